This is an optimization exercise on Yosys and OpenROAD, whose aim is small area, not a production implementation. Where RTL was checked, it was by simulation tests only, not by an equivalence proof against the original. Order is by start time. A run may have started before the one above it ended, and the first run may already hold edits. Some runs may be left out. An edit can pass the tests and still lose a function that they never use. No functional check of the RTL was part of runs 6 and 10.

## flow/design.v

```verilog
module WallaceTreeMul (A,B,C);
 input [13:0] A, B;
 output reg [27:0] C;
 reg [26:0] C_reg;
always @(*) begin
    C_reg = $signed(A) * $signed(B);
    C = {C_reg[26], C_reg};
end
endmodule
module Kogge_Stone_Rounder #(parameter DATA_WIDTH = 28, OUTPUT_WIDTH = 14) (
    input wire [DATA_WIDTH-1:0] IN,
    output reg [OUTPUT_WIDTH-1:0] OUT
);
wire [OUTPUT_WIDTH-1:0] out_round;
Kogge_Stone_ADDER_14 Stage_Round (IN[23:10], 14'b0, 1'b1, out_round);
always @(*) begin
    if(IN[9] == 1'b1) begin
        OUT = out_round;
    end
    else begin
        OUT = IN[23:10];
    end
end
endmodule
module Kogge_Stone_3IN #(parameter DATA_WIDTH = 14, OUTPUT_WIDTH = 14) (
    input wire [DATA_WIDTH-1:0] IN1,
    input wire [DATA_WIDTH-1:0] IN2,
    input wire [DATA_WIDTH-1:0] IN3,
    output wire [OUTPUT_WIDTH-1:0] RES
);
wire [DATA_WIDTH-1:0] out_1_12;
Kogge_Stone_ADDER_14 Stage1  (IN1, IN2, 1'b0, out_1_12);
Kogge_Stone_ADDER_14 Stage2  (out_1_12, IN3, 1'b0, RES);
endmodule
module Kogge_Stone_5IN #(parameter DATA_WIDTH = 28, OUTPUT_WIDTH = 14) (
    input wire [DATA_WIDTH-1:0] IN1,
    input wire [DATA_WIDTH-1:0] IN2,
    input wire [DATA_WIDTH-1:0] IN3,
    input wire [DATA_WIDTH-1:0] IN4,
    input wire [DATA_WIDTH-1:0] IN5,
    output reg [OUTPUT_WIDTH-1:0] RES
);
wire [DATA_WIDTH-1:0] out_1_12;
wire [DATA_WIDTH-1:0] out_1_34;
wire [DATA_WIDTH-1:0] out_2;
wire [DATA_WIDTH-1:0] out_3;
wire [OUTPUT_WIDTH-1:0] out_3_round;
Kogge_Stone_ADDER_28 Stage1_14_12(IN1, IN2, 1'b0, out_1_12);
Kogge_Stone_ADDER_28 Stage1_14_34(IN3, IN4, 1'b0, out_1_34);
Kogge_Stone_ADDER_28 Stage2      (out_1_12, out_1_34, 1'b0, out_2);
Kogge_Stone_ADDER_28 Stage3      (out_2, IN5, 1'b0, out_3);
Kogge_Stone_ADDER_14 Stage_Round (out_3[23:10], 14'b0, 1'b1, out_3_round);
always @(*) begin
    if(out_3[9] == 1'b1) begin
        RES = out_3_round;
    end
    else begin
        RES = out_3[23:10];
    end
end
endmodule
module Kogge_Stone_ADDER_14 #(parameter DATA_WIDTH = 14, OUTPUT_WIDTH = 14) (
    input wire [DATA_WIDTH-1:0] A,
    input wire [DATA_WIDTH-1:0] B,
    input wire                  Cin,
    output reg [OUTPUT_WIDTH-1:0] S
);
always @(*) begin
    S = A + B + {{(DATA_WIDTH-1){1'b0}}, Cin};
end
endmodule
module Kogge_Stone_ADDER_28 #(parameter DATA_WIDTH = 28, OUTPUT_WIDTH = 28) (
    input wire [DATA_WIDTH-1:0] A,
    input wire [DATA_WIDTH-1:0] B,
    input wire                  Cin,
    output reg [OUTPUT_WIDTH-1:0] S
);
always @(*) begin
    S = A + B + {{(DATA_WIDTH-1){1'b0}}, Cin};
end
endmodule
module Sig_ROM #(parameter DATA_WIDTH = 14, OUTPUT_WIDTH = 28) (
    input wire clk, rst,
    input wire [DATA_WIDTH-1:0] IN_SAM,
    output reg [OUTPUT_WIDTH-1:0] OUTPUT
);
wire [5:0] rom_addr = IN_SAM[12:7];
reg [OUTPUT_WIDTH-1:0] C12_MEM_rd;
always @(*) begin
    case (rom_addr)
        6'd0: C12_MEM_rd = 28'b00000100000000_00001000000000;
        6'd1: C12_MEM_rd = 28'b00000011111110_00001000000000;
        6'd2: C12_MEM_rd = 28'b00000011111010_00001000000001;
        6'd3: C12_MEM_rd = 28'b00000011110100_00001000000011;
        6'd4: C12_MEM_rd = 28'b00000011101101_00001000000111;
        6'd5: C12_MEM_rd = 28'b00000011100100_00001000001101;
        6'd6: C12_MEM_rd = 28'b00000011011010_00001000010100;
        6'd7: C12_MEM_rd = 28'b00000011001111_00001000011110;
        6'd8: C12_MEM_rd = 28'b00000011000011_00001000101001;
        6'd9: C12_MEM_rd = 28'b00000010110111_00001000110111;
        6'd10: C12_MEM_rd = 28'b00000010101011_00001001000110;
        6'd11: C12_MEM_rd = 28'b00000010011111_00001001010111;
        6'd12: C12_MEM_rd = 28'b00000010010011_00001001101001;
        6'd13: C12_MEM_rd = 28'b00000010000111_00001001111100;
        6'd14: C12_MEM_rd = 28'b00000001111100_00001010010000;
        6'd15: C12_MEM_rd = 28'b00000001110001_00001010100100;
        6'd16: C12_MEM_rd = 28'b00000001100111_00001010111001;
        6'd17: C12_MEM_rd = 28'b00000001011101_00001011001101;
        6'd18: C12_MEM_rd = 28'b00000001010100_00001011100001;
        6'd19: C12_MEM_rd = 28'b00000001001100_00001011110101;
        6'd20: C12_MEM_rd = 28'b00000001000100_00001100001000;
        6'd21: C12_MEM_rd = 28'b00000000111101_00001100011010;
        6'd22: C12_MEM_rd = 28'b00000000110111_00001100101100;
        6'd23: C12_MEM_rd = 28'b00000000110001_00001100111101;
        6'd24: C12_MEM_rd = 28'b00000000101100_00001101001100;
        6'd25: C12_MEM_rd = 28'b00000000100111_00001101011011;
        6'd26: C12_MEM_rd = 28'b00000000100011_00001101101001;
        6'd27: C12_MEM_rd = 28'b00000000011111_00001101110110;
        6'd28: C12_MEM_rd = 28'b00000000011011_00001110000010;
        6'd29: C12_MEM_rd = 28'b00000000011000_00001110001101;
        6'd30: C12_MEM_rd = 28'b00000000010110_00001110010111;
        6'd31: C12_MEM_rd = 28'b00000000010011_00001110100001;
        6'd32: C12_MEM_rd = 28'b00000000010001_00001110101001;
        6'd33: C12_MEM_rd = 28'b00000000001111_00001110110001;
        6'd34: C12_MEM_rd = 28'b00000000001101_00001110111001;
        6'd35: C12_MEM_rd = 28'b00000000001100_00001110111111;
        6'd36: C12_MEM_rd = 28'b00000000001010_00001111000110;
        6'd37: C12_MEM_rd = 28'b00000000001001_00001111001011;
        6'd38: C12_MEM_rd = 28'b00000000001000_00001111010000;
        6'd39: C12_MEM_rd = 28'b00000000000111_00001111010101;
        6'd40: C12_MEM_rd = 28'b00000000000110_00001111011001;
        6'd41: C12_MEM_rd = 28'b00000000000110_00001111011101;
        6'd42: C12_MEM_rd = 28'b00000000000101_00001111100000;
        6'd43: C12_MEM_rd = 28'b00000000000100_00001111100100;
        6'd44: C12_MEM_rd = 28'b00000000000100_00001111100110;
        6'd45: C12_MEM_rd = 28'b00000000000011_00001111101001;
        6'd46: C12_MEM_rd = 28'b00000000000011_00001111101011;
        6'd47: C12_MEM_rd = 28'b00000000000011_00001111101101;
        6'd48: C12_MEM_rd = 28'b00000000000010_00001111101111;
        6'd49: C12_MEM_rd = 28'b00000000000010_00001111110001;
        6'd50: C12_MEM_rd = 28'b00000000000010_00001111110010;
        6'd51: C12_MEM_rd = 28'b00000000000010_00001111110100;
        6'd52: C12_MEM_rd = 28'b00000000000001_00001111110101;
        6'd53: C12_MEM_rd = 28'b00000000000001_00001111110110;
        6'd54: C12_MEM_rd = 28'b00000000000001_00001111110111;
        6'd55: C12_MEM_rd = 28'b00000000000001_00001111111000;
        6'd56: C12_MEM_rd = 28'b00000000000001_00001111111001;
        6'd57: C12_MEM_rd = 28'b00000000000001_00001111111010;
        6'd58: C12_MEM_rd = 28'b00000000000001_00001111111010;
        6'd59: C12_MEM_rd = 28'b00000000000001_00001111111011;
        6'd60: C12_MEM_rd = 28'b00000000000001_00001111111011;
        6'd61: C12_MEM_rd = 28'b00000000000000_00001111111100;
        6'd62: C12_MEM_rd = 28'b00000000000000_00001111111100;
        6'd63: C12_MEM_rd = 28'b00000000000000_00001111111100;
        default: C12_MEM_rd = 28'b0;
    endcase
end
always @(*) begin
    OUTPUT = C12_MEM_rd;
end
endmodule
module Sig_ADDER #(parameter DATA_WIDTH_1 = 28, DATA_WIDTH_2 = 14, OUTPUT_WIDTH = 14) (
    input wire clk, rst,
    input wire [DATA_WIDTH_2-1:0] A,
    input wire [DATA_WIDTH_1-1:0] B,
    input wire SIGN,
    output reg [OUTPUT_WIDTH-1:0] OUTPUT
);
wire [27:0] OUTPUT_POS_reg1;
wire [27:0] OUTPUT_NEG_reg1;
wire [13:0] out_round;
Kogge_Stone_ADDER_28 ADDER({ {4{A[13]}}, A, {10{1'b0}}}, B, 1'b0, OUTPUT_POS_reg1);
Kogge_Stone_ADDER_28 ADDER_NEG(28'b0_0000001_00000000000000000000, ~OUTPUT_POS_reg1, 1'b1, OUTPUT_NEG_reg1);
reg [27:0] mux_out;
always @(*) begin
    if(SIGN == 1'b0) begin
        mux_out = OUTPUT_POS_reg1;
    end
    else begin
        mux_out = OUTPUT_NEG_reg1;
    end
end
Kogge_Stone_ADDER_14 Stage_Round_POS (mux_out[23:10], 14'b0, mux_out[9], out_round);
always @(*) begin
    OUTPUT = out_round;
end
endmodule
module Sig_SIGNMOD #(parameter DATA_WIDTH = 14, OUTPUT_WIDTH = 14) (
    input wire [DATA_WIDTH-1:0] IN_SAM,
    output reg [OUTPUT_WIDTH-1:0] OUTPUT
);
wire [DATA_WIDTH-1:0] OUTPUT_reg;
Kogge_Stone_ADDER_14 ADD (14'd0, ~IN_SAM, 1'b1, OUTPUT_reg);
always @(*) begin
    if(IN_SAM[13] == 1'b0) begin
        OUTPUT = IN_SAM;
    end
    else begin
        OUTPUT = OUTPUT_reg;
    end
end
endmodule
module Sig_TOP (
    input wire clk, rst,
    input wire [13:0] IN_SAM,
    output wire [13:0] FINAL_OUTPUT
);
wire [27:0] PROD;
wire [27:0] OUTPUT;
wire [13:0] IN_SAM_reg;
Sig_SIGNMOD SMOD(IN_SAM, IN_SAM_reg);
Sig_ROM ROM(clk, rst, IN_SAM_reg, OUTPUT);
WallaceTreeMul MUL(IN_SAM_reg, OUTPUT[27:14], PROD);
Sig_ADDER ADD(clk, rst, OUTPUT[13:0], PROD, IN_SAM[13],FINAL_OUTPUT);
endmodule
module Kernel_Out_MULT #(parameter DATA_WIDTH = 14, OUTPUT_WIDTH = 14) (
    input wire clk, rst,
    input wire [DATA_WIDTH-1:0] h_1,
    input wire [DATA_WIDTH-1:0] h_2,
    input wire [DATA_WIDTH-1:0] h_3,
    input wire [DATA_WIDTH-1:0] h_4,
    input wire [DATA_WIDTH-1:0] h_5,
    output reg [OUTPUT_WIDTH-1:0] Output_1,
    output reg [OUTPUT_WIDTH-1:0] Output_2,
    output reg [OUTPUT_WIDTH-1:0] Output_3,
    output reg [OUTPUT_WIDTH-1:0] Output_4
);
reg [DATA_WIDTH-1:0] kernel_out_1_1;
reg [DATA_WIDTH-1:0] kernel_out_1_2;
reg [DATA_WIDTH-1:0] kernel_out_1_3;
reg [DATA_WIDTH-1:0] kernel_out_1_4;
reg [DATA_WIDTH-1:0] kernel_out_2_1;
reg [DATA_WIDTH-1:0] kernel_out_2_2;
reg [DATA_WIDTH-1:0] kernel_out_2_3;
reg [DATA_WIDTH-1:0] kernel_out_2_4;
reg [DATA_WIDTH-1:0] kernel_out_3_1;
reg [DATA_WIDTH-1:0] kernel_out_3_2;
reg [DATA_WIDTH-1:0] kernel_out_3_3;
reg [DATA_WIDTH-1:0] kernel_out_3_4;
reg [DATA_WIDTH-1:0] kernel_out_4_1;
reg [DATA_WIDTH-1:0] kernel_out_4_2;
reg [DATA_WIDTH-1:0] kernel_out_4_3;
reg [DATA_WIDTH-1:0] kernel_out_4_4;
reg [DATA_WIDTH-1:0] kernel_out_5_1;
reg [DATA_WIDTH-1:0] kernel_out_5_2;
reg [DATA_WIDTH-1:0] kernel_out_5_3;
reg [DATA_WIDTH-1:0] kernel_out_5_4;
always @(posedge clk or negedge rst) begin
    if(!rst) begin
        kernel_out_1_1 <= 14'b11110101101110;
        kernel_out_1_2 <= 14'b00010001111111;
        kernel_out_1_3 <= 14'b11011111000111;
        kernel_out_1_4 <= 14'b00001111101110;
        kernel_out_2_1 <= 14'b00101100100110;
        kernel_out_2_2 <= 14'b11101111100011;
        kernel_out_2_3 <= 14'b11100001001110;
        kernel_out_2_4 <= 14'b11110101000101;
        kernel_out_3_1 <= 14'b00000100101001;
        kernel_out_3_2 <= 14'b11011111110001;
        kernel_out_3_3 <= 14'b00001001011011;
        kernel_out_3_4 <= 14'b11110110101100;
        kernel_out_4_1 <= 14'b11111100011001;
        kernel_out_4_2 <= 14'b11101111101100;
        kernel_out_4_3 <= 14'b00000001111111;
        kernel_out_4_4 <= 14'b00101111101001;
        kernel_out_5_1 <= 14'b00001111010001;
        kernel_out_5_2 <= 14'b00000111110001;
        kernel_out_5_3 <= 14'b00000011000110;
        kernel_out_5_4 <= 14'b11011100110110;
    end
    else begin
        kernel_out_1_1 <= 14'b11110101101110;
        kernel_out_1_2 <= 14'b00010001111111;
        kernel_out_1_3 <= 14'b11011111000111;
        kernel_out_1_4 <= 14'b00001111101110;
        kernel_out_2_1 <= 14'b00101100100110;
        kernel_out_2_2 <= 14'b11101111100011;
        kernel_out_2_3 <= 14'b11100001001110;
        kernel_out_2_4 <= 14'b11110101000101;
        kernel_out_3_1 <= 14'b00000100101001;
        kernel_out_3_2 <= 14'b11011111110001;
        kernel_out_3_3 <= 14'b00001001011011;
        kernel_out_3_4 <= 14'b11110110101100;
        kernel_out_4_1 <= 14'b11111100011001;
        kernel_out_4_2 <= 14'b11101111101100;
        kernel_out_4_3 <= 14'b00000001111111;
        kernel_out_4_4 <= 14'b00101111101001;
        kernel_out_5_1 <= 14'b00001111010001;
        kernel_out_5_2 <= 14'b00000111110001;
        kernel_out_5_3 <= 14'b00000011000110;
        kernel_out_5_4 <= 14'b11011100110110;
    end
end
localparam OUTPUT_WIDTH_NEW = 28;
wire [OUTPUT_WIDTH_NEW-1:0] h2ko_1_c1_r1;
wire [OUTPUT_WIDTH_NEW-1:0] h2ko_2_c1_r2;
wire [OUTPUT_WIDTH_NEW-1:0] h2ko_3_c1_r3;
wire [OUTPUT_WIDTH_NEW-1:0] h2ko_4_c1_r4;
wire [OUTPUT_WIDTH_NEW-1:0] h2ko_5_c1_r5;
wire [OUTPUT_WIDTH_NEW-1:0] h2ko_1_c2_r1;
wire [OUTPUT_WIDTH_NEW-1:0] h2ko_2_c2_r2;
wire [OUTPUT_WIDTH_NEW-1:0] h2ko_3_c2_r3;
wire [OUTPUT_WIDTH_NEW-1:0] h2ko_4_c2_r4;
wire [OUTPUT_WIDTH_NEW-1:0] h2ko_5_c2_r5;
wire [OUTPUT_WIDTH_NEW-1:0] h2ko_1_c3_r1;
wire [OUTPUT_WIDTH_NEW-1:0] h2ko_2_c3_r2;
wire [OUTPUT_WIDTH_NEW-1:0] h2ko_3_c3_r3;
wire [OUTPUT_WIDTH_NEW-1:0] h2ko_4_c3_r4;
wire [OUTPUT_WIDTH_NEW-1:0] h2ko_5_c3_r5;
wire [OUTPUT_WIDTH_NEW-1:0] h2ko_1_c4_r1;
wire [OUTPUT_WIDTH_NEW-1:0] h2ko_2_c4_r2;
wire [OUTPUT_WIDTH_NEW-1:0] h2ko_3_c4_r3;
wire [OUTPUT_WIDTH_NEW-1:0] h2ko_4_c4_r4;
wire [OUTPUT_WIDTH_NEW-1:0] h2ko_5_c4_r5;
WallaceTreeMul MULT11( kernel_out_1_1, h_1, h2ko_1_c1_r1);
WallaceTreeMul MULT12( kernel_out_2_1, h_2, h2ko_2_c1_r2);
WallaceTreeMul MULT13( kernel_out_3_1, h_3, h2ko_3_c1_r3);
WallaceTreeMul MULT14( kernel_out_4_1, h_4, h2ko_4_c1_r4);
WallaceTreeMul MULT15( kernel_out_5_1, h_5, h2ko_5_c1_r5);
WallaceTreeMul MULT21( kernel_out_1_2, h_1, h2ko_1_c2_r1);
WallaceTreeMul MULT22( kernel_out_2_2, h_2, h2ko_2_c2_r2);
WallaceTreeMul MULT23( kernel_out_3_2, h_3, h2ko_3_c2_r3);
WallaceTreeMul MULT24( kernel_out_4_2, h_4, h2ko_4_c2_r4);
WallaceTreeMul MULT25( kernel_out_5_2, h_5, h2ko_5_c2_r5);
WallaceTreeMul MULT31( kernel_out_1_3, h_1, h2ko_1_c3_r1);
WallaceTreeMul MULT32( kernel_out_2_3, h_2, h2ko_2_c3_r2);
WallaceTreeMul MULT33( kernel_out_3_3, h_3, h2ko_3_c3_r3);
WallaceTreeMul MULT34( kernel_out_4_3, h_4, h2ko_4_c3_r4);
WallaceTreeMul MULT35( kernel_out_5_3, h_5, h2ko_5_c3_r5);
WallaceTreeMul MULT41( kernel_out_1_4, h_1, h2ko_1_c4_r1);
WallaceTreeMul MULT42( kernel_out_2_4, h_2, h2ko_2_c4_r2);
WallaceTreeMul MULT43( kernel_out_3_4, h_3, h2ko_3_c4_r3);
WallaceTreeMul MULT44( kernel_out_4_4, h_4, h2ko_4_c4_r4);
WallaceTreeMul MULT45( kernel_out_5_4, h_5, h2ko_5_c4_r5);
wire [OUTPUT_WIDTH-1:0] Output_1_reg;
wire [OUTPUT_WIDTH-1:0] Output_2_reg;
wire [OUTPUT_WIDTH-1:0] Output_3_reg;
wire [OUTPUT_WIDTH-1:0] Output_4_reg;
Kogge_Stone_5IN ADD_1(h2ko_1_c1_r1, h2ko_2_c1_r2, h2ko_3_c1_r3, h2ko_4_c1_r4, h2ko_5_c1_r5, Output_1_reg);
Kogge_Stone_5IN ADD_2(h2ko_1_c2_r1, h2ko_2_c2_r2, h2ko_3_c2_r3, h2ko_4_c2_r4, h2ko_5_c2_r5, Output_2_reg);
Kogge_Stone_5IN ADD_3(h2ko_1_c3_r1, h2ko_2_c3_r2, h2ko_3_c3_r3, h2ko_4_c3_r4, h2ko_5_c3_r5, Output_3_reg);
Kogge_Stone_5IN ADD_4(h2ko_1_c4_r1, h2ko_2_c4_r2, h2ko_3_c4_r3, h2ko_4_c4_r4, h2ko_5_c4_r5, Output_4_reg);
always @(posedge clk or negedge rst) begin
    if(!rst) begin
        Output_1 <= 14'b0_000_0000000000;
        Output_2 <= 14'b0_000_0000000000;
        Output_3 <= 14'b0_000_0000000000;
        Output_4 <= 14'b0_000_0000000000;
    end
    else begin
        Output_1 <= Output_1_reg;
        Output_2 <= Output_2_reg;
        Output_3 <= Output_3_reg;
        Output_4 <= Output_4_reg;        
    end
end
endmodule
module BIAS_Out_ADD #(parameter DATA_WIDTH = 14, OUTPUT_WIDTH = 14) (
    input wire clk, rst,
    input wire [DATA_WIDTH-1:0] X1,
    input wire [DATA_WIDTH-1:0] X2,
    input wire [DATA_WIDTH-1:0] X3,
    input wire [DATA_WIDTH-1:0] X4,
    output reg [DATA_WIDTH-1:0] O1,
    output reg [DATA_WIDTH-1:0] O2,
    output reg [DATA_WIDTH-1:0] O3,
    output reg [DATA_WIDTH-1:0] O4
);
reg [DATA_WIDTH-1:0] bias_1;
reg [DATA_WIDTH-1:0] bias_2;
reg [DATA_WIDTH-1:0] bias_3;
reg [DATA_WIDTH-1:0] bias_4;
always @(posedge clk or negedge rst) begin
    if(!rst) begin
        bias_1 <= 14'b00000001010101;
        bias_2 <= 14'b11110101001001;
        bias_3 <= 14'b11111101011000;
        bias_4 <= 14'b00001011100100;
    end
    else begin
        bias_1 <= 14'b00000001010101;
        bias_2 <= 14'b11110101001001;
        bias_3 <= 14'b11111101011000;
        bias_4 <= 14'b00001011100100;
    end
end
wire [DATA_WIDTH-1:0] O1_wire;
wire [DATA_WIDTH-1:0] O2_wire;
wire [DATA_WIDTH-1:0] O3_wire;
wire [DATA_WIDTH-1:0] O4_wire;
Kogge_Stone_ADDER_14 ADDER1(bias_1, X1, 1'b0, O1_wire);
Kogge_Stone_ADDER_14 ADDER2(bias_2, X2, 1'b0, O2_wire);
Kogge_Stone_ADDER_14 ADDER3(bias_3, X3, 1'b0, O3_wire);
Kogge_Stone_ADDER_14 ADDER4(bias_4, X4, 1'b0, O4_wire);
always @(posedge clk or negedge rst) begin
    if(!rst) begin
        O1 <= 14'b0_000_0000000000;
        O2 <= 14'b0_000_0000000000;
        O3 <= 14'b0_000_0000000000;
        O4 <= 14'b0_000_0000000000;
    end
    else begin
        O1 <= O1_wire;
        O2 <= O2_wire;
        O3 <= O3_wire;
        O4 <= O4_wire;        
    end
end
endmodule
module OUTPUT_LAYER_TOP #(parameter DATA_WIDTH = 14, OUTPUT_WIDTH = 14) (
    input wire clk, rst,
    input wire valid,
    input wire [DATA_WIDTH-1:0] h_1,
    input wire [DATA_WIDTH-1:0] h_2,
    input wire [DATA_WIDTH-1:0] h_3,
    input wire [DATA_WIDTH-1:0] h_4,
    input wire [DATA_WIDTH-1:0] h_5,
    output wire [OUTPUT_WIDTH-1:0] Output_1,
    output wire [OUTPUT_WIDTH-1:0] Output_2,
    output wire [OUTPUT_WIDTH-1:0] Output_3,
    output wire [OUTPUT_WIDTH-1:0] Output_4
);
reg [DATA_WIDTH-1:0] h_1_reg;
reg [DATA_WIDTH-1:0] h_2_reg;
reg [DATA_WIDTH-1:0] h_3_reg;
reg [DATA_WIDTH-1:0] h_4_reg;
reg [DATA_WIDTH-1:0] h_5_reg;
always @(posedge clk or negedge rst) begin
    if(!rst) begin
        h_1_reg <= 14'b0_000_0000000000;
        h_2_reg <= 14'b0_000_0000000000;
        h_3_reg <= 14'b0_000_0000000000;
        h_4_reg <= 14'b0_000_0000000000;
        h_5_reg <= 14'b0_000_0000000000;        
    end
    else begin
        if(valid == 1'b1) begin
            h_1_reg <= h_1;
            h_2_reg <= h_2;
            h_3_reg <= h_3;
            h_4_reg <= h_4;
            h_5_reg <= h_5;
        end
    end
end
wire [DATA_WIDTH-1:0] internal_1;
wire [DATA_WIDTH-1:0] internal_2;
wire [DATA_WIDTH-1:0] internal_3;
wire [DATA_WIDTH-1:0] internal_4;
wire [DATA_WIDTH-1:0] Output_1_sig;
wire [DATA_WIDTH-1:0] Output_2_sig;
wire [DATA_WIDTH-1:0] Output_3_sig;
wire [DATA_WIDTH-1:0] Output_4_sig;
Kernel_Out_MULT KOM(clk, rst, h_1_reg,
                              h_2_reg,
                              h_3_reg,
                              h_4_reg,
                              h_5_reg,
                              internal_1,
                              internal_2,
                              internal_3,
                              internal_4
);
BIAS_Out_ADD BOA(clk, rst, internal_1,
                           internal_2,
                           internal_3,
                           internal_4,
                           Output_1_sig,
                           Output_2_sig,
                           Output_3_sig,
                           Output_4_sig
);
Sig_TOP SIG1(clk, rst, Output_1_sig, Output_1);
Sig_TOP SIG2(clk, rst, Output_2_sig, Output_2);
Sig_TOP SIG3(clk, rst, Output_3_sig, Output_3);
Sig_TOP SIG4(clk, rst, Output_4_sig, Output_4);
endmodule
module COMP #(parameter DATA_WIDTH = 14, OUTPUT_WIDTH = 2)  (
    input wire clk, rst,
    input wire [DATA_WIDTH-1:0] INX1,
    input wire [DATA_WIDTH-1:0] INX2,
    input wire [DATA_WIDTH-1:0] INX3,
    input wire [DATA_WIDTH-1:0] INX4,
    output reg [OUTPUT_WIDTH-1:0] OUTX
);
wire COM12;
wire COM13;
wire COM14;
wire COM21;
wire COM23;
wire COM24;
wire COM32;
wire COM31;
wire COM34;
wire COM42;
wire COM43;
wire COM41;
AgreaterB SUB1_2(INX1, INX2, COM12);
AgreaterB SUB1_3(INX1, INX3, COM13);
AgreaterB SUB1_4(INX1, INX4, COM14);
AgreaterB SUB2_1(INX2, INX2, COM21);
AgreaterB SUB2_3(INX2, INX3, COM23);
AgreaterB SUB2_4(INX2, INX4, COM24);
AgreaterB SUB3_2(INX3, INX2, COM32);
AgreaterB SUB3_1(INX3, INX3, COM31);
AgreaterB SUB3_4(INX3, INX4, COM34);
AgreaterB SUB4_2(INX4, INX2, COM42);
AgreaterB SUB4_3(INX4, INX3, COM43);
AgreaterB SUB4_1(INX4, INX4, COM41);
reg [3:0] MUXSEL;
always @(*) begin
    MUXSEL[0] = COM12 & COM13 & COM14;
    MUXSEL[1] = COM21 & COM23 & COM24;
    MUXSEL[2] = COM32 & COM31 & COM34;
    MUXSEL[3] = COM42 & COM43 & COM41;
end
reg [OUTPUT_WIDTH-1:0] OUTX_reg;
always @(*) begin
    case (MUXSEL)
        4'b0001: begin
            OUTX_reg = 2'b00;
        end 
        4'b0010: begin
            OUTX_reg = 2'b01;
        end 
        4'b0100: begin
            OUTX_reg = 2'b10;
        end 
        4'b1000: begin
            OUTX_reg = 2'b11;
        end 
        default: begin
            OUTX_reg = 2'b00;
        end
    endcase
end
always @(posedge clk or negedge rst) begin
    if(!rst) begin
        OUTX <= 2'b00;
    end
    else begin
        OUTX <= OUTX_reg;
    end
end
endmodule
module AgreaterB #(parameter DATA_WIDTH = 14) (
    input wire [DATA_WIDTH-1:0] A,
    input wire [DATA_WIDTH-1:0] B,
    output reg                  OUTX
);
wire [DATA_WIDTH-1:0] RES;
Kogge_Stone_ADDER_14 SUBER(A, ~B, 1'b1, RES);
always @(*) begin
    if(RES[13] == 1'b0) begin
        OUTX = 1'b1;
    end
    else begin
        OUTX = 1'b0;
    end
end
endmodule
module LSTM_HEAD (
    input  wire        clk,
    input  wire        rst,
    input  wire        valid,
    input  wire [13:0] h_1,
    input  wire [13:0] h_2,
    input  wire [13:0] h_3,
    input  wire [13:0] h_4,
    input  wire [13:0] h_5,
    output wire [1:0]  OUTX,
    output wire [13:0] SCORE_1,
    output wire [13:0] SCORE_2,
    output wire [13:0] SCORE_3,
    output wire [13:0] SCORE_4
);
OUTPUT_LAYER_TOP DENSE(clk, rst, valid,
                                 h_1,
                                 h_2,
                                 h_3,
                                 h_4,
                                 h_5,
                                 SCORE_1,
                                 SCORE_2,
                                 SCORE_3,
                                 SCORE_4
);
COMP CMP(clk, rst, SCORE_1,
                   SCORE_2,
                   SCORE_3,
                   SCORE_4,
                   OUTX
);
endmodule
```

## flow/run.sh

```bash
#!/bin/bash
# synth_recipe.tcl (not shown) runs the flow's synth.tcl, then flattens the netlist and writes it again
# the make line also repeats each setting of config.mk as NAME=value (left out here)
make -C /OpenROAD-flow-scripts/flow DESIGN_CONFIG=/design/flow/config.mk WORK_HOME=/design/flow/orfs CLKGATE_MAP_FILE= SYNTH_SCRIPT=/design/flow/synth_recipe.tcl finish
```

## flow/config.mk

```make
export PLATFORM = sky130hd
export DESIGN_NAME = LSTM_HEAD
export DESIGN_NICKNAME = LSTM_HEAD
export VERILOG_FILES = /design/flow/design.v
export SDC_FILE = /design/flow/constraint.sdc
export NUM_CORES = 4
export LEC_CHECK = 0
export CAP_MARGIN = 20
export CORE_MARGIN = 2
export CORE_UTILIZATION = 40
export SLEW_MARGIN = 20
```

## flow/constraint.sdc

```tcl
create_clock -name core_clock -period 20.0 [get_ports {clk}]
set_input_delay 4.0000 -clock core_clock [delete_from_list [all_inputs] [get_ports {clk}]]
set_output_delay 4.0000 -clock core_clock [all_outputs]
set_load 0.01 [all_outputs]
```

==> results.py, run 1 <==
metrics = {
    "sta": {
        "relSlewSlack_pct": 17.45,
        "rsz0062_at_grt": "no",
        "timing_hold_violations_final": 0,
        "finalSetupViolCount": 0,
        "period_minus_slack_ns": 17.80,
        "fin_tns_setup_ns": 0,
        "finalMaxSlewViolations": 0,
        "fmax_mhz": 56.18,
        "worst_pin_slew_ns": 1.207,
        "fin_crit_sh_pct": 89.01,
        "finClkSkew_ns": 0.03887,
    },
    "clock_network": {
        "cts.sinks": 184,
        "cts_tree": "done",
        "root_buffer": "clkbuf_16",
        "clk-insertion-delay-late_ns": 0.58,
        "clk_path_buf_depth": 2,
        "post_cts_buffers": 0,
        "cts_buffers": 17,
        "htree_levels": 4,
        "ctsHoldBuffers": 0,
        "path_clk_slew_ns": 0.11,
        "cts-resized-gates": 0,
    },
    "floorplan": {
        "num_io_pins": 131,
        "die_h_um": 504.4,
        "core_um2": 248900,
        "initial_core_util_pct": 40.24,
        "dieArea_um2": 254400,
        "die_w_um": 504.4,
        "core.rowCount": 183,
    },
    "flow_run": {
        "maxCapViolCount": 0,
    },
    "hold_path": {
        "whs_path_depth": 0,
        "hold_start": "DENSE.KOM.Output_4[0]",
        "hp-class": "reg2reg",
        "min_to": "DENSE.BOA.O4[0]",
    },
    "routing": {
        "vias": 73120,
        "first_pass_iters": 6,
        "drcViolationCount": 0,
        "via_per_inst": 5.154,
        "wire_per_inst_um": 23.03,
        "ant_nets": 0,
        "drt-initial-drc-count": 5493,
        "wl_um": 326700,
    },
    "setup_path": {
        "cp-end-kind": "output port",
        "crit_top_cell": "fa_1",
        "r2r-end": "CMP.OUTX[0]",
        "rr_worst_depth": 47,
        "crit_path_start_kind": "flop",
        "regToRegStartpoint": "DENSE.BOA.O4[4]",
        "critPathArrivalTime_ns": 13.80,
        "slowest_delay_ns": 0.91,
        "crit_type": "reg2out",
        "crit_fanout": 19,
        "required_ns": 16.00,
        "rrSetupSlack_ns": 4.70,
        "cpMaxStageDelayCell": "a2111oi_0",
    },
    "logic_synthesis": {
        "yosysTopAreaCell": "fa_1",
        "synth-main-ff-cell": "dfrtp_1",
        "yosys_warnings": 12,
        "synth_cells": 10710,
        "synth-edff-count": 0,
        "syn-cell-area_um2": 100100,
        "synthArstFlopShare_pct": 100.0,
        "synth.distinct_cells": 94,
        "ys_seq_area_share_pct": 4.598,
        "yosys_register_bits": 184,
        "avgSynthCellArea_um2": 9.353,
        "yosys-top-cells-count": "inv_1 (2925), fa_1 (2004), ha_1 (1689), nor2_1 (674), xnor2_1 (460)",
        "synth_most_common_cell": "inv_1",
        "synth_area_leaders": "fa_1 (40%), ha_1 (21%), inv_1 (11%)",
        "yosysTopAreaCellShare_pct": 40.06,
    },
    "cells_and_area": {
        "fin_nets": 14610,
        "fillers": 24470,
        "synthToLayoutAreaGrowth_pct": 6.676,
        "seqCellArea_um2": 4611,
        "drive_gt1_share_pct": 2.810,
        "multi_input_area_um2": 84060,
    },
    "status": {
        "status": "timing/DRC/antenna clean",
    },
    "grt": {
        "grt_usage_pct": 26.05,
        "grt_pass1_vias": 78040,
        "grt_max_degree": 74,
        "grt_pass1_wl_um": 496200,
        "antenna_found_initial": 7,
        "grt_remaining_overflow": 0,
    },
    "place": {
        "io_buffers": 130,
        "gp_congestion": 0.9902,
        "dpl.hpwl_um": 283100,
    },
}
[cells by family after synthesis]
kind of cell | synth area share [%]
buffers and inverters | 11.72
muxes | 0.4135
adders and majority gates | 61.18
other | 0.007499
AOI/OAI and AO/OA | 8.061
xor gates and xnor gates | 5.981
and+or+nand+nor | 8.035
DFF | 4.598
[metal layers]
metal	track usage, %	part of all wire [%]
met1	34.51	42
met2	41.01	45
met3	3.697	5.9
met4	14.47	6.9
met5	0	0
[layout make-up]
cell class / count / area share, %
antenna: 2 / 0.004685
timing repair buffer: 269 / 2.197
clock inverter: 15 / 0.1897
inverter: 2934 / 10.31
tap: 3330 / 3.900
clock buffer: 17 / 0.3982
multi-input combinational: 7436 / 78.69
sequential: 184 / 4.316
[through the flow]
| step | hold WS, ns | instance area (um^2) | worst slack [ns] | std cells | utilization [%] |
|---|---|---|---|---|---|
| detailed placement | 0.3347 | 106200 | 2.796 | 14150 | 42.67 |
| CTS | 0.3529 | 106800 | 2.104 | 14190 | 42.92 |
| global placement | 0.3388 | 106200 | 3.132 | 14150 | 42.66 |
| global route | 0.3715 | 106800 | 1.205 | 14190 | 42.92 |
| floorplan | 0.3312 | 100300 | 5.163 | 10750 | - |
| finish | 0.3507 | 106800 | 2.199 | 14190 | 42.92 |
[worst max path at each step]
stage	slack, ns	from	end
floorplan	5.16	DENSE.BOA.O1[0]	SCORE_1[13]
global placement	3.13	DENSE.BOA.O1[0]	SCORE_1[13]
detailed placement	2.80	DENSE.BOA.O1[0]	SCORE_1[12]
CTS	2.10	DENSE.BOA.O1[0]	SCORE_1[12]
global route	1.21	DENSE.BOA.O1[0]	SCORE_1[12]
finish	2.20	DENSE.BOA.O1[0]	SCORE_1[12]
[worst max-delay path: cells and delay by family, from the launching register on]
| kind | cells | cell delay [ns] |
|---|---|---|
| AND/OR/NAND/NOR | 6 | 1.95 |
| XOR/XNOR | 3 | 1.56 |
| AO/OA/AOI/OAI | 11 | 3.41 |
| flip-flops | 1 | 0.64 |
| buffers and inverters | 6 | 1.79 |
| adder cells (fa/ha/maj) | 9 | 3.88 |
[cells in the final DEF (no fill, tap or decap), types with 29 or more instances in the layout]
cell,instances
a211oi_1,37
xnor2_1,449
nor3_1,111
inv_1,2925
nand2_1,397
nor2b_1,55
or2_2,60
a31oi_1,44
nor2_1,674
and3_1,42
o21bai_1,35
dfrtp_1,179
nand2b_1,84
o211ai_1,52
and2_1,33
buf_4,140
mux2i_1,29
a21oi_1,309
ha_1,1689
conb_1,40
a21o_1,113
o21ai_0,354
a21boi_0,42
xor2_1,209
or3_1,46
clkdlybuf4s50_1,128
o21a_1,37
fa_1,2004
nand3_1,114
Power of run 1 is left out: the tool's default activity adds up to more than one toggle a clock period on the data nets, which glitch-free logic cannot reach.
## Run 2: large edit since run 1, in outline
flow/design.v: 594 -> 4302 lines; modules unchanged: 0
  DENSE: new, 3639 lines, shown in part
  FA: new, 4 lines
  HA: new, 4 lines
  SIGMOID: new, 550 lines, not shown
  GE13: new, 13 lines
  ARGMAX: new, 27 lines
  LSTM_HEAD: edited, 33 -> 65 lines
  removed: WallaceTreeMul, Kogge_Stone_Rounder, Kogge_Stone_3IN, Kogge_Stone_5IN, Kogge_Stone_ADDER_14, Kogge_Stone_ADDER_28, Sig_ROM, Sig_ADDER, Sig_SIGNMOD, Sig_TOP, Kernel_Out_MULT, BIAS_Out_ADD, OUTPUT_LAYER_TOP, COMP, AgreaterB
==> module DENSE as of run 2, first 167 of 3639 lines <==
module DENSE (
    input  wire [13:0] h_1, h_2, h_3, h_4, h_5,
    output wire [13:0] p_1, p_2, p_3, p_4
);
wire n0;
wire n1;
wire n2;
wire n3;
wire n4;
wire n5;
wire n6;
wire n7;
wire n8;
wire n9;
wire n10;
wire n11;
wire n12;
wire n13;
wire n14;
wire n15;
wire n16;
wire n17;
wire n18;
wire n19;
wire n20;
wire n21;
wire n22;
wire n23;
wire n24;
wire n25;
wire n26;
wire n27;
wire n28;
wire n29;
wire n30;
wire n31;
wire n32;
wire n33;
wire n34;
wire n35;
wire n36;
wire n37;
wire n38;
wire n39;
wire n40;
wire n41;
wire n42;
wire n43;
wire n44;
wire n45;
wire n46;
wire n47;
wire n48;
wire n49;
wire n50;
wire n51;
wire n52;
wire n53;
wire n54;
wire n55;
wire n56;
wire n57;
wire n58;
wire n59;
wire n60;
wire n61;
wire n62;
wire n63;
wire n64;
wire n65;
wire n66;
wire n67;
wire n68;
wire n69;
wire n70;
wire n71;
wire n72;
wire n73;
wire n74;
wire n75;
wire n76;
wire n77;
wire n78;
wire n79;
wire n80;
wire n81;
wire n82;
wire n83;
wire n84;
wire n85;
wire n86;
wire n87;
wire n88;
wire n89;
wire n90;
wire n91;
wire n92;
wire n93;
wire n94;
wire n95;
wire n96;
wire n97;
wire n98;
wire n99;
wire n100;
wire n101;
wire n102;
wire n103;
wire n104;
wire n105;
wire n106;
wire n107;
wire n108;
wire n109;
wire n110;
wire n111;
wire n112;
wire n113;
wire n114;
wire n115;
wire n116;
wire n117;
wire n118;
wire n119;
wire n120;
wire n121;
wire n122;
wire n123;
wire n124;
wire n125;
wire n126;
wire n127;
wire n128;
wire n129;
wire n130;
wire n131;
wire n132;
wire n133;
wire n134;
wire n135;
wire n136;
wire n137;
wire n138;
wire n139;
wire n140;
wire n141;
wire n142;
wire n143;
wire n144;
wire n145;
wire n146;
wire n147;
wire n148;
wire n149;
wire n150;
wire n151;
wire n152;
wire n153;
wire n154;
wire n155;
wire n156;
wire n157;
wire n158;
wire n159;
wire n160;
wire n161;
wire n162;
==> module FA as of run 2 <==
module FA (input wire a, b, c, output wire s, co);
assign s = a ^ b ^ c;
assign co = (a & b) | (a & c) | (b & c);
endmodule
==> module HA as of run 2 <==
module HA (input wire a, b, output wire s, co);
assign s = a ^ b;
assign co = a & b;
endmodule
==> module GE13 as of run 2 <==
module GE13 (
    input  wire [12:0] x,
    input  wire [12:0] y,
    output wire        ge
);
wire [13:0] c;
assign c[0] = 1'b1;
genvar i;
generate for (i = 0; i < 13; i = i + 1) begin : rc
    assign c[i+1] = (x[i] & ~y[i]) | (x[i] & c[i]) | (~y[i] & c[i]);
end endgenerate
assign ge = c[13];
endmodule
==> module ARGMAX as of run 2 <==
module ARGMAX (
    input  wire [11:0] s1, s2, s3, s4,
    output wire [1:0]  sel
);
wire [12:0] k1 = {~(s1[11] & s1[10]), s1};
wire [12:0] k2 = {~(s2[11] & s2[10]), s2};
wire [12:0] k3 = {~(s3[11] & s3[10]), s3};
wire [12:0] k4 = {~(s4[11] & s4[10]), s4};
wire g12, g13, g14, g23, g32, g24, g42, g34, g43;
GE13 c12 (k1, k2, g12);
GE13 c13 (k1, k3, g13);
GE13 c14 (k1, k4, g14);
GE13 c23 (k2, k3, g23);
GE13 c32 (k3, k2, g32);
GE13 c24 (k2, k4, g24);
GE13 c42 (k4, k2, g42);
GE13 c34 (k3, k4, g34);
GE13 c43 (k4, k3, g43);
wire m0 = g12 & g13 & g14;
wire m1 = g23 & g24;
wire m2 = g32 & g34;
wire m3 = g42 & g43;
assign sel = (m0 & ~m1 & ~m2 & ~m3) ? 2'd0 :
             (~m0 & m1 & ~m2 & ~m3) ? 2'd1 :
             (~m0 & ~m1 & m2 & ~m3) ? 2'd2 :
             (~m0 & ~m1 & ~m2 & m3) ? 2'd3 : 2'd0;
endmodule
==> module LSTM_HEAD as of run 2 <==
module LSTM_HEAD (
    input  wire        clk,
    input  wire        rst,
    input  wire        valid,
    input  wire [13:0] h_1,
    input  wire [13:0] h_2,
    input  wire [13:0] h_3,
    input  wire [13:0] h_4,
    input  wire [13:0] h_5,
    output reg  [1:0]  OUTX,
    output wire [13:0] SCORE_1,
    output wire [13:0] SCORE_2,
    output wire [13:0] SCORE_3,
    output wire [13:0] SCORE_4
);
localparam [13:0] M1 = 14'd3392;    
localparam [13:0] RY1 = 14'd3349;   
localparam [11:0] RZ1 = 12'd533;   
localparam [13:0] M2 = 14'd13671;    
localparam [13:0] RY2 = 14'd2094;   
localparam [11:0] RZ2 = 12'd344;   
localparam [13:0] M3 = 14'd9956;    
localparam [13:0] RY3 = 14'd6588;   
localparam [11:0] RZ3 = 12'd470;   
localparam [13:0] M4 = 14'd14847;    
localparam [13:0] RY4 = 14'd15131;   
localparam [11:0] RZ4 = 12'd690;   
wire [13:0] p_1, p_2, p_3, p_4;
DENSE dense (.h_1(h_1), .h_2(h_2), .h_3(h_3), .h_4(h_4), .h_5(h_5),
             .p_1(p_1), .p_2(p_2), .p_3(p_3), .p_4(p_4));
reg [13:0] y_1, y_2, y_3, y_4;
always @(posedge clk or negedge rst) begin
    if (!rst) begin
        y_1 <= RY1; y_2 <= RY2; y_3 <= RY3; y_4 <= RY4;
    end else if (valid) begin
        y_1 <= p_1; y_2 <= p_2; y_3 <= p_3; y_4 <= p_4;
    end
end
wire [11:0] s_1, s_2, s_3, s_4;
SIGMOID #(.M(M1)) sg1 (.y(y_1), .s(s_1));
SIGMOID #(.M(M2)) sg2 (.y(y_2), .s(s_2));
SIGMOID #(.M(M3)) sg3 (.y(y_3), .s(s_3));
SIGMOID #(.M(M4)) sg4 (.y(y_4), .s(s_4));
reg [11:0] z1_1, z1_2, z1_3, z1_4;
reg [11:0] z2_1, z2_2, z2_3, z2_4;
always @(posedge clk or negedge rst) begin
    if (!rst) begin
        z1_1 <= RZ1; z1_2 <= RZ2; z1_3 <= RZ3; z1_4 <= RZ4;
        z2_1 <= 12'd512; z2_2 <= 12'd512; z2_3 <= 12'd512; z2_4 <= 12'd512;
    end else begin
        z1_1 <= s_1; z1_2 <= s_2; z1_3 <= s_3; z1_4 <= s_4;
        z2_1 <= z1_1; z2_2 <= z1_2; z2_3 <= z1_3; z2_4 <= z1_4;
    end
end
assign SCORE_1 = {{2{z2_1[11] & z2_1[10]}}, z2_1};
assign SCORE_2 = {{2{z2_2[11] & z2_2[10]}}, z2_2};
assign SCORE_3 = {{2{z2_3[11] & z2_3[10]}}, z2_3};
assign SCORE_4 = {{2{z2_4[11] & z2_4[10]}}, z2_4};
wire [1:0] sel;
ARGMAX am (.s1(z2_1), .s2(z2_2), .s3(z2_3), .s4(z2_4), .sel(sel));
always @(posedge clk or negedge rst) begin
    if (!rst) OUTX <= 2'd0;
    else      OUTX <= sel;
end
endmodule
--- a/flow/config.mk
+++ b/flow/config.mk
@@ -11 +11,3 @@
 export SLEW_MARGIN = 20
+export SYNTH_HIERARCHICAL = 1
+export SYNTH_MINIMUM_KEEP_SIZE = 0
==> results.py, run 2 <==
metrics = {
    "setup_path": {
        "rrSetupSlack_ns": 9.66,
        "cp-end-kind": "flop",
        "regToRegStartpoint": "y_1[8]",
        "required_ns": 20.37,
        "crit_fanout": 11,
        "crit_type": "in2reg",
        "cpMaxStageDelayCell": "clkdlybuf4s50_1",
        "crit_path_start_kind": "input port",
        "critPathArrivalTime_ns": 18.35,
        "crit_top_cell": "fa_1",
        "slowest_delay_ns": 0.88,
        "rr_worst_depth": 31,
        "r2r-end": "z1_1[11]",
    },
    "routing": {
        "wl_um": 165700,
        "vias": 36290,
        "first_pass_iters": 8,
        "ant_nets": 0,
        "via_per_inst": 6.174,
        "wire_per_inst_um": 28.20,
        "drcViolationCount": 0,
        "drt-initial-drc-count": 5005,
    },
    "grt": {
        "grt_max_degree": 95,
        "grt_usage_pct": 27.89,
        "use_met2_pct": 42.46,
        "busiest_layer": "met2",
        "grt_pass1_wl_um": 251900,
        "antenna_found_initial": 2,
        "grt_remaining_overflow": 0,
        "grt_pass1_vias": 38390,
        "met3_usage_pct": 7.144,
        "grt_use_met1_pct": 38.35,
    },
    "sta": {
        "fin_tns_setup_ns": 0,
        "fmax_mhz": 55.59,
        "rsz0062_at_grt": "no",
        "period_minus_slack_ns": 17.99,
        "finalMaxSlewViolations": 0,
        "fin_crit_sh_pct": 89.94,
        "relSlewSlack_pct": 25.33,
        "worst_pin_slew_ns": 1.118,
        "finalSetupViolCount": 0,
        "timing_hold_violations_final": 0,
        "finClkSkew_ns": 0.01753,
    },
    "logic_synthesis": {
        "avgSynthCellArea_um2": 10.65,
        "yosys_register_bits": 154,
        "synth_xor_area_share_pct": 0.9624,
        "ys_seq_area_share_pct": 8.278,
        "yosys_warnings": 11,
        "synth_cells": 4442,
        "synth_fa_ha_area_share_pct": 55.61,
        "synth-edff-count": 0,
        "synth_top_family_by_area": "adder cells",
        "synth_mux_area_share_pct": 3.059,
        "synthArstFlopShare_pct": 100.0,
        "yosysTopAreaCell": "fa_1",
        "synth_most_common_cell": "fa_1",
        "synthSimpleGateAreaFrac_pct": 10.99,
        "synth_area_leaders": "fa_1 (51%), dfrtp_1 (5.4%), ha_1 (2.9%)",
        "yosysTopAreaCellShare_pct": 51.40,
        "synth_compound_area_share_pct": 14.23,
        "synth-main-ff-cell": "dfrtp_1",
        "syn-cell-area_um2": 47330,
        "yosys-top-cells-count": "fa_1 (1215), nor2_1 (317), inv_1 (305), a21oi_1 (262), nand2_1 (231)",
        "synth.distinct_cells": 102,
    },
    "clock_network": {
        "clk_path_buf_depth": 2,
        "cts_tree": "done",
        "clk-insertion-delay-late_ns": 0.49,
        "path_clk_slew_ns": 0.08,
        "ctsHoldBuffers": 0,
        "cts_buffers": 17,
        "cts-resized-gates": 0,
        "post_cts_buffers": 0,
        "htree_levels": 4,
        "cts.sinks": 154,
        "root_buffer": "clkbuf_16",
    },
    "cells_and_area": {
        "synthToLayoutAreaGrowth_pct": 5.444,
        "antenna_cells": 0,
        "fillers": 11280,
        "fin_nets": 5728,
        "multi_input_area_um2": 40160,
        "drive_gt1_share_pct": 8.591,
        "layout_common_cells": "fa_1 (1215), nor2_1 (317), inv_1 (305)",
        "layout_commonest_cell": "fa_1",
        "seqCellArea_um2": 3931,
    },
    "hold_path": {
        "whs_path_depth": 0,
        "hold_start": "z1_4[2]",
        "hp-class": "reg2reg",
        "min_to": "z2_4[2]",
    },
    "floorplan": {
        "initial_core_util_pct": 40.19,
        "core.rowCount": 126,
        "dieArea_um2": 121100,
        "core_um2": 117800,
        "num_io_pins": 131,
        "die_w_um": 348.0,
        "die_h_um": 348.0,
    },
    "status": {
        "status": "timing/DRC/antenna clean",
    },
    "place": {
        "gp_congestion": 0.9971,
        "dpl.hpwl_um": 122400,
        "io_buffers": 130,
    },
    "flow_run": {
        "maxCapViolCount": 0,
    },
}
==> run 2: cell count changes after synthesis, sizes merged, moves of 203 or more <==
cell / delta
xnor2: -419
ha: -1578
inv: -2615
nor2: -358
buf: +229
xor2: -203
fa: -789
==> run 2: final cells by class <==
| type | instances | area share [%] |
|---|---|---|
| Tap cell | 1536 | 3.851 |
| Multi-Input combinational cell | 3599 | 80.47 |
| Clock buffer | 17 | 0.8525 |
| Inverter | 316 | 2.377 |
| Timing Repair Buffer | 241 | 4.185 |
| Sequential cell | 154 | 7.878 |
| Clock inverter | 15 | 0.3861 |
==> run 2: cell families (layout without fill, tap and decap cells) <==
family | Yosys count | count (layout)
simple gates | 1060 | 1060
buf+inv | 689 | 589
flops | 154 | 154
xor+xnor | 52 | 52
fa+ha+maj | 1383 | 1383
mux | 97 | 97
compound gates | 1007 | 1007
==> run 2: how the worst max path moves through the flow <==
stage	start	end	slack, ns
final	h_3[1]	y_1[13]	2.01
after global routing	h_3[1]	y_1[13]	1.47
after CTS	h_3[1]	y_1[13]	2.07
after detailed placement	h_3[1]	y_1[13]	1.54
after global placement	h_3[1]	y_1[13]	1.62
after floorplan	h_3[2]	y_1[13]	2.88
==> run 2: layer usage <==
metal | vias to the layer above | part of all wire [%]
li1 | 14750 | -
met1 | 18650 | 40
met2 | 2442 | 45
met3 | 450 | 11
met4 | 4 | 4.6
met5 | - | 0.016
==> run 2: per-module statistics from Yosys, one instance, submodules excluded, a selection <==
module | area, um^2 | cells | flip-flops and latches | copies in the design
LSTM_HEAD | 4815 | 224 | 154 | 1
DENSE | 1720 | 315 | 0 | 1
GE13 | 202.7 | 31 | 0 | 9
ARGMAX | 66.31 | 12 | 0 | 1
FA | 20.02 | 1 | 0 | 1215
HA | 12.51 | 1 | 0 | 55
==> run 2: worst max-delay path: cells and delay by family <==
family                   cells  cell delay [ns]
buffers and inverters       14             1.96
AND/OR/NAND/NOR              2             0.67
AO/OA/AOI/OAI                2             0.27
XOR/XNOR                     4             0.57
adder cells (fa/ha/maj)     29            10.60
multiplexers                 1             0.26
==> run 2: per-stage QoR <==
step                instance area [um^2]  cells  util, %  hold WS [ns]  worst slack, ns
floorplan                          47330   4442        -        0.3312            2.883
global placement                   49280   5846    41.85        0.3322            1.619
detailed placement                 49280   5846    41.85        0.3347            1.537
CTS                                49900   5878    42.37        0.3351            2.070
global route                       49900   5878    42.37        0.3559            1.474
finish                             49900   5878    42.37        0.3325            2.012
Power of run 2 is left out for the same reason.
==> run 3: too many edits to list; what changed since run 2 <==
flow/design.v: 4302 -> 3766 lines; modules unchanged: 4
  DENSE: edited, 3639 -> 3171 lines, shown in part
  SIGMOID: edited, 550 -> 482 lines, not shown
  LSTM_HEAD: edited, 65 -> 65 lines
==> module DENSE as of run 3, first 167 of 3171 lines <==
module DENSE (
    input  wire [13:0] h_1, h_2, h_3, h_4, h_5,
    output wire [13:0] p_1, p_2, p_3, p_4
);
wire n0;
wire n1;
wire n2;
wire n3;
wire n4;
wire n5;
wire n6;
wire n7;
wire n8;
wire n9;
wire n10;
wire n11;
wire n12;
wire n13;
wire n14;
wire n15;
wire n16;
wire n17;
wire n18;
wire n19;
wire n20;
wire n21;
wire n22;
wire n23;
wire n24;
wire n25;
wire n26;
wire n27;
wire n28;
wire n29;
wire n30;
wire n31;
wire n32;
wire n33;
wire n34;
wire n35;
wire n36;
wire n37;
wire n38;
wire n39;
wire n40;
wire n41;
wire n42;
wire n43;
wire n44;
wire n45;
wire n46;
wire n47;
wire n48;
wire n49;
wire n50;
wire n51;
wire n52;
wire n53;
wire n54;
wire n55;
wire n56;
wire n57;
wire n58;
wire n59;
wire n60;
wire n61;
wire n62;
wire n63;
wire n64;
wire n65;
wire n66;
wire n67;
wire n68;
wire n69;
wire n70;
wire n71;
wire n72;
wire n73;
wire n74;
wire n75;
wire n76;
wire n77;
wire n78;
wire n79;
wire n80;
wire n81;
wire n82;
wire n83;
wire n84;
wire n85;
wire n86;
wire n87;
wire n88;
wire n89;
wire n90;
wire n91;
wire n92;
wire n93;
wire n94;
wire n95;
wire n96;
wire n97;
wire n98;
wire n99;
wire n100;
wire n101;
wire n102;
wire n103;
wire n104;
wire n105;
wire n106;
wire n107;
wire n108;
wire n109;
wire n110;
wire n111;
wire n112;
wire n113;
wire n114;
wire n115;
wire n116;
wire n117;
wire n118;
wire n119;
wire n120;
wire n121;
wire n122;
wire n123;
wire n124;
wire n125;
wire n126;
wire n127;
wire n128;
wire n129;
wire n130;
wire n131;
wire n132;
wire n133;
wire n134;
wire n135;
wire n136;
wire n137;
wire n138;
wire n139;
wire n140;
wire n141;
wire n142;
wire n143;
wire n144;
wire n145;
wire n146;
wire n147;
wire n148;
wire n149;
wire n150;
wire n151;
wire n152;
wire n153;
wire n154;
wire n155;
wire n156;
wire n157;
wire n158;
wire n159;
wire n160;
wire n161;
wire n162;
==> module LSTM_HEAD, changes in run 3 <==
@@ -15,13 +15,13 @@
 );
-localparam [13:0] M1 = 14'd3392;    
-localparam [13:0] RY1 = 14'd3349;   
+localparam [13:0] M1 = 14'd9406;    
+localparam [13:0] RY1 = 14'd9451;   
 localparam [11:0] RZ1 = 12'd533;   
-localparam [13:0] M2 = 14'd13671;    
-localparam [13:0] RY2 = 14'd2094;   
+localparam [13:0] M2 = 14'd10861;    
+localparam [13:0] RY2 = 14'd5924;   
 localparam [11:0] RZ2 = 12'd344;   
-localparam [13:0] M3 = 14'd9956;    
-localparam [13:0] RY3 = 14'd6588;   
+localparam [13:0] M3 = 14'd2940;    
+localparam [13:0] RY3 = 14'd13348;   
 localparam [11:0] RZ3 = 12'd470;   
-localparam [13:0] M4 = 14'd14847;    
-localparam [13:0] RY4 = 14'd15131;   
+localparam [13:0] M4 = 14'd2063;    
+localparam [13:0] RY4 = 14'd2795;   
 localparam [11:0] RZ4 = 12'd690;   
==> results.py, run 3 <==
metrics = {
    "status": {
        "status": "timing/DRC/antenna clean",
    },
    "routing": {
        "ant_nets": 0,
        "first_pass_iters": 8,
        "vias": 27090,
        "drcViolationCount": 0,
        "drt-initial-drc-count": 2672,
        "via_per_inst": 5.630,
        "wl_um": 125800,
        "wire_per_inst_um": 26.14,
    },
    "grt": {
        "grt_usage_pct": 24.66,
        "grt_pass1_wl_um": 190600,
        "grt_remaining_overflow": 0,
        "grt_pass1_vias": 29350,
        "grt_max_degree": 98,
        "antenna_found_initial": 5,
    },
    "setup_path": {
        "crit_type": "in2reg",
        "slowest_delay_ns": 0.94,
        "cpMaxStageDelayCell": "clkdlybuf4s50_1",
        "crit_path_start_kind": "input port",
        "critPathArrivalTime_ns": 17.02,
        "cp-end-kind": "flop",
        "required_ns": 20.37,
        "crit_top_cell": "fa_1",
        "cp_top_family": "adder cells",
        "critPathBufInv": 2,
        "crit_fanout": 9,
    },
    "sta": {
        "period_minus_slack_ns": 16.65,
        "rsz0062_at_grt": "no",
        "worst_pin_slew_ns": 0.9256,
        "whs_ns": 0.3479,
        "worst_slack_ns": 3.347,
        "timing_hold_violations_final": 0,
        "fin_crit_sh_pct": 83.27,
        "fin_tns_setup_ns": 0,
        "relSlewSlack_pct": 38.30,
        "finalSetupViolCount": 0,
        "finClkSkew_ns": 0.01561,
        "fmax_mhz": 60.05,
        "finalMaxSlewViolations": 0,
    },
    "place": {
        "dpl.hpwl_um": 103900,
        "dp_slack_ns": 2.936,
        "gp_congestion": 1.019,
        "io_buffers": 130,
    },
    "flow_run": {
        "maxCapViolCount": 0,
    },
    "logic_synthesis": {
        "yosysTopAreaCell": "fa_1",
        "syn-cell-area_um2": 40980,
        "avgSynthCellArea_um2": 11.96,
        "yosys_register_bits": 154,
        "ys_seq_area_share_pct": 9.556,
        "yosys-top-cells-count": "fa_1 (1108), inv_1 (369), ha_1 (151), nor2_1 (118), and2_1 (113)",
        "synth-main-ff-cell": "dfrtp_1",
        "synthArstFlopShare_pct": 100.0,
        "yosysTopAreaCellShare_pct": 54.12,
        "synth_area_leaders": "fa_1 (54%), dfrtp_1 (6.3%), ha_1 (4.6%)",
        "synth-edff-count": 0,
        "synth_most_common_cell": "fa_1",
        "synth_cells": 3427,
        "synth.distinct_cells": 104,
        "yosys_warnings": 11,
    },
    "clock_network": {
        "path_clk_slew_ns": 0.07,
        "root_buffer": "clkbuf_16",
        "cts.sinks": 154,
        "cts_buffers": 17,
        "ctsHoldBuffers": 0,
        "clk-insertion-delay-late_ns": 0.46,
        "cts-resized-gates": 0,
        "htree_levels": 4,
        "clk_path_buf_depth": 2,
        "cts_tree": "done",
        "post_cts_buffers": 0,
    },
    "floorplan": {
        "die_w_um": 324.1,
        "dieArea_um2": 105000,
        "initial_core_util_pct": 40.28,
        "num_io_pins": 131,
        "core.rowCount": 117,
        "die_h_um": 324.1,
        "core_um2": 101700,
    },
    "cells_and_area": {
        "drive_gt1_share_pct": 8.372,
        "synthToLayoutAreaGrowth_pct": 6.652,
        "layout_commonest_cell": "fa_1",
        "fin_nets": 4759,
        "layout_common_cells": "fa_1 (1108), inv_1 (369), ha_1 (146)",
    },
    "hold_path": {
        "hp-class": "reg2reg",
    },
}
run 3: worst paths after layout:
| path | from | to | slack [ns] | cells after the start |
|---|---|---|---|---|
| hold / removal | z1_1[8] | z2_1[8] | 0.35 | 0 |
| setup reg to reg | y_3[13] | z1_3[11] | 5.63 | 41 |
| setup / recovery | h_2[0] | y_3[13] | 3.35 | 32 |
| max in group asynchronous | rst | z1_2[10] | 15.10 | 2 |
| hold reg to reg | z1_1[8] | z2_1[8] | 0.35 | 0 |
| min in group asynchronous | rst | z2_3[8] | 3.63 | 1 |
run 3: per-stage QoR:
stage          util [%]  area, um^2  instances
6_report          42.96       43710       4812
5_1_grt           42.96       43710       4812
4_1_cts           42.95       43700       4808
3_5_place_dp      42.39       43130       4776
3_3_place_gp      42.39       43130       4776
2_1_floorplan         -       40980       3427
run 3: per-module statistics from Yosys, one instance, submodules excluded, a selection:
module,times used,cells inside,flops+latches
LSTM_HEAD,1,224,154
DENSE,1,342,0
GE13,9,31,0
ARGMAX,1,12,0
FA,1108,1,0
HA,72,1,0
run 3: logic make-up after synthesis:
| family | share of synthesized area (%) |
|---|---|
| xor+xnor | 3.013 |
| mux | 3.184 |
| compound gates | 9.211 |
| simple gates | 8.737 |
| flops | 9.556 |
| buf+inv | 6.335 |
| fa+ha+maj | 59.96 |
run 3: final cells by class:
type                    count  area, um^2
fillers                  9540       58030
multi-input cells        2708       34480
clock buffers              19       442.9
diodes                      4       10.01
well taps                1368        1712
repair buffers            172        1615
clock inverters            13       126.4
flip-flops and latches    154        3916
inverters                 374        1404
run 3: routing by layer:
metal	GRT usage, %	share of wire (%)	vias to the layer above
li1	-	-	11200
met1	34.46	43	14400
met2	38.97	46	1310
met3	5.126	8.3	182
met4	6.975	3.1	2
met5	0	0.0095	-
Power of run 3 is left out for the same reason.
==> inputs of run 4 (changes only) <==
--- a/flow/design.v
+++ b/flow/design.v
@@ -1,5 +1,562 @@
-module DENSE (
-    input  wire [13:0] h_1, h_2, h_3, h_4, h_5,
-    output wire [13:0] p_1, p_2, p_3, p_4
+module FA (input wire a, b, c, output wire s, co);
+assign s = a ^ b ^ c;
+assign co = (a & b) | (a & c) | (b & c);
+endmodule
+module HA (input wire a, b, output wire s, co);
+assign s = a ^ b;
+assign co = a & b;
+endmodule
+module MX (input wire a0, a1, s, output wire y);
+assign y = s ? a1 : a0;
+endmodule
+module SIGMOID #(parameter [13:0] M = 14'd0) (
+    input  wire [13:0] y,    
+    output wire [11:0] s
 );
+wire [13:0] o = y ^ M;
+wire neg = o[13];
+wire [12:0] x = o[12:0] ^ {13{neg}};
+reg [8:0] st;
+reg [21:0] kt;
+always @(*) begin
+    case ({a12, a11, a10, a9, a8, a7})
+        6'd0: begin st = 9'd256; kt = 22'd524800; end
+        6'd1: begin st = 9'd254; kt = 22'd557312; end
+        6'd2: begin st = 9'd250; kt = 22'd589824; end
+        6'd3: begin st = 9'd244; kt = 22'd621568; end
+        6'd4: begin st = 9'd237; kt = 22'd653312; end
+        6'd5: begin st = 9'd228; kt = 22'd684032; end
+        6'd6: begin st = 9'd218; kt = 22'd712704; end
+        6'd7: begin st = 9'd207; kt = 22'd740992; end
+        6'd8: begin st = 9'd195; kt = 22'd766464; end
+        6'd9: begin st = 9'd183; kt = 22'd791936; end
+        6'd10: begin st = 9'd171; kt = 22'd815360; end
+        6'd11: begin st = 9'd159; kt = 22'd837760; end
+        6'd12: begin st = 9'd147; kt = 22'd858112; end
+        6'd13: begin st = 9'd135; kt = 22'd876416; end
+        6'd14: begin st = 9'd124; kt = 22'd894464; end
+        6'd15: begin st = 9'd113; kt = 22'd909696; end
+        6'd16: begin st = 9'd103; kt = 22'd925184; end
+        6'd17: begin st = 9'd93; kt = 22'd937088; end
+        6'd18: begin st = 9'd84; kt = 22'd948736; end
+        6'd19: begin st = 9'd76; kt = 22'd960512; end
+        6'd20: begin st = 9'd68; kt = 22'd969216; end
+        6'd21: begin st = 9'd61; kt = 22'd977536; end
+        6'd22: begin st = 9'd55; kt = 22'd986880; end
+        6'd23: begin st = 9'd49; kt = 22'd993664; end
+        6'd24: begin st = 9'd44; kt = 22'd999936; end
+        6'd25: begin st = 9'd39; kt = 22'd1004928; end
+        6'd26: begin st = 9'd35; kt = 22'd1010944; end
+        6'd27: begin st = 9'd31; kt = 22'd1014912; end
+        6'd28: begin st = 9'd27; kt = 22'd1016832; end
+        6'd29: begin st = 9'd24; kt = 22'd1020416; end
+        6'd30: begin st = 9'd22; kt = 22'd1026048; end
+        6'd31: begin st = 9'd19; kt = 22'd1027200; end
+        6'd32: begin st = 9'd17; kt = 22'd1029632; end
+        6'd33: begin st = 9'd15; kt = 22'd1031552; end
+        6'd34: begin st = 9'd13; kt = 22'd1032960; end
+        6'd35: begin st = 9'd12; kt = 22'd1036288; end
+        6'd36: begin st = 9'd10; kt = 22'd1035776; end
+        6'd37: begin st = 9'd9; kt = 22'd1037440; end
+        6'd38: begin st = 9'd8; kt = 22'd1038848; end
+        6'd39: begin st = 9'd7; kt = 22'd1040000; end
+        6'd40: begin st = 9'd6; kt = 22'd1039872; end
+        6'd41: begin st = 9'd6; kt = 22'd1044736; end
+        6'd42: begin st = 9'd5; kt = 22'd1043200; end
+        6'd43: begin st = 9'd4; kt = 22'd1042432; end
+        6'd44: begin st = 9'd4; kt = 22'd1044992; end
+        6'd45: begin st = 9'd3; kt = 22'd1042944; end
+        6'd46: begin st = 9'd3; kt = 22'd1045248; end
+        6'd47: begin st = 9'd3; kt = 22'd1048064; end
+        6'd48: begin st = 9'd2; kt = 22'd1043968; end
+        6'd49: begin st = 9'd2; kt = 22'd1046016; end
+        6'd50: begin st = 9'd2; kt = 22'd1047552; end
+        6'd51: begin st = 9'd2; kt = 22'd1050112; end
+        6'd52: begin st = 9'd1; kt = 22'd1044480; end
+        6'd53: begin st = 9'd1; kt = 22'd1046016; end
+        6'd54: begin st = 9'd1; kt = 22'd1047040; end
+        6'd55: begin st = 9'd1; kt = 22'd1048064; end
+        6'd56: begin st = 9'd1; kt = 22'd1049088; end
+        6'd57: begin st = 9'd1; kt = 22'd1050112; end
+        6'd58: begin st = 9'd1; kt = 22'd1050112; end
+        6'd59: begin st = 9'd1; kt = 22'd1051136; end
+        6'd60: begin st = 9'd1; kt = 22'd1051648; end
+        6'd61: begin st = 9'd0; kt = 22'd1044992; end
+        6'd62: begin st = 9'd0; kt = 22'd1044992; end
+        6'd63: begin st = 9'd0; kt = 22'd1044992; end
+        default: begin st = 9'd0; kt = 22'd0; end
+    endcase
+end
+wire a0;
+wire c1;
+wire a1;
+wire c2;
+wire a2;
+wire c3;
+wire a3;
+wire c4;
+wire a4;
+wire c5;
+wire a5;
+wire c6;
+wire a6;
+wire c7;
+wire a7;
+wire c8;
+wire a8;
+wire c9;
+wire a9;
+wire c10;
+wire a10;
+wire c11;
+wire a11;
+wire c12;
+wire a12;
+wire c13;
+wire pp0_0;
+wire pp0_1;
+wire pp0_2;
+wire pp0_3;
+wire pp0_4;
+wire pp0_5;
+wire pp0_6;
+wire pp0_7;
+wire pp0_8;
+wire pp1_0;
+wire pp1_1;
+wire pp1_2;
+wire pp1_3;
+wire pp1_4;
+wire pp1_5;
+wire pp1_6;
+wire pp1_7;
+wire pp1_8;
+wire pp2_0;
+wire pp2_1;
+wire pp2_2;
+wire pp2_3;
+wire pp2_4;
+wire pp2_5;
+wire pp2_6;
+wire pp2_7;
+wire pp2_8;
+wire pp3_0;
+wire pp3_1;
+wire pp3_2;
+wire pp3_3;
+wire pp3_4;
+wire pp3_5;
+wire pp3_6;
+wire pp3_7;
+wire pp3_8;
+wire pp4_0;
+wire pp4_1;
+wire pp4_2;
+wire pp4_3;
+wire pp4_4;
+wire pp4_5;
+wire pp4_6;
+wire pp4_7;
+wire pp4_8;
+wire pp5_0;
+wire pp5_1;
+wire pp5_2;
+wire pp5_3;
+wire pp5_4;
+wire pp5_5;
+wire pp5_6;
+wire pp5_7;
+wire pp5_8;
+wire pp6_0;
+wire pp6_1;
+wire pp6_2;
+wire pp6_3;
+wire pp6_4;
+wire pp6_5;
+wire pp6_6;
+wire pp6_7;
+wire pp6_8;
+wire n0;
+wire n1;
+wire n2;
+wire n3;
+wire n4;
+wire n5;
+wire n6;
+wire n7;
+wire n8;
+wire n9;
+wire n10;
+wire n11;
+wire n12;
+wire n13;
+wire n14;
+wire n15;
+wire n16;
+wire n17;
+wire n18;
+wire n19;
+wire n20;
+wire n21;
+wire n22;
+wire n23;
+wire n24;
+wire n25;
+wire n26;
+wire n27;
+wire n28;
+wire n29;
+wire n30;
+wire n31;
+wire n32;
+wire n33;
+wire n34;
+wire n35;
+wire n36;
+wire n37;
+wire n38;
+wire n39;
+wire n40;
+wire n41;
+wire n42;
+wire n43;
+wire n44;
+wire n45;
+wire n46;
+wire n47;
+wire n48;
+wire n49;
+wire n50;
+wire n51;
+wire n52;
+wire n53;
+wire n54;
+wire n55;
+wire n56;
+wire n57;
+wire n58;
+wire n59;
+wire n60;
+wire n61;
+wire n62;
+wire n63;
+wire n64;
+wire n65;
+wire n66;
+wire n67;
+wire n68;
+wire n69;
+wire n70;
+wire n71;
+wire n72;
+wire n73;
+wire n74;
+wire n75;
+wire n76;
+wire n77;
+wire n78;
+wire n79;
+wire n80;
+wire n81;
+wire n82;
+wire n83;
+wire n84;
+wire n85;
+wire n86;
+wire n87;
+wire n88;
+wire n89;
+wire n90;
+wire n91;
+wire n92;
+wire n93;
+wire n94;
+wire n95;
+wire n96;
+wire n97;
+wire n98;
+wire n99;
+wire n100;
+wire n101;
+wire n102;
+wire n103;
+wire n104;
+wire n105;
+wire n106;
+wire n107;
+wire n108;
+wire n109;
+wire n110;
+wire n111;
+wire n112;
+wire n113;
+wire n114;
+wire n115;
+wire n116;
+wire n117;
+wire n118;
+wire n119;
+wire n120;
+wire n121;
+wire n122;
+wire n123;
+wire n124;
+wire n125;
+wire n126;
+wire n127;
+wire n128;
+wire n129;
+wire n130;
+wire n131;
+wire n132;
+wire n133;
+wire n134;
+wire n135;
+wire n136;
+wire n137;
+wire n138;
+wire n139;
+wire n140;
+wire n141;
+wire n142;
+wire n143;
+wire n144;
+wire n145;
+wire n146;
+wire n147;
+wire n148;
+wire n149;
+wire n150;
+wire n151;
+HA ua0 (.a(x[0]), .b(neg), .s(a0), .co(c1));
+HA ua1 (.a(x[1]), .b(c1), .s(a1), .co(c2));
+HA ua2 (.a(x[2]), .b(c2), .s(a2), .co(c3));
+HA ua3 (.a(x[3]), .b(c3), .s(a3), .co(c4));
+HA ua4 (.a(x[4]), .b(c4), .s(a4), .co(c5));
+HA ua5 (.a(x[5]), .b(c5), .s(a5), .co(c6));
+HA ua6 (.a(x[6]), .b(c6), .s(a6), .co(c7));
+HA ua7 (.a(x[7]), .b(c7), .s(a7), .co(c8));
+HA ua8 (.a(x[8]), .b(c8), .s(a8), .co(c9));
+HA ua9 (.a(x[9]), .b(c9), .s(a9), .co(c10));
+HA ua10 (.a(x[10]), .b(c10), .s(a10), .co(c11));
+HA ua11 (.a(x[11]), .b(c11), .s(a11), .co(c12));
+HA ua12 (.a(x[12]), .b(c12), .s(a12), .co(c13));
+assign pp0_0 = a0 & st[0];
+assign pp0_1 = a0 & st[1];
+assign pp0_2 = a0 & st[2];
+assign pp0_3 = a0 & st[3];
+assign pp0_4 = a0 & st[4];
+assign pp0_5 = a0 & st[5];
+assign pp0_6 = a0 & st[6];
+assign pp0_7 = a0 & st[7];
+assign pp0_8 = a0 & st[8];
+assign pp1_0 = a1 & st[0];
+assign pp1_1 = a1 & st[1];
+assign pp1_2 = a1 & st[2];
+assign pp1_3 = a1 & st[3];
+assign pp1_4 = a1 & st[4];
+assign pp1_5 = a1 & st[5];
+assign pp1_6 = a1 & st[6];
+assign pp1_7 = a1 & st[7];
+assign pp1_8 = a1 & st[8];
+assign pp2_0 = a2 & st[0];
+assign pp2_1 = a2 & st[1];
+assign pp2_2 = a2 & st[2];
+assign pp2_3 = a2 & st[3];
+assign pp2_4 = a2 & st[4];
+assign pp2_5 = a2 & st[5];
+assign pp2_6 = a2 & st[6];
+assign pp2_7 = a2 & st[7];
+assign pp2_8 = a2 & st[8];
+assign pp3_0 = a3 & st[0];
+assign pp3_1 = a3 & st[1];
+assign pp3_2 = a3 & st[2];
+assign pp3_3 = a3 & st[3];
+assign pp3_4 = a3 & st[4];
+assign pp3_5 = a3 & st[5];
+assign pp3_6 = a3 & st[6];
+assign pp3_7 = a3 & st[7];
+assign pp3_8 = a3 & st[8];
+assign pp4_0 = a4 & st[0];
+assign pp4_1 = a4 & st[1];
+assign pp4_2 = a4 & st[2];
+assign pp4_3 = a4 & st[3];
+assign pp4_4 = a4 & st[4];
+assign pp4_5 = a4 & st[5];
+assign pp4_6 = a4 & st[6];
+assign pp4_7 = a4 & st[7];
+assign pp4_8 = a4 & st[8];
+assign pp5_0 = a5 & st[0];
+assign pp5_1 = a5 & st[1];
+assign pp5_2 = a5 & st[2];
+assign pp5_3 = a5 & st[3];
+assign pp5_4 = a5 & st[4];
+assign pp5_5 = a5 & st[5];
+assign pp5_6 = a5 & st[6];
+assign pp5_7 = a5 & st[7];
+assign pp5_8 = a5 & st[8];
+assign pp6_0 = a6 & st[0];
+assign pp6_1 = a6 & st[1];
+assign pp6_2 = a6 & st[2];
+assign pp6_3 = a6 & st[3];
+assign pp6_4 = a6 & st[4];
+assign pp6_5 = a6 & st[5];
+assign pp6_6 = a6 & st[6];
+assign pp6_7 = a6 & st[7];
+assign pp6_8 = a6 & st[8];
+assign n0 = ~neg;
+assign n1 = pp0_0 | n0;
+FA un2 (.a(pp0_1), .b(pp1_0), .c(n1), .s(n2), .co(n3));
+FA un4 (.a(pp0_2), .b(pp1_1), .c(pp2_0), .s(n4), .co(n5));
+FA un6 (.a(n4), .b(n3), .c(n2), .s(n6), .co(n7));
+FA un8 (.a(pp0_3), .b(pp1_2), .c(pp2_1), .s(n8), .co(n9));
+FA un10 (.a(pp3_0), .b(n5), .c(n8), .s(n10), .co(n11));
+FA un12 (.a(n10), .b(n7), .c(n6), .s(n12), .co(n13));
+FA un14 (.a(pp0_4), .b(pp1_3), .c(pp2_2), .s(n14), .co(n15));
+FA un16 (.a(pp3_1), .b(pp4_0), .c(n9), .s(n16), .co(n17));
+FA un18 (.a(n14), .b(n11), .c(n16), .s(n18), .co(n19));
+FA un20 (.a(n18), .b(n13), .c(n12), .s(n20), .co(n21));
+FA un22 (.a(pp0_5), .b(pp1_4), .c(pp2_3), .s(n22), .co(n23));
+FA un24 (.a(pp3_2), .b(pp4_1), .c(pp5_0), .s(n24), .co(n25));
+FA un26 (.a(n15), .b(n22), .c(n24), .s(n26), .co(n27));
+FA un28 (.a(n17), .b(n26), .c(n19), .s(n28), .co(n29));
+FA un30 (.a(n28), .b(n21), .c(n20), .s(n30), .co(n31));
+FA un32 (.a(pp0_6), .b(pp1_5), .c(pp2_4), .s(n32), .co(n33));
+FA un34 (.a(pp3_3), .b(pp4_2), .c(pp5_1), .s(n34), .co(n35));
+FA un36 (.a(pp6_0), .b(n23), .c(n25), .s(n36), .co(n37));
+FA un38 (.a(n32), .b(n34), .c(n27), .s(n38), .co(n39));
+FA un40 (.a(n36), .b(n38), .c(n29), .s(n40), .co(n41));
+FA un42 (.a(n40), .b(n31), .c(n30), .s(n42), .co(n43));
+FA un44 (.a(pp0_7), .b(pp1_6), .c(pp2_5), .s(n44), .co(n45));
+FA un46 (.a(pp3_4), .b(pp4_3), .c(pp5_2), .s(n46), .co(n47));
+FA un48 (.a(pp6_1), .b(kt[7]), .c(n33), .s(n48), .co(n49));
+FA un50 (.a(n35), .b(n44), .c(n46), .s(n50), .co(n51));
+FA un52 (.a(n37), .b(n48), .c(n50), .s(n52), .co(n53));
+FA un54 (.a(n39), .b(n52), .c(n41), .s(n54), .co(n55));
+FA un56 (.a(n54), .b(n43), .c(n42), .s(n56), .co(n57));
+FA un58 (.a(pp0_8), .b(pp1_7), .c(pp2_6), .s(n58), .co(n59));
+FA un60 (.a(pp3_5), .b(pp4_4), .c(pp5_3), .s(n60), .co(n61));
+FA un62 (.a(pp6_2), .b(kt[8]), .c(n45), .s(n62), .co(n63));
+FA un64 (.a(n47), .b(n58), .c(n60), .s(n64), .co(n65));
+FA un66 (.a(n49), .b(n51), .c(n62), .s(n66), .co(n67));
+FA un68 (.a(n64), .b(n53), .c(n66), .s(n68), .co(n69));
+FA un70 (.a(n68), .b(n55), .c(n57), .s(n70), .co(n71));
+assign n72 = n56 | n70;
+FA un73 (.a(pp1_8), .b(pp2_7), .c(pp3_6), .s(n73), .co(n74));
+FA un75 (.a(pp4_5), .b(pp5_4), .c(pp6_3), .s(n75), .co(n76));
+FA un77 (.a(kt[9]), .b(n59), .c(n61), .s(n77), .co(n78));
+FA un79 (.a(n73), .b(n75), .c(n63), .s(n79), .co(n80));
+FA un81 (.a(n65), .b(n77), .c(n67), .s(n81), .co(n82));
+FA un83 (.a(n79), .b(n81), .c(n69), .s(n83), .co(n84));
+FA un85 (.a(n83), .b(n71), .c(n72), .s(n85), .co(n86));
+FA un87 (.a(pp2_8), .b(pp3_7), .c(pp4_6), .s(n87), .co(n88));
+FA un89 (.a(pp5_5), .b(pp6_4), .c(kt[10]), .s(n89), .co(n90));
+FA un91 (.a(n74), .b(n76), .c(n87), .s(n91), .co(n92));
+FA un93 (.a(n89), .b(n78), .c(n91), .s(n93), .co(n94));
+FA un95 (.a(n80), .b(n93), .c(n82), .s(n95), .co(n96));
+FA un97 (.a(n0), .b(n84), .c(n95), .s(n97), .co(n98));
+FA un99 (.a(n97), .b(n86), .c(n85), .s(n99), .co(n100));
+FA un101 (.a(pp3_8), .b(pp4_7), .c(pp5_6), .s(n101), .co(n102));
+FA un103 (.a(pp6_5), .b(kt[11]), .c(n88), .s(n103), .co(n104));
+FA un105 (.a(n90), .b(n101), .c(n92), .s(n105), .co(n106));
+FA un107 (.a(n103), .b(n94), .c(n105), .s(n107), .co(n108));
+FA un109 (.a(n107), .b(n96), .c(n98), .s(n109), .co(n110));
+assign n111 = n109 ^ n100;
+assign n112 = n109 | n100;
+FA un113 (.a(pp4_8), .b(pp5_7), .c(pp6_6), .s(n113), .co(n114));
+FA un115 (.a(kt[12]), .b(n102), .c(n113), .s(n115), .co(n116));
+FA un117 (.a(n104), .b(n115), .c(n106), .s(n117), .co(n118));
+FA un119 (.a(n117), .b(n108), .c(n110), .s(n119), .co(n120));
+assign n121 = n119 ^ n112;
+assign n122 = n119 | n112;
+FA un123 (.a(pp5_8), .b(pp6_7), .c(kt[13]), .s(n123), .co(n124));
+FA un125 (.a(n114), .b(n123), .c(n116), .s(n125), .co(n126));
+FA un127 (.a(n125), .b(n118), .c(n120), .s(n127), .co(n128));
+assign n129 = n127 ^ n122;
+assign n130 = n127 | n122;
+FA un131 (.a(pp6_8), .b(kt[14]), .c(n124), .s(n131), .co(n132));
+FA un133 (.a(n131), .b(n126), .c(n128), .s(n133), .co(n134));
+assign n135 = n133 ^ n130;
+assign n136 = n133 | n130;
+FA un137 (.a(kt[15]), .b(n132), .c(n134), .s(n137), .co(n138));
+assign n139 = n137 ^ n136;
+assign n140 = n137 | n136;
+FA un141 (.a(kt[16]), .b(n138), .c(n140), .s(n141), .co(n142));
+FA un143 (.a(kt[17]), .b(n142), .c(n141), .s(n143), .co(n144));
+FA un145 (.a(kt[18]), .b(n144), .c(n143), .s(n145), .co(n146));
+FA un147 (.a(kt[19]), .b(n146), .c(n145), .s(n147), .co(n148));
+FA un149 (.a(kt[20]), .b(n148), .c(n147), .s(n149), .co(n150));
+assign n151 = n150 ^ n149;
+wire [11:0] r = {~n151, ~n149, ~n147, ~n145, ~n143, ~n141, ~n139, ~n135, ~n129, ~n121, ~n111, n99};
+wire [11:0] sx = {r[11] ^ (neg & r[10]), r[10], r[9:0] ^ {10{neg}}};
+assign s = sx ^ ({12{c13}} & 12'd2048);    
+endmodule
+module GE13 (
+    input  wire [12:0] x,
+    input  wire [12:0] y,
+    output wire        ge
+);
+wire [13:0] c;
+assign c[0] = 1'b1;
+genvar i;
+generate for (i = 0; i < 13; i = i + 1) begin : rc
+    assign c[i+1] = (x[i] & ~y[i]) | (x[i] & c[i]) | (~y[i] & c[i]);
+end endgenerate
+assign ge = c[13];
+endmodule
+module ARGMAX (
+    input  wire [11:0] s1, s2, s3, s4,
+    output wire [1:0]  sel
+);
+wire [12:0] k1 = {~(s1[11] & s1[10]), s1};
+wire [12:0] k2 = {~(s2[11] & s2[10]), s2};
+wire [12:0] k3 = {~(s3[11] & s3[10]), s3};
+wire [12:0] k4 = {~(s4[11] & s4[10]), s4};
+wire g12, g13, g14, g23, g32, g24, g42, g34, g43;
+GE13 c12 (k1, k2, g12);
+GE13 c13 (k1, k3, g13);
+GE13 c14 (k1, k4, g14);
+GE13 c23 (k2, k3, g23);
+GE13 c32 (k3, k2, g32);
+GE13 c24 (k2, k4, g24);
+GE13 c42 (k4, k2, g42);
+GE13 c34 (k3, k4, g34);
+GE13 c43 (k4, k3, g43);
+wire m0 = g12 & g13 & g14;
+wire m1 = g23 & g24;
+wire m2 = g32 & g34;
+wire m3 = g42 & g43;
+assign sel = (m0 & ~m1 & ~m2 & ~m3) ? 2'd0 :
+             (~m0 & m1 & ~m2 & ~m3) ? 2'd1 :
+             (~m0 & ~m1 & m2 & ~m3) ? 2'd2 :
+             (~m0 & ~m1 & ~m2 & m3) ? 2'd3 : 2'd0;
+endmodule
+module LSTM_HEAD (
+    input  wire        clk,
+    input  wire        rst,
+    input  wire        valid,
+    input  wire [13:0] h_1,
+    input  wire [13:0] h_2,
+    input  wire [13:0] h_3,
+    input  wire [13:0] h_4,
+    input  wire [13:0] h_5,
+    output reg  [1:0]  OUTX,
+    output wire [13:0] SCORE_1,
+    output wire [13:0] SCORE_2,
+    output wire [13:0] SCORE_3,
+    output wire [13:0] SCORE_4
+);
+localparam [13:0] M1 = 14'd9406;    
+localparam [13:0] RY1 = 14'd9451;   
+localparam [11:0] RZ1 = 12'd533;   
+localparam [13:0] M2 = 14'd10861;    
+localparam [13:0] RY2 = 14'd5924;   
+localparam [11:0] RZ2 = 12'd344;   
+localparam [13:0] M3 = 14'd2940;    
+localparam [13:0] RY3 = 14'd13348;   
+localparam [11:0] RZ3 = 12'd470;   
+localparam [13:0] M4 = 14'd2063;    
+localparam [13:0] RY4 = 14'd2795;   
+localparam [11:0] RZ4 = 12'd690;   
+wire [13:0] p_1, p_2, p_3, p_4;
 wire n0;
@@ -3170,564 +3727,11 @@
 assign p_4[13] = n1980;
-endmodule
-module FA (input wire a, b, c, output wire s, co);
-assign s = a ^ b ^ c;
-assign co = (a & b) | (a & c) | (b & c);
-endmodule
-module HA (input wire a, b, output wire s, co);
-assign s = a ^ b;
-assign co = a & b;
-endmodule
-module SIGMOID #(parameter [13:0] M = 14'd0) (
-    input  wire [13:0] y,    
-    output wire [11:0] s
-);
-wire [13:0] o = y ^ M;
-wire neg = o[13];
-wire [12:0] x = o[12:0] ^ {13{neg}};
-reg [8:0] st;
-reg [21:0] kt;
-always @(*) begin
-    case ({a12, a11, a10, a9, a8, a7})
-        6'd0: begin st = 9'd256; kt = 22'd524800; end
-        6'd1: begin st = 9'd254; kt = 22'd557312; end
-        6'd2: begin st = 9'd250; kt = 22'd589824; end
-        6'd3: begin st = 9'd244; kt = 22'd621568; end
-        6'd4: begin st = 9'd237; kt = 22'd653312; end
-        6'd5: begin st = 9'd228; kt = 22'd684032; end
-        6'd6: begin st = 9'd218; kt = 22'd712704; end
-        6'd7: begin st = 9'd207; kt = 22'd740992; end
-        6'd8: begin st = 9'd195; kt = 22'd766464; end
-        6'd9: begin st = 9'd183; kt = 22'd791936; end
-        6'd10: begin st = 9'd171; kt = 22'd815360; end
-        6'd11: begin st = 9'd159; kt = 22'd837760; end
-        6'd12: begin st = 9'd147; kt = 22'd858112; end
-        6'd13: begin st = 9'd135; kt = 22'd876416; end
-        6'd14: begin st = 9'd124; kt = 22'd894464; end
-        6'd15: begin st = 9'd113; kt = 22'd909696; end
-        6'd16: begin st = 9'd103; kt = 22'd925184; end
-        6'd17: begin st = 9'd93; kt = 22'd937088; end
-        6'd18: begin st = 9'd84; kt = 22'd948736; end
-        6'd19: begin st = 9'd76; kt = 22'd960512; end
-        6'd20: begin st = 9'd68; kt = 22'd969216; end
-        6'd21: begin st = 9'd61; kt = 22'd977536; end
-        6'd22: begin st = 9'd55; kt = 22'd986880; end
-        6'd23: begin st = 9'd49; kt = 22'd993664; end
-        6'd24: begin st = 9'd44; kt = 22'd999936; end
-        6'd25: begin st = 9'd39; kt = 22'd1004928; end
-        6'd26: begin st = 9'd35; kt = 22'd1010944; end
-        6'd27: begin st = 9'd31; kt = 22'd1014912; end
-        6'd28: begin st = 9'd27; kt = 22'd1016832; end
-        6'd29: begin st = 9'd24; kt = 22'd1020416; end
-        6'd30: begin st = 9'd22; kt = 22'd1026048; end
-        6'd31: begin st = 9'd19; kt = 22'd1027200; end
-        6'd32: begin st = 9'd17; kt = 22'd1029632; end
-        6'd33: begin st = 9'd15; kt = 22'd1031552; end
-        6'd34: begin st = 9'd13; kt = 22'd1032960; end
-        6'd35: begin st = 9'd12; kt = 22'd1036288; end
-        6'd36: begin st = 9'd10; kt = 22'd1035776; end
-        6'd37: begin st = 9'd9; kt = 22'd1037440; end
-        6'd38: begin st = 9'd8; kt = 22'd1038848; end
-        6'd39: begin st = 9'd7; kt = 22'd1040000; end
-        6'd40: begin st = 9'd6; kt = 22'd1039872; end
-        6'd41: begin st = 9'd6; kt = 22'd1044736; end
-        6'd42: begin st = 9'd5; kt = 22'd1043200; end
-        6'd43: begin st = 9'd4; kt = 22'd1042432; end
-        6'd44: begin st = 9'd4; kt = 22'd1044992; end
-        6'd45: begin st = 9'd3; kt = 22'd1042944; end
-        6'd46: begin st = 9'd3; kt = 22'd1045248; end
-        6'd47: begin st = 9'd3; kt = 22'd1048064; end
-        6'd48: begin st = 9'd2; kt = 22'd1043968; end
-        6'd49: begin st = 9'd2; kt = 22'd1046016; end
-        6'd50: begin st = 9'd2; kt = 22'd1047552; end
-        6'd51: begin st = 9'd2; kt = 22'd1050112; end
-        6'd52: begin st = 9'd1; kt = 22'd1044480; end
-        6'd53: begin st = 9'd1; kt = 22'd1046016; end
-        6'd54: begin st = 9'd1; kt = 22'd1047040; end
-        6'd55: begin st = 9'd1; kt = 22'd1048064; end
-        6'd56: begin st = 9'd1; kt = 22'd1049088; end
-        6'd57: begin st = 9'd1; kt = 22'd1050112; end
-        6'd58: begin st = 9'd1; kt = 22'd1050112; end
-        6'd59: begin st = 9'd1; kt = 22'd1051136; end
-        6'd60: begin st = 9'd1; kt = 22'd1051648; end
-        6'd61: begin st = 9'd0; kt = 22'd1044992; end
-        6'd62: begin st = 9'd0; kt = 22'd1044992; end
-        6'd63: begin st = 9'd0; kt = 22'd1044992; end
-        default: begin st = 9'd0; kt = 22'd0; end
-    endcase
-end
-wire a0;
-wire c1;
-wire a1;
-wire c2;
-wire a2;
-wire c3;
-wire a3;
-wire c4;
-wire a4;
-wire c5;
-wire a5;
-wire c6;
-wire a6;
-wire c7;
-wire a7;
-wire c8;
-wire a8;
-wire c9;
-wire a9;
-wire c10;
-wire a10;
-wire c11;
-wire a11;
-wire c12;
-wire a12;
-wire c13;
-wire pp0_0;
-wire pp0_1;
-wire pp0_2;
-wire pp0_3;
-wire pp0_4;
-wire pp0_5;
-wire pp0_6;
-wire pp0_7;
-wire pp0_8;
-wire pp1_0;
-wire pp1_1;
-wire pp1_2;
-wire pp1_3;
-wire pp1_4;
-wire pp1_5;
-wire pp1_6;
-wire pp1_7;
-wire pp1_8;
-wire pp2_0;
-wire pp2_1;
-wire pp2_2;
-wire pp2_3;
-wire pp2_4;
-wire pp2_5;
-wire pp2_6;
-wire pp2_7;
-wire pp2_8;
-wire pp3_0;
-wire pp3_1;
-wire pp3_2;
-wire pp3_3;
-wire pp3_4;
-wire pp3_5;
-wire pp3_6;
-wire pp3_7;
-wire pp3_8;
-wire pp4_0;
-wire pp4_1;
-wire pp4_2;
-wire pp4_3;
-wire pp4_4;
-wire pp4_5;
-wire pp4_6;
-wire pp4_7;
-wire pp4_8;
-wire pp5_0;
-wire pp5_1;
-wire pp5_2;
-wire pp5_3;
-wire pp5_4;
-wire pp5_5;
-wire pp5_6;
-wire pp5_7;
-wire pp5_8;
-wire pp6_0;
-wire pp6_1;
-wire pp6_2;
-wire pp6_3;
-wire pp6_4;
-wire pp6_5;
-wire pp6_6;
-wire pp6_7;
-wire pp6_8;
-wire n0;
-wire n1;
-wire n2;
-wire n3;
-wire n4;
-wire n5;
-wire n6;
-wire n7;
-wire n8;
-wire n9;
-wire n10;
-wire n11;
-wire n12;
-wire n13;
-wire n14;
-wire n15;
-wire n16;
-wire n17;
-wire n18;
-wire n19;
-wire n20;
-wire n21;
-wire n22;
-wire n23;
-wire n24;
-wire n25;
-wire n26;
-wire n27;
-wire n28;
-wire n29;
-wire n30;
-wire n31;
-wire n32;
-wire n33;
-wire n34;
-wire n35;
-wire n36;
-wire n37;
-wire n38;
-wire n39;
-wire n40;
-wire n41;
-wire n42;
-wire n43;
-wire n44;
-wire n45;
-wire n46;
-wire n47;
-wire n48;
-wire n49;
-wire n50;
-wire n51;
-wire n52;
-wire n53;
-wire n54;
-wire n55;
-wire n56;
-wire n57;
-wire n58;
-wire n59;
-wire n60;
-wire n61;
-wire n62;
-wire n63;
-wire n64;
-wire n65;
-wire n66;
-wire n67;
-wire n68;
-wire n69;
-wire n70;
-wire n71;
-wire n72;
-wire n73;
-wire n74;
-wire n75;
-wire n76;
-wire n77;
-wire n78;
-wire n79;
-wire n80;
-wire n81;
-wire n82;
-wire n83;
-wire n84;
-wire n85;
-wire n86;
-wire n87;
-wire n88;
-wire n89;
-wire n90;
-wire n91;
-wire n92;
-wire n93;
-wire n94;
-wire n95;
-wire n96;
-wire n97;
-wire n98;
-wire n99;
-wire n100;
-wire n101;
-wire n102;
-wire n103;
-wire n104;
-wire n105;
-wire n106;
-wire n107;
-wire n108;
-wire n109;
-wire n110;
-wire n111;
-wire n112;
-wire n113;
-wire n114;
-wire n115;
-wire n116;
-wire n117;
-wire n118;
-wire n119;
-wire n120;
-wire n121;
-wire n122;
-wire n123;
-wire n124;
-wire n125;
-wire n126;
-wire n127;
-wire n128;
-wire n129;
-wire n130;
-wire n131;
-wire n132;
-wire n133;
-wire n134;
-wire n135;
-wire n136;
-wire n137;
-wire n138;
-wire n139;
-wire n140;
-wire n141;
-wire n142;
-wire n143;
-wire n144;
-wire n145;
-wire n146;
-wire n147;
-wire n148;
-wire n149;
-wire n150;
-wire n151;
-HA ua0 (.a(x[0]), .b(neg), .s(a0), .co(c1));
-HA ua1 (.a(x[1]), .b(c1), .s(a1), .co(c2));
-HA ua2 (.a(x[2]), .b(c2), .s(a2), .co(c3));
-HA ua3 (.a(x[3]), .b(c3), .s(a3), .co(c4));
-HA ua4 (.a(x[4]), .b(c4), .s(a4), .co(c5));
-HA ua5 (.a(x[5]), .b(c5), .s(a5), .co(c6));
-HA ua6 (.a(x[6]), .b(c6), .s(a6), .co(c7));
-HA ua7 (.a(x[7]), .b(c7), .s(a7), .co(c8));
-HA ua8 (.a(x[8]), .b(c8), .s(a8), .co(c9));
-HA ua9 (.a(x[9]), .b(c9), .s(a9), .co(c10));
-HA ua10 (.a(x[10]), .b(c10), .s(a10), .co(c11));
-HA ua11 (.a(x[11]), .b(c11), .s(a11), .co(c12));
-HA ua12 (.a(x[12]), .b(c12), .s(a12), .co(c13));
-assign pp0_0 = a0 & st[0];
-assign pp0_1 = a0 & st[1];
-assign pp0_2 = a0 & st[2];
-assign pp0_3 = a0 & st[3];
-assign pp0_4 = a0 & st[4];
-assign pp0_5 = a0 & st[5];
-assign pp0_6 = a0 & st[6];
-assign pp0_7 = a0 & st[7];
-assign pp0_8 = a0 & st[8];
-assign pp1_0 = a1 & st[0];
-assign pp1_1 = a1 & st[1];
-assign pp1_2 = a1 & st[2];
-assign pp1_3 = a1 & st[3];
-assign pp1_4 = a1 & st[4];
-assign pp1_5 = a1 & st[5];
-assign pp1_6 = a1 & st[6];
-assign pp1_7 = a1 & st[7];
-assign pp1_8 = a1 & st[8];
-assign pp2_0 = a2 & st[0];
-assign pp2_1 = a2 & st[1];
-assign pp2_2 = a2 & st[2];
-assign pp2_3 = a2 & st[3];
-assign pp2_4 = a2 & st[4];
-assign pp2_5 = a2 & st[5];
-assign pp2_6 = a2 & st[6];
-assign pp2_7 = a2 & st[7];
-assign pp2_8 = a2 & st[8];
-assign pp3_0 = a3 & st[0];
-assign pp3_1 = a3 & st[1];
-assign pp3_2 = a3 & st[2];
-assign pp3_3 = a3 & st[3];
-assign pp3_4 = a3 & st[4];
-assign pp3_5 = a3 & st[5];
-assign pp3_6 = a3 & st[6];
-assign pp3_7 = a3 & st[7];
-assign pp3_8 = a3 & st[8];
-assign pp4_0 = a4 & st[0];
-assign pp4_1 = a4 & st[1];
-assign pp4_2 = a4 & st[2];
-assign pp4_3 = a4 & st[3];
-assign pp4_4 = a4 & st[4];
-assign pp4_5 = a4 & st[5];
-assign pp4_6 = a4 & st[6];
-assign pp4_7 = a4 & st[7];
-assign pp4_8 = a4 & st[8];
-assign pp5_0 = a5 & st[0];
-assign pp5_1 = a5 & st[1];
-assign pp5_2 = a5 & st[2];
-assign pp5_3 = a5 & st[3];
-assign pp5_4 = a5 & st[4];
-assign pp5_5 = a5 & st[5];
-assign pp5_6 = a5 & st[6];
-assign pp5_7 = a5 & st[7];
-assign pp5_8 = a5 & st[8];
-assign pp6_0 = a6 & st[0];
-assign pp6_1 = a6 & st[1];
-assign pp6_2 = a6 & st[2];
-assign pp6_3 = a6 & st[3];
-assign pp6_4 = a6 & st[4];
-assign pp6_5 = a6 & st[5];
-assign pp6_6 = a6 & st[6];
-assign pp6_7 = a6 & st[7];
-assign pp6_8 = a6 & st[8];
-assign n0 = ~neg;
-assign n1 = pp0_0 | n0;
-FA un2 (.a(pp0_1), .b(pp1_0), .c(n1), .s(n2), .co(n3));
-FA un4 (.a(pp0_2), .b(pp1_1), .c(pp2_0), .s(n4), .co(n5));
-FA un6 (.a(n4), .b(n3), .c(n2), .s(n6), .co(n7));
-FA un8 (.a(pp0_3), .b(pp1_2), .c(pp2_1), .s(n8), .co(n9));
-FA un10 (.a(pp3_0), .b(n5), .c(n8), .s(n10), .co(n11));
-FA un12 (.a(n10), .b(n7), .c(n6), .s(n12), .co(n13));
-FA un14 (.a(pp0_4), .b(pp1_3), .c(pp2_2), .s(n14), .co(n15));
-FA un16 (.a(pp3_1), .b(pp4_0), .c(n9), .s(n16), .co(n17));
-FA un18 (.a(n14), .b(n11), .c(n16), .s(n18), .co(n19));
-FA un20 (.a(n18), .b(n13), .c(n12), .s(n20), .co(n21));
-FA un22 (.a(pp0_5), .b(pp1_4), .c(pp2_3), .s(n22), .co(n23));
-FA un24 (.a(pp3_2), .b(pp4_1), .c(pp5_0), .s(n24), .co(n25));
-FA un26 (.a(n15), .b(n22), .c(n24), .s(n26), .co(n27));
-FA un28 (.a(n17), .b(n26), .c(n19), .s(n28), .co(n29));
-FA un30 (.a(n28), .b(n21), .c(n20), .s(n30), .co(n31));
-FA un32 (.a(pp0_6), .b(pp1_5), .c(pp2_4), .s(n32), .co(n33));
-FA un34 (.a(pp3_3), .b(pp4_2), .c(pp5_1), .s(n34), .co(n35));
-FA un36 (.a(pp6_0), .b(n23), .c(n25), .s(n36), .co(n37));
-FA un38 (.a(n32), .b(n34), .c(n27), .s(n38), .co(n39));
-FA un40 (.a(n36), .b(n38), .c(n29), .s(n40), .co(n41));
-FA un42 (.a(n40), .b(n31), .c(n30), .s(n42), .co(n43));
-FA un44 (.a(pp0_7), .b(pp1_6), .c(pp2_5), .s(n44), .co(n45));
-FA un46 (.a(pp3_4), .b(pp4_3), .c(pp5_2), .s(n46), .co(n47));
-FA un48 (.a(pp6_1), .b(kt[7]), .c(n33), .s(n48), .co(n49));
-FA un50 (.a(n35), .b(n44), .c(n46), .s(n50), .co(n51));
-FA un52 (.a(n37), .b(n48), .c(n50), .s(n52), .co(n53));
-FA un54 (.a(n39), .b(n52), .c(n41), .s(n54), .co(n55));
-FA un56 (.a(n54), .b(n43), .c(n42), .s(n56), .co(n57));
-FA un58 (.a(pp0_8), .b(pp1_7), .c(pp2_6), .s(n58), .co(n59));
-FA un60 (.a(pp3_5), .b(pp4_4), .c(pp5_3), .s(n60), .co(n61));
-FA un62 (.a(pp6_2), .b(kt[8]), .c(n45), .s(n62), .co(n63));
-FA un64 (.a(n47), .b(n58), .c(n60), .s(n64), .co(n65));
-FA un66 (.a(n49), .b(n51), .c(n62), .s(n66), .co(n67));
-FA un68 (.a(n64), .b(n53), .c(n66), .s(n68), .co(n69));
-FA un70 (.a(n68), .b(n55), .c(n57), .s(n70), .co(n71));
-assign n72 = n56 | n70;
-FA un73 (.a(pp1_8), .b(pp2_7), .c(pp3_6), .s(n73), .co(n74));
-FA un75 (.a(pp4_5), .b(pp5_4), .c(pp6_3), .s(n75), .co(n76));
-FA un77 (.a(kt[9]), .b(n59), .c(n61), .s(n77), .co(n78));
-FA un79 (.a(n73), .b(n75), .c(n63), .s(n79), .co(n80));
-FA un81 (.a(n65), .b(n77), .c(n67), .s(n81), .co(n82));
-FA un83 (.a(n79), .b(n81), .c(n69), .s(n83), .co(n84));
-FA un85 (.a(n83), .b(n71), .c(n72), .s(n85), .co(n86));
-FA un87 (.a(pp2_8), .b(pp3_7), .c(pp4_6), .s(n87), .co(n88));
-FA un89 (.a(pp5_5), .b(pp6_4), .c(kt[10]), .s(n89), .co(n90));
-FA un91 (.a(n74), .b(n76), .c(n87), .s(n91), .co(n92));
-FA un93 (.a(n89), .b(n78), .c(n91), .s(n93), .co(n94));
-FA un95 (.a(n80), .b(n93), .c(n82), .s(n95), .co(n96));
-FA un97 (.a(n0), .b(n84), .c(n95), .s(n97), .co(n98));
-FA un99 (.a(n97), .b(n86), .c(n85), .s(n99), .co(n100));
-FA un101 (.a(pp3_8), .b(pp4_7), .c(pp5_6), .s(n101), .co(n102));
-FA un103 (.a(pp6_5), .b(kt[11]), .c(n88), .s(n103), .co(n104));
-FA un105 (.a(n90), .b(n101), .c(n92), .s(n105), .co(n106));
-FA un107 (.a(n103), .b(n94), .c(n105), .s(n107), .co(n108));
-FA un109 (.a(n107), .b(n96), .c(n98), .s(n109), .co(n110));
-assign n111 = n109 ^ n100;
-assign n112 = n109 | n100;
-FA un113 (.a(pp4_8), .b(pp5_7), .c(pp6_6), .s(n113), .co(n114));
-FA un115 (.a(kt[12]), .b(n102), .c(n113), .s(n115), .co(n116));
-FA un117 (.a(n104), .b(n115), .c(n106), .s(n117), .co(n118));
-FA un119 (.a(n117), .b(n108), .c(n110), .s(n119), .co(n120));
-assign n121 = n119 ^ n112;
-assign n122 = n119 | n112;
-FA un123 (.a(pp5_8), .b(pp6_7), .c(kt[13]), .s(n123), .co(n124));
-FA un125 (.a(n114), .b(n123), .c(n116), .s(n125), .co(n126));
-FA un127 (.a(n125), .b(n118), .c(n120), .s(n127), .co(n128));
-assign n129 = n127 ^ n122;
-assign n130 = n127 | n122;
-FA un131 (.a(pp6_8), .b(kt[14]), .c(n124), .s(n131), .co(n132));
-FA un133 (.a(n131), .b(n126), .c(n128), .s(n133), .co(n134));
-assign n135 = n133 ^ n130;
-assign n136 = n133 | n130;
-FA un137 (.a(kt[15]), .b(n132), .c(n134), .s(n137), .co(n138));
-assign n139 = n137 ^ n136;
-assign n140 = n137 | n136;
-FA un141 (.a(kt[16]), .b(n138), .c(n140), .s(n141), .co(n142));
-FA un143 (.a(kt[17]), .b(n142), .c(n141), .s(n143), .co(n144));
-FA un145 (.a(kt[18]), .b(n144), .c(n143), .s(n145), .co(n146));
-FA un147 (.a(kt[19]), .b(n146), .c(n145), .s(n147), .co(n148));
-FA un149 (.a(kt[20]), .b(n148), .c(n147), .s(n149), .co(n150));
-assign n151 = n150 ^ n149;
-wire [11:0] r = {~n151, ~n149, ~n147, ~n145, ~n143, ~n141, ~n139, ~n135, ~n129, ~n121, ~n111, n99};
-wire [11:0] sx = {r[11] ^ (neg & r[10]), r[10], r[9:0] ^ {10{neg}}};
-assign s = sx ^ ({12{c13}} & 12'd2048);    
-endmodule
-module GE13 (
-    input  wire [12:0] x,
-    input  wire [12:0] y,
-    output wire        ge
-);
-wire [13:0] c;
-assign c[0] = 1'b1;
-genvar i;
-generate for (i = 0; i < 13; i = i + 1) begin : rc
-    assign c[i+1] = (x[i] & ~y[i]) | (x[i] & c[i]) | (~y[i] & c[i]);
-end endgenerate
-assign ge = c[13];
-endmodule
-module ARGMAX (
-    input  wire [11:0] s1, s2, s3, s4,
-    output wire [1:0]  sel
-);
-wire [12:0] k1 = {~(s1[11] & s1[10]), s1};
-wire [12:0] k2 = {~(s2[11] & s2[10]), s2};
-wire [12:0] k3 = {~(s3[11] & s3[10]), s3};
-wire [12:0] k4 = {~(s4[11] & s4[10]), s4};
-wire g12, g13, g14, g23, g32, g24, g42, g34, g43;
-GE13 c12 (k1, k2, g12);
-GE13 c13 (k1, k3, g13);
-GE13 c14 (k1, k4, g14);
-GE13 c23 (k2, k3, g23);
-GE13 c32 (k3, k2, g32);
-GE13 c24 (k2, k4, g24);
-GE13 c42 (k4, k2, g42);
-GE13 c34 (k3, k4, g34);
-GE13 c43 (k4, k3, g43);
-wire m0 = g12 & g13 & g14;
-wire m1 = g23 & g24;
-wire m2 = g32 & g34;
-wire m3 = g42 & g43;
-assign sel = (m0 & ~m1 & ~m2 & ~m3) ? 2'd0 :
-             (~m0 & m1 & ~m2 & ~m3) ? 2'd1 :
-             (~m0 & ~m1 & m2 & ~m3) ? 2'd2 :
-             (~m0 & ~m1 & ~m2 & m3) ? 2'd3 : 2'd0;
-endmodule
-module LSTM_HEAD (
-    input  wire        clk,
-    input  wire        rst,
-    input  wire        valid,
-    input  wire [13:0] h_1,
-    input  wire [13:0] h_2,
-    input  wire [13:0] h_3,
-    input  wire [13:0] h_4,
-    input  wire [13:0] h_5,
-    output reg  [1:0]  OUTX,
-    output wire [13:0] SCORE_1,
-    output wire [13:0] SCORE_2,
-    output wire [13:0] SCORE_3,
-    output wire [13:0] SCORE_4
-);
-localparam [13:0] M1 = 14'd9406;    
-localparam [13:0] RY1 = 14'd9451;   
-localparam [11:0] RZ1 = 12'd533;   
-localparam [13:0] M2 = 14'd10861;    
-localparam [13:0] RY2 = 14'd5924;   
-localparam [11:0] RZ2 = 12'd344;   
-localparam [13:0] M3 = 14'd2940;    
-localparam [13:0] RY3 = 14'd13348;   
-localparam [11:0] RZ3 = 12'd470;   
-localparam [13:0] M4 = 14'd2063;    
-localparam [13:0] RY4 = 14'd2795;   
-localparam [11:0] RZ4 = 12'd690;   
-wire [13:0] p_1, p_2, p_3, p_4;
-DENSE dense (.h_1(h_1), .h_2(h_2), .h_3(h_3), .h_4(h_4), .h_5(h_5),
-             .p_1(p_1), .p_2(p_2), .p_3(p_3), .p_4(p_4));
 reg [13:0] y_1, y_2, y_3, y_4;
+wire [13:0] yn_1, yn_2, yn_3, yn_4;
+genvar gi;
+generate for (gi = 0; gi < 14; gi = gi + 1) begin : ld
+    MX m1 (.a0(y_1[gi]), .a1(p_1[gi]), .s(valid), .y(yn_1[gi]));
+    MX m2 (.a0(y_2[gi]), .a1(p_2[gi]), .s(valid), .y(yn_2[gi]));
+    MX m3 (.a0(y_3[gi]), .a1(p_3[gi]), .s(valid), .y(yn_3[gi]));
+    MX m4 (.a0(y_4[gi]), .a1(p_4[gi]), .s(valid), .y(yn_4[gi]));
+end endgenerate
 always @(posedge clk or negedge rst) begin
@@ -3735,4 +3739,4 @@
         y_1 <= RY1; y_2 <= RY2; y_3 <= RY3; y_4 <= RY4;
-    end else if (valid) begin
-        y_1 <= p_1; y_2 <= p_2; y_3 <= p_3; y_4 <= p_4;
+    end else begin
+        y_1 <= yn_1; y_2 <= yn_2; y_3 <= yn_3; y_4 <= yn_4;
     end
==> flow/flow/run.sh (new file) <==
#!/bin/bash
# Own layout flow: the standard flow, except that Yosys's ABC maps the
# combinational logic for area (strash; dch; map -a) instead of for speed.
# Registers are mapped before ABC runs, so they keep the standard names and cells.
set -euo pipefail
here=$(pwd)
rm -rf "$here/scripts_area"
mkdir -p "$here/scripts_area"
cp -r "$FLOW_HOME/scripts/." "$here/scripts_area/"
cp "$here/flow/abc_area.script" "$here/scripts_area/abc_area.script"
bash standard.sh finish ABC_AREA=1 SCRIPTS_DIR="$here/scripts_area" > "$here/orfs_make.log" 2>&1 || { tail -50 "$here/orfs_make.log"; exit 1; }
tail -5 "$here/orfs_make.log"
==> flow/flow/abc_area.script (new file) <==
strash
dch
map -a
==> flow/standard.sh (new file) <==
#!/bin/bash
# synth_recipe.tcl (not shown) runs the flow's synth.tcl, then flattens the netlist and writes it again
# the make line also repeats each setting of config.mk as NAME=value (left out here)
make -C /OpenROAD-flow-scripts/flow DESIGN_CONFIG=/design/flow/config.mk WORK_HOME=/design/flow/orfs CLKGATE_MAP_FILE= SYNTH_SCRIPT=/design/flow/synth_recipe.tcl "${@:-finish}"
--- a/flow/config.mk
+++ b/flow/config.mk
@@ -7,2 +7,3 @@
 export LEC_CHECK = 0
+export ABC_AREA = 1
 export CAP_MARGIN = 20
removed: flow/run.sh
==> results.py, run 4 <==
metrics = {
    "grt": {
        "grt_remaining_overflow": 0,
        "grt_pass1_wl_um": 183700,
        "grt_pass1_vias": 29280,
        "grt_max_degree": 80,
        "antenna_found_initial": 1,
        "grt_usage_pct": 26.17,
    },
    "floorplan": {
        "dieArea_um2": 96340,
        "die_h_um": 310.4,
        "num_io_pins": 131,
        "core.rowCount": 112,
        "initial_core_util_pct": 40.29,
        "die_w_um": 310.4,
        "core_um2": 93190,
    },
    "routing": {
        "drt-initial-drc-count": 2841,
        "via_per_inst": 5.553,
        "ant_nets": 0,
        "first_pass_iters": 6,
        "wire_per_inst_um": 25.23,
        "vias": 26310,
        "drcViolationCount": 0,
        "wl_um": 119500,
    },
    "sta": {
        "finalMaxSlewViolations": 0,
        "timing_hold_violations_final": 0,
        "worst_pin_slew_ns": 0.9767,
        "finClkSkew_ns": 0.02241,
        "finalSetupViolCount": 0,
        "relSlewSlack_pct": 34.89,
        "rsz0062_at_grt": "no",
        "fin_tns_setup_ns": 0,
        "period_minus_slack_ns": 16.84,
        "fin_crit_sh_pct": 84.21,
        "fmax_mhz": 59.37,
    },
    "clock_network": {
        "cts_tree": "done",
        "cts-resized-gates": 0,
        "cts.sinks": 154,
        "cts_buffers": 17,
        "clk_path_buf_depth": 2,
        "htree_levels": 4,
        "ctsHoldBuffers": 0,
        "post_cts_buffers": 0,
        "root_buffer": "clkbuf_16",
        "clk-insertion-delay-late_ns": 0.47,
        "path_clk_slew_ns": 0.07,
    },
    "logic_synthesis": {
        "avgSynthCellArea_um2": 11.41,
        "yosys_register_bits": 154,
        "yosysTopAreaCell": "fa_1",
        "yosys_warnings": 11,
        "synth_most_common_cell": "fa_1",
        "synth-edff-count": 0,
        "synth.distinct_cells": 42,
        "synthArstFlopShare_pct": 100.0,
        "synth-main-ff-cell": "dfrtp_1",
        "ys_seq_area_share_pct": 10.43,
        "synth_area_leaders": "fa_1 (59%), dfrtp_1 (6.9%), ha_1 (5.0%)",
        "synth_cells": 3292,
        "yosysTopAreaCellShare_pct": 59.07,
        "syn-cell-area_um2": 37550,
        "yosys-top-cells-count": "fa_1 (1108), clkinv_1 (490), nor2_1 (471), nand2_1 (169), ha_1 (151)",
    },
    "place": {
        "gp_congestion": 1.031,
        "dpl.hpwl_um": 101000,
        "io_buffers": 130,
    },
    "cells_and_area": {
        "drive_gt1_share_pct": 5.455,
        "synthToLayoutAreaGrowth_pct": 9.793,
        "antenna_cells": 0,
        "fin_nets": 4802,
        "layout_common_cells": "fa_1 (1108), clkinv_1 (490), nor2_1 (471)",
        "layout_commonest_cell": "fa_1",
    },
    "setup_path": {
        "rrSetupSlack_ns": 5.31,
        "slowest_delay_ns": 0.88,
        "required_ns": 20.38,
        "crit_fanout": 8,
        "crit_type": "in2reg",
        "critPathBufInv": 2,
        "cp_top_family": "adder cells",
        "r2r-end": "z1_3[11]",
        "rr_worst_depth": 46,
        "critPathArrivalTime_ns": 17.22,
        "crit_top_cell": "fa_1",
        "crit_path_start_kind": "input port",
        "cpMaxStageDelayCell": "clkdlybuf4s50_1",
        "cp-end-kind": "flop",
        "regToRegStartpoint": "y_3[13]",
    },
    "status": {
        "status": "timing/DRC/antenna clean",
    },
    "hold_path": {
        "min_to": "z2_2[10]",
        "hp-class": "reg2reg",
        "hold_start": "z1_2[10]",
        "whs_path_depth": 0,
    },
    "flow_run": {
        "maxCapViolCount": 0,
    },
}
## run 4: how the worst max path moves through the flow
stage,start,endpoint,slack (ns),cells past startpoint
global route,h_2[1],y_3[13],2.74,32
floorplan,h_1[2],y_3[13],4.62,31
detailed placement,h_2[1],y_3[13],2.62,32
CTS,h_2[1],y_3[13],3.11,32
global placement,h_2[1],y_3[13],2.80,32
finish,h_2[1],y_3[13],3.16,32
## run 4: kinds of logic after synthesis
group,synth area share [%]
AO/OA/AOI/OAI,8.334
flip-flops,10.43
adder cells (fa/ha/maj),64.13
buffers and inverters,4.978
multiplexers,1.679
XOR/XNOR,3.196
AND/OR/NAND/NOR,7.251
## run 4: area by class of cell
| cell class | count | area [um^2] |
|---|---|---|
| tap | 1254 | 1569 |
| multi-input combinational | 2644 | 31760 |
| timing repair buffer | 163 | 1545 |
| inverter | 490 | 1839 |
| fill | 8777 | 51960 |
| clock buffer | 17 | 425.4 |
| sequential | 154 | 3916 |
| clock inverter | 15 | 167.7 |
## run 4: routing by layer
layer  vias up  share of wire, %  global-route usage [%]
met5         -            0.0092                       0
met4         2               3.6                   8.505
met3       239               9.0                   5.973
met2      1275                46                   41.27
met1     13820                41                   35.97
li1      10970                 -                       -
## run 4: through the flow
stage / hold slack, ns / worst slack, ns / utilization (%) / area [um^2] / cells
5_1_grt: 0.3588 / 2.743 / 44.24 / 41230 / 4737
2_1_floorplan: 0.3312 / 4.619 / - / 37550 / 3292
3_3_place_gp: 0.3342 / 2.796 / 43.60 / 40630 / 4705
4_1_cts: 0.3521 / 3.114 / 44.24 / 41230 / 4737
6_report: 0.3500 / 3.158 / 44.24 / 41230 / 4737
3_5_place_dp: 0.3355 / 2.625 / 43.60 / 40630 / 4705
## run 4: modules after synthesis, one instance, submodules excluded, excerpt
| module | flops+latches | times used |
|---|---|---|
| LSTM_HEAD | 154 | 1 |
| GE13 | 0 | 9 |
| ARGMAX | 0 | 1 |
| FA | 0 | 1108 |
| HA | 0 | 72 |
| MX | 0 | 56 |
Power of run 4 is left out for the same reason.
## Run 5: large edit since run 4, in outline
flow/design.v: 3770 -> 3354 lines; modules unchanged: 6
  LSTM_HEAD: edited, 3237 -> 2821 lines, shown in part
==> module LSTM_HEAD, changes in run 5, first 98 of 2542 lines <==
@@ -15,13 +15,13 @@
 );
-localparam [13:0] M1 = 14'd9406;    
-localparam [13:0] RY1 = 14'd9451;   
+localparam [13:0] M1 = 14'd14455;    
+localparam [13:0] RY1 = 14'd14370;   
 localparam [11:0] RZ1 = 12'd533;   
-localparam [13:0] M2 = 14'd10861;    
-localparam [13:0] RY2 = 14'd5924;   
+localparam [13:0] M2 = 14'd12978;    
+localparam [13:0] RY2 = 14'd4091;   
 localparam [11:0] RZ2 = 12'd344;   
-localparam [13:0] M3 = 14'd2940;    
-localparam [13:0] RY3 = 14'd13348;   
+localparam [13:0] M3 = 14'd13396;    
+localparam [13:0] RY3 = 14'd2828;   
 localparam [11:0] RZ3 = 12'd470;   
-localparam [13:0] M4 = 14'd2063;    
-localparam [13:0] RY4 = 14'd2795;   
+localparam [13:0] M4 = 14'd4934;    
+localparam [13:0] RY4 = 14'd4514;   
 localparam [11:0] RZ4 = 12'd690;   
@@ -1727,1469 +1727,1053 @@
 wire n1698;
-wire n1699;
-wire n1700;
-wire n1701;
-wire n1702;
-wire n1703;
-wire n1704;
-wire n1705;
-wire n1706;
-wire n1707;
-wire n1708;
-wire n1709;
-wire n1710;
-wire n1711;
-wire n1712;
-wire n1713;
-wire n1714;
-wire n1715;
-wire n1716;
-wire n1717;
-wire n1718;
-wire n1719;
-wire n1720;
-wire n1721;
-wire n1722;
-wire n1723;
-wire n1724;
-wire n1725;
-wire n1726;
-wire n1727;
-wire n1728;
-wire n1729;
-wire n1730;
-wire n1731;
-wire n1732;
-wire n1733;
-wire n1734;
-wire n1735;
-wire n1736;
-wire n1737;
-wire n1738;
-wire n1739;
-wire n1740;
-wire n1741;
-wire n1742;
-wire n1743;
-wire n1744;
-wire n1745;
-wire n1746;
-wire n1747;
-wire n1748;
-wire n1749;
-wire n1750;
-wire n1751;
-wire n1752;
-wire n1753;
-wire n1754;
-wire n1755;
-wire n1756;
-wire n1757;
-wire n1758;
-wire n1759;
-wire n1760;
-wire n1761;
-wire n1762;
-wire n1763;
-wire n1764;
-wire n1765;
-wire n1766;
-wire n1767;
-wire n1768;
-wire n1769;
-wire n1770;
-wire n1771;
-wire n1772;
==> results.py, run 5 <==
metrics = {
    "hold_path": {
        "whs_path_depth": 0,
        "hold_start": "z1_3[11]",
        "hp-class": "reg2reg",
        "min_to": "z2_3[11]",
    },
    "logic_synthesis": {
        "syn-cell-area_um2": 34540,
        "synth-edff-count": 0,
        "synth-main-ff-cell": "dfrtp_1",
        "synth_cells": 3170,
        "synth_most_common_cell": "fa_1",
        "yosys_register_bits": 154,
        "yosys-top-cells-count": "fa_1 (954), clkinv_1 (541), nor2_1 (461), nand2_1 (155), ha_1 (150)",
        "synthArstFlopShare_pct": 100.0,
        "yosys_warnings": 11,
        "yosysTopAreaCell": "fa_1",
        "synth_area_leaders": "fa_1 (55%), dfrtp_1 (7.6%), clkinv_1 (5.9%)",
        "ys_seq_area_share_pct": 11.33,
        "yosysTopAreaCellShare_pct": 55.29,
        "synth.distinct_cells": 43,
        "avgSynthCellArea_um2": 10.90,
    },
    "sta": {
        "finalSetupViolCount": 0,
        "relSlewSlack_pct": 35.49,
        "period_minus_slack_ns": 16.44,
        "fin_tns_setup_ns": 0,
        "finClkSkew_ns": 0.01382,
        "fmax_mhz": 60.82,
        "worst_pin_slew_ns": 0.9575,
        "fin_crit_sh_pct": 82.21,
        "timing_hold_violations_final": 0,
        "rsz0062_at_grt": "no",
        "finalMaxSlewViolations": 0,
    },
    "cells_and_area": {
        "drive_gt1_share_pct": 5.280,
        "layout_commonest_cell": "fa_1",
        "fillers": 8120,
        "antenna_cells": 0,
        "synthToLayoutAreaGrowth_pct": 10.04,
        "layout_common_cells": "fa_1 (954), clkinv_1 (541), nor2_1 (461)",
        "fin_nets": 4517,
    },
    "setup_path": {
        "required_ns": 20.39,
        "cpMaxStageDelayCell": "clkdlybuf4s50_1",
        "crit_path_start_kind": "input port",
        "cp_top_family": "adder cells",
        "cp-end-kind": "flop",
        "critPathBufInv": 5,
        "rrSetupSlack_ns": 5.23,
        "crit_top_cell": "fa_1",
        "slowest_delay_ns": 0.58,
        "regToRegStartpoint": "y_1[13]",
        "crit_type": "in2reg",
        "startpoint": "h_3[0]",
        "crit_fanout": 6,
        "rr_worst_depth": 45,
        "critPathArrivalTime_ns": 16.83,
        "r2r-end": "z1_1[11]",
    },
    "place": {
        "io_buffers": 130,
        "dpl.hpwl_um": 94690,
        "gp_congestion": 1.017,
    },
    "clock_network": {
        "htree_levels": 4,
        "clk-insertion-delay-late_ns": 0.47,
        "cts-resized-gates": 0,
        "post_cts_buffers": 0,
        "cts_buffers": 17,
        "cts_tree": "done",
        "cts.sinks": 154,
        "clk_path_buf_depth": 2,
        "path_clk_slew_ns": 0.07,
        "ctsHoldBuffers": 0,
        "root_buffer": "clkbuf_16",
    },
    "routing": {
        "via_per_inst": 5.516,
        "ant_nets": 0,
        "wl_um": 110400,
        "drt-initial-drc-count": 2193,
        "drcViolationCount": 0,
        "wire_per_inst_um": 24.55,
        "first_pass_iters": 5,
        "vias": 24800,
    },
    "floorplan": {
        "initial_core_util_pct": 40.44,
        "core_um2": 85410,
        "die_h_um": 297.9,
        "die_w_um": 297.9,
        "num_io_pins": 131,
        "core.rowCount": 107,
        "dieArea_um2": 88720,
    },
    "grt": {
        "grt_remaining_overflow": 0,
        "grt_usage_pct": 25.87,
        "antenna_found_initial": 1,
        "grt_pass1_vias": 27370,
        "grt_pass1_wl_um": 172200,
        "grt_max_degree": 82,
    },
    "status": {
        "status": "timing/DRC/antenna clean",
    },
    "flow_run": {
        "maxCapViolCount": 0,
    },
}
==> run 5: cell count changes in the layout (fill, tap and decap cells not counted), sizes merged, moves of 4 or more <==
cell and change:
a32oi -4, nand3 +4, xnor2 -13, o2111ai +6, fa -154, nand2 -14, clkinv +50, nor2 -10
a21oi +14, buf -8, o221ai -4
==> run 5: final cells by class <==
class,count,area (um^2),share of cell area (%)
Clock buffer,17,425.4,1.119
Clock inverter,14,156.4,0.4115
Inverter,541,2031,5.342
Multi-Input combinational cell,2471,28570,75.15
Sequential cell,154,3915,10.30
Tap cell,1144,1431,3.766
Timing Repair Buffer,155,1485,3.907
==> run 5: worst max-delay path by stage <==
stage,end,depth (start not counted)
after floorplan,y_1[13],36
after global placement,y_1[13],37
after detailed placement,y_4[13],32
after CTS,y_1[13],37
after global routing,y_1[13],37
final,y_1[13],37
==> run 5: through the flow <==
step / util [%] / worst slack [ns] / std cells / hold slack, ns / instance area (um^2)
floorplan: - / 4.386 / 3170 / 0.3312 / 34540
global placement: 43.82 / 3.243 / 4465 / 0.3315 / 37430
detailed placement: 43.82 / 3.210 / 4465 / 0.3347 / 37430
CTS: 44.50 / 3.699 / 4496 / 0.3342 / 38010
global route: 44.50 / 3.127 / 4496 / 0.3396 / 38010
finish: 44.50 / 3.558 / 4496 / 0.3344 / 38010
==> run 5: cells by family after synthesis <==
| kind of cell | share of synthesized area [%] |
|---|---|
| adders and majority gates | 60.75 |
| muxes | 1.826 |
| xor gates and xnor gates | 3.195 |
| and+or+nand+nor | 7.679 |
| buffers and inverters | 5.966 |
| DFF | 11.33 |
| AOI/OAI and AO/OA | 9.251 |
==> run 5: worst reg2reg max path, delay by kind of cell, from the launching register on <==
| family | cells | cell delay (ns) |
|---|---|---|
| buffers and inverters | 5 | 1.00 |
| flip-flops | 1 | 1.02 |
| adder cells (fa/ha/maj) | 33 | 10.84 |
| AO/OA/AOI/OAI | 2 | 0.53 |
| XOR/XNOR | 1 | 0.32 |
| AND/OR/NAND/NOR | 4 | 0.95 |
==> run 5: per-layer routing <==
metal	share of wire, %	wire, um	track usage [%]
met5	0.012	13	0
met4	4.2	4626	9.273
met3	7.1	7878	4.441
met2	47	51760	41.99
met1	42	46100	35.11
==> run 5: modules after synthesis, one instance, submodules excluded, excerpt <==
module,flops+latches,cell area (um^2),cells inside
GE13,0,166.4,32
HA,0,12.51,1
MX,0,11.26,1
ARGMAX,0,60.06,13
FA,0,20.02,1
LSTM_HEAD,154,5524,483
Power of run 5 is left out for the same reason.
## Run 6: large edit since run 5, in outline
flow/design.v: 3354 -> 3233 lines; modules unchanged: 4
  GE13: edited, 13 -> 13 lines
  ARGMAX: edited, 27 -> 28 lines
  LSTM_HEAD: edited, 2821 -> 2699 lines, shown in part
==> module GE13 as of run 6 <==
module GE13 (
    input  wire [12:0] x,
    input  wire [12:0] yn,    
    output wire        ge
);
wire [13:0] c;
assign c[0] = 1'b1;
genvar i;
generate for (i = 0; i < 13; i = i + 1) begin : rc
    assign c[i+1] = (x[i] & yn[i]) | (x[i] & c[i]) | (yn[i] & c[i]);
end endgenerate
assign ge = c[13];
endmodule
==> module ARGMAX as of run 6 <==
module ARGMAX (
    input  wire [11:0] s1, s2, s3, s4,
    output wire [1:0]  sel
);
wire [12:0] k1 = {~(s1[11] & s1[10]), s1};
wire [12:0] k2 = {~(s2[11] & s2[10]), s2};
wire [12:0] k3 = {~(s3[11] & s3[10]), s3};
wire [12:0] k4 = {~(s4[11] & s4[10]), s4};
wire [12:0] n2 = ~k2, n3 = ~k3, n4 = ~k4;
wire g12, g13, g14, g23, g32, g24, g42, g34, g43;
GE13 c12 (k1, n2, g12);
GE13 c13 (k1, n3, g13);
GE13 c14 (k1, n4, g14);
GE13 c23 (k2, n3, g23);
GE13 c32 (k3, n2, g32);
GE13 c24 (k2, n4, g24);
GE13 c42 (k4, n2, g42);
GE13 c34 (k3, n4, g34);
GE13 c43 (k4, n3, g43);
wire m0 = g12 & g13 & g14;
wire m1 = g23 & g24;
wire m2 = g32 & g34;
wire m3 = g42 & g43;
assign sel = (m0 & ~m1 & ~m2 & ~m3) ? 2'd0 :
             (~m0 & m1 & ~m2 & ~m3) ? 2'd1 :
             (~m0 & ~m1 & m2 & ~m3) ? 2'd2 :
             (~m0 & ~m1 & ~m2 & m3) ? 2'd3 : 2'd0;
endmodule
==> module LSTM_HEAD, changes in run 6, first 98 of 2165 lines <==
@@ -15,13 +15,13 @@
 );
-localparam [13:0] M1 = 14'd14455;    
-localparam [13:0] RY1 = 14'd14370;   
+localparam [13:0] M1 = 14'd6326;    
+localparam [13:0] RY1 = 14'd6371;   
 localparam [11:0] RZ1 = 12'd533;   
-localparam [13:0] M2 = 14'd12978;    
-localparam [13:0] RY2 = 14'd4091;   
+localparam [13:0] M2 = 14'd8891;    
+localparam [13:0] RY2 = 14'd8178;   
 localparam [11:0] RZ2 = 12'd344;   
-localparam [13:0] M3 = 14'd13396;    
-localparam [13:0] RY3 = 14'd2828;   
+localparam [13:0] M3 = 14'd13330;    
+localparam [13:0] RY3 = 14'd2890;   
 localparam [11:0] RZ3 = 12'd470;   
-localparam [13:0] M4 = 14'd4934;    
-localparam [13:0] RY4 = 14'd4514;   
+localparam [13:0] M4 = 14'd6533;    
+localparam [13:0] RY4 = 14'd7009;   
 localparam [11:0] RZ4 = 12'd690;   
@@ -1647,1133 +1647,1011 @@
 wire n1618;
-wire n1619;
-wire n1620;
-wire n1621;
-wire n1622;
-wire n1623;
-wire n1624;
-wire n1625;
-wire n1626;
-wire n1627;
-wire n1628;
-wire n1629;
-wire n1630;
-wire n1631;
-wire n1632;
-wire n1633;
-wire n1634;
-wire n1635;
-wire n1636;
-wire n1637;
-wire n1638;
-wire n1639;
-wire n1640;
-wire n1641;
-wire n1642;
-wire n1643;
-wire n1644;
-wire n1645;
-wire n1646;
-wire n1647;
-wire n1648;
-wire n1649;
-wire n1650;
-wire n1651;
-wire n1652;
-wire n1653;
-wire n1654;
-wire n1655;
-wire n1656;
-wire n1657;
-wire n1658;
-wire n1659;
-wire n1660;
-wire n1661;
-wire n1662;
-wire n1663;
-wire n1664;
-wire n1665;
-wire n1666;
-wire n1667;
-wire n1668;
-wire n1669;
-wire n1670;
-wire n1671;
-wire n1672;
-wire n1673;
-wire n1674;
-wire n1675;
-wire n1676;
-wire n1677;
-wire n1678;
-wire n1679;
-wire n1680;
-wire n1681;
-wire n1682;
-wire n1683;
-wire n1684;
-wire n1685;
-wire n1686;
-wire n1687;
-wire n1688;
-wire n1689;
-wire n1690;
-wire n1691;
-wire n1692;
==> flow/flow/run.sh (replaced) <==
#!/bin/bash
# Own layout flow: the standard flow (standard.sh), with three changes in how
# the layout is made:
#  - Yosys's ABC maps the combinational logic for area (strash; dch; map -a)
#    instead of for speed; registers are mapped before ABC runs, so they keep
#    the standard synthesis's names and cells;
#  - the port buffers are sky130_fd_sc_hd__buf_1 cells;
#  - clock tree synthesis inserts no dummy loads.
set -euo pipefail
here=$(pwd)
rm -rf "$here/scripts_area"
mkdir -p "$here/scripts_area"
cp -r "$FLOW_HOME/scripts/." "$here/scripts_area/"
cp "$here/flow/abc_area.script" "$here/scripts_area/abc_area.script"
bash standard.sh finish ABC_AREA=1 SCRIPTS_DIR="$here/scripts_area" \
  "BUFFER_PORTS_ARGS=-buffer_cell sky130_fd_sc_hd__buf_1" \
  "CTS_ARGS=-sink_clustering_enable -repair_clock_nets -buf_list sky130_fd_sc_hd__clkbuf_8 -dont_use_dummy_load" \
  > "$here/orfs_make.log" 2>&1 || { tail -50 "$here/orfs_make.log"; exit 1; }
tail -5 "$here/orfs_make.log"
--- a/flow/config.mk
+++ b/flow/config.mk
@@ -10,3 +10,3 @@
 export CORE_MARGIN = 2
-export CORE_UTILIZATION = 40
+export CORE_UTILIZATION = 50
 export SLEW_MARGIN = 20
==> results.py, run 6 <==
metrics = {
    "setup_path": {
        "cp-end-kind": "flop",
        "rr_worst_depth": 47,
        "crit_fanout": 6,
        "startpoint": "h_2[1]",
        "crit_type": "in2reg",
        "critPathArrivalTime_ns": 17.04,
        "slowest_delay_ns": 0.57,
        "cpMaxStageDelayCell": "fa_1",
        "r2r-end": "z1_4[11]",
        "regToRegStartpoint": "y_4[13]",
        "worstSetupEndpoint": "y_1[13]",
        "required_ns": 20.35,
        "crit_path_start_kind": "input port",
        "rrSetupSlack_ns": 4.90,
        "crit_top_cell": "fa_1",
    },
    "place": {
        "dpl.hpwl_um": 91070,
        "io_buffers": 130,
        "dpl.cell_count": 4072,
        "gp_congestion": 1.018,
    },
    "hold_path": {
        "hp-class": "reg2reg",
        "hold_start": "z1_2[7]",
    },
    "logic_synthesis": {
        "synth-edff-count": 0,
        "synth_area_leaders": "fa_1 (55%), dfrtp_1 (7.5%), ha_1 (5.4%)",
        "yosys-top-cells-count": "fa_1 (924), nor2_1 (465), clkinv_1 (463), nand2_1 (151), ha_1 (146)",
        "yosys_register_bits": 154,
        "synth.distinct_cells": 42,
        "yosysTopAreaCell": "fa_1",
        "synth_most_common_cell": "fa_1",
        "avgSynthCellArea_um2": 11.02,
        "synth-main-ff-cell": "dfrtp_1",
        "synth_cells": 3043,
        "syn-cell-area_um2": 33520,
        "yosys_warnings": 11,
        "ys_seq_area_share_pct": 11.69,
        "synthArstFlopShare_pct": 100.0,
        "yosysTopAreaCellShare_pct": 55.18,
    },
    "routing": {
        "wl_um": 105000,
        "ant_nets": 0,
        "drt-initial-drc-count": 2213,
        "wire_per_inst_um": 25.67,
        "first_pass_iters": 6,
        "via_per_inst": 5.979,
        "drcViolationCount": 0,
        "vias": 24450,
    },
    "sta": {
        "fin_crit_sh_pct": 83.44,
        "relSlewSlack_pct": 33.60,
        "finClkSkew_ns": 0.04602,
        "fmax_mhz": 59.92,
        "rsz0062_at_grt": "no",
        "worst_pin_slew_ns": 0.9923,
        "period_minus_slack_ns": 16.69,
        "fin_tns_setup_ns": 0,
        "timing_hold_violations_final": 0,
        "finalSetupViolCount": 0,
        "finalMaxSlewViolations": 0,
    },
    "cells_and_area": {
        "layout_common_cells": "fa_1 (924), nor2_1 (465), clkinv_1 (463)",
        "layout_commonest_cell": "fa_1",
        "antenna_cells": 0,
        "synthToLayoutAreaGrowth_pct": 6.193,
        "final_cells": 4090,
        "fin_nets": 4371,
        "drive_gt1_share_pct": 5.704,
    },
    "grt": {
        "antenna_found_initial": 0,
        "grt_pass1_wl_um": 165700,
        "grt_usage_pct": 31.94,
        "grt_max_degree": 84,
        "grt_remaining_overflow": 0,
        "grt_pass1_vias": 27370,
    },
    "clock_network": {
        "cts.sinks": 154,
        "htree_levels": 4,
        "post_cts_buffers": 0,
        "clk_path_buf_depth": 2,
        "ctsHoldBuffers": 0,
        "root_buffer": "clkbuf_8",
        "cts_tree": "done",
        "clk-insertion-delay-late_ns": 0.51,
        "path_clk_slew_ns": 0.10,
        "cts_buffers": 17,
        "cts-resized-gates": 0,
    },
    "floorplan": {
        "die_w_um": 262.9,
        "num_io_pins": 131,
        "dieArea_um2": 69130,
        "initial_core_util_pct": 50.71,
        "die_h_um": 262.9,
        "core.rowCount": 94,
        "core_um2": 66100,
    },
    "flow_run": {
        "maxCapViolCount": 0,
    },
    "status": {
        "status": "timing/DRC/antenna clean",
    },
}
==> run 6: cell families after synthesis <==
| family | count (synthesis) | synth area share [%] |
|---|---|---|
| adders and majority gates | 1076 | 60.81 |
| and+or+nand+nor | 683 | 7.977 |
| AOI/OAI and AO/OA | 485 | 9.171 |
| buffers and inverters | 467 | 5.274 |
| DFF | 154 | 11.69 |
| xor gates and xnor gates | 122 | 3.188 |
| muxes | 56 | 1.881 |
==> run 6: cell type report <==
| class | count | area [um^2] |
|---|---|---|
| Clock buffer | 17 | 234.0 |
| Timing Repair Buffer | 170 | 790.8 |
| Tap cell | 864 | 1081 |
| Sequential cell | 154 | 3920 |
| Multi-Input combinational cell | 2422 | 27830 |
| Fill cell | 5912 | 30500 |
| Inverter | 463 | 1738 |
==> run 6: layer usage <==
layer  vias up  part of all wire, %  GRT usage, %
met1     12920                   42         44.58
met5         -                    0             0
met4         0                  2.8         7.969
met2      1138                   47         51.34
met3       177                  8.4         6.906
li1      10220                    -             -
==> run 6: through the flow <==
stage / setup slack (ns) / util [%] / hold slack, ns / instance area (um^2)
3_5_place_dp: 2.827 / 53.49 / 0.3370 / 35360
3_3_place_gp: 3.025 / 53.49 / 0.3345 / 35360
5_1_grt: 2.760 / 53.85 / 0.3247 / 35600
2_1_floorplan: 4.133 / - / 0.3312 / 33520
4_1_cts: 3.361 / 53.84 / 0.3221 / 35590
6_report: 3.312 / 53.85 / 0.3130 / 35600
==> run 6: worst max-delay path: cells and delay by family <==
family / cells / cell delay (ns)
adder cells (fa/ha/maj): 26 / 10.79
buffers and inverters: 6 / 1.33
XOR/XNOR: 3 / 0.46
multiplexers: 1 / 0.26
AND/OR/NAND/NOR: 1 / 0.18
==> run 6: worst min path at each step <==
stage / to / cells after the start
6_report: z2_2[7] / 0
5_1_grt: z2_2[7] / 0
4_1_cts: z2_2[7] / 0
3_5_place_dp: z2_1[8] / 0
3_3_place_gp: z2_2[2] / 0
2_1_floorplan: z2_1[10] / 0
==> run 6: Yosys stat by module, one instance, submodules excluded, excerpt <==
module     cell area [um^2]  flops+latches  times used  cells inside
MX                    11.26              0          56             1
HA                    12.51              0          69             1
FA                    20.02              0         924             1
GE13                  115.1              0           9            18
LSTM_HEAD              5498            154           1           472
ARGMAX                206.4              0           1            52
Power of run 6 is left out for the same reason.
## Run 7: large edit since run 6, in outline
flow/design.v: 3233 -> 3142 lines; modules unchanged: 5
  SIGMOID: edited, 482 -> 476 lines, not shown
  LSTM_HEAD: edited, 2699 -> 2614 lines, shown in part
==> module LSTM_HEAD, changes in run 7, first 74 of 2044 lines <==
@@ -15,13 +15,13 @@
 );
-localparam [13:0] M1 = 14'd6326;    
-localparam [13:0] RY1 = 14'd6371;   
+localparam [13:0] M1 = 14'd13735;    
+localparam [13:0] RY1 = 14'd13810;   
 localparam [11:0] RZ1 = 12'd533;   
-localparam [13:0] M2 = 14'd8891;    
-localparam [13:0] RY2 = 14'd8178;   
+localparam [13:0] M2 = 14'd1975;    
+localparam [13:0] RY2 = 14'd15102;   
 localparam [11:0] RZ2 = 12'd344;   
-localparam [13:0] M3 = 14'd13330;    
-localparam [13:0] RY3 = 14'd2890;   
+localparam [13:0] M3 = 14'd3040;    
+localparam [13:0] RY3 = 14'd13496;   
 localparam [11:0] RZ3 = 12'd470;   
-localparam [13:0] M4 = 14'd6533;    
-localparam [13:0] RY4 = 14'd7009;   
+localparam [13:0] M4 = 14'd15919;    
+localparam [13:0] RY4 = 14'd15563;   
 localparam [11:0] RZ4 = 12'd690;   
@@ -1604,1054 +1604,969 @@
 wire n1575;
-wire n1576;
-wire n1577;
-wire n1578;
-wire n1579;
-wire n1580;
-wire n1581;
-wire n1582;
-wire n1583;
-wire n1584;
-wire n1585;
-wire n1586;
-wire n1587;
-wire n1588;
-wire n1589;
-wire n1590;
-wire n1591;
-wire n1592;
-wire n1593;
-wire n1594;
-wire n1595;
-wire n1596;
-wire n1597;
-wire n1598;
-wire n1599;
-wire n1600;
-wire n1601;
-wire n1602;
-wire n1603;
-wire n1604;
-wire n1605;
-wire n1606;
-wire n1607;
-wire n1608;
-wire n1609;
-wire n1610;
-wire n1611;
-wire n1612;
-wire n1613;
-wire n1614;
-wire n1615;
-wire n1616;
-wire n1617;
-wire n1618;
-FA un28 (.a(n2), .b(n3), .c(n27), .s(n28), .co(n29));
-FA un30 (.a(n4), .b(n5), .c(n29), .s(n30), .co(n31));
-FA un32 (.a(n6), .b(n7), .c(n31), .s(n32), .co(n33));
-FA un34 (.a(n8), .b(n9), .c(n33), .s(n34), .co(n35));
-FA un36 (.a(n10), .b(n11), .c(n35), .s(n36), .co(n37));
-FA un38 (.a(n12), .b(n13), .c(n37), .s(n38), .co(n39));
-FA un40 (.a(n14), .b(n15), .c(n39), .s(n40), .co(n41));
==> results.py, run 7 <==
metrics = {
    "sta": {
        "worst_slack_ns": 3.539,
        "rsz0062_at_grt": "no",
        "relSlewSlack_pct": 20.71,
        "finalSetupViolCount": 0,
        "worst_pin_slew_ns": 1.189,
        "fmax_mhz": 60.75,
        "fin_crit_sh_pct": 82.30,
        "timing_hold_violations_final": 0,
        "whs_ns": 0.3216,
        "finClkSkew_ns": 0.02885,
        "period_minus_slack_ns": 16.46,
        "finalMaxSlewViolations": 0,
        "fin_tns_setup_ns": 0,
    },
    "grt": {
        "grt_usage_pct": 33.33,
        "grt_max_degree": 79,
        "grt_pass1_wl_um": 166700,
        "antenna_found_initial": 1,
        "grt_remaining_overflow": 0,
        "grt_pass1_vias": 26700,
    },
    "clock_network": {
        "cts-resized-gates": 0,
        "root_buffer": "clkbuf_8",
        "cts_buffers": 17,
        "post_cts_buffers": 0,
        "clk-insertion-delay-late_ns": 0.50,
        "htree_levels": 4,
        "cts.sinks": 154,
        "cts_tree": "done",
        "ctsHoldBuffers": 0,
        "clk_path_buf_depth": 2,
        "path_clk_slew_ns": 0.09,
    },
    "status": {
        "status": "timing/DRC/antenna clean",
    },
    "setup_path": {
        "cp-end-kind": "flop",
        "crit_path_start_kind": "input port",
        "critPathArrivalTime_ns": 16.86,
        "regToRegStartpoint": "y_4[13]",
        "crit_type": "in2reg",
        "crit_top_cell": "fa_1",
        "rr_worst_depth": 41,
        "cpMaxStageDelayCell": "fa_1",
        "r2r-end": "z1_4[11]",
        "slowest_delay_ns": 0.62,
        "startpoint": "h_2[2]",
        "rrSetupSlack_ns": 4.45,
        "required_ns": 20.40,
        "worstSetupEndpoint": "y_1[13]",
        "crit_fanout": 6,
    },
    "place": {
        "io_buffers": 130,
        "dpl.hpwl_um": 92730,
        "dp_slack_ns": 2.989,
        "gp_congestion": 1.022,
    },
    "cells_and_area": {
        "fillers": 5902,
        "drive_gt1_share_pct": 5.777,
        "final_util_pct": 53.47,
        "fin_nets": 4265,
        "seqCellArea_um2": 3928,
        "multi_input_area_um2": 27720,
        "layout_common_cells": "fa_1 (917), clkinv_1 (374), nand2_1 (359)",
        "synthToLayoutAreaGrowth_pct": 5.982,
        "layout_commonest_cell": "fa_1",
    },
    "logic_synthesis": {
        "synth-edff-count": 0,
        "yosys_register_bits": 154,
        "synth_area_leaders": "fa_1 (55%), dfrtp_1 (7.2%), ha_1 (5.3%)",
        "syn-cell-area_um2": 33110,
        "synth.distinct_cells": 44,
        "ys_seq_area_share_pct": 11.86,
        "synthArstFlopShare_pct": 100.0,
        "yosysTopAreaCell": "fa_1",
        "yosys-top-cells-count": "fa_1 (917), clkinv_1 (374), nand2_1 (359), nor2_1 (272), ha_1 (140)",
        "yosys_warnings": 11,
        "yosysTopAreaCellShare_pct": 55.44,
        "synth-main-ff-cell": "dfrtp_1",
        "avgSynthCellArea_um2": 11.18,
        "synth_most_common_cell": "fa_1",
        "synth_cells": 2963,
    },
    "routing": {
        "ant_nets": 0,
        "wire_per_inst_um": 26.90,
        "drt-initial-drc-count": 2339,
        "via_per_inst": 6.067,
        "drcViolationCount": 0,
        "wl_um": 107500,
        "first_pass_iters": 6,
        "vias": 24250,
    },
    "floorplan": {
        "dieArea_um2": 68300,
        "die_h_um": 261.3,
        "core.rowCount": 94,
        "initial_core_util_pct": 50.45,
        "core_um2": 65630,
        "die_w_um": 261.3,
        "num_io_pins": 131,
    },
    "hold_path": {
        "hp-class": "reg2reg",
    },
    "flow_run": {
        "maxCapViolCount": 0,
    },
}
run 7: cell count changes in the layout (fill, tap and decap cells not counted), moves of 7 or more:
cell and change:
nand2_1 +208, nor2_1 -193, clkinv_1 -89, nor3_1 +12
a21oi_1 -11, o31ai_1 +11, a32oi_1 -10, a31oi_1 -9
buf_4 -9, nand3_1 -9, a2111oi_0 +7, fa_1 -7
o311ai_0 +7
run 7: final cells by class:
class | count | share of cell area (%)
Timing Repair Buffer | 161 | 2.061
Sequential cell | 154 | 11.19
Clock buffer | 17 | 0.6667
Multi-Input combinational cell | 2427 | 78.99
Tap cell | 864 | 3.081
Antenna cell | 1 | 0.007131
Inverter | 374 | 4.000
run 7: per-module statistics from Yosys (local to each module, per instance), excerpt:
module     cell area (um^2)  flip-flops and latches  cells
MX                    11.26                       0      1
LSTM_HEAD              5321                     154    436
FA                    20.02                       0      1
GE13                  115.1                       0     18
ARGMAX                206.4                       0     52
HA                    12.51                       0      1
run 7: metal layers:
layer / routed length (um) / global-route usage (%)
met4: 3681 / 9.265
met1: 44340 / 46.41
met2: 50210 / 53.37
met3: 9211 / 6.988
met5: 92 / 0.9722
run 7: worst min-delay path by stage:
stage | to | startpoint | slack (ns) | cells after the start
floorplan | z2_1[10] | z1_1[10] | 0.33 | 0
global placement | z2_1[8] | z1_1[8] | 0.33 | 0
detailed placement | z2_1[3] | z1_1[3] | 0.34 | 0
CTS | z2_1[7] | z1_1[7] | 0.33 | 0
global route | z2_1[7] | z1_1[7] | 0.32 | 0
finish | z2_1[7] | z1_1[7] | 0.32 | 0
run 7: through the flow:
step / instance area, um^2 / instances
after floorplan: 33110 / 2963
after global placement: 34850 / 3979
after detailed placement: 34850 / 3979
after CTS: 35080 / 3996
after global routing: 35090 / 3998
final: 35090 / 3998
run 7: cells by family (layout without fill, tap and decap cells):
| kind of cell | after synthesis | count (layout) | synth area share, % |
|---|---|---|---|
| muxes | 56 | 56 | 1.904 |
| buffers and inverters | 382 | 552 | 4.421 |
| other | 0 | 1 | 0 |
| adders and majority gates | 1059 | 1059 | 60.79 |
| and+or+nand+nor | 708 | 708 | 8.434 |
| xor gates and xnor gates | 124 | 124 | 3.280 |
| DFF | 154 | 154 | 11.86 |
| AOI/OAI and AO/OA | 480 | 480 | 9.307 |
run 7: worst max-delay path: cells and delay by family:
family                   cells  cell delay, ns
adder cells (fa/ha/maj)     26           10.96
buffers and inverters        6            1.24
XOR/XNOR                     3            0.43
multiplexers                 1            0.27
Power of run 7 is left out for the same reason.
==> inputs of run 8 (changes only) <==
--- a/flow/flow/run.sh
+++ b/flow/flow/run.sh
@@ -16,3 +16,3 @@
   "BUFFER_PORTS_ARGS=-buffer_cell sky130_fd_sc_hd__buf_1" \
-  "CTS_ARGS=-sink_clustering_enable -repair_clock_nets -buf_list sky130_fd_sc_hd__clkbuf_8 -dont_use_dummy_load" \
+  "CTS_ARGS=-sink_clustering_enable -repair_clock_nets -buf_list sky130_fd_sc_hd__clkbuf_8 -sink_clustering_size 24 -dont_use_dummy_load" \
   > "$here/orfs_make.log" 2>&1 || { tail -50 "$here/orfs_make.log"; exit 1; }
--- a/flow/config.mk
+++ b/flow/config.mk
@@ -8,6 +8,6 @@
 export ABC_AREA = 1
-export CAP_MARGIN = 20
+export CAP_MARGIN = 10
 export CORE_MARGIN = 2
 export CORE_UTILIZATION = 50
-export SLEW_MARGIN = 20
+export SLEW_MARGIN = 10
 export SYNTH_HIERARCHICAL = 1
==> results.py, run 8 <==
metrics = {
    "clock_network": {
        "htree_levels": 4,
        "ctsHoldBuffers": 0,
        "post_cts_buffers": 0,
        "root_buffer": "clkbuf_8",
        "cts.sinks": 154,
        "clk-insertion-delay-late_ns": 0.50,
        "clk_path_buf_depth": 2,
        "cts_tree": "done",
        "cts-resized-gates": 0,
        "cts_buffers": 17,
        "path_clk_slew_ns": 0.09,
    },
    "setup_path": {
        "crit_path_start_kind": "input port",
        "required_ns": 20.40,
        "crit_top_cell": "fa_1",
        "crit_fanout": 6,
        "cp-end-kind": "flop",
        "crit_type": "in2reg",
        "rrSetupSlack_ns": 4.47,
        "slowest_delay_ns": 0.62,
        "cpMaxStageDelayCell": "fa_1",
        "critPathArrivalTime_ns": 16.87,
    },
    "routing": {
        "wire_per_inst_um": 26.88,
        "via_per_inst": 6.078,
        "vias": 24300,
        "drcViolationCount": 0,
        "drt-initial-drc-count": 2374,
        "ant_nets": 0,
        "wl_um": 107400,
        "first_pass_iters": 6,
    },
    "place": {
        "gp_congestion": 1.022,
        "placed_cell_area_um2": 34850,
        "io_buffers": 130,
        "dp_slack_ns": 2.989,
        "dpl.hpwl_um": 92730,
    },
    "floorplan": {
        "die_w_um": 261.3,
        "dieArea_um2": 68300,
        "initial_core_util_pct": 50.45,
        "core_um2": 65630,
        "die_h_um": 261.3,
        "num_io_pins": 131,
        "core.rowCount": 94,
    },
    "cells_and_area": {
        "layout_common_cells": "fa_1 (917), clkinv_1 (374), nand2_1 (359)",
        "drive_gt1_share_pct": 5.747,
        "fin_nets": 4264,
        "final_area_um2": 35090,
        "fillers": 5903,
        "layout_commonest_cell": "fa_1",
        "synthToLayoutAreaGrowth_pct": 5.967,
    },
    "sta": {
        "fin_crit_sh_pct": 82.34,
        "fmax_mhz": 60.73,
        "fin_tns_setup_ns": 0,
        "relSlewSlack_pct": 21.94,
        "worst_pin_slew_ns": 1.171,
        "finalSetupViolCount": 0,
        "worst_slack_ns": 3.532,
        "rsz0062_at_grt": "no",
        "finalMaxSlewViolations": 0,
        "timing_hold_violations_final": 0,
        "period_minus_slack_ns": 16.47,
        "finClkSkew_ns": 0.02944,
    },
    "logic_synthesis": {
        "yosys_warnings": 11,
        "synthArstFlopShare_pct": 100.0,
        "yosysTopAreaCell": "fa_1",
        "yosys_register_bits": 154,
        "syn-cell-area_um2": 33110,
        "synth_area_leaders": "fa_1 (55%), dfrtp_1 (7.2%), ha_1 (5.3%)",
        "synth-main-ff-cell": "dfrtp_1",
        "yosys-top-cells-count": "fa_1 (917), clkinv_1 (374), nand2_1 (359), nor2_1 (272), ha_1 (140)",
        "yosysTopAreaCellShare_pct": 55.44,
        "synth.distinct_cells": 44,
        "avgSynthCellArea_um2": 11.18,
        "synth_most_common_cell": "fa_1",
        "ys_seq_area_share_pct": 11.86,
        "synth_cells": 2963,
        "synth-edff-count": 0,
    },
    "grt": {
        "grt_pass1_vias": 26700,
        "grt_max_degree": 79,
        "grt_usage_pct": 33.33,
        "grt_pass1_wl_um": 166700,
        "antenna_found_initial": 1,
        "grt_remaining_overflow": 0,
    },
    "status": {
        "status": "timing/DRC/antenna clean",
    },
    "hold_path": {
        "hp-class": "reg2reg",
    },
    "flow_run": {
        "maxCapViolCount": 0,
    },
}
run 8: worst max-delay path: cells and delay by family:
family | cells | cell delay (ns)
buffers and inverters | 6 | 1.24
multiplexers | 1 | 0.27
XOR/XNOR | 3 | 0.43
adder cells (fa/ha/maj) | 26 | 10.93
run 8: cells by family after synthesis:
| family | share of synthesized area, % |
|---|---|
| flip-flops | 11.86 |
| buffers and inverters | 4.421 |
| AND/OR/NAND/NOR | 8.434 |
| XOR/XNOR | 3.280 |
| adder cells (fa/ha/maj) | 60.79 |
| multiplexers | 1.904 |
| AO/OA/AOI/OAI | 9.307 |
run 8: Yosys stat by module, one instance, submodules excluded, excerpt:
module / area, um^2 / flops+latches
MX: 11.26 / 0
HA: 12.51 / 0
LSTM_HEAD: 5321 / 154
ARGMAX: 206.4 / 0
GE13: 115.1 / 0
FA: 20.02 / 0
run 8: layout make-up:
| class | count | area [um^2] | share of cell area (%) |
|---|---|---|---|
| flip-flops and latches | 154 | 3928 | 11.19 |
| inverters | 374 | 1404 | 4.001 |
| diodes | 1 | 2.502 | 0.007132 |
| well taps | 864 | 1081 | 3.081 |
| clock buffers | 17 | 234.0 | 0.6668 |
| repair buffers | 160 | 718.2 | 2.047 |
| multi-input cells | 2427 | 27720 | 79.00 |
run 8: path summary, 6_finish.rpt:
| kind | start | to | cells past startpoint |
|---|---|---|---|
| worst max-delay path | h_2[2] | y_1[13] | 36 |
| min in group asynchronous | rst | OUTX[0] | 1 |
| worst max register to register | y_4[13] | z1_4[11] | 41 |
| worst min-delay path | z1_1[7] | z2_1[7] | 0 |
| worst min register to register | z1_1[7] | z2_1[7] | 0 |
| max in group asynchronous | rst | z2_4[1] | 2 |
run 8: through the flow:
| step | utilization (%) | hold slack (ns) | instances |
|---|---|---|---|
| 2_1_floorplan | - | 0.3312 | 2963 |
| 3_3_place_gp | 53.10 | 0.3315 | 3979 |
| 3_5_place_dp | 53.10 | 0.3358 | 3979 |
| 4_1_cts | 53.46 | 0.3271 | 3996 |
| 5_1_grt | 53.46 | 0.3216 | 3997 |
| 6_report | 53.46 | 0.3217 | 3997 |
run 8: layer usage:
layer	vias to the layer above	part of all wire (%)	track usage (%)
met5	-	0.086	0.9722
met1	12780	41	46.41
met3	223	8.3	6.988
met2	1211	47	53.37
met4	2	3.4	9.265
li1	10080	-	-
Power of run 8 is left out for the same reason.
==> run 9: too many edits to list; what changed since run 8 <==
flow/design.v: 3142 -> 3111 lines; modules unchanged: 6
  LSTM_HEAD: edited, 2614 -> 2583 lines, shown in part
==> module LSTM_HEAD, changes in run 9, first 54 of 1964 lines <==
@@ -15,13 +15,13 @@
 );
-localparam [13:0] M1 = 14'd13735;    
-localparam [13:0] RY1 = 14'd13810;   
+localparam [13:0] M1 = 14'd3766;    
+localparam [13:0] RY1 = 14'd3811;   
 localparam [11:0] RZ1 = 12'd533;   
-localparam [13:0] M2 = 14'd1975;    
-localparam [13:0] RY2 = 14'd15102;   
+localparam [13:0] M2 = 14'd13495;    
+localparam [13:0] RY2 = 14'd2558;   
 localparam [11:0] RZ2 = 12'd344;   
-localparam [13:0] M3 = 14'd3040;    
-localparam [13:0] RY3 = 14'd13496;   
+localparam [13:0] M3 = 14'd11800;    
+localparam [13:0] RY3 = 14'd4416;   
 localparam [11:0] RZ3 = 12'd470;   
-localparam [13:0] M4 = 14'd15919;    
-localparam [13:0] RY4 = 14'd15563;   
+localparam [13:0] M4 = 14'd4524;    
+localparam [13:0] RY4 = 14'd4936;   
 localparam [11:0] RZ4 = 12'd690;   
@@ -1585,988 +1585,957 @@
 wire n1556;
-wire n1557;
-wire n1558;
-wire n1559;
-wire n1560;
-wire n1561;
-wire n1562;
-wire n1563;
-wire n1564;
-wire n1565;
-wire n1566;
-wire n1567;
-wire n1568;
-wire n1569;
-wire n1570;
-wire n1571;
-wire n1572;
-wire n1573;
-wire n1574;
-wire n1575;
-HA un2 (.a(h_5[1]), .b(h_3[0]), .s(n2), .co(n3));
-FA un4 (.a(h_5[2]), .b(h_3[1]), .c(n3), .s(n4), .co(n5));
-FA un6 (.a(h_5[3]), .b(h_3[2]), .c(n5), .s(n6), .co(n7));
-FA un8 (.a(h_5[4]), .b(h_3[3]), .c(n7), .s(n8), .co(n9));
-FA un10 (.a(h_5[5]), .b(h_3[4]), .c(n9), .s(n10), .co(n11));
-FA un12 (.a(h_5[6]), .b(h_3[5]), .c(n11), .s(n12), .co(n13));
-FA un14 (.a(h_5[7]), .b(h_3[6]), .c(n13), .s(n14), .co(n15));
-FA un16 (.a(h_5[8]), .b(h_3[7]), .c(n15), .s(n16), .co(n17));
-FA un18 (.a(h_5[9]), .b(h_3[8]), .c(n17), .s(n18), .co(n19));
-FA un20 (.a(h_5[10]), .b(h_3[9]), .c(n19), .s(n20), .co(n21));
-FA un22 (.a(h_5[11]), .b(h_3[10]), .c(n21), .s(n22), .co(n23));
--- a/flow/flow/run.sh
+++ b/flow/flow/run.sh
@@ -16,3 +16,3 @@
   "BUFFER_PORTS_ARGS=-buffer_cell sky130_fd_sc_hd__buf_1" \
-  "CTS_ARGS=-sink_clustering_enable -repair_clock_nets -buf_list sky130_fd_sc_hd__clkbuf_8 -sink_clustering_size 24 -dont_use_dummy_load" \
+  "CTS_ARGS=-sink_clustering_enable -repair_clock_nets -buf_list sky130_fd_sc_hd__clkbuf_8 -dont_use_dummy_load" \
   > "$here/orfs_make.log" 2>&1 || { tail -50 "$here/orfs_make.log"; exit 1; }
--- a/flow/config.mk
+++ b/flow/config.mk
@@ -8,6 +8,6 @@
 export ABC_AREA = 1
-export CAP_MARGIN = 10
+export CAP_MARGIN = 20
 export CORE_MARGIN = 2
 export CORE_UTILIZATION = 50
-export SLEW_MARGIN = 10
+export SLEW_MARGIN = 20
 export SYNTH_HIERARCHICAL = 1
==> results.py, run 9 <==
metrics = {
    "status": {
        "status": "timing/DRC/antenna clean",
    },
    "cells_and_area": {
        "synthToLayoutAreaGrowth_pct": 6.386,
        "drive_gt1_share_pct": 5.860,
        "multi_input_area_um2": 27670,
        "fillers": 5797,
        "seqCellArea_um2": 3914,
        "fin_nets": 4269,
        "layout_common_cells": "fa_1 (912), clkinv_1 (367), nand2_1 (356)",
        "layout_commonest_cell": "fa_1",
    },
    "setup_path": {
        "crit_fanout": 8,
        "required_ns": 20.37,
        "cpMaxStageDelayCell": "fa_1",
        "cp-end-kind": "flop",
        "critPathArrivalTime_ns": 17.76,
        "slowest_delay_ns": 0.56,
        "crit_type": "in2reg",
        "crit_path_start_kind": "input port",
        "crit_top_cell": "fa_1",
    },
    "sta": {
        "worst_pin_slew_ns": 1.107,
        "fin_crit_sh_pct": 86.92,
        "finalSetupViolCount": 0,
        "timing_hold_violations_final": 0,
        "finalMaxSlewViolations": 0,
        "relSlewSlack_pct": 25.44,
        "period_minus_slack_ns": 17.38,
        "fmax_mhz": 57.52,
        "finClkSkew_ns": 0.06242,
        "fin_tns_setup_ns": 0,
        "rsz0062_at_grt": "no",
    },
    "floorplan": {
        "initial_core_util_pct": 50.37,
        "core.rowCount": 94,
        "dieArea_um2": 68060,
        "die_w_um": 260.9,
        "core_um2": 65510,
        "num_io_pins": 131,
        "die_h_um": 260.9,
    },
    "routing": {
        "wire_per_inst_um": 26.60,
        "drcViolationCount": 0,
        "vias": 24330,
        "first_pass_iters": 7,
        "ant_nets": 0,
        "drt-initial-drc-count": 2101,
        "wl_um": 106500,
        "via_per_inst": 6.072,
    },
    "logic_synthesis": {
        "yosys-top-cells-count": "fa_1 (912), clkinv_1 (367), nand2_1 (356), nor2_1 (257), ha_1 (142)",
        "synth.distinct_cells": 41,
        "avgSynthCellArea_um2": 11.16,
        "synth-edff-count": 0,
        "yosys_warnings": 11,
        "yosysTopAreaCellShare_pct": 55.33,
        "synth-main-ff-cell": "dfrtp_1",
        "synth_most_common_cell": "fa_1",
        "synthArstFlopShare_pct": 100.0,
        "yosysTopAreaCell": "fa_1",
        "synth_cells": 2957,
        "yosys_register_bits": 154,
        "synth_area_leaders": "fa_1 (55%), dfrtp_1 (8.0%), ha_1 (5.4%)",
        "syn-cell-area_um2": 33000,
        "ys_seq_area_share_pct": 11.86,
    },
    "flow_run": {
        "maxCapViolCount": 0,
    },
    "place": {
        "gp_congestion": 1.023,
        "io_buffers": 130,
        "dpl.hpwl_um": 91440,
    },
    "grt": {
        "grt_remaining_overflow": 0,
        "grt_max_degree": 89,
        "grt_usage_pct": 33.19,
        "grt_pass1_vias": 26950,
        "antenna_found_initial": 1,
        "grt_pass1_wl_um": 165000,
    },
    "clock_network": {
        "ctsHoldBuffers": 0,
        "cts-resized-gates": 0,
        "cts_tree": "done",
        "root_buffer": "clkbuf_8",
        "clk_path_buf_depth": 2,
        "clk-insertion-delay-late_ns": 0.51,
        "cts.sinks": 154,
        "post_cts_buffers": 0,
        "cts_buffers": 17,
        "path_clk_slew_ns": 0.11,
        "htree_levels": 4,
    },
    "hold_path": {
        "hp-class": "reg2reg",
    },
}
-- run 9: layout make-up --
cell class              count  area share, %
clock buffers              17         0.6665
inverters                 367          3.924
diodes                      2        0.01426
multi-input cells        2428          78.81
flip-flops and latches    154          11.15
well taps                 864          3.080
repair buffers            174          2.356
-- run 9: worst paths after layout --
| check | to | cells past startpoint | startpoint | slack [ns] |
|---|---|---|---|---|
| max in group asynchronous | z2_1[6] | 3 | rst | 14.98 |
| max | y_3[13] | 42 | h_4[0] | 2.62 |
| min in group asynchronous | z1_4[6] | 1 | rst | 3.39 |
| min reg2reg | z2_2[1] | 0 | z1_2[1] | 0.29 |
| min | z2_2[1] | 0 | z1_2[1] | 0.29 |
| max reg2reg | z1_3[11] | 43 | y_3[13] | 4.28 |
-- run 9: per-module statistics from Yosys (local to each module, per instance), a selection --
module / cells / times used / area [um^2]
HA: 1 / 94 / 12.51
MX: 1 / 56 / 11.26
LSTM_HEAD: 442 / 1 / 5351
ARGMAX: 52 / 1 / 206.4
FA: 1 / 912 / 20.02
GE13: 18 / 9 / 115.1
-- run 9: cell families after synthesis --
| family | Yosys count | synth area share (%) |
|---|---|---|
| flip-flops | 154 | 11.86 |
| AND/OR/NAND/NOR | 698 | 8.407 |
| XOR/XNOR | 124 | 3.291 |
| AO/OA/AOI/OAI | 495 | 9.427 |
| adder cells (fa/ha/maj) | 1055 | 60.75 |
| multiplexers | 56 | 1.911 |
| buffers and inverters | 375 | 4.357 |
-- run 9: metal layers --
layer	track usage, %	up-vias	share of wire (%)
li1	-	10070	-
met1	45.08	12810	40
met2	52.53	1228	46
met3	8.605	217	9.9
met4	10.59	0	3.5
met5	0	-	0
-- run 9: worst max-delay path, delay by kind of cell --
| family | cells | cell delay (ns) |
|---|---|---|
| XOR/XNOR | 3 | 0.46 |
| adder cells (fa/ha/maj) | 31 | 12.31 |
| buffers and inverters | 7 | 0.73 |
| multiplexers | 1 | 0.26 |
-- run 9: stage by stage --
stage	cells	setup slack, ns	util [%]	hold slack, ns	instance area [um^2]
2_1_floorplan	2957	3.230	-	0.3312	33000
3_3_place_gp	3987	2.293	53.20	0.3323	34850
3_5_place_dp	3987	2.088	53.20	0.3347	34850
4_1_cts	4004	2.623	53.56	0.2887	35090
5_1_grt	4005	2.108	53.58	0.2913	35100
6_report	4006	2.615	53.58	0.2892	35100
Power of run 9 is left out for the same reason.
--- run 10: outline of the changes from run 9 ---
flow/design.v: 3111 -> 3069 lines; modules unchanged: 6
  LSTM_HEAD: edited, 2583 -> 2541 lines, shown in part
==> module LSTM_HEAD, changes in run 10, first 60 of 1892 lines <==
@@ -15,13 +15,13 @@
 );
-localparam [13:0] M1 = 14'd3766;    
-localparam [13:0] RY1 = 14'd3811;   
+localparam [13:0] M1 = 14'd12053;    
+localparam [13:0] RY1 = 14'd12096;   
 localparam [11:0] RZ1 = 12'd533;   
-localparam [13:0] M2 = 14'd13495;    
-localparam [13:0] RY2 = 14'd2558;   
+localparam [13:0] M2 = 14'd225;    
+localparam [13:0] RY2 = 14'd15784;   
 localparam [11:0] RZ2 = 12'd344;   
-localparam [13:0] M3 = 14'd11800;    
-localparam [13:0] RY3 = 14'd4416;   
+localparam [13:0] M3 = 14'd3754;    
+localparam [13:0] RY3 = 14'd12786;   
 localparam [11:0] RZ3 = 12'd470;   
-localparam [13:0] M4 = 14'd4524;    
-localparam [13:0] RY4 = 14'd4936;   
+localparam [13:0] M4 = 14'd8300;    
+localparam [13:0] RY4 = 14'd8840;   
 localparam [11:0] RZ4 = 12'd690;   
@@ -1560,27 +1560,2 @@
 wire n1531;
-wire n1532;
-wire n1533;
-wire n1534;
-wire n1535;
-wire n1536;
-wire n1537;
-wire n1538;
-wire n1539;
-wire n1540;
-wire n1541;
-wire n1542;
-wire n1543;
-wire n1544;
-wire n1545;
-wire n1546;
-wire n1547;
-wire n1548;
-wire n1549;
-wire n1550;
-wire n1551;
-wire n1552;
-wire n1553;
-wire n1554;
-wire n1555;
-wire n1556;
 HA un2 (.a(h_3[0]), .b(h_4[0]), .s(n2), .co(n3));
@@ -1599,71 +1574,71 @@
 FA un28 (.a(n0), .b(n1), .c(n27), .s(n28), .co(n29));
-FA un46 (.a(h_2[2]), .b(n31), .c(n45), .s(n46), .co(n47));
-FA un48 (.a(h_2[3]), .b(n32), .c(n47), .s(n48), .co(n49));
-FA un50 (.a(h_2[4]), .b(n33), .c(n49), .s(n50), .co(n51));
-FA un52 (.a(h_2[5]), .b(n34), .c(n51), .s(n52), .co(n53));
-FA un54 (.a(h_2[6]), .b(n35), .c(n53), .s(n54), .co(n55));
-FA un56 (.a(h_2[7]), .b(n36), .c(n55), .s(n56), .co(n57));
-FA un58 (.a(h_2[8]), .b(n37), .c(n57), .s(n58), .co(n59));
-FA un60 (.a(h_2[9]), .b(n38), .c(n59), .s(n60), .co(n61));
--- a/flow/flow/run.sh
+++ b/flow/flow/run.sh
@@ -16,3 +16,3 @@
   "BUFFER_PORTS_ARGS=-buffer_cell sky130_fd_sc_hd__buf_1" \
-  "CTS_ARGS=-sink_clustering_enable -repair_clock_nets -buf_list sky130_fd_sc_hd__clkbuf_8 -dont_use_dummy_load" \
+  "CTS_ARGS=-sink_clustering_enable -repair_clock_nets -buf_list sky130_fd_sc_hd__clkbuf_8 -sink_clustering_max_diameter 60 -dont_use_dummy_load" \
   > "$here/orfs_make.log" 2>&1 || { tail -50 "$here/orfs_make.log"; exit 1; }
==> results.py, run 10 <==
metrics = {
    "setup_path": {
        "cp-end-kind": "flop",
        "worstSetupEndpoint": "y_3[13]",
        "crit_fanout": 7,
        "critPathArrivalTime_ns": 17.50,
        "cpMaxStageDelayCell": "fa_1",
        "r2r-end": "z1_1[11]",
        "regToRegStartpoint": "y_1[13]",
        "slowest_delay_ns": 0.58,
        "crit_path_start_kind": "input port",
        "required_ns": 20.43,
        "startpoint": "h_4[0]",
        "crit_top_cell": "fa_1",
        "crit_type": "in2reg",
        "rrSetupSlack_ns": 4.17,
        "rr_worst_depth": 43,
    },
    "sta": {
        "finalSetupViolCount": 0,
        "relSlewSlack_pct": 27.02,
        "rsz0062_at_grt": "no",
        "timing_hold_violations_final": 0,
        "finalMaxSlewViolations": 0,
        "period_minus_slack_ns": 17.08,
        "worst_pin_slew_ns": 1.095,
        "fin_tns_setup_ns": 0,
        "finClkSkew_ns": 0.03673,
        "fmax_mhz": 58.56,
        "fin_crit_sh_pct": 85.38,
    },
    "cells_and_area": {
        "final_cells": 3960,
        "fillers": 5736,
        "drive_gt1_share_pct": 5.958,
        "layout_common_cells": "fa_1 (897), clkinv_1 (360), nand2_1 (345)",
        "synthToLayoutAreaGrowth_pct": 6.404,
        "fin_nets": 4224,
        "antenna_cells": 0,
        "layout_commonest_cell": "fa_1",
        "final_area_um2": 34800,
        "final_util_pct": 53.89,
    },
    "routing": {
        "wl_um": 104800,
        "drt-initial-drc-count": 2459,
        "vias": 24140,
        "first_pass_iters": 6,
        "drcViolationCount": 0,
        "wire_per_inst_um": 26.48,
        "ant_nets": 0,
        "via_per_inst": 6.095,
    },
    "grt": {
        "grt_usage_pct": 32.70,
        "grt_remaining_overflow": 0,
        "antenna_found_initial": 1,
        "grt_max_degree": 81,
        "grt_pass1_wl_um": 163300,
        "grt_pass1_vias": 26600,
    },
    "place": {
        "placed_cell_area_um2": 34540,
        "dpl.cell_count": 3941,
        "gp_congestion": 1.051,
        "io_buffers": 130,
        "dpl.hpwl_um": 88930,
    },
    "logic_synthesis": {
        "yosysTopAreaCell": "fa_1",
        "yosys_warnings": 11,
        "yosys-top-cells-count": "fa_1 (897), clkinv_1 (360), nand2_1 (345), nor2_1 (251), ha_1 (147)",
        "synth.distinct_cells": 39,
        "syn-cell-area_um2": 32710,
        "yosysTopAreaCellShare_pct": 54.91,
        "yosys_register_bits": 154,
        "synth_area_leaders": "fa_1 (55%), dfrtp_1 (8.0%), ha_1 (5.6%)",
        "synthArstFlopShare_pct": 100.0,
        "synth_most_common_cell": "fa_1",
        "ys_seq_area_share_pct": 11.97,
        "synth-edff-count": 0,
        "synth_cells": 2922,
        "avgSynthCellArea_um2": 11.19,
        "synth-main-ff-cell": "dfrtp_1",
    },
    "floorplan": {
        "die_w_um": 259.8,
        "die_h_um": 259.8,
        "dieArea_um2": 67470,
        "num_io_pins": 131,
        "initial_core_util_pct": 50.64,
        "core.rowCount": 93,
        "core_um2": 64580,
    },
    "clock_network": {
        "cts_buffers": 17,
        "htree_levels": 4,
        "path_clk_slew_ns": 0.09,
        "ctsHoldBuffers": 0,
        "cts-resized-gates": 0,
        "root_buffer": "clkbuf_8",
        "clk_path_buf_depth": 2,
        "cts.sinks": 154,
        "clk-insertion-delay-late_ns": 0.51,
        "cts_tree": "done",
        "post_cts_buffers": 0,
    },
    "hold_path": {
        "whs_path_depth": 0,
        "hp-class": "reg2reg",
    },
    "status": {
        "status": "timing/DRC/antenna clean",
    },
    "flow_run": {
        "maxCapViolCount": 0,
    },
}
-- run 10: cell count changes after synthesis, moves of 6 or more --
cell / change
nand3_1: -7
nor2_1: -6
a21oi_1: -6
fa_1: -15
nand2_1: -11
clkinv_1: -7
xnor2_1: -7
xor2_1: +6
-- run 10: cells by family (layout without fill, tap and decap cells) --
group / after synthesis / after routing / synth area share, %
adder cells (fa/ha/maj): 1044 / 1044 / 60.53
AND/OR/NAND/NOR: 674 / 674 / 8.168
AO/OA/AOI/OAI: 503 / 503 / 9.794
flip-flops: 154 / 154 / 11.97
XOR/XNOR: 123 / 123 / 3.294
buffers and inverters: 368 / 551 / 4.315
multiplexers: 56 / 56 / 1.928
-- run 10: worst min-delay path by stage --
stage                           to  slack (ns)     start
after floorplan           z2_1[10]        0.33  z1_1[10]
after global placement    z2_3[10]        0.33  z1_3[10]
after detailed placement  z2_3[11]        0.33  z1_3[11]
after CTS                  z2_1[8]        0.33   z1_1[8]
after global routing       z2_1[8]        0.33   z1_1[8]
final                      z2_1[8]        0.32   z1_1[8]
-- run 10: cell type report --
type	count	area [um^2]	area share [%]
Timing Repair Buffer	174	818.3	2.351
Clock buffer	17	234.0	0.6723
Multi-Input combinational cell	2400	27410	78.77
Inverter	360	1351	3.883
Tap cell	855	1070	3.074
Sequential cell	154	3915	11.25
-- run 10: critical path: cells and delay by family --
kind                     cells  cell delay, ns
XOR/XNOR                     2            0.31
adder cells (fa/ha/maj)     31           12.52
multiplexers                 1            0.26
buffers and inverters        2            0.38
-- run 10: metal layers --
metal  vias up  part of all wire [%]  GRT usage (%)
met1     12690                    41          45.11
met3       201                   9.8          9.123
li1       9982                     -              -
met5         -                 0.010              0
met2      1261                    45          49.87
met4         2                   3.8          11.65
-- run 10: per-module statistics from Yosys, one instance, submodules excluded, a selection --
module / flops+latches / cells / cell area, um^2
LSTM_HEAD: 154 / 428 / 5288
GE13: 0 / 18 / 115.1
ARGMAX: 0 / 52 / 206.4
MX: 0 / 1 / 11.26
HA: 0 / 1 / 12.51
FA: 0 / 1 / 20.02
-- run 10: through the flow --
stage / hold slack (ns) / setup slack [ns]
after floorplan: 0.3312 / 3.414
after global placement: 0.3315 / 2.664
after detailed placement: 0.3347 / 2.468
after CTS: 0.3274 / 3.020
after global routing: 0.3289 / 2.548
final: 0.3242 / 2.924
Power of run 10 is left out for the same reason.
==> inputs of run 11 (changes only) <==
--- a/flow/design.v
+++ b/flow/design.v
@@ -22,66 +22,66 @@
     case ({a12, a11, a10, a9, a8, a7})
-        6'd0: begin st = 9'd256; kt = 22'd524800; end
-        6'd1: begin st = 9'd254; kt = 22'd557312; end
-        6'd2: begin st = 9'd250; kt = 22'd589824; end
-        6'd3: begin st = 9'd244; kt = 22'd621568; end
-        6'd4: begin st = 9'd237; kt = 22'd653312; end
-        6'd5: begin st = 9'd228; kt = 22'd684032; end
-        6'd6: begin st = 9'd218; kt = 22'd712704; end
-        6'd7: begin st = 9'd207; kt = 22'd740992; end
-        6'd8: begin st = 9'd195; kt = 22'd766464; end
-        6'd9: begin st = 9'd183; kt = 22'd791936; end
-        6'd10: begin st = 9'd171; kt = 22'd815360; end
-        6'd11: begin st = 9'd159; kt = 22'd837760; end
-        6'd12: begin st = 9'd147; kt = 22'd858112; end
-        6'd13: begin st = 9'd135; kt = 22'd876416; end
-        6'd14: begin st = 9'd124; kt = 22'd894464; end
-        6'd15: begin st = 9'd113; kt = 22'd909696; end
-        6'd16: begin st = 9'd103; kt = 22'd925184; end
-        6'd17: begin st = 9'd93; kt = 22'd937088; end
-        6'd18: begin st = 9'd84; kt = 22'd948736; end
-        6'd19: begin st = 9'd76; kt = 22'd960512; end
-        6'd20: begin st = 9'd68; kt = 22'd969216; end
-        6'd21: begin st = 9'd61; kt = 22'd977536; end
-        6'd22: begin st = 9'd55; kt = 22'd986880; end
-        6'd23: begin st = 9'd49; kt = 22'd993664; end
-        6'd24: begin st = 9'd44; kt = 22'd999936; end
-        6'd25: begin st = 9'd39; kt = 22'd1004928; end
-        6'd26: begin st = 9'd35; kt = 22'd1010944; end
-        6'd27: begin st = 9'd31; kt = 22'd1014912; end
-        6'd28: begin st = 9'd27; kt = 22'd1016832; end
-        6'd29: begin st = 9'd24; kt = 22'd1020416; end
-        6'd30: begin st = 9'd22; kt = 22'd1026048; end
-        6'd31: begin st = 9'd19; kt = 22'd1027200; end
-        6'd32: begin st = 9'd17; kt = 22'd1029632; end
-        6'd33: begin st = 9'd15; kt = 22'd1031552; end
-        6'd34: begin st = 9'd13; kt = 22'd1032960; end
-        6'd35: begin st = 9'd12; kt = 22'd1036288; end
-        6'd36: begin st = 9'd10; kt = 22'd1035776; end
-        6'd37: begin st = 9'd9; kt = 22'd1037440; end
-        6'd38: begin st = 9'd8; kt = 22'd1038848; end
-        6'd39: begin st = 9'd7; kt = 22'd1040000; end
-        6'd40: begin st = 9'd6; kt = 22'd1039872; end
-        6'd41: begin st = 9'd6; kt = 22'd1044736; end
-        6'd42: begin st = 9'd5; kt = 22'd1043200; end
-        6'd43: begin st = 9'd4; kt = 22'd1042432; end
-        6'd44: begin st = 9'd4; kt = 22'd1044992; end
-        6'd45: begin st = 9'd3; kt = 22'd1042944; end
-        6'd46: begin st = 9'd3; kt = 22'd1045248; end
-        6'd47: begin st = 9'd3; kt = 22'd1048064; end
-        6'd48: begin st = 9'd2; kt = 22'd1043968; end
-        6'd49: begin st = 9'd2; kt = 22'd1046016; end
-        6'd50: begin st = 9'd2; kt = 22'd1047552; end
-        6'd51: begin st = 9'd2; kt = 22'd1050112; end
-        6'd52: begin st = 9'd1; kt = 22'd1044480; end
-        6'd53: begin st = 9'd1; kt = 22'd1046016; end
-        6'd54: begin st = 9'd1; kt = 22'd1047040; end
-        6'd55: begin st = 9'd1; kt = 22'd1048064; end
-        6'd56: begin st = 9'd1; kt = 22'd1049088; end
-        6'd57: begin st = 9'd1; kt = 22'd1050112; end
-        6'd58: begin st = 9'd1; kt = 22'd1050112; end
-        6'd59: begin st = 9'd1; kt = 22'd1051136; end
-        6'd60: begin st = 9'd1; kt = 22'd1051648; end
-        6'd61: begin st = 9'd0; kt = 22'd1044992; end
-        6'd62: begin st = 9'd0; kt = 22'd1044992; end
-        6'd63: begin st = 9'd0; kt = 22'd1044992; end
+        6'd0: begin st = 9'd256; kt = 22'd512; end
+        6'd1: begin st = 9'd254; kt = 22'd33024; end
+        6'd2: begin st = 9'd250; kt = 22'd65536; end
+        6'd3: begin st = 9'd244; kt = 22'd97280; end
+        6'd4: begin st = 9'd237; kt = 22'd129024; end
+        6'd5: begin st = 9'd228; kt = 22'd159744; end
+        6'd6: begin st = 9'd218; kt = 22'd188416; end
+        6'd7: begin st = 9'd207; kt = 22'd216704; end
+        6'd8: begin st = 9'd195; kt = 22'd242176; end
+        6'd9: begin st = 9'd183; kt = 22'd267648; end
+        6'd10: begin st = 9'd171; kt = 22'd291072; end
+        6'd11: begin st = 9'd159; kt = 22'd313472; end
+        6'd12: begin st = 9'd147; kt = 22'd333824; end
+        6'd13: begin st = 9'd135; kt = 22'd352128; end
+        6'd14: begin st = 9'd124; kt = 22'd370176; end
+        6'd15: begin st = 9'd113; kt = 22'd385408; end
+        6'd16: begin st = 9'd103; kt = 22'd400896; end
+        6'd17: begin st = 9'd93; kt = 22'd412800; end
+        6'd18: begin st = 9'd84; kt = 22'd424448; end
+        6'd19: begin st = 9'd76; kt = 22'd436224; end
+        6'd20: begin st = 9'd68; kt = 22'd444928; end
+        6'd21: begin st = 9'd61; kt = 22'd453248; end
+        6'd22: begin st = 9'd55; kt = 22'd462592; end
+        6'd23: begin st = 9'd49; kt = 22'd469376; end
+        6'd24: begin st = 9'd44; kt = 22'd475648; end
+        6'd25: begin st = 9'd39; kt = 22'd480640; end
+        6'd26: begin st = 9'd35; kt = 22'd486656; end
+        6'd27: begin st = 9'd31; kt = 22'd490624; end
+        6'd28: begin st = 9'd27; kt = 22'd492544; end
+        6'd29: begin st = 9'd24; kt = 22'd496128; end
+        6'd30: begin st = 9'd22; kt = 22'd501760; end
+        6'd31: begin st = 9'd19; kt = 22'd502912; end
+        6'd32: begin st = 9'd17; kt = 22'd505344; end
+        6'd33: begin st = 9'd15; kt = 22'd507264; end
+        6'd34: begin st = 9'd13; kt = 22'd508672; end
+        6'd35: begin st = 9'd12; kt = 22'd512000; end
+        6'd36: begin st = 9'd10; kt = 22'd511488; end
+        6'd37: begin st = 9'd9; kt = 22'd513152; end
+        6'd38: begin st = 9'd8; kt = 22'd514560; end
+        6'd39: begin st = 9'd7; kt = 22'd515712; end
+        6'd40: begin st = 9'd6; kt = 22'd515584; end
+        6'd41: begin st = 9'd6; kt = 22'd520448; end
+        6'd42: begin st = 9'd5; kt = 22'd518912; end
+        6'd43: begin st = 9'd4; kt = 22'd518144; end
+        6'd44: begin st = 9'd4; kt = 22'd520704; end
+        6'd45: begin st = 9'd3; kt = 22'd518656; end
+        6'd46: begin st = 9'd3; kt = 22'd520960; end
+        6'd47: begin st = 9'd3; kt = 22'd523776; end
+        6'd48: begin st = 9'd2; kt = 22'd519680; end
+        6'd49: begin st = 9'd2; kt = 22'd521728; end
+        6'd50: begin st = 9'd2; kt = 22'd523264; end
+        6'd51: begin st = 9'd2; kt = 22'd525824; end
+        6'd52: begin st = 9'd1; kt = 22'd520192; end
+        6'd53: begin st = 9'd1; kt = 22'd521728; end
+        6'd54: begin st = 9'd1; kt = 22'd522752; end
+        6'd55: begin st = 9'd1; kt = 22'd523776; end
+        6'd56: begin st = 9'd1; kt = 22'd524800; end
+        6'd57: begin st = 9'd1; kt = 22'd525824; end
+        6'd58: begin st = 9'd1; kt = 22'd525824; end
+        6'd59: begin st = 9'd1; kt = 22'd526848; end
+        6'd60: begin st = 9'd1; kt = 22'd527360; end
+        6'd61: begin st = 9'd0; kt = 22'd520704; end
+        6'd62: begin st = 9'd0; kt = 22'd520704; end
+        6'd63: begin st = 9'd0; kt = 22'd520704; end
         default: begin st = 9'd0; kt = 22'd0; end
@@ -327,5 +327,2 @@
 wire n147;
-wire n148;
-wire n149;
-wire n150;
 HA ua0 (.a(x[0]), .b(neg), .s(a0), .co(c1));
@@ -481,5 +478,3 @@
 FA un146 (.a(ktn[19]), .b(n145), .c(n144), .s(n146), .co(n147));
-FA un148 (.a(ktn[20]), .b(n147), .c(n146), .s(n148), .co(n149));
-assign n150 = n149 ^ n148;
-wire [11:0] r = {~n150, n148, n146, n144, n142, n140, ~n138, ~n134, ~n128, ~n120, ~n110, ~n98};
+wire [11:0] r = {~1'b1, ~n147, ~n146, n144, n142, n140, ~n138, ~n134, ~n128, ~n120, ~n110, ~n98};
 wire [11:0] sx = {r[11] ^ (neg & r[10]), r[10], r[9:0] ^ {10{neg}}};
==> results.py, run 11 <==
metrics = {
    "status": {
        "status": "timing/DRC/antenna clean",
    },
    "setup_path": {
        "cpMaxStageDelayCell": "fa_1",
        "crit_top_cell": "fa_1",
        "crit_fanout": 7,
        "crit_path_start_kind": "input port",
        "critPathArrivalTime_ns": 17.44,
        "required_ns": 20.43,
        "cp-end-kind": "flop",
        "crit_type": "in2reg",
        "slowest_delay_ns": 0.55,
    },
    "logic_synthesis": {
        "avgSynthCellArea_um2": 11.15,
        "synthArstFlopShare_pct": 100.0,
        "synth_most_common_cell": "fa_1",
        "yosys_register_bits": 154,
        "yosysTopAreaCellShare_pct": 54.89,
        "yosysTopAreaCell": "fa_1",
        "synth_cells": 2920,
        "ys_seq_area_share_pct": 12.02,
        "syn-cell-area_um2": 32570,
        "yosys-top-cells-count": "fa_1 (893), clkinv_1 (365), nand2_1 (349), nor2_1 (253), ha_1 (147)",
        "synth.distinct_cells": 39,
        "synth_mux_area_share_pct": 1.936,
        "yosys_warnings": 11,
        "synthSimpleGateAreaFrac_pct": 8.340,
        "synth-edff-count": 0,
        "synth_area_leaders": "fa_1 (55%), dfrtp_1 (8.1%), ha_1 (5.6%)",
        "synth_xor_area_share_pct": 3.200,
        "synth-main-ff-cell": "dfrtp_1",
        "synth_top_family_by_area": "adder cells",
        "synth_compound_area_share_pct": 9.669,
        "synth_fa_ha_area_share_pct": 60.54,
    },
    "routing": {
        "wl_um": 106100,
        "drcViolationCount": 0,
        "via_per_inst": 6.101,
        "first_pass_iters": 6,
        "ant_nets": 0,
        "drt-initial-drc-count": 2156,
        "vias": 24260,
        "wire_per_inst_um": 26.68,
    },
    "sta": {
        "finClkSkew_ns": 0.03728,
        "fin_crit_sh_pct": 85.04,
        "relSlewSlack_pct": 26.85,
        "rsz0062_at_grt": "no",
        "worst_pin_slew_ns": 1.097,
        "period_minus_slack_ns": 17.01,
        "fin_tns_setup_ns": 0,
        "fmax_mhz": 58.80,
        "finalSetupViolCount": 0,
        "timing_hold_violations_final": 0,
        "finalMaxSlewViolations": 0,
    },
    "clock_network": {
        "cts_tree": "done",
        "cts-resized-gates": 0,
        "cts.sinks": 154,
        "cts_buffers": 17,
        "clk_path_buf_depth": 2,
        "root_buffer": "clkbuf_8",
        "post_cts_buffers": 0,
        "path_clk_slew_ns": 0.09,
        "clk-insertion-delay-late_ns": 0.52,
        "htree_levels": 4,
        "ctsHoldBuffers": 0,
    },
    "grt": {
        "grt_pass1_wl_um": 164300,
        "grt_remaining_overflow": 0,
        "antenna_found_initial": 0,
        "grt_usage_pct": 33.10,
        "grt_max_degree": 61,
        "grt_pass1_vias": 26400,
    },
    "cells_and_area": {
        "synthToLayoutAreaGrowth_pct": 6.784,
        "layout_common_cells": "fa_1 (893), clkinv_1 (365), nand2_1 (349)",
        "fin_nets": 4236,
        "antenna_cells": 0,
        "layout_commonest_cell": "fa_1",
        "drive_gt1_share_pct": 6.248,
    },
    "floorplan": {
        "dieArea_um2": 67200,
        "initial_core_util_pct": 50.52,
        "core_um2": 64460,
        "core.rowCount": 93,
        "num_io_pins": 131,
        "die_w_um": 259.2,
        "die_h_um": 259.2,
    },
    "place": {
        "dpl.hpwl_um": 90000,
        "io_buffers": 130,
        "gp_congestion": 1.024,
    },
    "hold_path": {
        "hp-class": "reg2reg",
    },
    "flow_run": {
        "maxCapViolCount": 0,
    },
}
==> run 11: per-module statistics from Yosys, one instance, submodules excluded, excerpt <==
module     cells inside  cell area [um^2]  copies in the design
LSTM_HEAD           428              5288                     1
ARGMAX               52             206.4                     1
GE13                 18             115.1                     9
FA                    1             20.02                   893
HA                    1             12.51                   100
MX                    1             11.26                    56
==> run 11: stage by stage <==
| step | hold slack, ns | utilization [%] | worst slack [ns] | cells | cell area, um^2 |
|---|---|---|---|---|---|
| after floorplan | 0.3312 | - | 3.414 | 2920 | 32570 |
| after global placement | 0.3322 | 53.55 | 2.647 | 3957 | 34520 |
| after detailed placement | 0.3347 | 53.55 | 2.535 | 3957 | 34520 |
| after CTS | 0.3066 | 53.92 | 3.084 | 3974 | 34760 |
| after global routing | 0.2970 | 53.95 | 2.619 | 3976 | 34780 |
| final | 0.3080 | 53.95 | 2.993 | 3976 | 34780 |
==> run 11: worst paths after layout <==
kind | start | to | slack (ns) | cells past startpoint
hold reg to reg | z1_3[5] | z2_3[5] | 0.31 | 0
max in group asynchronous | rst | z1_2[11] | 15.13 | 2
setup reg to reg | y_4[13] | z1_4[11] | 5.43 | 42
min in group asynchronous | rst | z1_4[0] | 3.59 | 1
setup / recovery | h_4[0] | y_3[13] | 2.99 | 36
hold / removal | z1_3[5] | z2_3[5] | 0.31 | 0
==> run 11: cell type report <==
cell class / count / area (um^2)
fill: 5796 / 29680
sequential: 154 / 3915
timing repair buffer: 188 / 923.4
multi-input combinational: 2397 / 27270
tap: 855 / 1070
inverter: 365 / 1370
clock buffer: 17 / 234.0
==> run 11: per-layer routing <==
layer  global-route usage [%]  routed length, um
met1                    45.19              43180
met5                        0                  0
met3                    8.319               9557
met2                    52.54              49470
met4                    10.30               3854
==> run 11: critical path, delay by kind of cell <==
kind                     cells  cell delay [ns]
buffers and inverters        2             0.35
adder cells (fa/ha/maj)     31            12.49
multiplexers                 1             0.26
XOR/XNOR                     2             0.33
==> run 11: cell families after synthesis <==
| kind of cell | count (synthesis) |
|---|---|
| adder cells (fa/ha/maj) | 1040 |
| AND/OR/NAND/NOR | 685 |
| AO/OA/AOI/OAI | 497 |
| buffers and inverters | 369 |
| flip-flops | 154 |
| XOR/XNOR | 119 |
| multiplexers | 56 |
Power of run 11 is left out for the same reason.
==> inputs of run 12 (changes only) <==
--- a/flow/flow/run.sh
+++ b/flow/flow/run.sh
@@ -15,3 +15,3 @@
 bash standard.sh finish ABC_AREA=1 SCRIPTS_DIR="$here/scripts_area" \
-  "BUFFER_PORTS_ARGS=-buffer_cell sky130_fd_sc_hd__buf_1" \
+  "BUFFER_PORTS_ARGS=-buffer_cell sky130_fd_sc_hd__buf_2" \
   "CTS_ARGS=-sink_clustering_enable -repair_clock_nets -buf_list sky130_fd_sc_hd__clkbuf_8 -sink_clustering_max_diameter 60 -dont_use_dummy_load" \
==> results.py, run 12 <==
metrics = {
    "grt": {
        "grt_remaining_overflow": 0,
        "antenna_found_initial": 2,
        "grt_pass1_vias": 26700,
        "grt_pass1_wl_um": 165400,
        "grt_usage_pct": 33.36,
        "grt_max_degree": 88,
    },
    "setup_path": {
        "slowest_delay_ns": 0.57,
        "cpMaxStageDelayCell": "fa_1",
        "required_ns": 20.46,
        "cp-end-kind": "flop",
        "crit_type": "in2reg",
        "crit_top_cell": "fa_1",
        "crit_fanout": 7,
        "critPathArrivalTime_ns": 17.36,
        "crit_path_start_kind": "input port",
    },
    "place": {
        "placed_cell_area_um2": 34510,
        "gp_congestion": 1.013,
        "dpl.hpwl_um": 90690,
        "io_buffers": 130,
        "dpl.cell_count": 3932,
        "dp_slack_ns": 2.581,
    },
    "logic_synthesis": {
        "ys_seq_area_share_pct": 12.02,
        "synth_cells": 2920,
        "synth-edff-count": 0,
        "yosys_warnings": 11,
        "yosysTopAreaCellShare_pct": 54.89,
        "synth_area_leaders": "fa_1 (55%), dfrtp_1 (8.1%), ha_1 (5.6%)",
        "synth.distinct_cells": 39,
        "yosys_register_bits": 154,
        "yosys-top-cells-count": "fa_1 (893), clkinv_1 (365), nand2_1 (349), nor2_1 (253), ha_1 (147)",
        "synth_most_common_cell": "fa_1",
        "synthArstFlopShare_pct": 100.0,
        "yosysTopAreaCell": "fa_1",
        "syn-cell-area_um2": 32570,
        "avgSynthCellArea_um2": 11.15,
        "synth-main-ff-cell": "dfrtp_1",
    },
    "cells_and_area": {
        "fillers": 5746,
        "final_cells": 3950,
        "synthToLayoutAreaGrowth_pct": 6.688,
        "layout_common_cells": "fa_1 (893), clkinv_1 (365), nand2_1 (349)",
        "drive_gt1_share_pct": 9.567,
        "final_area_um2": 34750,
        "fin_nets": 4209,
        "layout_commonest_cell": "fa_1",
    },
    "sta": {
        "timing_hold_violations_final": 0,
        "finalMaxSlewViolations": 0,
        "rsz0062_at_grt": "no",
        "fin_crit_sh_pct": 84.50,
        "finalSetupViolCount": 0,
        "worst_slack_ns": 3.100,
        "period_minus_slack_ns": 16.90,
        "fin_tns_setup_ns": 0,
        "worst_pin_slew_ns": 1.124,
        "relSlewSlack_pct": 25.06,
        "fmax_mhz": 59.17,
        "finClkSkew_ns": 0.04224,
    },
    "routing": {
        "wl_um": 106600,
        "first_pass_iters": 5,
        "wl_met1_um": 43610,
        "wire_per_inst_um": 26.99,
        "via_per_inst": 6.090,
        "wl_met3_um": 9666,
        "met2WireLength_um": 50430,
        "drcViolationCount": 0,
        "ant_nets": 0,
        "routed.top_layer": "met4",
        "vias": 24050,
        "drt-initial-drc-count": 2305,
    },
    "clock_network": {
        "root_buffer": "clkbuf_8",
        "clk-insertion-delay-late_ns": 0.55,
        "cts.sinks": 154,
        "path_clk_slew_ns": 0.10,
        "htree_levels": 4,
        "post_cts_buffers": 0,
        "ctsHoldBuffers": 0,
        "cts-resized-gates": 0,
        "cts_tree": "done",
        "clk_path_buf_depth": 2,
        "cts_buffers": 17,
    },
    "floorplan": {
        "dieArea_um2": 67200,
        "core.rowCount": 93,
        "num_io_pins": 131,
        "die_w_um": 259.2,
        "die_h_um": 259.2,
        "core_um2": 64460,
        "initial_core_util_pct": 50.52,
    },
    "flow_run": {
        "maxCapViolCount": 0,
    },
    "hold_path": {
        "hp-class": "reg2reg",
    },
    "status": {
        "status": "timing/DRC/antenna clean",
    },
}
run 12: cell types whose count changed in the layout (fill, tap and decap cells not counted):
cell      previous run  this run
buf_1              128         0
buf_2                1       129
buf_4               56        31
buf_6                0         1
clkbuf_2             2         0
clkbuf_4             1         0
diode_2              0         1
o32ai_1              5         6
o32ai_2              1         0
o41ai_1              4         3
o41ai_2              0         1
run 12: worst paths after layout:
path	end	start	depth (start not counted)	slack, ns
max	y_3[13]	h_4[0]	36	3.10
min	z2_4[8]	z1_4[8]	0	0.33
max reg2reg	z1_1[11]	y_1[13]	40	5.62
min reg2reg	z2_4[8]	z1_4[8]	0	0.33
max in group asynchronous	z1_2[5]	rst	2	15.13
min in group asynchronous	z1_3[9]	rst	1	3.48
run 12: stage by stage:
step	util (%)	hold WS [ns]
global route	53.90	0.3320
global placement	53.53	0.3321
detailed placement	53.53	0.3347
finish	53.90	0.3330
CTS	53.89	0.3310
floorplan	-	0.3312
run 12: cells by family (layout without fill, tap and decap cells):
family,count (synthesis),count (layout),share of synthesized area [%]
AO/OA/AOI/OAI,497,497,9.669
XOR/XNOR,119,119,3.200
adder cells (fa/ha/maj),1040,1040,60.54
buffers and inverters,369,543,4.299
flip-flops,154,154,12.02
multiplexers,56,56,1.936
other,0,1,0
AND/OR/NAND/NOR,685,685,8.340
run 12: critical path: cells and delay by family:
kind / cells / cell delay [ns]
muxes: 1 / 0.26
adders and majority gates: 31 / 12.48
buffers and inverters: 2 / 0.29
xor gates and xnor gates: 2 / 0.31
run 12: final cells by class:
class                           count  area [um^2]  share of cell area (%)
Clock buffer                       17        234.0                  0.6733
Antenna cell                        1        2.502                0.007202
Tap cell                          855         1070                   3.079
Timing Repair Buffer              161        889.6                   2.560
Inverter                          365         1370                   3.943
Multi-Input combinational cell   2397        27270                   78.47
Sequential cell                   154         3915                   11.27
run 12: layer usage:
metal / global-route usage, % / up-vias
li1: - / 9975
met1: 45.67 / 12690
met2: 53.61 / 1224
met3: 8.241 / 165
met4: 9.004 / 0
met5: 0 / -
run 12: Yosys stat by module, one instance, submodules excluded, a selection:
module,cell area (um^2),cells
ARGMAX,206.4,52
MX,11.26,1
GE13,115.1,18
HA,12.51,1
LSTM_HEAD,5288,428
FA,20.02,1
Power of run 12 is left out for the same reason.
==> inputs of run 13 (changes only) <==
--- a/flow/flow/run.sh
+++ b/flow/flow/run.sh
@@ -15,3 +15,3 @@
 bash standard.sh finish ABC_AREA=1 SCRIPTS_DIR="$here/scripts_area" \
-  "BUFFER_PORTS_ARGS=-buffer_cell sky130_fd_sc_hd__buf_2" \
+  "BUFFER_PORTS_ARGS=-buffer_cell sky130_fd_sc_hd__buf_4" \
   "CTS_ARGS=-sink_clustering_enable -repair_clock_nets -buf_list sky130_fd_sc_hd__clkbuf_8 -sink_clustering_max_diameter 60 -dont_use_dummy_load" \
==> results.py, run 13 <==
metrics = {
    "logic_synthesis": {
        "avgSynthCellArea_um2": 11.15,
        "synth_most_common_cell": "fa_1",
        "yosysTopAreaCellShare_pct": 54.89,
        "ys_seq_area_share_pct": 12.02,
        "synth_area_leaders": "fa_1 (55%), dfrtp_1 (8.1%), ha_1 (5.6%)",
        "synth_cells": 2920,
        "synth-edff-count": 0,
        "yosys_warnings": 11,
        "synthArstFlopShare_pct": 100.0,
        "yosys-top-cells-count": "fa_1 (893), clkinv_1 (365), nand2_1 (349), nor2_1 (253), ha_1 (147)",
        "synth.distinct_cells": 39,
        "yosysTopAreaCell": "fa_1",
        "synth-main-ff-cell": "dfrtp_1",
        "yosys_register_bits": 154,
        "syn-cell-area_um2": 32570,
    },
    "clock_network": {
        "cts_buffers": 17,
        "cts_tree": "done",
        "clk-insertion-delay-late_ns": 0.52,
        "path_clk_slew_ns": 0.08,
        "cts.sinks": 154,
        "clk_path_buf_depth": 2,
        "ctsHoldBuffers": 0,
        "root_buffer": "clkbuf_8",
        "htree_levels": 4,
        "cts-resized-gates": 0,
        "post_cts_buffers": 0,
    },
    "setup_path": {
        "rr_worst_depth": 41,
        "cp-end-kind": "flop",
        "slowest_delay_ns": 0.63,
        "critPathArrivalTime_ns": 17.28,
        "required_ns": 20.45,
        "crit_path_start_kind": "input port",
        "worstSetupEndpoint": "y_3[13]",
        "rrSetupSlack_ns": 5.12,
        "crit_top_cell": "fa_1",
        "critPathBufInv": 2,
        "cpMaxStageDelayCell": "fa_1",
        "startpoint": "h_3[0]",
        "regToRegStartpoint": "y_3[13]",
        "worst-path-stages": 36,
        "cp_top_family": "adder cells",
        "r2r-end": "z1_3[11]",
        "crit_fanout": 5,
        "crit_type": "in2reg",
    },
    "place": {
        "dpl.hpwl_um": 91390,
        "io_buffers": 130,
        "dp_slack_ns": 2.686,
        "gp_congestion": 1.054,
        "dpl.cell_count": 3935,
    },
    "sta": {
        "finalSetupViolCount": 0,
        "finClkSkew_ns": 0.03576,
        "worst_pin_slew_ns": 1.052,
        "timing_hold_violations_final": 0,
        "rsz0062_at_grt": "no",
        "fmax_mhz": 59.42,
        "relSlewSlack_pct": 29.86,
        "fin_crit_sh_pct": 84.15,
        "period_minus_slack_ns": 16.83,
        "finalMaxSlewViolations": 0,
        "fin_tns_setup_ns": 0,
        "worst_slack_ns": 3.170,
    },
    "floorplan": {
        "dieArea_um2": 67200,
        "core.rowCount": 93,
        "die_h_um": 259.2,
        "die_w_um": 259.2,
        "initial_core_util_pct": 50.52,
        "core_um2": 64460,
        "num_io_pins": 131,
    },
    "routing": {
        "wl_um": 107000,
        "via_per_inst": 6.112,
        "vias": 24160,
        "drcViolationCount": 0,
        "drt-initial-drc-count": 2197,
        "wire_per_inst_um": 27.06,
        "first_pass_iters": 6,
        "ant_nets": 0,
    },
    "cells_and_area": {
        "layout_common_cells": "fa_1 (893), clkinv_1 (365), nand2_1 (349)",
        "drive_gt1_share_pct": 9.651,
        "final_cells": 3953,
        "fin_nets": 4213,
        "fillers": 5726,
        "antenna_cells": 0,
        "synthToLayoutAreaGrowth_pct": 7.741,
        "layout_commonest_cell": "fa_1",
    },
    "grt": {
        "grt_max_degree": 90,
        "grt_pass1_vias": 27040,
        "grt_usage_pct": 33.57,
        "grt_pass1_wl_um": 166600,
        "antenna_found_initial": 0,
        "grt_remaining_overflow": 0,
    },
    "hold_path": {
        "hold_start": "z1_4[3]",
        "hp-class": "reg2reg",
    },
    "flow_run": {
        "maxCapViolCount": 0,
    },
    "status": {
        "status": "timing/DRC/antenna clean",
    },
}
[run 13: cell counts after synthesis]
Identical to the previous run, type by type.
[run 13: final cells by class]
type | count | area [um^2] | share of cell area [%]
Clock buffer | 17 | 234.0 | 0.6668
Inverter | 365 | 1370 | 3.904
Multi-Input combinational cell | 2397 | 27260 | 77.69
Sequential cell | 154 | 3915 | 11.16
Tap cell | 855 | 1070 | 3.049
Timing Repair Buffer | 165 | 1240 | 3.533
[run 13: cells by family (layout without fill, tap and decap cells)]
group | after synthesis | count (layout) | share of synthesized area (%)
buffers and inverters | 369 | 547 | 4.299
AO/OA/AOI/OAI | 497 | 497 | 9.669
flip-flops | 154 | 154 | 12.02
multiplexers | 56 | 56 | 1.936
AND/OR/NAND/NOR | 685 | 685 | 8.340
XOR/XNOR | 119 | 119 | 3.200
adder cells (fa/ha/maj) | 1040 | 1040 | 60.54
[run 13: stage by stage]
stage	area (um^2)	hold WS (ns)	util, %
after global routing	35090	0.3292	54.44
final	35090	0.3102	54.44
after global placement	34840	0.3335	54.05
after CTS	35080	0.3158	54.42
after detailed placement	34840	0.3347	54.05
after floorplan	32570	0.3312	-
[run 13: modules after synthesis, one instance, submodules excluded, excerpt]
module / flip-flops and latches / times used
LSTM_HEAD: 154 / 1
ARGMAX: 0 / 1
GE13: 0 / 9
FA: 0 / 893
HA: 0 / 100
MX: 0 / 56
[run 13: worst min-delay path by stage]
stage / endpoint / cells after the start / slack [ns]
floorplan: z2_1[10] / 0 / 0.33
global placement: z2_1[3] / 0 / 0.33
detailed placement: z2_1[1] / 0 / 0.33
CTS: z2_4[3] / 0 / 0.32
global route: z2_4[3] / 0 / 0.33
finish: z2_4[3] / 0 / 0.31
[run 13: metal layers]
layer,global-route usage [%],part of all wire [%],routed length [um],vias up
met5,0,0,0,-
met4,12.80,4.2,4507,0
met3,7.762,8.8,9377,240
met2,54.82,48,51180,1281
met1,43.93,39,41890,12680
li1,-,-,-,9959
Power of run 13 is left out for the same reason.
==> run 14: too many edits to list; what changed since run 13 <==
flow/design.v: 3064 -> 3068 lines; modules unchanged: 6
  LSTM_HEAD: edited, 2541 -> 2545 lines, shown in part
==> module LSTM_HEAD, changes in run 14, first 42 of 1908 lines <==
@@ -15,13 +15,13 @@
 );
-localparam [13:0] M1 = 14'd12053;    
-localparam [13:0] RY1 = 14'd12096;   
+localparam [13:0] M1 = 14'd438;    
+localparam [13:0] RY1 = 14'd483;   
 localparam [11:0] RZ1 = 12'd533;   
-localparam [13:0] M2 = 14'd225;    
-localparam [13:0] RY2 = 14'd15784;   
+localparam [13:0] M2 = 14'd14295;    
+localparam [13:0] RY2 = 14'd2718;   
 localparam [11:0] RZ2 = 12'd344;   
-localparam [13:0] M3 = 14'd3754;    
-localparam [13:0] RY3 = 14'd12786;   
+localparam [13:0] M3 = 14'd15320;    
+localparam [13:0] RY3 = 14'd1152;   
 localparam [11:0] RZ3 = 12'd470;   
-localparam [13:0] M4 = 14'd8300;    
-localparam [13:0] RY4 = 14'd8840;   
+localparam [13:0] M4 = 14'd6853;    
+localparam [13:0] RY4 = 14'd6177;   
 localparam [11:0] RZ4 = 12'd690;   
@@ -1557,943 +1557,947 @@
 wire n1528;
-wire n1529;
-wire n1530;
-wire n1531;
-HA un2 (.a(h_3[0]), .b(h_4[0]), .s(n2), .co(n3));
-FA un4 (.a(h_3[1]), .b(h_4[1]), .c(n3), .s(n4), .co(n5));
-FA un6 (.a(h_3[2]), .b(h_4[2]), .c(n5), .s(n6), .co(n7));
-FA un8 (.a(h_3[3]), .b(h_4[3]), .c(n7), .s(n8), .co(n9));
-FA un10 (.a(h_3[4]), .b(h_4[4]), .c(n9), .s(n10), .co(n11));
-FA un12 (.a(h_3[5]), .b(h_4[5]), .c(n11), .s(n12), .co(n13));
-FA un14 (.a(h_3[6]), .b(h_4[6]), .c(n13), .s(n14), .co(n15));
-FA un16 (.a(h_3[7]), .b(h_4[7]), .c(n15), .s(n16), .co(n17));
-FA un18 (.a(h_3[8]), .b(h_4[8]), .c(n17), .s(n18), .co(n19));
-FA un20 (.a(h_3[9]), .b(h_4[9]), .c(n19), .s(n20), .co(n21));
-FA un22 (.a(h_3[10]), .b(h_4[10]), .c(n21), .s(n22), .co(n23));
-FA un24 (.a(h_3[11]), .b(h_4[11]), .c(n23), .s(n24), .co(n25));
-FA un26 (.a(h_3[12]), .b(h_4[12]), .c(n25), .s(n26), .co(n27));
-FA un28 (.a(n0), .b(n1), .c(n27), .s(n28), .co(n29));
-HA un31 (.a(h_2[2]), .b(h_2[0]), .s(n31), .co(n32));
--- a/flow/flow/run.sh
+++ b/flow/flow/run.sh
@@ -6,4 +6,5 @@
 #    the standard synthesis's names and cells;
-#  - the port buffers are sky130_fd_sc_hd__buf_1 cells;
-#  - clock tree synthesis inserts no dummy loads.
+#  - the port buffers are sky130_fd_sc_hd__buf_2 cells;
+#  - clock tree synthesis builds the tree from sky130_fd_sc_hd__clkbuf_8 cells, in
+#    clusters at most 60 um across, and inserts no dummy loads.
 set -euo pipefail
@@ -15,3 +16,3 @@
 bash standard.sh finish ABC_AREA=1 SCRIPTS_DIR="$here/scripts_area" \
-  "BUFFER_PORTS_ARGS=-buffer_cell sky130_fd_sc_hd__buf_4" \
+  "BUFFER_PORTS_ARGS=-buffer_cell sky130_fd_sc_hd__buf_2" \
   "CTS_ARGS=-sink_clustering_enable -repair_clock_nets -buf_list sky130_fd_sc_hd__clkbuf_8 -sink_clustering_max_diameter 60 -dont_use_dummy_load" \
==> results.py, run 14 <==
metrics = {
    "logic_synthesis": {
        "synth_most_common_cell": "fa_1",
        "ys_seq_area_share_pct": 12.03,
        "synth-edff-count": 0,
        "avgSynthCellArea_um2": 11.12,
        "syn-cell-area_um2": 32480,
        "synth_cells": 2920,
        "synth-main-ff-cell": "dfrtp_1",
        "yosys_register_bits": 154,
        "synthArstFlopShare_pct": 100.0,
        "synth.distinct_cells": 42,
        "synth_area_leaders": "fa_1 (55%), dfrtp_1 (8.6%), ha_1 (5.5%)",
        "yosys-top-cells-count": "fa_1 (888), clkinv_1 (375), nand2_1 (346), nor2_1 (257), ha_1 (143)",
        "yosysTopAreaCellShare_pct": 54.73,
        "yosys_warnings": 11,
        "yosysTopAreaCell": "fa_1",
    },
    "routing": {
        "wl_um": 103800,
        "vias": 23760,
        "wire_per_inst_um": 26.35,
        "drcViolationCount": 0,
        "drt-initial-drc-count": 2389,
        "ant_nets": 0,
        "first_pass_iters": 7,
        "via_per_inst": 6.034,
    },
    "floorplan": {
        "die_w_um": 258.9,
        "core_um2": 64350,
        "num_io_pins": 131,
        "core.rowCount": 93,
        "die_h_um": 258.9,
        "dieArea_um2": 67020,
        "initial_core_util_pct": 50.48,
    },
    "clock_network": {
        "post_cts_buffers": 0,
        "cts.sinks": 154,
        "cts_buffers": 17,
        "cts_tree": "done",
        "clk-insertion-delay-late_ns": 0.48,
        "htree_levels": 4,
        "clk_path_buf_depth": 2,
        "ctsHoldBuffers": 0,
        "path_clk_slew_ns": 0.11,
        "cts-resized-gates": 0,
        "root_buffer": "clkbuf_8",
    },
    "sta": {
        "fmax_mhz": 60.02,
        "worst_pin_slew_ns": 1.134,
        "whs_ns": 0.3346,
        "finalSetupViolCount": 0,
        "fin_tns_setup_ns": 0,
        "relSlewSlack_pct": 23.57,
        "rsz0062_at_grt": "no",
        "finalMaxSlewViolations": 0,
        "timing_hold_violations_final": 0,
        "finClkSkew_ns": 0.03945,
        "fin_crit_sh_pct": 83.30,
        "period_minus_slack_ns": 16.66,
    },
    "setup_path": {
        "cp_top_family": "adder cells",
        "cpMaxStageDelayCell": "fa_1",
        "slowest_delay_ns": 0.74,
        "critPathBufInv": 3,
        "rr_worst_depth": 42,
        "crit_type": "in2reg",
        "regToRegStartpoint": "y_3[13]",
        "rrSetupSlack_ns": 5.10,
        "r2r-end": "z1_3[11]",
        "critPathArrivalTime_ns": 16.99,
        "crit_fanout": 6,
        "required_ns": 20.33,
        "crit_top_cell": "fa_1",
        "cp-end-kind": "flop",
        "crit_path_start_kind": "input port",
    },
    "hold_path": {
        "min_to": "z2_4[6]",
        "hold_start": "z1_4[6]",
        "hp-class": "reg2reg",
        "whs_path_depth": 0,
    },
    "place": {
        "gp_congestion": 1.046,
        "dpl.hpwl_um": 90200,
        "io_buffers": 130,
    },
    "cells_and_area": {
        "multi_input_area_um2": 27150,
        "drive_gt1_share_pct": 9.179,
        "layout_common_cells": "fa_1 (888), clkinv_1 (375), nand2_1 (346)",
        "antenna_cells": 0,
        "seqCellArea_um2": 3906,
        "fillers": 5727,
        "synthToLayoutAreaGrowth_pct": 6.417,
        "layout_commonest_cell": "fa_1",
        "fin_nets": 4189,
    },
    "grt": {
        "grt_remaining_overflow": 0,
        "grt_max_degree": 80,
        "antenna_found_initial": 0,
        "grt_pass1_wl_um": 161300,
        "grt_pass1_vias": 26330,
        "grt_usage_pct": 32.47,
    },
    "status": {
        "status": "timing/DRC/antenna clean",
    },
    "flow_run": {
        "maxCapViolCount": 0,
    },
}
## run 14: worst max path at each step
stage / depth (start not counted) / end / from / slack, ns
floorplan: 31 / y_3[13] / h_1[0] / 4.52
global placement: 32 / y_3[13] / h_4[0] / 3.01
detailed placement: 32 / y_3[13] / h_4[0] / 3.03
CTS: 32 / y_3[13] / h_4[0] / 3.53
global route: 32 / y_3[13] / h_4[0] / 3.18
finish: 32 / y_3[13] / h_4[0] / 3.34
## run 14: logic make-up (layout without fill, tap and decap cells)
kind of cell / count (synthesis) / count (layout) / share of synthesized area, %
AND/OR/NAND/NOR: 688 / 688 / 8.420
buffers and inverters: 379 / 542 / 4.426
multiplexers: 56 / 56 / 1.941
adder cells (fa/ha/maj): 1031 / 1031 / 60.23
AO/OA/AOI/OAI: 490 / 490 / 9.664
XOR/XNOR: 122 / 122 / 3.289
flip-flops: 154 / 154 / 12.03
## run 14: layer usage
metal	vias up	GRT usage (%)	part of all wire, %
li1	9919	-	-
met1	12500	45.84	41
met2	1183	51.89	47
met3	164	5.741	8.2
met4	0	9.522	3.3
met5	-	0	0
## run 14: final cells by class
cell class	instances	share of cell area (%)
Inverter	375	4.072
Tap cell	855	3.095
Clock buffer	17	0.6768
Multi-Input combinational cell	2387	78.53
Sequential cell	154	11.30
Timing Repair Buffer	150	2.327
## run 14: modules after synthesis (local to each module, per instance), excerpt
module | cells | flops+latches
ARGMAX | 52 | 0
FA | 1 | 0
GE13 | 18 | 0
HA | 1 | 0
LSTM_HEAD | 439 | 154
MX | 1 | 0
## run 14: through the flow
step,utilization [%],worst slack [ns],std cells,instance area (um^2)
floorplan,-,4.521,2920,32480
global placement,53.34,3.011,3920,34320
detailed placement,53.34,3.026,3920,34320
CTS,53.70,3.535,3937,34560
global route,53.72,3.178,3938,34570
finish,53.72,3.340,3938,34570
Power of run 14 is left out for the same reason.
--- run 15: outline of the changes from run 14 ---
flow/design.v: 3068 -> 3013 lines; modules unchanged: 6
  LSTM_HEAD: edited, 2545 -> 2490 lines, shown in part
==> module LSTM_HEAD, changes in run 15, first 71 of 1939 lines <==
@@ -15,13 +15,13 @@
 );
-localparam [13:0] M1 = 14'd438;    
-localparam [13:0] RY1 = 14'd483;   
+localparam [13:0] M1 = 14'd16054;    
+localparam [13:0] RY1 = 14'd16099;   
 localparam [11:0] RZ1 = 12'd533;   
-localparam [13:0] M2 = 14'd14295;    
-localparam [13:0] RY2 = 14'd2718;   
+localparam [13:0] M2 = 14'd10191;    
+localparam [13:0] RY2 = 14'd6790;   
 localparam [11:0] RZ2 = 12'd344;   
-localparam [13:0] M3 = 14'd15320;    
-localparam [13:0] RY3 = 14'd1152;   
+localparam [13:0] M3 = 14'd3424;    
+localparam [13:0] RY3 = 14'd12856;   
 localparam [11:0] RZ3 = 12'd470;   
-localparam [13:0] M4 = 14'd6853;    
-localparam [13:0] RY4 = 14'd6177;   
+localparam [13:0] M4 = 14'd10114;    
+localparam [13:0] RY4 = 14'd9574;   
 localparam [11:0] RZ4 = 12'd690;   
@@ -1517,987 +1517,932 @@
 wire n1488;
-wire n1489;
-wire n1490;
-wire n1491;
-wire n1492;
-wire n1493;
-wire n1494;
-wire n1495;
-wire n1496;
-wire n1497;
-wire n1498;
-wire n1499;
-wire n1500;
-wire n1501;
-wire n1502;
-wire n1503;
-wire n1504;
-wire n1505;
-wire n1506;
-wire n1507;
-wire n1508;
-wire n1509;
-wire n1510;
-wire n1511;
-wire n1512;
-wire n1513;
-wire n1514;
-wire n1515;
-wire n1516;
-wire n1517;
-wire n1518;
-wire n1519;
-wire n1520;
-wire n1521;
-wire n1522;
-wire n1523;
-wire n1524;
-wire n1525;
-wire n1526;
-wire n1527;
-wire n1528;
-HA un2 (.a(h_3[1]), .b(h_5[0]), .s(n2), .co(n3));
-FA un4 (.a(h_3[2]), .b(h_5[1]), .c(n3), .s(n4), .co(n5));
-FA un6 (.a(h_3[3]), .b(h_5[2]), .c(n5), .s(n6), .co(n7));
-FA un8 (.a(h_3[4]), .b(h_5[3]), .c(n7), .s(n8), .co(n9));
-FA un10 (.a(h_3[5]), .b(h_5[4]), .c(n9), .s(n10), .co(n11));
-FA un12 (.a(h_3[6]), .b(h_5[5]), .c(n11), .s(n12), .co(n13));
-FA un14 (.a(h_3[7]), .b(h_5[6]), .c(n13), .s(n14), .co(n15));
==> results.py, run 15 <==
metrics = {
    "place": {
        "gp_congestion": 1.012,
        "dpl.hpwl_um": 89210,
        "dpl.cell_count": 3918,
        "placed_cell_area_um2": 34040,
        "io_buffers": 130,
    },
    "flow_run": {
        "maxCapViolCount": 0,
    },
    "cells_and_area": {
        "final_cells": 3937,
        "fillers": 5669,
        "final_area_um2": 34290,
        "layout_commonest_cell": "fa_1",
        "layout_common_cells": "fa_1 (870), clkinv_1 (386), nand2_1 (347)",
        "synthToLayoutAreaGrowth_pct": 6.530,
        "fin_nets": 4168,
        "multi_input_area_um2": 26800,
        "drive_gt1_share_pct": 9.510,
        "seqCellArea_um2": 3919,
    },
    "clock_network": {
        "clk-insertion-delay-late_ns": 0.50,
        "root_buffer": "clkbuf_8",
        "clk_path_buf_depth": 2,
        "cts.sinks": 154,
        "post_cts_buffers": 0,
        "ctsHoldBuffers": 0,
        "path_clk_slew_ns": 0.09,
        "cts_tree": "done",
        "cts_buffers": 17,
        "cts-resized-gates": 0,
        "htree_levels": 4,
    },
    "routing": {
        "drcViolationCount": 0,
        "vias": 23930,
        "ant_nets": 0,
        "via_per_inst": 6.077,
        "wl_um": 104000,
        "first_pass_iters": 6,
        "drt-initial-drc-count": 2104,
        "wire_per_inst_um": 26.42,
    },
    "logic_synthesis": {
        "synthArstFlopShare_pct": 100.0,
        "yosys_register_bits": 154,
        "yosysTopAreaCell": "fa_1",
        "synth_compound_area_share_pct": 9.885,
        "synth-edff-count": 0,
        "synth_fa_ha_area_share_pct": 59.63,
        "ys_seq_area_share_pct": 12.17,
        "synthSimpleGateAreaFrac_pct": 8.388,
        "avgSynthCellArea_um2": 11.04,
        "synth_most_common_cell": "fa_1",
        "yosys_warnings": 11,
        "synth_area_leaders": "fa_1 (54%), dfrtp_1 (7.9%), ha_1 (5.5%)",
        "yosys-top-cells-count": "fa_1 (870), clkinv_1 (386), nand2_1 (347), nor2_1 (257), ha_1 (142)",
        "synth-main-ff-cell": "dfrtp_1",
        "syn-cell-area_um2": 32190,
        "synth_xor_area_share_pct": 3.374,
        "synth_cells": 2917,
        "synth.distinct_cells": 43,
        "synth_top_family_by_area": "adder cells",
        "synth_mux_area_share_pct": 1.959,
        "yosysTopAreaCellShare_pct": 54.11,
    },
    "sta": {
        "fin_crit_sh_pct": 80.42,
        "fin_tns_setup_ns": 0,
        "rsz0062_at_grt": "no",
        "finClkSkew_ns": 0.03562,
        "fmax_mhz": 62.18,
        "timing_hold_violations_final": 0,
        "finalSetupViolCount": 0,
        "period_minus_slack_ns": 16.08,
        "relSlewSlack_pct": 20.94,
        "finalMaxSlewViolations": 0,
        "worst_pin_slew_ns": 1.186,
    },
    "floorplan": {
        "initial_core_util_pct": 50.30,
        "die_w_um": 257.7,
        "num_io_pins": 131,
        "core.rowCount": 93,
        "dieArea_um2": 66420,
        "core_um2": 64000,
        "die_h_um": 257.7,
    },
    "setup_path": {
        "crit_path_start_kind": "input port",
        "crit_type": "in2reg",
        "crit_fanout": 9,
        "critPathArrivalTime_ns": 16.49,
        "crit_top_cell": "fa_1",
        "required_ns": 20.41,
        "cp-end-kind": "flop",
        "cp_top_family": "adder cells",
        "rrSetupSlack_ns": 4.51,
        "cpMaxStageDelayCell": "fa_1",
        "critPathBufInv": 6,
        "slowest_delay_ns": 0.58,
    },
    "grt": {
        "grt_pass1_vias": 26380,
        "grt_remaining_overflow": 0,
        "grt_pass1_wl_um": 163000,
        "grt_max_degree": 84,
        "antenna_found_initial": 1,
        "grt_usage_pct": 32.83,
    },
    "hold_path": {
        "hp-class": "reg2reg",
    },
    "status": {
        "status": "timing/DRC/antenna clean",
    },
}
==> run 15: per-layer routing <==
metal  share of wire [%]  up-vias  wire (um)  track usage, %
li1                    -     9928          -               -
met3                 9.0      191       9399           7.293
met2                  47     1232      48730           52.55
met5                   0        -          0               0
met1                  41    12570      42910           45.93
met4                 2.9        0       2998           8.237
==> run 15: layout make-up <==
| class | instances | area share, % |
|---|---|---|
| antenna | 1 | 0.007297 |
| timing repair buffer | 151 | 2.372 |
| tap | 855 | 3.120 |
| clock buffer | 17 | 0.6823 |
| multi-input combinational | 2373 | 78.17 |
| inverter | 386 | 4.225 |
| sequential | 154 | 11.43 |
==> run 15: final timing paths <==
path,start,end,depth (start not counted)
min in group asynchronous,rst,y_3[11],1
max in group asynchronous,rst,z1_4[8],2
min reg2reg,z1_1[3],z2_1[3],0
max reg2reg,y_4[13],z1_4[11],42
max,h_2[0],y_1[13],37
min,z1_1[3],z2_1[3],0
==> run 15: cell families after synthesis <==
| group | count (synthesis) |
|---|---|
| DFF | 154 |
| xor gates and xnor gates | 124 |
| AOI/OAI and AO/OA | 499 |
| adders and majority gates | 1012 |
| buffers and inverters | 390 |
| muxes | 56 |
| and+or+nand+nor | 682 |
==> run 15: per-stage QoR <==
stage                     hold slack [ns]  setup WS [ns]  util, %
final                              0.3161          3.916    53.58
after detailed placement           0.3347          3.469    53.19
after global routing               0.3375          3.538    53.58
after global placement             0.3323          3.535    53.17
after CTS                          0.3216          4.000    53.55
after floorplan                    0.3312          4.274        -
==> run 15: modules after synthesis, one instance, submodules excluded, a selection <==
module     cell area, um^2  times used
HA                   12.51          89
GE13                 115.1           9
FA                   20.02         870
ARGMAX               206.4           1
MX                   11.26          56
LSTM_HEAD             5508           1
Power of run 15 is left out for the same reason.
==> inputs of run 16 (changes only) <==
--- a/flow/config.mk
+++ b/flow/config.mk
@@ -10,3 +10,3 @@
 export CORE_MARGIN = 2
-export CORE_UTILIZATION = 50
+export CORE_UTILIZATION = 62
 export SLEW_MARGIN = 20
==> results.py, run 16 <==
metrics = {
    "status": {
        "status": "timing/DRC/antenna clean",
    },
    "logic_synthesis": {
        "synth-main-ff-cell": "dfrtp_1",
        "synth-edff-count": 0,
        "avgSynthCellArea_um2": 11.04,
        "synthSimpleGateAreaFrac_pct": 8.388,
        "synth_area_leaders": "fa_1 (54%), dfrtp_1 (7.9%), ha_1 (5.5%)",
        "synthArstFlopShare_pct": 100.0,
        "synth_compound_area_share_pct": 9.885,
        "ys_seq_area_share_pct": 12.17,
        "synth_cells": 2917,
        "synth_mux_area_share_pct": 1.959,
        "yosys_warnings": 11,
        "yosysTopAreaCellShare_pct": 54.11,
        "synth_fa_ha_area_share_pct": 59.63,
        "synth_most_common_cell": "fa_1",
        "yosys_register_bits": 154,
        "syn-cell-area_um2": 32190,
        "synth_top_family_by_area": "adder cells",
        "synth.distinct_cells": 43,
        "yosys-top-cells-count": "fa_1 (870), clkinv_1 (386), nand2_1 (347), nor2_1 (257), ha_1 (142)",
        "synth_xor_area_share_pct": 3.374,
        "yosysTopAreaCell": "fa_1",
    },
    "sta": {
        "period_minus_slack_ns": 16.34,
        "relSlewSlack_pct": 26.70,
        "finalMaxSlewViolations": 0,
        "finalSetupViolCount": 0,
        "timing_hold_violations_final": 0,
        "worst_slack_ns": 3.664,
        "rsz0062_at_grt": "no",
        "fin_crit_sh_pct": 81.68,
        "fmax_mhz": 61.21,
        "worst_pin_slew_ns": 1.100,
        "finClkSkew_ns": 0.03671,
        "fin_tns_setup_ns": 0,
    },
    "cells_and_area": {
        "final_area_um2": 34010,
        "fin_nets": 4157,
        "final_util_pct": 66.29,
        "drive_gt1_share_pct": 9.251,
        "layout_commonest_cell": "fa_1",
        "fillers": 3892,
        "layout_common_cells": "fa_1 (870), clkinv_1 (386), nand2_1 (347)",
        "synthToLayoutAreaGrowth_pct": 5.652,
    },
    "floorplan": {
        "die_h_um": 231.9,
        "core_um2": 51300,
        "core.rowCount": 83,
        "initial_core_util_pct": 62.75,
        "num_io_pins": 131,
        "die_w_um": 231.9,
        "dieArea_um2": 53760,
    },
    "grt": {
        "antenna_found_initial": 2,
        "grt_remaining_overflow": 0,
        "grt_pass1_wl_um": 156200,
        "grt_pass1_vias": 26540,
        "grt_usage_pct": 39.14,
        "grt_max_degree": 84,
    },
    "setup_path": {
        "crit_type": "in2reg",
        "slowest_delay_ns": 0.75,
        "cp-end-kind": "flop",
        "critPathArrivalTime_ns": 16.69,
        "crit_top_cell": "fa_1",
        "rr_worst_depth": 42,
        "required_ns": 20.35,
        "crit_fanout": 5,
        "crit_path_start_kind": "input port",
        "cpMaxStageDelayCell": "fa_1",
    },
    "clock_network": {
        "root_buffer": "clkbuf_8",
        "cts-resized-gates": 0,
        "ctsHoldBuffers": 0,
        "cts_buffers": 17,
        "post_cts_buffers": 0,
        "clk_path_buf_depth": 2,
        "htree_levels": 4,
        "cts_tree": "done",
        "cts.sinks": 154,
        "path_clk_slew_ns": 0.09,
        "clk-insertion-delay-late_ns": 0.45,
    },
    "place": {
        "gp_congestion": 1.057,
        "io_buffers": 130,
        "dp_slack_ns": 3.378,
        "placed_cell_area_um2": 33740,
        "dpl.hpwl_um": 86300,
    },
    "hold_path": {
        "whs_path_depth": 0,
        "hp-class": "reg2reg",
    },
    "routing": {
        "wire_per_inst_um": 26.65,
        "via_per_inst": 6.560,
        "drcViolationCount": 0,
        "wl_um": 99960,
        "first_pass_iters": 6,
        "ant_nets": 0,
        "vias": 24610,
        "drt-initial-drc-count": 2998,
    },
    "flow_run": {
        "maxCapViolCount": 0,
    },
}
==> run 16: path summary, 6_finish.rpt <==
path / from / end / slack [ns]
setup / recovery: h_4[0] / y_1[13] / 3.66
hold / removal: z1_1[7] / z2_1[7] / 0.31
setup reg to reg: y_4[13] / z1_4[11] / 4.92
hold reg to reg: z1_1[7] / z2_1[7] / 0.31
max in group asynchronous: rst / y_4[0] / 15.26
min in group asynchronous: rst / z2_3[0] / 3.53
==> run 16: worst max-delay path: cells and delay by family <==
family                     cells  cell delay, ns
adders and majority gates     27           11.34
xor gates and xnor gates       3            0.60
buffers and inverters          5            0.44
muxes                          1            0.29
==> run 16: per-module statistics from Yosys (local to each module, per instance), excerpt <==
module	cell area [um^2]	cells inside	flip-flops and latches
ARGMAX	206.4	52	0
MX	11.26	1	0
FA	20.02	1	0
LSTM_HEAD	5508	463	154
HA	12.51	1	0
GE13	115.1	18	0
==> run 16: layout make-up <==
cell class                      count  area [um^2]  area share [%]
Inverter                          386         1449           4.260
Timing Repair Buffer              140        735.7           2.163
Sequential cell                   154         3919           11.52
Antenna cell                        1        2.502        0.007358
Multi-Input combinational cell   2373        26820           78.86
Tap cell                          680        850.8           2.502
Clock buffer                       17        234.0          0.6880
==> run 16: cell families after synthesis <==
logic type,after synthesis
mux,56
compound gates,499
xor+xnor,124
fa+ha+maj,1012
buf+inv,390
simple gates,682
flops,154
==> run 16: stage by stage <==
stage               instances  hold WS, ns
floorplan                2917       0.3312
global placement         3733       0.3327
detailed placement       3733       0.3347
CTS                      3750       0.3171
global route             3750       0.3144
finish                   3751       0.3118
==> run 16: layer usage <==
layer	up-vias	global-route usage, %	wire length, um
met4	2	11.46	3612
met3	262	10.46	12060
met1	12690	54.36	37910
met5	-	0	13
met2	1755	61.32	46360
li1	9895	-	-
Power of run 16 is left out for the same reason.
==> run 17: too many edits to list; what changed since run 16 <==
flow/design.v: 3013 -> 3005 lines; modules unchanged: 6
  LSTM_HEAD: edited, 2490 -> 2482 lines, shown in part
==> module LSTM_HEAD, changes in run 17, first 44 of 1707 lines <==
@@ -15,13 +15,13 @@
 );
-localparam [13:0] M1 = 14'd16054;    
-localparam [13:0] RY1 = 14'd16099;   
+localparam [13:0] M1 = 14'd16182;    
+localparam [13:0] RY1 = 14'd16227;   
 localparam [11:0] RZ1 = 12'd533;   
-localparam [13:0] M2 = 14'd10191;    
-localparam [13:0] RY2 = 14'd6790;   
+localparam [13:0] M2 = 14'd4802;    
+localparam [13:0] RY2 = 14'd12171;   
 localparam [11:0] RZ2 = 12'd344;   
-localparam [13:0] M3 = 14'd3424;    
-localparam [13:0] RY3 = 14'd12856;   
+localparam [13:0] M3 = 14'd3944;    
+localparam [13:0] RY3 = 14'd12336;   
 localparam [11:0] RZ3 = 12'd470;   
-localparam [13:0] M4 = 14'd10114;    
-localparam [13:0] RY4 = 14'd9574;   
+localparam [13:0] M4 = 14'd16242;    
+localparam [13:0] RY4 = 14'd15766;   
 localparam [11:0] RZ4 = 12'd690;   
@@ -1511,8 +1511,2 @@
 wire n1482;
-wire n1483;
-wire n1484;
-wire n1485;
-wire n1486;
-wire n1487;
-wire n1488;
 HA un2 (.a(h_5[1]), .b(h_3[0]), .s(n2), .co(n3));
@@ -1571,563 +1565,559 @@
 FA un141 (.a(h_4[13]), .b(n29), .c(n140), .s(n141), .co(n142));
-HA un144 (.a(h_1[0]), .b(h_2[0]), .s(n144), .co(n145));
-FA un146 (.a(h_1[1]), .b(h_2[1]), .c(n145), .s(n146), .co(n147));
-FA un148 (.a(h_1[2]), .b(h_2[2]), .c(n147), .s(n148), .co(n149));
-FA un150 (.a(h_1[3]), .b(h_2[3]), .c(n149), .s(n150), .co(n151));
-FA un152 (.a(h_1[4]), .b(h_2[4]), .c(n151), .s(n152), .co(n153));
-FA un154 (.a(h_1[5]), .b(h_2[5]), .c(n153), .s(n154), .co(n155));
-FA un156 (.a(h_1[6]), .b(h_2[6]), .c(n155), .s(n156), .co(n157));
-FA un158 (.a(h_1[7]), .b(h_2[7]), .c(n157), .s(n158), .co(n159));
-FA un160 (.a(h_1[8]), .b(h_2[8]), .c(n159), .s(n160), .co(n161));
-FA un162 (.a(h_1[9]), .b(h_2[9]), .c(n161), .s(n162), .co(n163));
-FA un164 (.a(h_1[10]), .b(h_2[10]), .c(n163), .s(n164), .co(n165));
==> results.py, run 17 <==
metrics = {
    "cells_and_area": {
        "layout_common_cells": "fa_1 (861), clkinv_1 (388), nand2_1 (348)",
        "layout_commonest_cell": "fa_1",
        "drive_gt1_share_pct": 9.433,
        "final_area_um2": 34010,
        "fin_nets": 4169,
        "synthToLayoutAreaGrowth_pct": 5.759,
        "antenna_cells": 0,
        "final_cells": 3765,
    },
    "grt": {
        "grt_usage_pct": 39.77,
        "grt_pass1_vias": 26790,
        "grt_max_degree": 80,
        "grt_remaining_overflow": 0,
        "grt_pass1_wl_um": 157700,
        "antenna_found_initial": 1,
    },
    "logic_synthesis": {
        "synth_cells": 2925,
        "synthArstFlopShare_pct": 100.0,
        "yosysTopAreaCellShare_pct": 53.61,
        "synth-main-ff-cell": "dfrtp_1",
        "synth.distinct_cells": 45,
        "synth_area_leaders": "fa_1 (54%), dfrtp_1 (7.7%), ha_1 (5.8%)",
        "yosys_warnings": 11,
        "synth-edff-count": 0,
        "yosys-top-cells-count": "fa_1 (861), clkinv_1 (388), nand2_1 (348), nor2_1 (253), o21ai_0 (149)",
        "synth_most_common_cell": "fa_1",
        "syn-cell-area_um2": 32150,
        "avgSynthCellArea_um2": 10.99,
        "ys_seq_area_share_pct": 12.20,
        "yosys_register_bits": 154,
        "yosysTopAreaCell": "fa_1",
    },
    "routing": {
        "via_per_inst": 6.510,
        "drt-initial-drc-count": 3098,
        "wl_um": 101000,
        "vias": 24510,
        "first_pass_iters": 6,
        "drcViolationCount": 0,
        "ant_nets": 0,
        "wire_per_inst_um": 26.83,
    },
    "place": {
        "dpl.hpwl_um": 86680,
        "placed_cell_area_um2": 33730,
        "io_buffers": 130,
        "gp_congestion": 1.090,
        "dpl.cell_count": 3744,
    },
    "clock_network": {
        "post_cts_buffers": 0,
        "cts_tree": "done",
        "root_buffer": "clkbuf_8",
        "cts.sinks": 154,
        "ctsHoldBuffers": 0,
        "clk-insertion-delay-late_ns": 0.50,
        "cts_buffers": 17,
        "htree_levels": 4,
        "clk_path_buf_depth": 2,
        "cts-resized-gates": 0,
        "path_clk_slew_ns": 0.09,
    },
    "setup_path": {
        "regToRegStartpoint": "y_2[13]",
        "critPathArrivalTime_ns": 16.63,
        "rrSetupSlack_ns": 4.82,
        "critPathBufInv": 5,
        "crit_path_start_kind": "input port",
        "cpMaxStageDelayCell": "fa_1",
        "cp-end-kind": "flop",
        "required_ns": 20.39,
        "cp_top_family": "adder cells",
        "crit_top_cell": "fa_1",
        "crit_type": "in2reg",
        "crit_fanout": 4,
        "slowest_delay_ns": 0.66,
        "startpoint": "h_1[1]",
    },
    "sta": {
        "rsz0062_at_grt": "no",
        "period_minus_slack_ns": 16.24,
        "finalSetupViolCount": 0,
        "timing_hold_violations_final": 0,
        "worst_pin_slew_ns": 1.143,
        "fin_tns_setup_ns": 0,
        "relSlewSlack_pct": 23.34,
        "finClkSkew_ns": 0.05191,
        "fmax_mhz": 61.58,
        "whs_ns": 0.3402,
        "finalMaxSlewViolations": 0,
        "fin_crit_sh_pct": 81.19,
    },
    "floorplan": {
        "core.rowCount": 83,
        "dieArea_um2": 53700,
        "core_um2": 51300,
        "num_io_pins": 131,
        "die_w_um": 231.7,
        "initial_core_util_pct": 62.67,
        "die_h_um": 231.7,
    },
    "status": {
        "status": "timing/DRC/antenna clean",
    },
    "flow_run": {
        "maxCapViolCount": 0,
    },
    "hold_path": {
        "hold_start": "z1_2[5]",
        "hp-class": "reg2reg",
    },
}
[run 17: Yosys stat by module (local to each module, per instance), excerpt]
module | cells | times used
ARGMAX | 52 | 1
FA | 1 | 861
GE13 | 18 | 9
HA | 1 | 94
LSTM_HEAD | 464 | 1
MX | 1 | 56
[run 17: final timing paths]
path	to	cells past startpoint
max in group asynchronous	z2_2[0]	2
max	y_3[13]	34
max reg2reg	z1_2[11]	41
min in group asynchronous	OUTX[0]	1
min	z2_2[5]	0
min reg2reg	z2_2[5]	0
[run 17: cells by family (layout without fill, tap and decap cells)]
kind of cell             count (synthesis)  after routing  share of synthesized area [%]
adder cells (fa/ha/maj)               1010           1010                          59.40
AND/OR/NAND/NOR                        674            674                          8.285
AO/OA/AOI/OAI                          515            515                          10.16
buffers and inverters                  392            552                          4.623
flip-flops                             154            154                          12.20
XOR/XNOR                               124            124                          3.378
multiplexers                            56             56                          1.961
[run 17: layout make-up]
type	instances	area [um^2]
inverter	388	1456
fill	3867	17300
timing repair buffer	147	784.5
multi-input combinational	2379	26760
tap	680	850.8
sequential	154	3923
clock buffer	17	234.0
[run 17: per-layer routing]
metal | vias to the layer above | global-route usage, % | wire (um)
met5 | - | 0 | 0
met2 | 1709 | 62.20 | 46660
met1 | 12570 | 53.72 | 37770
li1 | 9954 | - | -
met3 | 284 | 11.31 | 12000
met4 | 0 | 14.44 | 4588
[run 17: through the flow]
| stage | utilization [%] | worst slack, ns |
|---|---|---|
| 2_1_floorplan | - | 4.349 |
| 3_3_place_gp | 65.75 | 3.537 |
| 3_5_place_dp | 65.75 | 3.298 |
| 4_1_cts | 66.20 | 3.812 |
| 5_1_grt | 66.28 | 3.421 |
| 6_report | 66.28 | 3.761 |
Power of run 17 is left out for the same reason.

[afterwards: timing with drivers on the ports]
Ports are ideal in the flow. The routed layouts listed here were re-timed in OpenROAD. Step 1, drivers: a clkbuf_16 drives clk and a buf_2 each remaining input, both assumed. Step 2 times the ports against the registers' clock, not the clock port: input delays grow and output delays shrink by t, the midpoint of the rising clock arrivals with the driver on. Slacks: ideal ports / drivers / drivers and shift; pairs: ideal ports / drivers.
| run | t (ns) | setup WS [ns] | worst data-port slew with drivers (ns) |
|---|---|---|---|
| run 1 | 0.649 | 2.199 / 2.109 / 2.758 | 0.07 |
| run 2 | 0.552 | 2.012 / 2.051 / 1.499 | 0.05 |
| run 3 | 0.510 | 3.347 / 3.382 / 2.872 | 0.10 |
| run 4 | 0.522 | 3.158 / 3.202 / 2.680 | 0.06 |
| run 5 | 0.523 | 3.558 / 3.594 / 3.071 | 0.08 |
| run 6 | 0.533 | 3.312 / 3.334 / 2.801 | 0.06 |
| run 7 | 0.538 | 3.539 / 3.564 / 3.027 | 0.05 |
| run 8 | 0.536 | 3.532 / 3.557 / 3.021 | 0.05 |
| run 9 | 0.537 | 2.615 / 2.654 / 2.116 | 0.04 |
| run 10 | 0.554 | 2.924 / 2.954 / 2.400 | 0.10 |
| run 11 | 0.559 | 2.993 / 3.027 / 2.468 | 0.04 |
| run 12 | 0.585 | 3.100 / 3.129 / 2.544 | 0.06 |
| run 13 | 0.561 | 3.170 / 3.207 / 2.646 | 0.05 |
| run 14 | 0.514 | 3.340 / 3.370 / 2.857 | 0.04 |
| run 15 | 0.536 | 3.916 / 3.954 / 3.417 | 0.04 |
| run 16 | 0.480 | 3.664 / 3.690 / 3.211 | 0.05 |
| run 17 | 0.526 | 3.761 / 3.785 / 3.259 | 0.04 |
After both steps setup and hold are still met in every run listed. The setup slack of run 12, which loses most, moves by +0.029 ns with the drivers and by -0.556 ns with both steps.
